What follows belongs to an exercise in optimizing a design on an open flow for a short achievable clock period and few clock cycles; a production flow would make more cautious choices.
At most, simulation tests tie the RTL to the original design; equivalence was not proved.
The runs stand in the order in which they began. Some may have run side by side, so a run need not build on the results above it, and the first need not be the original design.
Not every run is shown, and edits may drop behaviour that the tests do not exercise.
Only the layout flow was run in run 3; the RTL was not checked for function there.
Power is estimated from default activity; no workload was simulated.

==> flow/design.v <==
/*verilator lint_off WIDTHEXPAND*/
/*verilator lint_off UNUSEDPARAM*/
/*verilator lint_off LATCH*/
/*verilator lint_off COMBDLY*/
/*verilator lint_off SYNCASYNCNET*/
/*verilator lint_off MULTIDRIVEN*/
/*verilator lint_off UNOPTFLAT*/
module alu (
    input wire [31:0] i_op_a,
    input wire [31:0] i_op_b,
    input wire [3:0] i_alu_op,
    output reg [31:0] o_alu_data
);
    localparam ADD = 4'b0000;
    localparam SUB = 4'b1000;
    localparam SLL = 4'b0001;
    localparam SLT = 4'b0010;
    localparam SLTU = 4'b0011;
    localparam XOR = 4'b0100;
    localparam SRL = 4'b0101;
    localparam SRA = 4'b1101;
    localparam OR = 4'b0110;
    localparam AND = 4'b0111;
    localparam LUI = 4'b1111;  
    wire[31:0] temp_i_op_b;
    assign temp_i_op_b = i_op_b^{32{i_alu_op[3]}};
    wire sign_bit_sra;
    assign sign_bit_sra = i_op_a[31]&i_alu_op[3];
    wire A_lt_B;
    wire [31:0] A_xor_B;  
    wire [31:0] not_A_and_B;  
    genvar i;
    generate
        for (i = 0; i < 32; i = i + 1) begin : bit_comparison
            assign A_xor_B[i] = i_op_a[i] ^ i_op_b[i];  
            assign not_A_and_B[i] = ~i_op_a[i] & i_op_b[i];  
        end
    endgenerate
    wire [31:0] lt_temp;
    assign lt_temp[0] = not_A_and_B[0];
    generate
        for (i = 1; i < 32; i = i + 1) begin : lt_check
            assign lt_temp[i] = not_A_and_B[i] | (lt_temp[i-1] & ~A_xor_B[i]);
        end
    endgenerate
    assign A_lt_B = lt_temp[31];
    always @(*) begin
        case (i_alu_op[2:0])
            ADD[2:0]: o_alu_data <= i_op_a + temp_i_op_b + i_alu_op[3];  
            XOR[2:0]: o_alu_data <= i_op_a ^ i_op_b;
            AND[2:0]: o_alu_data <= (i_op_a | {32{i_alu_op[3]}}) & i_op_b;
            OR[2:0]: o_alu_data <= i_op_a | i_op_b;
            SLL[2:0]: begin
                case (i_op_b[4:0])
                    1: o_alu_data <= {i_op_a[30:0], 1'd0};
                    2: o_alu_data <= {i_op_a[29:0], 2'd0};
                    3: o_alu_data <= {i_op_a[28:0], 3'd0};
                    4: o_alu_data <= {i_op_a[27:0], 4'd0};
                    5: o_alu_data <= {i_op_a[26:0], 5'd0};
                    6: o_alu_data <= {i_op_a[25:0], 6'd0};
                    7: o_alu_data <= {i_op_a[24:0], 7'd0};
                    8: o_alu_data <= {i_op_a[23:0], 8'd0};
                    9: o_alu_data <= {i_op_a[22:0], 9'd0};
                    10: o_alu_data <= {i_op_a[21:0], 10'd0};
                    11: o_alu_data <= {i_op_a[20:0], 11'd0};
                    12: o_alu_data <= {i_op_a[19:0], 12'd0};
                    13: o_alu_data <= {i_op_a[18:0], 13'd0};
                    14: o_alu_data <= {i_op_a[17:0], 14'd0};
                    15: o_alu_data <= {i_op_a[16:0], 15'd0};
                    16: o_alu_data <= {i_op_a[15:0], 16'd0};
                    17: o_alu_data <= {i_op_a[14:0], 17'd0};
                    18: o_alu_data <= {i_op_a[13:0], 18'd0};
                    19: o_alu_data <= {i_op_a[12:0], 19'd0};
                    20: o_alu_data <= {i_op_a[11:0], 20'd0};
                    21: o_alu_data <= {i_op_a[10:0], 21'd0};
                    22: o_alu_data <= {i_op_a[9:0], 22'd0};
                    23: o_alu_data <= {i_op_a[8:0], 23'd0};
                    24: o_alu_data <= {i_op_a[7:0], 24'd0};
                    25: o_alu_data <= {i_op_a[6:0], 25'd0};
                    26: o_alu_data <= {i_op_a[5:0], 26'd0};
                    27: o_alu_data <= {i_op_a[4:0], 27'd0};
                    28: o_alu_data <= {i_op_a[3:0], 28'd0};
                    29: o_alu_data <= {i_op_a[2:0], 29'd0};
                    30: o_alu_data <= {i_op_a[1:0], 30'd0};
                    31: o_alu_data <= {i_op_a[0:0], 31'd0};
                    default: o_alu_data <= i_op_a[31:0];
                endcase
            end
            SRL[2:0]: begin  
                case (i_op_b[4:0])
                    1: o_alu_data <= {{1{sign_bit_sra}}, i_op_a[31:1]};
                    2: o_alu_data <= {{2{sign_bit_sra}}, i_op_a[31:2]};
                    3: o_alu_data <= {{3{sign_bit_sra}}, i_op_a[31:3]};
                    4: o_alu_data <= {{4{sign_bit_sra}}, i_op_a[31:4]};
                    5: o_alu_data <= {{5{sign_bit_sra}}, i_op_a[31:5]};
                    6: o_alu_data <= {{6{sign_bit_sra}}, i_op_a[31:6]};
                    7: o_alu_data <= {{7{sign_bit_sra}}, i_op_a[31:7]};
                    8: o_alu_data <= {{8{sign_bit_sra}}, i_op_a[31:8]};
                    9: o_alu_data <= {{9{sign_bit_sra}}, i_op_a[31:9]};
                    10: o_alu_data <= {{10{sign_bit_sra}}, i_op_a[31:10]};
                    11: o_alu_data <= {{11{sign_bit_sra}}, i_op_a[31:11]};
                    12: o_alu_data <= {{12{sign_bit_sra}}, i_op_a[31:12]};
                    13: o_alu_data <= {{13{sign_bit_sra}}, i_op_a[31:13]};
                    14: o_alu_data <= {{14{sign_bit_sra}}, i_op_a[31:14]};
                    15: o_alu_data <= {{15{sign_bit_sra}}, i_op_a[31:15]};
                    16: o_alu_data <= {{16{sign_bit_sra}}, i_op_a[31:16]};
                    17: o_alu_data <= {{17{sign_bit_sra}}, i_op_a[31:17]};
                    18: o_alu_data <= {{18{sign_bit_sra}}, i_op_a[31:18]};
                    19: o_alu_data <= {{19{sign_bit_sra}}, i_op_a[31:19]};
                    20: o_alu_data <= {{20{sign_bit_sra}}, i_op_a[31:20]};
                    21: o_alu_data <= {{21{sign_bit_sra}}, i_op_a[31:21]};
                    22: o_alu_data <= {{22{sign_bit_sra}}, i_op_a[31:22]};
                    23: o_alu_data <= {{23{sign_bit_sra}}, i_op_a[31:23]};
                    24: o_alu_data <= {{24{sign_bit_sra}}, i_op_a[31:24]};
                    25: o_alu_data <= {{25{sign_bit_sra}}, i_op_a[31:25]};
                    26: o_alu_data <= {{26{sign_bit_sra}}, i_op_a[31:26]};
                    27: o_alu_data <= {{27{sign_bit_sra}}, i_op_a[31:27]};
                    28: o_alu_data <= {{28{sign_bit_sra}}, i_op_a[31:28]};
                    29: o_alu_data <= {{29{sign_bit_sra}}, i_op_a[31:29]};
                    30: o_alu_data <= {{30{sign_bit_sra}}, i_op_a[31:30]};
                    31: o_alu_data <= {{31{sign_bit_sra}}, i_op_a[31:31]};
                    default: o_alu_data <= i_op_a[31:0];
                endcase
            end
            SLTU[2:0]:  o_alu_data <= {31'd0, A_lt_B};
            SLT[2:0]: o_alu_data <= {31'd0, (A_lt_B ^ (~i_op_a[31] & i_op_b[31]) ^ (i_op_a[31] & ~i_op_b[31]))};
            default: ;
        endcase
    end
endmodule
/*verilator lint_off WIDTHEXPAND*/
/*verilator lint_off UNUSEDPARAM*/
/*verilator lint_off LATCH*/
/*verilator lint_off COMBDLY*/
/*verilator lint_off SYNCASYNCNET*/
/*verilator lint_off MULTIDRIVEN*/
/*verilator lint_off UNOPTFLAT*/
/*verilator lint_off DECLFILENAME*/
module brc (
    input wire [31:0] i_rs1_data,
    input wire [31:0] i_rs2_data,
    input wire i_br_un,  
    output wire o_br_less,
    output wire o_br_equal
);
wire [31:0] A_xor_B;  
wire [31:0] not_A_and_B;  
genvar i;
generate
    for (i = 0; i < 32; i = i + 1) begin : bit_comparison
        assign A_xor_B[i] = i_rs1_data[i] ^ i_rs2_data[i];  
        assign not_A_and_B[i] = ~i_rs1_data[i] & i_rs2_data[i];  
    end
endgenerate
assign o_br_equal = &(~A_xor_B);  
wire [31:0] lt_temp;
assign lt_temp[0] = not_A_and_B[0];
generate
    for (i = 1; i < 32; i = i + 1) begin : lt_check
        assign lt_temp[i] = not_A_and_B[i] | (lt_temp[i-1] & ~A_xor_B[i]);
    end
endgenerate
assign o_br_less = lt_temp[31] ^ (~i_br_un & (~i_rs1_data[31] & i_rs2_data[31])) ^ (~i_br_un & (i_rs1_data[31] & ~i_rs2_data[31]));
endmodule
module brc_control (
    input wire [31:0] i_rs1_data,
    input wire [31:0] i_rs2_data,
    input wire i_br_un,  
    input wire [2:0] i_br_type,
    output reg o_jump
);
    localparam BEQ = 3'b000;
    localparam BNE = 3'b001;
    localparam BLT = 3'b100;
    localparam BGE = 3'b101;
    localparam BLTU = 3'b110;
    localparam BGEU = 3'b111;
    wire br_less, br_equal;
    brc branchcompare(
        .i_rs1_data(i_rs1_data),
        .i_rs2_data(i_rs2_data),
        .i_br_un(i_br_un),  
        .o_br_less(br_less),
        .o_br_equal(br_equal)
    );
    always @(*) begin
        case (i_br_type)
            BEQ: o_jump <= br_equal;
            BNE: o_jump <= !br_equal;
            BLT: o_jump <= br_less; 
            BGE: o_jump <= !br_less; 
            BLTU: o_jump <= br_less; 
            BGEU: o_jump <= !br_less; 
            default: o_jump <= 0; 
        endcase
    end
endmodule
/*verilator lint_off WIDTHEXPAND*/
/*verilator lint_off UNUSEDPARAM*/
/*verilator lint_off LATCH*/
/*verilator lint_off COMBDLY*/
/*verilator lint_off SYNCASYNCNET*/
/*verilator lint_off MULTIDRIVEN*/
module control_unit (
    input wire i_clk,
    input wire i_reset,
    input wire[31:0] i_instr,
    output wire o_pc_sel,
    output wire [2:0] o_imm_sel,
    output wire o_rd_wren,
    output wire o_insn_vld,
    output wire o_br_un,
    output wire o_opa_sel,
    output wire o_opb_sel,
    output wire[3:0] o_alu_op,
    output wire o_mem_wren,
    output wire[1:0] o_wb_sel,
    output wire [1:0] o_lsu_op,  
    output wire o_ld_un  
);
    reg [18:0] crom [511:0];
    initial begin
        $readmemb("rom.mem", crom);
    end
    reg[8:0] romAddr;
    always @(*) begin
        if (i_reset) romAddr <= 9'd0;
        else romAddr <= {i_instr[30], i_instr[14:12], i_instr[6:2]};
    end
    assign o_pc_sel = crom[romAddr][18];
    assign o_imm_sel = crom[romAddr][17:15];
    assign o_rd_wren = crom[romAddr][14];
    assign o_insn_vld = crom[romAddr][13];
    assign o_br_un = crom[romAddr][12];
    assign o_opa_sel = crom[romAddr][11];
    assign o_opb_sel = crom[romAddr][10];
    assign o_alu_op = crom[romAddr][9:6];
    assign o_mem_wren = crom[romAddr][5];
    assign o_wb_sel = crom[romAddr][4:3];
    assign o_lsu_op = crom[romAddr][2:1];
    assign o_ld_un = crom[romAddr][0];
endmodule
/*verilator lint_off WIDTHEXPAND*/
/*verilator lint_off UNUSEDPARAM*/
/*verilator lint_off LATCH*/
/*verilator lint_off COMBDLY*/
/*verilator lint_off SYNCASYNCNET*/
/*verilator lint_off MULTIDRIVEN*/
module forwarding_unit(
    input  wire [4:0] ex_rs1_addr,
    input  wire [4:0] ex_rs2_addr,
    input  wire [4:0] mem_rd_addr,
    input  wire       mem_reg_write,
    input  wire [4:0] wb_rd_addr,
    input  wire       wb_reg_write,
    input  wire [4:0] temp_rd_addr,
    input  wire       temp_reg_write,
    output reg [1:0]  forward_a,
    output reg [1:0]  forward_b
);
    always @(*) begin
        if (mem_reg_write && (mem_rd_addr != 0) && (mem_rd_addr == ex_rs1_addr)) 
            forward_a = 2'b10;
        else if (wb_reg_write && (wb_rd_addr != 0) && (wb_rd_addr == ex_rs1_addr))
            forward_a = 2'b01;
        else if (temp_reg_write && (temp_rd_addr != 0) && (temp_rd_addr == ex_rs1_addr))
            forward_a = 2'b11;
        else 
            forward_a = 2'b00;
        if (mem_reg_write && (mem_rd_addr != 0) && (mem_rd_addr == ex_rs2_addr))
            forward_b = 2'b10;
        else if (wb_reg_write && (wb_rd_addr != 0) && (wb_rd_addr == ex_rs2_addr))
            forward_b = 2'b01;
        else if (temp_reg_write && (temp_rd_addr != 0) && (temp_rd_addr == ex_rs2_addr))
            forward_b = 2'b11;
        else 
            forward_b = 2'b00;
    end
endmodule
module hazard_detection (
    input  wire        i_clk,
    input  wire        i_reset,
    input  wire [4:0]  ex_rs1_addr,         
    input  wire [4:0]  ex_rs2_addr,         
    input  wire        ex_branch,      
    input  wire [4:0]  mem_rd_addr,
    input  wire        mem_is_load,
    input  wire        mem_rd_wren,
    output reg        pc_stall,       
    output reg        if_id_stall,    
    output reg        id_ex_stall,    
    output reg        if_id_flush,    
    output reg        id_ex_flush,    
    output reg        ex_mem_flush    
);
    wire load_use_hazard;
    assign load_use_hazard = (mem_rd_wren && mem_is_load && ((ex_rs1_addr == mem_rd_addr) || ((ex_rs2_addr == mem_rd_addr))) &&
                            (mem_rd_addr != 5'b0));  
    wire branch_hazard;
    assign branch_hazard = ex_branch & ~load_use_hazard;
    assign pc_stall    = load_use_hazard;
    assign if_id_stall = load_use_hazard;
    assign id_ex_stall = load_use_hazard;
    assign id_ex_flush = branch_hazard;
    assign if_id_flush = branch_hazard;
    assign ex_mem_flush = load_use_hazard;
endmodule
/*verilator lint_off WIDTHEXPAND*/
/*verilator lint_off UNUSEDPARAM*/
/*verilator lint_off LATCH*/
/*verilator lint_off COMBDLY*/
/*verilator lint_off SYNCASYNCNET*/
/*verilator lint_off MULTIDRIVEN*/
module immgen (
	      input wire[31:7] i_instr,
          input wire[2:0] i_imm_sel,  
          output reg[31:0] o_imm
);
    localparam S_type = 3'b000;
    localparam B_type = 3'b001;
    localparam I_type = 3'b011;
    localparam J_type = 3'b010;
    localparam U_type = 3'b110;
    always @(*) begin
        case (i_imm_sel)
            S_type: o_imm = {{20{i_instr[31]}}, i_instr[31:25], i_instr[11:7]};
            I_type: o_imm = {{20{i_instr[31]}}, i_instr[31:20]};
            B_type: o_imm = {{20{i_instr[31]}}, i_instr[7], i_instr[30:25], i_instr[11:8], 1'b0};
            U_type: o_imm = {i_instr[31:12], 12'd0};
            J_type: o_imm = {{12{i_instr[31]}}, i_instr[19:12], i_instr[20], i_instr[30:25], i_instr[24:21], 1'b0};
            default: o_imm = 32'd0;
        endcase
    end
endmodule
/*verilator lint_off WIDTHEXPAND*/
/*verilator lint_off UNUSEDPARAM*/
/*verilator lint_off LATCH*/
/*verilator lint_off COMBDLY*/
/*verilator lint_off SYNCASYNCNET*/
/*verilator lint_off MULTIDRIVEN*/
module lsu (
    input wire i_clk,           
    input wire i_reset,         
    input wire [31:0] i_lsu_addr,  
    input wire [31:0] i_st_data,   
    input wire i_lsu_wren,      
    output reg [31:0] o_ld_data,  
    output wire [31:0] o_io_ledr,  
    output wire [31:0] o_io_ledg,  
    output wire [6:0] o_io_hex0,   
    output wire [6:0] o_io_hex1,   
    output wire [6:0] o_io_hex2,   
    output wire [6:0] o_io_hex3,   
    output wire [6:0] o_io_hex4,   
    output wire [6:0] o_io_hex5,   
    output wire [6:0] o_io_hex6,   
    output wire [6:0] o_io_hex7,   
    output wire [31:0] o_io_lcd,   
    input wire [31:0] i_io_sw,     
    input wire [1:0] i_lsu_op,  
    input wire i_ld_un,  
    input wire flush,
    input wire stall,
    input wire[31:0] i_pc,
    output reg[31:0] o_instr,
    output wire [16-3:0] o_imem_addr,
    input wire [31:0] i_imem_rdata,
    output wire [16-3:0] o_dmem_addr,
    output wire o_dmem_we,
    output reg [3:0] o_dmem_wmask,
    output reg [31:0] o_dmem_wdata,
    input wire [31:0] i_dmem_rdata
);
    reg [31:0] sw_buffer;
    reg [31:0] io_buffer[15:0];
    assign o_io_ledr = io_buffer[0];
    assign o_io_ledg = io_buffer[1];
    assign o_io_hex0 = io_buffer[2][6:0];
    assign o_io_hex1 = io_buffer[2][14:8];
    assign o_io_hex2 = io_buffer[2][22:16];
    assign o_io_hex3 = io_buffer[2][30:24];
    assign o_io_hex4 = io_buffer[3][6:0];
    assign o_io_hex5 = io_buffer[3][14:8];
    assign o_io_hex6 = io_buffer[3][22:16];
    assign o_io_hex7 = io_buffer[3][30:24];
    assign o_io_lcd = io_buffer[4];
    assign sw_buffer = i_io_sw;
    reg [16-3:0] pc_addr;
    assign pc_addr = {i_pc[16-1:2]};
    assign o_imem_addr = pc_addr;
    always @(*) begin
        o_instr <= i_imem_rdata;
    end
    assign o_dmem_addr = i_lsu_addr[16-1:2];
    assign o_dmem_we = i_lsu_wren & (i_lsu_addr[31:16] == 16'h0000);
    always @(*) begin
        if (!i_lsu_op[1]) begin
            o_dmem_wmask = 4'b1111;
            o_dmem_wdata = i_st_data;
        end
        else if (~i_lsu_op[0]) begin
            o_dmem_wmask = i_lsu_addr[1] ? 4'b1100 : 4'b0011;
            o_dmem_wdata = {2{i_st_data[15:0]}};
        end
        else begin
            o_dmem_wmask = 4'b0001 << i_lsu_addr[1:0];
            o_dmem_wdata = {4{i_st_data[7:0]}};
        end
    end
    always @(posedge i_clk or posedge i_reset) begin
        if (i_reset) begin
            o_ld_data <= 32'b0;
            for (int k = 0; k < 16; k++) io_buffer[k] <= 32'b0;
        end 
        else begin
            if (i_lsu_wren) begin
                case (i_lsu_addr[31:16])
                    16'h1000: begin
                        if (!i_lsu_op[1]) io_buffer[i_lsu_addr[15:12]] <= i_st_data;
                        else if (i_lsu_op[1] & ~i_lsu_op[0]) begin
                            if (!i_lsu_addr[1]) io_buffer[i_lsu_addr[15:12]][15:0] <= i_st_data[15:0];
                            else io_buffer[i_lsu_addr[15:12]][31:16] <= i_st_data[15:0];
                        end
                        else if (i_lsu_op[1] & i_lsu_op[0]) begin
                            case (i_lsu_addr[1:0])
                                2'b00: io_buffer[i_lsu_addr[15:12]][7:0] <= i_st_data[7:0];
                                2'b01: io_buffer[i_lsu_addr[15:12]][15:8] <= i_st_data[7:0];
                                2'b10: io_buffer[i_lsu_addr[15:12]][23:16] <= i_st_data[7:0];
                                2'b11: io_buffer[i_lsu_addr[15:12]][31:24] <= i_st_data[7:0];
                            endcase
                        end
                    end
                    default: ;
                endcase
            end
            else begin
                case (i_lsu_addr[31:16])
                    16'h1000: begin
                        if (!i_lsu_op[1]) begin 
                            o_ld_data <= io_buffer[i_lsu_addr[15:12]];
                        end
                        else if (i_lsu_op[1] & ~i_lsu_op[0]) begin
                            if (!i_lsu_addr[1]) begin
                                o_ld_data[15:0] <= io_buffer[i_lsu_addr[15:12]][15:0];
                                o_ld_data[31:16] <= {16{io_buffer[i_lsu_addr[15:12]][15] & ~i_ld_un}};
                            end
                            else begin
                                o_ld_data[15:0] <= io_buffer[i_lsu_addr[15:12]][31:16];
                                o_ld_data[31:16] <= {16{io_buffer[i_lsu_addr[15:12]][31] & ~i_ld_un}};
                            end
                        end
                        else if (i_lsu_op[1] & i_lsu_op[0]) begin
                            case (i_lsu_addr[1:0])
                                2'b00: begin
                                    o_ld_data[7:0] <= io_buffer[i_lsu_addr[15:12]][7:0];
                                    o_ld_data[31:8] <= {24{io_buffer[i_lsu_addr[15:12]][7] & ~i_ld_un}};
                                end
                                2'b01: begin
                                    o_ld_data[7:0] <= io_buffer[i_lsu_addr[15:12]][15:8];
                                    o_ld_data[31:8] <= {24{io_buffer[i_lsu_addr[15:12]][15] & ~i_ld_un}};
                                end
                                2'b10: begin
                                    o_ld_data[7:0] <= io_buffer[i_lsu_addr[15:12]][23:16];
                                    o_ld_data[31:8] <= {24{io_buffer[i_lsu_addr[15:12]][23] & ~i_ld_un}};
                                end
                                2'b11: begin
                                    o_ld_data[7:0] <= io_buffer[i_lsu_addr[15:12]][31:24];
                                    o_ld_data[31:8] <= {24{io_buffer[i_lsu_addr[15:12]][31] & ~i_ld_un}};
                                end
                            endcase
                        end
                    end
                    16'h1001: begin
                        if (!i_lsu_op[1]) begin 
                            o_ld_data <= sw_buffer;
                        end
                        else if (i_lsu_op[1] & ~i_lsu_op[0]) begin
                            if (!i_lsu_addr[1]) begin
                                o_ld_data[15:0] <= sw_buffer[15:0];
                                o_ld_data[31:16] <= {16{sw_buffer[15] & ~i_ld_un}};
                            end
                            else begin
                                o_ld_data[15:0] <= sw_buffer[31:16];
                                o_ld_data[31:16] <= {16{sw_buffer[31] & ~i_ld_un}};
                            end
                        end
                        else if (i_lsu_op[1] & i_lsu_op[0]) begin
                            case (i_lsu_addr[1:0])
                                2'b00: begin
                                    o_ld_data[7:0] <= sw_buffer[7:0];
                                    o_ld_data[31:8] <= {24{sw_buffer[7] & ~i_ld_un}};
                                end
                                2'b01: begin
                                    o_ld_data[7:0] <= sw_buffer[15:8];
                                    o_ld_data[31:8] <= {24{sw_buffer[15] & ~i_ld_un}};
                                end
                                2'b10: begin
                                    o_ld_data[7:0] <= sw_buffer[23:16];
                                    o_ld_data[31:8] <= {24{sw_buffer[23] & ~i_ld_un}};
                                end
                                2'b11: begin
                                    o_ld_data[7:0] <= sw_buffer[31:24];
                                    o_ld_data[31:8] <= {24{sw_buffer[31] & ~i_ld_un}};
                                end
                            endcase
                        end
                    end
                    16'h0000: begin
                        if (!i_lsu_op[1]) begin
                            o_ld_data <= i_dmem_rdata;
                        end
                        else if (i_lsu_op[1] & ~i_lsu_op[0]) begin
                            if (!i_lsu_addr[1]) begin
                                o_ld_data[15:0] <= i_dmem_rdata[15:0];
                                o_ld_data[31:16] <= {16{i_dmem_rdata[15] & ~i_ld_un}};
                            end
                            else begin
                                o_ld_data[15:0] <= i_dmem_rdata[31:16];
                                o_ld_data[31:16] <= {16{i_dmem_rdata[31] & ~i_ld_un}};
                            end
                        end
                        else begin
                            case (i_lsu_addr[1:0])
                                2'b00: begin
                                    o_ld_data[7:0] <= i_dmem_rdata[7:0];
                                    o_ld_data[31:8] <= {24{i_dmem_rdata[7] & ~i_ld_un}};
                                end
                                2'b01: begin
                                    o_ld_data[7:0] <= i_dmem_rdata[15:8];
                                    o_ld_data[31:8] <= {24{i_dmem_rdata[15] & ~i_ld_un}};
                                end
                                2'b10: begin
                                    o_ld_data[7:0] <= i_dmem_rdata[23:16];
                                    o_ld_data[31:8] <= {24{i_dmem_rdata[23] & ~i_ld_un}};
                                end
                                2'b11: begin
                                    o_ld_data[7:0] <= i_dmem_rdata[31:24];
                                    o_ld_data[31:8] <= {24{i_dmem_rdata[31] & ~i_ld_un}};
                                end
                            endcase
                        end
                    end
                    default: ;
                endcase
            end
        end
    end
endmodule
/*verilator lint_off WIDTHEXPAND*/
/*verilator lint_off UNUSEDPARAM*/
/*verilator lint_off LATCH*/
/*verilator lint_off COMBDLY*/
/*verilator lint_off SYNCASYNCNET*/
/*verilator lint_off MULTIDRIVEN*/
module pipeline_register #(
    parameter DATA_WIDTH = 32,            
    parameter RESET_VALUE = 0             
) (
    input  wire                     clk,        
    input  wire                     reset,      
    input  wire                     flush,      
    input  wire                     stall,      
    input  wire [DATA_WIDTH-1:0]    data_in,    
    output reg  [DATA_WIDTH-1:0]    data_out    
);
always @(posedge clk or posedge reset) begin
    if (reset) begin
        data_out <= RESET_VALUE;
    end else begin
        if (flush) begin
            data_out <= RESET_VALUE;   
        end else if (!stall) begin
            data_out <= data_in;       
        end
    end
end
endmodule
/*verilator lint_off WIDTHEXPAND*/
/*verilator lint_off UNUSEDPARAM*/
/*verilator lint_off LATCH*/
/*verilator lint_off COMBDLY*/
/*verilator lint_off SYNCASYNCNET*/
/*verilator lint_off MULTIDRIVEN*/
module regfile (
	      input wire i_clk,
	      input wire i_reset,
	      input wire[4:0] i_rs1_addr,
          input wire[4:0] i_rs2_addr,
          output reg[31:0] o_rs1_data,
          output reg[31:0] o_rs2_data,
	      input wire[4:0] i_rd_addr,
          input wire[31:0] i_rd_data,
	      input wire i_rd_wren
);
    reg [31:0] regfile_mem[31:0];
    always @(posedge i_clk or posedge i_reset) begin
        if (i_reset) begin
        end
        else begin
            if (i_rd_wren) begin
                if (i_rd_wren && i_rd_addr != 5'd0) regfile_mem[i_rd_addr] <= i_rd_data;
            end   
        end
    end
    always @(*) begin
        o_rs1_data <= (i_rs1_addr == 5'd0) ? 32'd0 :
                      (i_rd_wren && i_rd_addr == i_rs1_addr) ? i_rd_data : regfile_mem[i_rs1_addr];
        o_rs2_data <= (i_rs2_addr == 5'd0) ? 32'd0 :
                      (i_rd_wren && i_rd_addr == i_rs2_addr) ? i_rd_data : regfile_mem[i_rs2_addr];
    end
endmodule
/*verilator lint_off WIDTHEXPAND*/
/*verilator lint_off UNUSEDPARAM*/
/*verilator lint_off LATCH*/
/*verilator lint_off COMBDLY*/
/*verilator lint_off SYNCASYNCNET*/
/*verilator lint_off MULTIDRIVEN*/
module branch_predictor_2bit #(
    parameter NUM_ENTRIES = 1024,   
    parameter PC_WIDTH = 32         
) (
    input wire clk,
    input wire reset,
    input wire [PC_WIDTH-1:0] pc,
    input wire [PC_WIDTH-1:0] ex_pc,
    output reg predict_taken,
    input wire update_en,
    input wire actual_taken
);
reg [1:0] counter [0:NUM_ENTRIES-1];
localparam INDEX_BITS = $clog2(NUM_ENTRIES);
wire [INDEX_BITS-1:0] index = pc[INDEX_BITS+1:2];   
wire [INDEX_BITS-1:0] ex_index = ex_pc[INDEX_BITS+1:2];
always @(*) begin
    predict_taken = counter[index][1];   
end
always @(posedge clk or posedge reset) begin
    if (reset) begin
        for (int k = 0; k < NUM_ENTRIES; k++) counter[k] <= 2'b01;
    end
    else if (update_en) begin
        case (counter[ex_index])
            2'b00: counter[ex_index] <= actual_taken ? 2'b01 : 2'b00;
            2'b01: counter[ex_index] <= actual_taken ? 2'b10 : 2'b00;
            2'b10: counter[ex_index] <= actual_taken ? 2'b11 : 2'b01;
            2'b11: counter[ex_index] <= actual_taken ? 2'b11 : 2'b10;
        endcase
    end
end
endmodule
module branch_control (
    input wire clk,
    input wire reset,
    input wire [31:0] i_instr,
    input wire [31:0] pc,
    input wire [31:0] ex_pc,
    output reg [31:0] branch_pc,
    output reg branch_taken,
    input wire update_en,
    input wire actual_taken
);
    wire prediction;
    branch_predictor_2bit #(
        .PC_WIDTH(32),
        .NUM_ENTRIES(64)
    ) predictor (
        .clk(clk),
        .reset(reset),
        .pc(pc),
        .ex_pc(ex_pc),
        .predict_taken(prediction),
        .update_en(update_en),
        .actual_taken(actual_taken)
    );
    always @(*) begin
        if (i_instr[6:2] == 5'b11011) begin
            branch_taken = 1;
            branch_pc = pc + {{12{i_instr[31]}}, i_instr[19:12], i_instr[20], i_instr[30:25], i_instr[24:21], 1'b0};
        end
        else if (i_instr[6:2] == 5'b11000) begin  
            branch_taken = prediction;
            branch_pc = pc + {{20{i_instr[31]}}, i_instr[7], i_instr[30:25], i_instr[11:8], 1'b0};
        end
        else begin 
            branch_taken = 0;
            branch_pc = 0;
        end
    end
endmodule
/*verilator lint_off WIDTHEXPAND*/
/*verilator lint_off UNUSEDPARAM*/
/*verilator lint_off LATCH*/
/*verilator lint_off COMBDLY*/
/*verilator lint_off SYNCASYNCNET*/
/*verilator lint_off MULTIDRIVEN*/
module pipelined (
    input wire i_clk,
    input wire i_reset,
    output reg [31:0] o_pc_debug,
    output reg o_insn_vld,
    output reg o_ctrl,
    output reg o_mispred,
    output reg [31:0] o_io_ledr,  
    output reg [31:0] o_io_ledg,  
    output reg [6:0] o_io_hex0,   
    output reg [6:0] o_io_hex1,   
    output reg [6:0] o_io_hex2,   
    output reg [6:0] o_io_hex3,   
    output reg [6:0] o_io_hex4,   
    output reg [6:0] o_io_hex5,   
    output reg [6:0] o_io_hex6,   
    output reg [6:0] o_io_hex7,   
    output reg [31:0] o_io_lcd,   
    input wire [31:0] i_io_sw,    
    output wire [13:0] o_imem_addr,
    input wire [31:0] i_imem_rdata,
    output wire [13:0] o_dmem_addr,
    output wire o_dmem_we,
    output wire [3:0] o_dmem_wmask,
    output wire [31:0] o_dmem_wdata,
    input wire [31:0] i_dmem_rdata
);
    wire pc_stall, if_id_stall, id_ex_stall;
    wire if_id_flush, id_ex_flush, ex_mem_flush;
    wire [31:0] pc_four;
    reg [31:0] pc_next;
    wire [31:0] if_pc;
    wire[31:0] if_instr;
    wire [31:0] id_pc;
    wire id_insn_vld;
    wire id_cu_insn_vld, id_valid;
    wire[31:0] id_rs1_data, id_rs2_data;
    wire[31:0] id_imm;
    wire[31:0] id_instr;  
    wire [2:0] id_imm_sel;  
    wire id_pc_sel;  
    wire id_br_un;  
    wire id_opa_sel;  
    wire id_opb_sel;  
    wire[3:0] id_alu_op;  
    wire id_branch_cmd;
    wire[2:0] id_branch_type;
    wire id_mem_wren;  
    wire[1:0] id_lsu_op;
    wire id_ld_un;
    wire id_rd_wren;  
    wire[1:0] id_wb_sel;
    wire[4:0] id_wb_addr;
    wire[31:0] operand_a, operand_b;
    wire[31:0] ex_alu_data;
    wire [31:0] ex_pc;
    wire ex_insn_vld;
    wire ex_ctrl;
    wire[31:0] ex_rs1_data, ex_rs2_data;
    wire[31:0] ex_imm;
    wire ex_pc_sel;  
    wire ex_br_un;  
    wire ex_opa_sel;  
    wire ex_opb_sel;  
    wire[3:0] ex_alu_op;  
    wire ex_branch_cmd;
    wire[2:0] ex_branch_type;
    wire[1:0] ex_forward_a, ex_forward_b;
    wire[4:0] ex_rs1_addr, ex_rs2_addr;
    wire ex_mem_wren;  
    wire[1:0] ex_lsu_op;
    wire ex_ld_un;
    wire ex_rd_wren;  
    wire[1:0] ex_wb_sel;
    wire[4:0] ex_wb_addr;
    wire ex_jmp, ex_br_jmp;
    wire ex_mem_read;
    wire [31:0] ex_pc4;
    wire[31:0] mem_alu_data;
    wire [31:0] mem_pc;
    wire mem_insn_vld;
    wire mem_ctrl, mem_mispred;
    wire[31:0] mem_rs2_data, mem_pc_four, mem_alu_pc_data;
    wire mem_mem_wren;  
    wire[1:0] mem_lsu_op;
    wire mem_ld_un;
    wire mem_rd_wren;  
    wire[1:0] mem_wb_sel;
    wire[4:0] mem_wb_addr;
    wire mem_mem_read;
    wire wb_rd_wren;  
    wire[1:0] wb_wb_sel;
    wire[4:0] wb_wb_addr;
    wire wb_mem_read;
    wire[31:0] wb_alu_pc_data, wb_ld_data, wb_wb_data;
    wire temp_rd_wren;  
    wire[4:0] temp_wb_addr;
    wire[31:0] temp_wb_data;
    wire mem_branch_taken;
    wire if_branch_taken, id_branch_taken, ex_branch_taken, ex_br_mispred;
    wire [31:0] if_branch_pc;
    branch_control brpc(
        .clk(i_clk),
        .reset(i_reset),
        .i_instr(if_instr),
        .pc(if_pc),
        .ex_pc(ex_pc),
        .branch_pc(if_branch_pc),
        .branch_taken(if_branch_taken),
        .update_en(ex_branch_cmd),
        .actual_taken(ex_br_jmp)
    );
    hazard_detection hzd(
        .i_clk(i_clk),
        .i_reset(i_reset),
        .ex_rs1_addr(ex_rs1_addr),         
        .ex_rs2_addr(ex_rs2_addr),         
        .ex_branch(ex_jmp|ex_br_mispred),      
        .mem_rd_addr(mem_wb_addr),
        .mem_is_load(mem_mem_read), 
        .mem_rd_wren(mem_rd_wren),
        .pc_stall(pc_stall),       
        .if_id_stall(if_id_stall),    
        .id_ex_stall(id_ex_stall),    
        .if_id_flush(if_id_flush),    
        .id_ex_flush(id_ex_flush),    
        .ex_mem_flush(ex_mem_flush)    
    );
    forwarding_unit fw(
        .ex_rs1_addr(ex_rs1_addr),
        .ex_rs2_addr(ex_rs2_addr),
        .mem_rd_addr(mem_wb_addr),
        .mem_reg_write(mem_rd_wren),
        .wb_rd_addr(wb_wb_addr),
        .wb_reg_write(wb_rd_wren),
        .temp_rd_addr(temp_wb_addr),
        .temp_reg_write(temp_rd_wren),
        .forward_a(ex_forward_a),
        .forward_b(ex_forward_b)
    );
    always @(*) begin
        if (ex_jmp) begin
            pc_next <= ex_alu_data;
        end
        else if (ex_br_mispred) begin
            if (ex_br_jmp) pc_next <= ex_alu_data;
            else pc_next <= ex_pc4;
        end
        else if (if_branch_taken) pc_next <= if_branch_pc;
        else pc_next <= pc_four;
    end
    assign pc_four = if_pc + 4;
    pipeline_register #(32, 0) z_if_pc_reg (
        .clk(i_clk), .reset(i_reset), .flush(1'b0),
        .stall(pc_stall), .data_in(pc_next), .data_out(if_pc)
    );
    pipeline_register #(32, 0) if_id_pc_reg (
        .clk(i_clk), .reset(i_reset), .flush(if_id_flush),
        .stall(if_id_stall), .data_in(if_pc), .data_out(id_pc)
    );
    pipeline_register #(32, 0) if_id_instr_reg (
        .clk(i_clk), .reset(i_reset), .flush(if_id_flush),
        .stall(if_id_stall), .data_in(if_instr), .data_out(id_instr)
    );
    pipeline_register #(1, 0) if_id_valid_reg (
        .clk(i_clk), .reset(i_reset), .flush(if_id_flush),
        .stall(if_id_stall), .data_in(1'b1), .data_out(id_valid)
    );
    pipeline_register #(1, 0) if_id_branch_taken_reg (
        .clk(i_clk), .reset(i_reset), .flush(if_id_flush),
        .stall(if_id_stall), .data_in(if_branch_taken), .data_out(id_branch_taken)
    );
    control_unit CU(
        .i_clk(i_clk),
        .i_reset(i_reset),
        .i_instr(id_instr),  
        .o_imm_sel(id_imm_sel),  
        .o_pc_sel(id_pc_sel),  
        .o_br_un(id_br_un),  
        .o_opa_sel(id_opa_sel),  
        .o_opb_sel(id_opb_sel),  
        .o_alu_op(id_alu_op),  
        .o_mem_wren(id_mem_wren),  
        .o_lsu_op(id_lsu_op),  
        .o_ld_un(id_ld_un),  
        .o_wb_sel(id_wb_sel),  
        .o_rd_wren(id_rd_wren),  
        .o_insn_vld(id_cu_insn_vld)  
    );
    regfile RF(
        .i_clk(i_clk),
        .i_reset(i_reset),
        .i_rs1_addr(id_instr[19:15]),
        .i_rs2_addr(id_instr[24:20]),
        .o_rs1_data(id_rs1_data),
        .o_rs2_data(id_rs2_data),
        .i_rd_addr(wb_wb_addr),
        .i_rd_data(wb_wb_data),
        .i_rd_wren(wb_rd_wren)
    );
    assign id_wb_addr = id_instr[11:7];
    assign id_insn_vld = id_cu_insn_vld & id_valid;
    immgen IG(
        .i_instr(id_instr[31:7]),
        .i_imm_sel(id_imm_sel), 
        .o_imm(id_imm)
    );
    assign id_branch_cmd = ~id_imm_sel[2] & ~id_imm_sel[1] & id_imm_sel[0];
    assign id_branch_type = id_instr[14:12];
    pipeline_register #(32, 0) id_ex_pc_reg (
        .clk(i_clk), .reset(i_reset), .flush(id_ex_flush),
        .stall(id_ex_stall), .data_in(id_pc), .data_out(ex_pc)
    );
    pipeline_register #(1, 0) id_ex_insn_vld_reg (
        .clk(i_clk), .reset(i_reset), .flush(id_ex_flush),
        .stall(id_ex_stall), .data_in(id_insn_vld), .data_out(ex_insn_vld)
    );
    pipeline_register #(1, 0) id_ex_branch_taken_reg (
        .clk(i_clk), .reset(i_reset), .flush(id_ex_flush),
        .stall(id_ex_stall), .data_in(id_branch_taken), .data_out(ex_branch_taken)
    );
    pipeline_register #(32, 3) id_ex_imm_reg (
        .clk(i_clk), .reset(i_reset), .flush(id_ex_flush),
        .stall(id_ex_stall), .data_in(id_imm), .data_out(ex_imm)
    );
    pipeline_register #(32, 0) id_ex_rs1_reg (
        .clk(i_clk), .reset(i_reset), .flush(id_ex_flush),
        .stall(id_ex_stall), .data_in(id_rs1_data), .data_out(ex_rs1_data)
    );
    pipeline_register #(32, 0) id_ex_rs2_reg (
        .clk(i_clk), .reset(i_reset), .flush(id_ex_flush),
        .stall(id_ex_stall), .data_in(id_rs2_data), .data_out(ex_rs2_data)
    );
    pipeline_register #(5, 0) id_ex_rs1_addr_reg (
        .clk(i_clk), .reset(i_reset), .flush(id_ex_flush),
        .stall(id_ex_stall), .data_in(id_instr[19:15]), .data_out(ex_rs1_addr)
    );
    pipeline_register #(5, 0) id_ex_rs2_addr_reg (
        .clk(i_clk), .reset(i_reset), .flush(id_ex_flush),
        .stall(id_ex_stall), .data_in(id_instr[24:20]), .data_out(ex_rs2_addr)
    );
    pipeline_register #(1, 0) id_ex_pc_sel_reg (
        .clk(i_clk), .reset(i_reset), .flush(id_ex_flush),
        .stall(id_ex_stall), .data_in(id_pc_sel), .data_out(ex_pc_sel)
    );
    pipeline_register #(1, 0) id_ex_br_un_reg (
        .clk(i_clk), .reset(i_reset), .flush(id_ex_flush),
        .stall(id_ex_stall), .data_in(id_br_un), .data_out(ex_br_un)
    );
    pipeline_register #(1, 0) id_ex_opa_sel_reg (
        .clk(i_clk), .reset(i_reset), .flush(id_ex_flush),
        .stall(id_ex_stall), .data_in(id_opa_sel), .data_out(ex_opa_sel)
    );
    pipeline_register #(1, 1) id_ex_opb_sel_reg (
        .clk(i_clk), .reset(i_reset), .flush(id_ex_flush),
        .stall(id_ex_stall), .data_in(id_opb_sel), .data_out(ex_opb_sel)
    );
    pipeline_register #(4, 0) id_ex_alu_op_reg (
        .clk(i_clk), .reset(i_reset), .flush(id_ex_flush),
        .stall(id_ex_stall), .data_in(id_alu_op), .data_out(ex_alu_op)
    );
    pipeline_register #(1, 0) id_ex_branch_cmd_reg (
        .clk(i_clk), .reset(i_reset), .flush(id_ex_flush),
        .stall(id_ex_stall), .data_in(id_branch_cmd), .data_out(ex_branch_cmd)
    );
    pipeline_register #(3, 0) id_ex_branch_type_reg (
        .clk(i_clk), .reset(i_reset), .flush(id_ex_flush),
        .stall(id_ex_stall), .data_in(id_branch_type), .data_out(ex_branch_type)
    );
    pipeline_register #(1, 0) id_ex_mem_wren_reg (
        .clk(i_clk), .reset(i_reset), .flush(id_ex_flush),
        .stall(id_ex_stall), .data_in(id_mem_wren), .data_out(ex_mem_wren)
    );
    pipeline_register #(2, 0) id_ex_lsu_op_reg (
        .clk(i_clk), .reset(i_reset), .flush(id_ex_flush),
        .stall(id_ex_stall), .data_in(id_lsu_op), .data_out(ex_lsu_op)
    );
    pipeline_register #(1, 0) id_ex_ld_un_reg (
        .clk(i_clk), .reset(i_reset), .flush(id_ex_flush),
        .stall(id_ex_stall), .data_in(id_ld_un), .data_out(ex_ld_un)
    );
    pipeline_register #(2, 1) id_ex_wb_sel_reg (
        .clk(i_clk), .reset(i_reset), .flush(id_ex_flush),
        .stall(id_ex_stall), .data_in(id_wb_sel), .data_out(ex_wb_sel)
    );
    pipeline_register #(1, 1) id_ex_rd_wren_reg (
        .clk(i_clk), .reset(i_reset), .flush(id_ex_flush),
        .stall(id_ex_stall), .data_in(id_rd_wren), .data_out(ex_rd_wren)
    );
    pipeline_register #(5, 0) id_ex_wb_addr_reg (
        .clk(i_clk), .reset(i_reset), .flush(id_ex_flush),
        .stall(id_ex_stall), .data_in(id_wb_addr), .data_out(ex_wb_addr)
    );
    wire [31:0] fw_a, fw_b;
    assign ex_pc4 = ex_pc+4;
    assign fw_a = (ex_forward_a[1]&ex_forward_a[0]) ? temp_wb_data : (ex_forward_a[1]&~ex_forward_a[0]) ? mem_alu_pc_data : (~ex_forward_a[1]&ex_forward_a[0]) ? wb_wb_data : ex_rs1_data;
    assign fw_b = (ex_forward_b[1]&ex_forward_b[0]) ? temp_wb_data : (ex_forward_b[1]&~ex_forward_b[0]) ? mem_alu_pc_data : (~ex_forward_b[1]&ex_forward_b[0]) ? wb_wb_data : ex_rs2_data;
    assign operand_a = (ex_opa_sel) ? ex_pc : fw_a;
    assign operand_b = (ex_opb_sel) ? ex_imm : fw_b;
    alu AL(
        .i_op_a(operand_a),
        .i_op_b(operand_b),
        .i_alu_op(ex_alu_op),
        .o_alu_data(ex_alu_data)
    );
    brc_control BRC(
        .i_rs1_data(fw_a),
        .i_rs2_data(fw_b),
        .i_br_un(ex_br_un),  
        .i_br_type(ex_branch_type),
        .o_jump(ex_br_jmp)
    );
    assign ex_jmp = (~ex_branch_taken & ex_pc_sel);
    assign ex_br_mispred = ex_branch_cmd & (ex_branch_taken ^ ex_br_jmp);
    assign ex_ctrl = ex_pc_sel | ex_branch_cmd;
    assign ex_mem_read = (~ex_wb_sel[1]) & (~ex_wb_sel[0]);
    pipeline_register #(32, 0) ex_mem_pc_reg (
        .clk(i_clk), .reset(i_reset), .flush(ex_mem_flush),
        .stall(1'b0), .data_in(ex_pc), .data_out(mem_pc)
    );
    pipeline_register #(1, 0) ex_mem_insn_vld_reg (
        .clk(i_clk), .reset(i_reset), .flush(ex_mem_flush),
        .stall(1'b0), .data_in(ex_insn_vld), .data_out(mem_insn_vld)
    );
    pipeline_register #(1, 0) ex_mem_ctrl_reg (
        .clk(i_clk), .reset(i_reset), .flush(ex_mem_flush),
        .stall(1'b0), .data_in(ex_ctrl), .data_out(mem_ctrl)
    );
    pipeline_register #(1, 0) ex_mem_mispred_reg (
        .clk(i_clk), .reset(i_reset), .flush(ex_mem_flush),
        .stall(1'b0), .data_in(ex_br_mispred|ex_jmp), .data_out(mem_mispred)
    );
    pipeline_register #(32, 0) ex_mem_pc_four_reg (
        .clk(i_clk), .reset(i_reset), .flush(ex_mem_flush),
        .stall(1'b0), .data_in(ex_pc4), .data_out(mem_pc_four)
    );
    pipeline_register #(32, 0) ex_mem_alu_data_reg (
        .clk(i_clk), .reset(i_reset), .flush(ex_mem_flush),
        .stall(1'b0), .data_in(ex_alu_data), .data_out(mem_alu_data)
    );
    pipeline_register #(32, 0) ex_mem_rs2_reg (
        .clk(i_clk), .reset(i_reset), .flush(ex_mem_flush),
        .stall(1'b0), .data_in(fw_b), .data_out(mem_rs2_data)
    );
    pipeline_register #(1, 0) ex_mem_mem_wren_reg (
        .clk(i_clk), .reset(i_reset), .flush(ex_mem_flush),
        .stall(1'b0), .data_in(ex_mem_wren), .data_out(mem_mem_wren)
    );
    pipeline_register #(2, 0) ex_mem_lsu_op_reg (
        .clk(i_clk), .reset(i_reset), .flush(ex_mem_flush),
        .stall(1'b0), .data_in(ex_lsu_op), .data_out(mem_lsu_op)
    );
    pipeline_register #(1, 0) ex_mem_ld_un_reg (
        .clk(i_clk), .reset(i_reset), .flush(ex_mem_flush),
        .stall(1'b0), .data_in(ex_ld_un), .data_out(mem_ld_un)
    );
    pipeline_register #(1, 0) ex_mem_branch_taken_reg (
        .clk(i_clk), .reset(i_reset), .flush(ex_mem_flush),
        .stall(1'b0), .data_in(ex_br_jmp), .data_out(mem_branch_taken)
    );
    pipeline_register #(1, 0) ex_mem_is_read_reg (
        .clk(i_clk), .reset(i_reset), .flush(ex_mem_flush),
        .stall(1'b0), .data_in(ex_mem_read), .data_out(mem_mem_read)
    );
    pipeline_register #(2, 1) ex_mem_wb_sel_reg (
        .clk(i_clk), .reset(i_reset), .flush(ex_mem_flush),
        .stall(1'b0), .data_in(ex_wb_sel), .data_out(mem_wb_sel)
    );
    pipeline_register #(1, 0) ex_mem_rd_wren_reg (
        .clk(i_clk), .reset(i_reset), .flush(ex_mem_flush),
        .stall(1'b0), .data_in(ex_rd_wren), .data_out(mem_rd_wren)
    );
    pipeline_register #(5, 0) ex_mem_wb_addr_reg (
        .clk(i_clk), .reset(i_reset), .flush(ex_mem_flush),
        .stall(1'b0), .data_in(ex_wb_addr), .data_out(mem_wb_addr)
    );
    lsu LS(
        .i_clk(i_clk),
        .i_reset(i_reset),
        .i_lsu_addr(mem_alu_data),  
        .i_st_data(mem_rs2_data),   
        .i_lsu_wren(mem_mem_wren),      
        .o_ld_data(wb_ld_data),  
        .o_io_ledr(o_io_ledr),  
        .o_io_ledg(o_io_ledg),  
        .o_io_hex0(o_io_hex0),   
        .o_io_hex1(o_io_hex1),   
        .o_io_hex2(o_io_hex2),   
        .o_io_hex3(o_io_hex3),   
        .o_io_hex4(o_io_hex4),   
        .o_io_hex5(o_io_hex5),   
        .o_io_hex6(o_io_hex6),   
        .o_io_hex7(o_io_hex7),   
        .o_io_lcd(o_io_lcd),   
        .i_io_sw(i_io_sw),    
        .i_lsu_op(mem_lsu_op),  
        .i_ld_un(mem_ld_un),  
        .stall(if_id_stall),
        .flush(if_id_flush),
        .i_pc(if_pc),  
        .o_instr(if_instr),  
        .o_imem_addr(o_imem_addr),
        .i_imem_rdata(i_imem_rdata),
        .o_dmem_addr(o_dmem_addr),
        .o_dmem_we(o_dmem_we),
        .o_dmem_wmask(o_dmem_wmask),
        .o_dmem_wdata(o_dmem_wdata),
        .i_dmem_rdata(i_dmem_rdata)
    );
    assign mem_alu_pc_data = (mem_wb_sel[1]) ?  mem_pc_four : mem_alu_data;  
    pipeline_register #(32, 0) mem_wb_pc_reg (
        .clk(i_clk), .reset(i_reset), .flush(1'b0),
        .stall(1'b0), .data_in(mem_pc), .data_out(o_pc_debug)
    );
    pipeline_register #(1, 0) mem_wb_insn_vld_reg (
        .clk(i_clk), .reset(i_reset), .flush(1'b0),
        .stall(1'b0), .data_in(mem_insn_vld), .data_out(o_insn_vld)
    );
    pipeline_register #(1, 0) mem_wb_ctrl_reg (
        .clk(i_clk), .reset(i_reset), .flush(1'b0),
        .stall(1'b0), .data_in(mem_ctrl), .data_out(o_ctrl)
    );
    pipeline_register #(1, 0) mem_wb_mispred_reg (
        .clk(i_clk), .reset(i_reset), .flush(1'b0),
        .stall(1'b0), .data_in(mem_mispred), .data_out(o_mispred)
    );
    pipeline_register #(1, 0) mem_wb_mem_read_reg (
        .clk(i_clk), .reset(i_reset), .flush(1'b0),
        .stall(1'b0), .data_in(mem_mem_read), .data_out(wb_mem_read)
    );
    pipeline_register #(32, 0) mem_wb_alu_pc_reg (
        .clk(i_clk), .reset(i_reset), .flush(1'b0),
        .stall(1'b0), .data_in(mem_alu_pc_data), .data_out(wb_alu_pc_data)
    );
    pipeline_register #(2, 1) mem_wb_wb_sel_reg (
        .clk(i_clk), .reset(i_reset), .flush(1'b0),
        .stall(1'b0), .data_in(mem_wb_sel), .data_out(wb_wb_sel)
    );
    pipeline_register #(1, 0) mem_wb_rd_wren_reg (
        .clk(i_clk), .reset(i_reset), .flush(1'b0),
        .stall(1'b0), .data_in(mem_rd_wren), .data_out(wb_rd_wren)
    );
    pipeline_register #(5, 0) mem_wb_wb_addr_reg (
        .clk(i_clk), .reset(i_reset), .flush(1'b0),
        .stall(1'b0), .data_in(mem_wb_addr), .data_out(wb_wb_addr)
    );
    assign wb_wb_data = (wb_wb_sel[1] | wb_wb_sel[0]) ? wb_alu_pc_data : wb_ld_data;  
    pipeline_register #(1, 0) wb_temp_rd_wren_reg (
        .clk(i_clk), .reset(i_reset), .flush(1'b0),
        .stall(1'b0), .data_in(wb_rd_wren), .data_out(temp_rd_wren)
    );
    pipeline_register #(5, 0) wb_temp_wb_addr_reg (
        .clk(i_clk), .reset(i_reset), .flush(1'b0),
        .stall(1'b0), .data_in(wb_wb_addr), .data_out(temp_wb_addr)
    );
    pipeline_register #(32, 0) wb_temp_wb_data_reg (
        .clk(i_clk), .reset(i_reset), .flush(1'b0),
        .stall(1'b0), .data_in(wb_wb_data), .data_out(temp_wb_data)
    );
endmodule
==> flow/rom.mem <==
0011110010000000110
0000000000000000000
0000000000000000000
0011010010000001000
0011110010000001000
0110110110000001000
0000000000000000000
0000000000000000000
0000010010000100110
0000000000000000000
0000000000000000000
0000000000000000000
0000110000000001000
0110110111111001000
0000000000000000000
0000000000000000000
0000000000000000000
0000000000000000000
0000000000000000000
0000000000000000000
0000000000000000000
0000000000000000000
0000000000000000000
0000000000000000000
0001010110000000000
1011110010000010000
0000000000000000000
1010110110000010000
0011010010000001000
0000000000000000000
0000000000000000000
0000000000000000000
0011110010000000100
0000000000000000000
0000000000000000000
0000000000000000000
0011110010001001000
0110110110000001000
0000000000000000000
0000000000000000000
0000010010000100100
0000000000000000000
0000000000000000000
0000000000000000000
0000110000001001000
0110110111111001000
0000000000000000000
0000000000000000000
0000000000000000000
0000000000000000000
0000000000000000000
0000000000000000000
0000000000000000000
0000000000000000000
0000000000000000000
0000000000000000000
0001010110000000000
0000000000000000000
0000000000000000000
1010110110000010000
0000000000000000000
0000000000000000000
0000000000000000000
0000000000000000000
0011110010000000000
0000000000000000000
0000000000000000000
0000000000000000000
0011110010010001000
0110110110000001000
0000000000000000000
0000000000000000000
0000010010000100000
0000000000000000000
0000000000000000000
0000000000000000000
0000110000010001000
0110110111111001000
0000000000000000000
0000000000000000000
0000000000000000000
0000000000000000000
0000000000000000000
0000000000000000000
0000000000000000000
0000000000000000000
0000000000000000000
0000000000000000000
0000000000000000000
0000000000000000000
0000000000000000000
1010110110000010000
0000000000000000000
0000000000000000000
0000000000000000000
0000000000000000000
0000000000000000000
0000000000000000000
0000000000000000000
0000000000000000000
0011110010011001000
0110110110000001000
0000000000000000000
0000000000000000000
0000000000000000000
0000000000000000000
0000000000000000000
0000000000000000000
0000110000011001000
0110110111111001000
0000000000000000000
0000000000000000000
0000000000000000000
0000000000000000000
0000000000000000000
0000000000000000000
0000000000000000000
0000000000000000000
0000000000000000000
0000000000000000000
0000000000000000000
0000000000000000000
0000000000000000000
1010110110000010000
0000000000000000000
0000000000000000000
0000000000000000000
0000000000000000000
0011110010000000111
0000000000000000000
0000000000000000000
0000000000000000000
0011110010100001000
0110110110000001000
0000000000000000000
0000000000000000000
0000000000000000000
0000000000000000000
0000000000000000000
0000000000000000000
0000110000100001000
0110110111111001000
0000000000000000000
0000000000000000000
0000000000000000000
0000000000000000000
0000000000000000000
0000000000000000000
0000000000000000000
0000000000000000000
0000000000000000000
0000000000000000000
0001010110000000000
0000000000000000000
0000000000000000000
1010110110000010000
0000000000000000000
0000000000000000000
0000000000000000000
0000000000000000000
0011110010000000101
0000000000000000000
0000000000000000000
0000000000000000000
0011110010101001000
0110110110000001000
0000000000000000000
0000000000000000000
0000000000000000000
0000000000000000000
0000000000000000000
0000000000000000000
0000110000101001000
0110110111111001000
0000000000000000000
0000000000000000000
0000000000000000000
0000000000000000000
0000000000000000000
0000000000000000000
0000000000000000000
0000000000000000000
0000000000000000000
0000000000000000000
0001010110000000000
0000000000000000000
0000000000000000000
1010110110000010000
0000000000000000000
0000000000000000000
0000000000000000000
0000000000000000000
0000000000000000000
0000000000000000000
0000000000000000000
0000000000000000000
0011110010110001000
0110110110000001000
0000000000000000000
0000000000000000000
0000000000000000000
0000000000000000000
0000000000000000000
0000000000000000000
0000110000110001000
0110110111111001000
0000000000000000000
0000000000000000000
0000000000000000000
0000000000000000000
0000000000000000000
0000000000000000000
0000000000000000000
0000000000000000000
0000000000000000000
0000000000000000000
0001011110000000000
0000000000000000000
0000000000000000000
1010110110000010000
0000000000000000000
0000000000000000000
0000000000000000000
0000000000000000000
0000000000000000000
0000000000000000000
0000000000000000000
0000000000000000000
0011110010111001000
0110110110000001000
0000000000000000000
0000000000000000000
0000000000000000000
0000000000000000000
0000000000000000000
0000000000000000000
0000110000111001000
0110110111111001000
0000000000000000000
0000000000000000000
0000000000000000000
0000000000000000000
0000000000000000000
0000000000000000000
0000000000000000000
0000000000000000000
0000000000000000000
0000000000000000000
0001011110000000000
0000000000000000000
0000000000000000000
1010110110000010000
0000000000000000000
0000000000000000000
0000000000000000000
0000000000000000000
0011110010000000110
0000000000000000000
0000000000000000000
0011010010000001000
0011110010000001000
0110110110000001000
0000000000000000000
0000000000000000000
0000010010000100110
0000000000000000000
0000000000000000000
0000000000000000000
0000110001000001000
0110110111111001000
0000000000000000000
0000000000000000000
0000000000000000000
0000000000000000000
0000000000000000000
0000000000000000000
0000000000000000000
0000000000000000000
0000000000000000000
0000000000000000000
0001010110000000000
1011110010000010000
0000000000000000000
1010110110000010000
0011010010000001000
0000000000000000000
0000000000000000000
0000000000000000000
0011110010000000100
0000000000000000000
0000000000000000000
0000000000000000000
0000000000000000000
0110110110000001000
0000000000000000000
0000000000000000000
0000010010000100100
0000000000000000000
0000000000000000000
0000000000000000000
0000000000000000000
0110110111111001000
0000000000000000000
0000000000000000000
0000000000000000000
0000000000000000000
0000000000000000000
0000000000000000000
0000000000000000000
0000000000000000000
0000000000000000000
0000000000000000000
0001010110000000000
0000000000000000000
0000000000000000000
1010110110000010000
0000000000000000000
0000000000000000000
0000000000000000000
0000000000000000000
0011110010000000000
0000000000000000000
0000000000000000000
0000000000000000000
0011110010010001000
0110110110000001000
0000000000000000000
0000000000000000000
0000010010000100000
0000000000000000000
0000000000000000000
0000000000000000000
0000000000000000000
0110110111111001000
0000000000000000000
0000000000000000000
0000000000000000000
0000000000000000000
0000000000000000000
0000000000000000000
0000000000000000000
0000000000000000000
0000000000000000000
0000000000000000000
0000000000000000000
0000000000000000000
0000000000000000000
1010110110000010000
0000000000000000000
0000000000000000000
0000000000000000000
0000000000000000000
0000000000000000000
0000000000000000000
0000000000000000000
0000000000000000000
0011110010011001000
0110110110000001000
0000000000000000000
0000000000000000000
0000000000000000000
0000000000000000000
0000000000000000000
0000000000000000000
0000000000000000000
0110110111111001000
0000000000000000000
0000000000000000000
0000000000000000000
0000000000000000000
0000000000000000000
0000000000000000000
0000000000000000000
0000000000000000000
0000000000000000000
0000000000000000000
0000000000000000000
0000000000000000000
0000000000000000000
1010110110000010000
0000000000000000000
0000000000000000000
0000000000000000000
0000000000000000000
0011110010000000111
0000000000000000000
0000000000000000000
0000000000000000000
0011110010100001000
0110110110000001000
0000000000000000000
0000000000000000000
0000000000000000000
0000000000000000000
0000000000000000000
0000000000000000000
0000000000000000000
0110110111111001000
0000000000000000000
0000000000000000000
0000000000000000000
0000000000000000000
0000000000000000000
0000000000000000000
0000000000000000000
0000000000000000000
0000000000000000000
0000000000000000000
0001010110000000000
0000000000000000000
0000000000000000000
1010110110000010000
0000000000000000000
0000000000000000000
0000000000000000000
0000000000000000000
0011110010000000101
0000000000000000000
0000000000000000000
0000000000000000000
0011110011101001000
0110110110000001000
0000000000000000000
0000000000000000000
0000000000000000000
0000000000000000000
0000000000000000000
0000000000000000000
0000110001101001000
0110110111111001000
0000000000000000000
0000000000000000000
0000000000000000000
0000000000000000000
0000000000000000000
0000000000000000000
0000000000000000000
0000000000000000000
0000000000000000000
0000000000000000000
0001010110000000000
0000000000000000000
0000000000000000000
1010110110000010000
0000000000000000000
0000000000000000000
0000000000000000000
0000000000000000000
0000000000000000000
0000000000000000000
0000000000000000000
0000000000000000000
0011110010110001000
0110110110000001000
0000000000000000000
0000000000000000000
0000000000000000000
0000000000000000000
0000000000000000000
0000000000000000000
0000000000000000000
0110110111111001000
0000000000000000000
0000000000000000000
0000000000000000000
0000000000000000000
0000000000000000000
0000000000000000000
0000000000000000000
0000000000000000000
0000000000000000000
0000000000000000000
0001011110000000000
0000000000000000000
0000000000000000000
1010110110000010000
0000000000000000000
0000000000000000000
0000000000000000000
0000000000000000000
0000000000000000000
0000000000000000000
0000000000000000000
0000000000000000000
0011110010111001000
0110110110000001000
0000000000000000000
0000000000000000000
0000000000000000000
0000000000000000000
0000000000000000000
0000000000000000000
0000000000000000000
0110110111111001000
0000000000000000000
0000000000000000000
0000000000000000000
0000000000000000000
0000000000000000000
0000000000000000000
0000000000000000000
0000000000000000000
0000000000000000000
0000000000000000000
0001011110000000000
0000000000000000000
0000000000000000000
1010110110000010000
0000000000000000000
0000000000000000000
0000000000000000000
0000000000000000000
==> flow/run.sh <==
#!/bin/bash
# synth_recipe.tcl (not shown) runs the flow's synth.tcl, then flattens the netlist and writes it again
# the make line also repeats each setting of config.mk as NAME=value (left out here)
make -C /OpenROAD-flow-scripts/flow DESIGN_CONFIG=/design/flow/config.mk WORK_HOME=/design/flow/orfs CLKGATE_MAP_FILE= SYNTH_SCRIPT=/design/flow/synth_recipe.tcl finish
==> flow/config.mk <==
export PLATFORM = sky130hd
export DESIGN_NAME = pipelined
export DESIGN_NICKNAME = pipelined
export VERILOG_FILES = /design/flow/design.v
export SDC_FILE = /design/flow/constraint.sdc
export NUM_CORES = 4
export LEC_CHECK = 0
export CAP_MARGIN = 20
export CORE_MARGIN = 2
export CORE_UTILIZATION = 40
export SLEW_MARGIN = 20
export SYNTH_MEMORY_MAX_BITS = 20000
==> flow/constraint.sdc <==
create_clock -name core_clock -period 10.5 [get_ports {i_clk}]
set_input_delay 2.1000 -clock core_clock [delete_from_list [all_inputs] [get_ports {i_clk}]]
set_output_delay 2.1000 -clock core_clock [all_outputs]
set_load 0.01 [all_outputs]
==> results of run 1 <==
critical path, stage by stage (launching register included):
cell	delay, ns
dfrtp_1	0.69
xnor2_1	0.20
nand4_1	0.39
nor2_4	0.66
nor2_2	0.18
buf_4	0.28
o21ai_0	0.46
o21ai_0	0.26
ha_1	0.37
nand3_1	0.12
o22ai_1	0.20
o221ai_1	0.17
a31o_2	0.28
a211oi_1	0.30
xor2_1	0.18
or4_1	0.46
and3_1	0.18
buf_4	0.22
a211o_1	0.65
nor2_4	0.89
o21ai_4	0.43
o21ai_0	0.28
cells in the final DEF, fill, tap and decap left out, drive strengths merged, types with 80 or more instances in the layout:
cell and instances:
a21oi 532, a222oi 88, nand3 280, clkbuf 309
clkdlybuf4s50 347, nor3 276, a22o 334, a22oi 745
buf 432, a221oi 289, dfrtp 1115, edfxtp 992
mux2 330, nand2 994, mux2i 110, nand4 254
nor2 707, o21ai 850, inv 200, and2 80
o22ai 256, ha 182, xnor2 121
power by group through the flow:
stage | logic, mW | registers (mW) | clock network [mW]
global placement | 25.9 | 12.5 | 0
CTS | 26.1 | 12.4 | 8.65
global route | 28.2 | 12.6 | 9.01
floorplan | 14.7 | 11.6 | 0
finish | 27.9 | 12.5 | 8.63
detailed placement | 26.0 | 12.6 | 0
cells by family (layout without fill, tap and decap cells):
kind of cell,after synthesis,after routing,synth area share
multiplexers,441,441,0.0427
AND/OR/NAND/NOR,2907,2907,0.118
other,0,21,0
XOR/XNOR,178,178,0.0138
AO/OA/AOI/OAI,3824,3824,0.235
buffers and inverters,1218,1412,0.0446
flip-flops,2178,2178,0.526
adder cells (fa/ha/maj),186,186,0.0207
registers in the layout, indices dropped and copies added, names as in the netlist, 30 cells and up:
name / cells
if_id_pc_reg.data_out: 32
ex_mem_pc_reg.data_out: 30
mem_wb_pc_reg.data_out: 32
id_ex_pc_reg.data_out: 32
ex_mem_pc_four_reg.data_out: 32
id_ex_rs1_reg.data_out: 32
RF.regfile_mem: 992
LS.io_buffer: 512
z_if_pc_reg.data_out: 32
id_ex_imm_reg.data_out: 32
wb_temp_wb_data_reg.data_out: 32
id_ex_rs2_reg.data_out: 32
ex_mem_rs2_reg.data_out: 32
ex_mem_alu_data_reg.data_out: 32
if_id_instr_reg.data_out: 30
brpc.predictor.counter: 128
mem_wb_alu_pc_reg.data_out: 32
LS.o_ld_data: 32
layout make-up:
cell class / instances / area [um2]
Antenna cell: 21 / 52.6
Clock buffer: 308 / 6390
Clock inverter: 121 / 1470
Fill cell: 26200 / 152000
Inverter: 203 / 769
Multi-Input combinational cell: 7536 / 49900
Sequential cell: 2178 / 59600
Tap cell: 3743 / 4680
Timing Repair Buffer: 780 / 6790
how the worst min path moves through the flow:
stage,endpoint
global placement,mem_wb_pc_reg.data_out[23]
CTS,mem_wb_pc_reg.data_out[12]
detailed placement,mem_wb_pc_reg.data_out[12]
finish,mem_wb_pc_reg.data_out[3]
global route,mem_wb_pc_reg.data_out[12]
floorplan,mem_wb_ctrl_reg.data_out
through the flow:
stage / std cells / setup WS, ns / utilization
4_1_cts: 14900 / 2.44 / 0.459
3_3_place_gp: 14400 / 2.59 / 0.431
3_5_place_dp: 14400 / 2.50 / 0.431
5_1_grt: 14900 / 2.12 / 0.459
2_1_floorplan: 10900 / 2.21 / -
6_report: 14900 / 2.42 / 0.460
metal layers:
metal | vias up | wire [um] | global-route usage
li1 | 42100 | - | -
met4 | 16 | 48600 | 0.253
met5 | - | 131 | 0.00167
met2 | 9992 | 239000 | 0.560
met1 | 52900 | 215000 | 0.509
met3 | 2688 | 90600 | 0.156
==> flow_summary_export.csv, run 1 <==
group,metric,value,unit
timing,fin_setup_tns,0,ns
clock_tree,cts_tree,"yes",
finish,final_area,130000,um2
hold_path,holdPathStages,0,
detailed_routing,vias,108000,
clock_tree,holdBufCountCts,0,
timing,fmax,0.124,GHz
power,clock_power_share,0.176,
clock_tree,clockBufferDepth,4,
logic_synthesis,synth_cell_type_count,105,
logic_synthesis,synth_flop_cell,"dfrtp_1",
setup_path,setup.worst_path.class,"register to register",
flow_run,maxCapViolCount,0,
detailed_routing,drt_first_pass_iters,13,
power,ir_drop,0.000391,V
timing,skew,0.150,ns
timing,min_period,8.08,ns
setup_path,r2r_slack,2.42,ns
clock_tree,h-tree-depth,4,
die,die-height,536,um
global_route,overflow,0,
global_route,grt_first_pass_wirelength,812000,um
timing,slew_headroom,0.0437,
power,powerDensity,378,nW/um2
detailed_routing,drt_wl_total,593000,um
setup_path,start_kind,"register",
setup_path,cp.required,11.27,ns
timing,slew_viol_final,0,
power,p_sw_frac,0.524,
die,die_area,288000,um2
clock_tree,clk_latency,0.99,ns
clock_tree,cts.repair.resized,0,
power,seq_power_share,0.255,
logic_synthesis,synth-async-reset-ratio,0.545,
setup_path,r2r-end,"id_ex_rs1_reg.data_out[30]",
placed_design,place_congestion,1.05,
logic_synthesis,synth.most_common_cell,"dfrtp_1",
finish,layout-drive-gt1-share,0.131,
die,start_util,0.402,
logic_synthesis,ys_ff_latch,2178,
power,intPower,23.3,mW
setup_path,reg2reg_depth,21,
die,core,282000,um2
detailed_routing,routedWlPerCell,39.8,um
logic_synthesis,netlist_top_cells_count,"1,115 x dfrtp_1, 992 x edfxtp_1, 992 x nand2_1",
setup_path,cp_data_arrival_time,8.85,ns
die,rows,195,
logic_synthesis,yosysTopAreaCellShare,0.263,
clock_tree,clk_transition_reported_paths,0.06,ns
clock_tree,cts_setup_buffers,0,
power,p_total,49.0,mW
clock_tree,cts_made_buffers,232,
global_route,track_usage,0.398,
placed_design,dpl_cell_area,122000,um2
global_route,first_global_vias,101000,
global_route,antenna_found_initial,40,
logic_synthesis,synth_nets,11200,
detailed_routing,vias_per_cell,7.23,
finish,syn_to_final_growth,14.4,%
logic_synthesis,yosys_warnings,30,
setup_path,startpoint,"mem_wb_wb_addr_reg.data_out[1]",
timing,timing.hold.ws,0.347,ns
global_route,grt_start_max_net_pins,151,
timing,setup_viol,0,
die,io_pins,350,
logic_synthesis,yosysSeqAreaShare,0.526,
timing,worstMarginPinSlew,1.43,ns
logic_synthesis,yosysTopAreaCell,"edfxtp_1",
detailed_routing,drt_iter0_drc,19800,
hold_path,hp-start,"ex_mem_pc_reg.data_out[3]",
status,outcome,"complete, no violations",
power,comb_power_share,0.569,
power,p_sw,25.7,mW
timing,hold_viol,0,
setup_path,critPathCapture,"id_ex_rs1_reg.data_out[30]",
logic_synthesis,synth.top_cells.by_area,"edfxtp_1 26%, dfrtp_1 25%, a22oi_1 4.9%, o21ai_0 3.7%, nand2_1 3.3%",
clock_tree,cts_root_buf,"clkbuf_16",
power,p_leak,48.4,nW
finish,finalNetCount,11200,
detailed_routing,ant_nets,0,
logic_synthesis,syn_area_per_cell,10.4,um2
die,die_w,536,um
clock_tree,cts_sinks,2178,
setup_path,endpoint_kind,"register",
timing,fin_crit_sh,0.769,
detailed_routing,drc,0,
setup_path,rr_startpoint,"mem_wb_wb_addr_reg.data_out[1]",
logic_synthesis,synth_area,113000,um2
setup_path,worstPathMaxFanout,33,
logic_synthesis,synthCells,10900,
timing,grt_setup_unrepaired,"no",
placed_design,dpl.hpwl,373000,um
placed_design,io_buffer_count,347,
hold_path,hp-class,"register to register",
logic_synthesis,synth_edf_count,992,
Testbench counts, summed over its fixed seeds: cycles 102,988.
==> run 2, diff against run 1 <==
==> flow/design.v (replaced) <==
module pipelined (
    input wire i_clk,
    input wire i_reset,
    output reg [31:0] o_pc_debug,
    output reg o_insn_vld,
    output reg o_ctrl,
    output reg o_mispred,
    output reg [31:0] o_io_ledr,
    output reg [31:0] o_io_ledg,
    output reg [6:0] o_io_hex0,
    output reg [6:0] o_io_hex1,
    output reg [6:0] o_io_hex2,
    output reg [6:0] o_io_hex3,
    output reg [6:0] o_io_hex4,
    output reg [6:0] o_io_hex5,
    output reg [6:0] o_io_hex6,
    output reg [6:0] o_io_hex7,
    output reg [31:0] o_io_lcd,
    input wire [31:0] i_io_sw,
    output wire [13:0] o_imem_addr,
    input wire [31:0] i_imem_rdata,
    output wire [13:0] o_dmem_addr,
    output wire o_dmem_we,
    output wire [3:0] o_dmem_wmask,
    output wire [31:0] o_dmem_wdata,
    input wire [31:0] i_dmem_rdata
);
    localparam BI = 5;               
    localparam BN = 1 << BI;         
    localparam RI = 2;               
    localparam RN = 1 << RI;
    reg [31:0] pc_f;
    reg [BN-1:0]    btb_v;
    reg [31:BI+2]   btb_tag [0:BN-1];
    reg [31:2]      btb_tgt [0:BN-1];
    reg [1:0]       btb_typ [0:BN-1];    
    reg [1:0]       btb_ctr [0:BN-1];
    reg [31:2]      ras [0:RN-1];
    reg [RI-1:0]    ras_p;
    reg        valid_d;
    reg [31:0] ins_d;
    reg [31:0] pc_d;
    reg [31:0] pnpc_d;       
    reg        ptk_d;        
    reg        hit_d;
    reg [1:0]  ctr_d;
    reg        valid_e;
    reg [31:0] pc_e, pc4_e, tgt_e, pnpc_e;
    reg [31:0] a_e, b_e, s_e, pv_e;
    reg        fa_m, fa_w, fa_r, fb_m, fb_w, fb_r, fs_m, fs_w, fs_r;
    reg        sub_e, uns_e, sra_e;
    reg        r_add, r_xor, r_or, r_and, r_sll, r_sr, r_slt, r_pass;
    reg        br_e, jal_e, jalr_e, ld_e, st_e, wen_e, ctrl_e, rpt_e;
    reg [2:0]  f3_e;
    reg [4:0]  rd_e;
    reg        hit_e, ret_e;
    reg [1:0]  ctr_e;
    reg        valid_m;
    reg [31:0] pc_m, res_m, addr_m, pnpc_m, tgt_m;
    reg        we_m;
    reg [3:0]  wmask_m;
    reg [31:0] wdata_m;
    reg        ld_m, st_m, wen_m, jalr_m, br_m, jal_m, ret_m, hit_m, tkn_m, ctrl_m, mis_m, vrpt_m;
    reg [2:0]  f3_m;
    reg [4:0]  rd_m;
    reg [1:0]  ctr_m;
    reg        wen_w;
    reg [4:0]  rd_w;
    reg [31:0] res_w;
    reg [31:0] rf [1:31];
    reg [31:0] io [0:15];
    wire        red_m, red_e, red_d, stall;
    wire [31:0] tgt_red_m, tgt_red_e, tgt_red_d;
    assign o_imem_addr = pc_f[15:2];
    wire [BI-1:0] fi = pc_f[BI+1:2];
    wire        f_hit = btb_v[fi] && (btb_tag[fi] == pc_f[31:BI+2]);
    wire [1:0]  f_typ = btb_typ[fi];
    wire [1:0]  f_ctr = btb_ctr[fi];
    wire        f_ptk = f_hit && (f_typ != 2'd0 || f_ctr[1]);
    wire [31:0] f_pc4 = pc_f + 32'd4;
    wire [31:2] f_ptgt = (f_typ == 2'd2) ? ras[ras_p] : btb_tgt[fi];
    wire [31:0] f_pnpc = f_ptk ? {f_ptgt, 2'b00} : f_pc4;
    wire [31:0] pc_n = red_m ? tgt_red_m :
                       red_e ? tgt_red_e :
                       stall ? pc_f :
                       red_d ? tgt_red_d : f_pnpc;
    always @(posedge i_clk or posedge i_reset) begin
        if (i_reset) pc_f <= 32'd0;
        else pc_f <= pc_n;
    end
    always @(posedge i_clk or posedge i_reset) begin
        if (i_reset) valid_d <= 1'b0;
        else valid_d <= ~(red_m | red_e) & (stall ? valid_d : ~red_d);
    end
    always @(posedge i_clk) begin
        if (!stall) begin
            ins_d  <= i_imem_rdata;
            pc_d   <= pc_f;
            pnpc_d <= f_pnpc;
            ptk_d  <= f_ptk;
            hit_d  <= f_hit;
            ctr_d  <= f_ctr;
        end
    end
    wire [4:0] d_op  = ins_d[6:2];
    wire [2:0] d_f3  = ins_d[14:12];
    wire       d_b30 = ins_d[30];
    wire [4:0] d_rs1 = ins_d[19:15];
    wire [4:0] d_rs2 = ins_d[24:20];
    wire [4:0] d_rd  = ins_d[11:7];
    wire d_lui   = d_op == 5'b01101;
    wire d_auipc = d_op == 5'b00101;
    wire d_jal   = d_op == 5'b11011;
    wire d_jalr  = (d_op == 5'b11001) && d_f3 == 3'd0;
    wire d_br    = (d_op == 5'b11000) && d_f3 != 3'd2 && d_f3 != 3'd3;
    wire d_ld    = (d_op == 5'b00000) && d_f3 != 3'd3 && d_f3[2:1] != 2'b11;
    wire d_st    = (d_op == 5'b01000) && d_f3[2:1] != 2'b11 && !d_f3[2];
    wire d_opi   = (d_op == 5'b00100) && !(d_b30 && d_f3 == 3'd1);
    wire d_opr   = (d_op == 5'b01100) && !(d_b30 && d_f3 != 3'd0 && d_f3 != 3'd5);
    wire d_nop   = (d_op == 5'b00011 || d_op == 5'b11100) && d_f3 == 3'd0;
    wire d_rpt   = d_lui | d_auipc | d_jal | d_jalr | d_br | d_ld | d_st | d_opi | d_opr | d_nop;
    wire d_wen   = (d_lui | d_auipc | d_jal | d_jalr | d_ld | d_opi | d_opr) && d_rd != 5'd0;
    wire d_use1  = d_jalr | d_br | d_ld | d_st | d_opi | d_opr;
    wire d_use2  = d_br | d_st | d_opr;
    wire [31:0] immI = {{20{ins_d[31]}}, ins_d[31:20]};
    wire [31:0] immS = {{20{ins_d[31]}}, ins_d[31:25], ins_d[11:7]};
    wire [31:0] immB = {{20{ins_d[31]}}, ins_d[7], ins_d[30:25], ins_d[11:8], 1'b0};
    wire [31:0] immU = {ins_d[31:12], 12'd0};
    wire [31:0] immJ = {{12{ins_d[31]}}, ins_d[19:12], ins_d[20], ins_d[30:21], 1'b0};
    wire [31:0] d_pc4 = pc_d + 32'd4;
    wire [31:0] d_toff = d_jal ? immJ : d_br ? immB : immU;
    wire [31:0] d_tgt = pc_d + d_toff;
    wire [31:0] d_pv  = d_lui ? immU : d_auipc ? d_tgt : d_pc4;
    wire [31:0] d_r1 = (d_rs1 == 5'd0) ? 32'd0 : (wen_w && rd_w == d_rs1) ? res_w : rf[d_rs1];
    wire [31:0] d_r2 = (d_rs2 == 5'd0) ? 32'd0 : (wen_w && rd_w == d_rs2) ? res_w : rf[d_rs2];
    wire        d_bimm = d_opi | d_ld | d_jalr | d_st;
    wire [31:0] d_b = d_st ? immS : d_bimm ? immI : d_r2;
    wire e_pw = valid_e & wen_e;
    wire m_pw = valid_m & wen_m;
    wire d1_m = e_pw && rd_e == d_rs1;
    wire d1_w = !d1_m && m_pw && rd_m == d_rs1;
    wire d2_m = e_pw && rd_e == d_rs2;
    wire d2_w = !d2_m && m_pw && rd_m == d_rs2;
    wire lu = valid_d && valid_e && ld_e && wen_e &&
              ((d_use1 && rd_e == d_rs1) || (d_use2 && rd_e == d_rs2));
    assign stall = lu;
    assign red_d = valid_d & d_jal & ~ptk_d;
    assign tgt_red_d = d_tgt;
    wire d_alu = d_opi | d_opr;
    wire d_add = (d_alu && d_f3 == 3'd0);
    always @(posedge i_clk or posedge i_reset) begin
        if (i_reset) valid_e <= 1'b0;
        else valid_e <= ~(red_m | red_e) & ~stall & valid_d;
    end
    always @(posedge i_clk) begin
        pc_e   <= pc_d;
        pc4_e  <= d_pc4;
        tgt_e  <= d_tgt;
        pnpc_e <= red_d ? d_tgt : pnpc_d;
        a_e    <= d_r1;
        b_e    <= d_b;
        s_e    <= d_r2;
        pv_e   <= d_pv;
        fa_m   <= d1_m;
        fa_w   <= d1_w;
        fa_r   <= !d1_m && !d1_w;
        fb_m   <= d2_m & !d_bimm;
        fb_w   <= d2_w & !d_bimm;
        fb_r   <= d_bimm | (!d2_m && !d2_w);
        fs_m   <= d2_m;
        fs_w   <= d2_w;
        fs_r   <= !d2_m && !d2_w;
        sub_e  <= d_opr && d_b30 && d_f3 == 3'd0;
        uns_e  <= d_br ? d_f3[1] : d_f3[0];
        sra_e  <= d_b30;
        r_add  <= d_add;
        r_xor  <= d_alu && d_f3 == 3'd4;
        r_or   <= d_alu && d_f3 == 3'd6;
        r_and  <= d_alu && d_f3 == 3'd7;
        r_sll  <= d_alu && d_f3 == 3'd1;
        r_sr   <= d_alu && d_f3 == 3'd5;
        r_slt  <= d_alu && d_f3[2:1] == 2'b01;
        r_pass <= d_lui | d_auipc | d_jal | d_jalr;
        br_e   <= d_br;
        jal_e  <= d_jal;
        jalr_e <= d_jalr;
        ld_e   <= d_ld;
        st_e   <= d_st;
        wen_e  <= d_wen;
        ctrl_e <= d_br | d_jal | d_jalr;
        rpt_e  <= d_rpt;
        f3_e   <= d_f3;
        rd_e   <= d_rd;
        hit_e  <= hit_d;
        ctr_e  <= ctr_d;
        ret_e  <= d_jalr && d_rs1 == 5'd1 && d_rd == 5'd0;
    end
    wire d_go = valid_d & ~stall;
    wire d_call = (d_jal | d_jalr) && d_rd == 5'd1;
    wire d_ret = d_jalr && d_rs1 == 5'd1 && d_rd == 5'd0;
    integer k;
    always @(posedge i_clk or posedge i_reset) begin
        if (i_reset) begin
            ras_p <= {RI{1'b0}};
            for (k = 0; k < RN; k = k + 1) ras[k] <= 30'd0;
        end else if (d_go && d_call) begin
            ras_p <= ras_p + 1'b1;
            ras[ras_p + 1'b1] <= d_pc4[31:2];
        end else if (d_go && d_ret) begin
            ras_p <= ras_p - 1'b1;
        end
    end
    wire [31:0] ea = ({32{fa_m}} & res_m) | ({32{fa_w}} & res_w) | ({32{fa_r}} & a_e);
    wire [31:0] eb = ({32{fb_m}} & res_m) | ({32{fb_w}} & res_w) | ({32{fb_r}} & b_e);
    wire [31:0] es = ({32{fs_m}} & res_m) | ({32{fs_w}} & res_w) | ({32{fs_r}} & s_e);
    wire [31:0] e_sum = ea + (eb ^ {32{sub_e}}) + {31'd0, sub_e};
    wire        e_eq  = ea == eb;
    wire        e_ltu31 = ea[30:0] < eb[30:0];
    wire        e_lt  = (ea[31] ^ eb[31]) ? (uns_e ? eb[31] : ea[31]) : e_ltu31;
    wire [31:0] e_sll = ea << eb[4:0];
    wire [31:0] e_fill = {32{sra_e & ea[31]}};
    wire [31:0] e_sr = (ea >> eb[4:0]) | (e_fill & ~(32'hFFFFFFFF >> eb[4:0]));
    wire [31:0] e_res = ({32{r_add}} & e_sum) |
                        ({32{r_xor}} & (ea ^ eb)) |
                        ({32{r_or}}  & (ea | eb)) |
                        ({32{r_and}} & (ea & eb)) |
                        ({32{r_sll}} & e_sll) |
                        ({32{r_sr}}  & e_sr) |
                        ({31'd0, r_slt & e_lt}) |
                        ({32{r_pass}} & pv_e);
    wire e_cond = f3_e[2] ? (e_lt ^ f3_e[0]) : (e_eq ^ f3_e[0]);
    wire e_tkn  = br_e ? e_cond : jal_e;
    wire e_neq_t = tgt_e[31:1] != pnpc_e[31:1];
    wire e_neq_n = pc4_e[31:1] != pnpc_e[31:1];
    assign red_e = valid_e & ~jalr_e & (e_tkn ? e_neq_t : e_neq_n);
    assign tgt_red_e = e_tkn ? tgt_e : pc4_e;
    reg [3:0]  e_wmask;
    reg [31:0] e_wdata;
    always @(*) begin
        case (f3_e[1:0])
            2'd0: begin e_wmask = 4'b0001 << e_sum[1:0]; e_wdata = {4{es[7:0]}}; end
            2'd1: begin e_wmask = e_sum[1] ? 4'b1100 : 4'b0011; e_wdata = {2{es[15:0]}}; end
            default: begin e_wmask = 4'b1111; e_wdata = es; end
        endcase
    end
    always @(posedge i_clk or posedge i_reset) begin
        if (i_reset) begin
            valid_m <= 1'b0;
            vrpt_m <= 1'b0;
            mis_m <= 1'b0;
            we_m <= 1'b0;
        end else begin
            valid_m <= valid_e & ~red_m;
            vrpt_m <= valid_e & ~red_m & rpt_e;
            mis_m <= red_e & ctrl_e & ~red_m;
            we_m <= valid_e & ~red_m & st_e & (e_sum[31:16] == 16'h0000);
        end
    end
    always @(posedge i_clk) begin
        pc_m    <= pc_e;
        res_m   <= e_res;
        addr_m  <= e_sum;
        pnpc_m  <= pnpc_e;
        tgt_m   <= tgt_e;
        wmask_m <= e_wmask;
        wdata_m <= e_wdata;
        ld_m    <= ld_e;
        st_m    <= st_e;
        wen_m   <= wen_e;
        jalr_m  <= jalr_e;
        br_m    <= br_e;
        jal_m   <= jal_e;
        ret_m   <= ret_e;
        hit_m   <= hit_e;
        ctr_m   <= ctr_e;
        tkn_m   <= e_tkn;
        ctrl_m  <= ctrl_e;
        f3_m    <= f3_e;
        rd_m    <= rd_e;
    end
    assign o_dmem_addr  = addr_m[15:2];
    assign o_dmem_we    = we_m;
    assign o_dmem_wmask = wmask_m;
    assign o_dmem_wdata = wdata_m;
    assign red_m = valid_m & jalr_m & (addr_m[31:1] != pnpc_m[31:1]);
    assign tgt_red_m = {addr_m[31:1], 1'b0};
    wire m_io = addr_m[31:16] == 16'h1000;
    wire m_sw = addr_m[31:16] == 16'h1001;
    wire io_we = valid_m & st_m & m_io;
    integer j;
    always @(posedge i_clk or posedge i_reset) begin
        if (i_reset) begin
            for (j = 0; j < 16; j = j + 1) io[j] <= 32'd0;
        end else if (io_we) begin
            if (wmask_m[0]) io[addr_m[15:12]][7:0]   <= wdata_m[7:0];
            if (wmask_m[1]) io[addr_m[15:12]][15:8]  <= wdata_m[15:8];
            if (wmask_m[2]) io[addr_m[15:12]][23:16] <= wdata_m[23:16];
            if (wmask_m[3]) io[addr_m[15:12]][31:24] <= wdata_m[31:24];
        end
    end
    always @(*) begin
        o_io_ledr = io[0];
        o_io_ledg = io[1];
        o_io_hex0 = io[2][6:0];
        o_io_hex1 = io[2][14:8];
        o_io_hex2 = io[2][22:16];
        o_io_hex3 = io[2][30:24];
        o_io_hex4 = io[3][6:0];
        o_io_hex5 = io[3][14:8];
        o_io_hex6 = io[3][22:16];
        o_io_hex7 = io[3][30:24];
        o_io_lcd  = io[4];
    end
    wire [31:0] m_raw = m_io ? io[addr_m[15:12]] : m_sw ? i_io_sw : i_dmem_rdata;
    wire [7:0]  m_byte = addr_m[1] ? (addr_m[0] ? m_raw[31:24] : m_raw[23:16])
                                   : (addr_m[0] ? m_raw[15:8]  : m_raw[7:0]);
    wire [15:0] m_half = addr_m[1] ? m_raw[31:16] : m_raw[15:0];
    wire [31:0] m_ld = (f3_m[1:0] == 2'd0) ? {{24{~f3_m[2] & m_byte[7]}}, m_byte} :
                       (f3_m[1:0] == 2'd1) ? {{16{~f3_m[2] & m_half[15]}}, m_half} : m_raw;
    always @(posedge i_clk or posedge i_reset) begin
        if (i_reset) wen_w <= 1'b0;
        else wen_w <= valid_m & wen_m;
    end
    always @(posedge i_clk) begin
        rd_w  <= rd_m;
        res_w <= ld_m ? m_ld : res_m;
    end
    always @(*) begin
        o_insn_vld = vrpt_m;
        o_pc_debug = pc_m;
        o_ctrl     = ctrl_m;
        o_mispred  = mis_m;
    end
    wire [BI-1:0] mi = pc_m[BI+1:2];
    wire m_upd = valid_m & (jal_m | jalr_m | (br_m & (hit_m | tkn_m)));
    reg [1:0] m_ctr;
    always @(*) begin
        if (!hit_m) m_ctr = 2'b10;
        else if (tkn_m) m_ctr = (ctr_m == 2'b11) ? 2'b11 : ctr_m + 2'b01;
        else m_ctr = (ctr_m == 2'b00) ? 2'b00 : ctr_m - 2'b01;
    end
    always @(posedge i_clk or posedge i_reset) begin
        if (i_reset) btb_v <= {BN{1'b0}};
        else if (m_upd) btb_v[mi] <= 1'b1;
    end
    always @(posedge i_clk) begin
        if (m_upd) begin
            btb_tag[mi] <= pc_m[31:BI+2];
            btb_tgt[mi] <= jalr_m ? addr_m[31:2] : tgt_m[31:2];
            btb_typ[mi] <= br_m ? 2'd0 : ret_m ? 2'd2 : 2'd1;
            btb_ctr[mi] <= m_ctr;
        end
    end
    always @(posedge i_clk) begin
        if (wen_w) rf[rd_w] <= res_w;
    end
endmodule
--- a/flow/config.mk
+++ b/flow/config.mk
@@ -5,8 +5,10 @@
 export SDC_FILE = /design/flow/constraint.sdc
 export NUM_CORES = 4
 export LEC_CHECK = 0
+export ABC_CLOCK_PERIOD_IN_PS = 3000
 export CAP_MARGIN = 20
 export CORE_MARGIN = 2
 export CORE_UTILIZATION = 40
+export SETUP_SLACK_MARGIN = 5
 export SLEW_MARGIN = 20
 export SYNTH_MEMORY_MAX_BITS = 20000
removed: flow/rom.mem
==> flow_summary_export.csv, run 2 <==
group,metric,value,unit
finish,fin_util,0.460,
clock_tree,cts_root_buf,"clkbuf_16",
timing,fin_crit_sh,0.555,
finish,regMostFlops,"rf",
placed_design,dpl.hpwl,386000,um
die,core,452000,um2
setup_path,cp_data_arrival_time,6.72,ns
status,outcome,"complete, no violations",
placed_design,place_congestion,0.969,
die,rows,247,
flow_run,maxCapViolCount,0,
timing,min_period,5.83,ns
clock_tree,clk_transition_reported_paths,0.06,ns
clock_tree,clockBufferDepth,4,
detailed_routing,vias_per_cell,6.16,
finish,nFillCells,38600,
logic_synthesis,synthCells,11300,
power,powerDensity,235,nW/um2
logic_synthesis,synth_cell_type_count,91,
detailed_routing,routedWlPerCell,33.8,um
detailed_routing,drt_iter0_drc,15000,
global_route,antenna_found_initial,28,
finish,layout_commonest_cell,"edfxtp_1",
clock_tree,cts_tree,"yes",
power,p_sw,15.8,mW
logic_synthesis,yosys_warnings,3,
power,intPower,33.1,mW
finish,final_cell_mix,"2,977 x edfxtp_1, 1,102 x mux4_2, 701 x dfrtp_1",
timing,slew_viol_final,0,
logic_synthesis,synth.top_cells.by_area,"edfxtp_1 49%, mux4_2 14%, dfrtp_1 9.7%, dfxtp_1 6.0%, mux2_2 3.7%",
timing,setup_ws,4.67,ns
die,die-height,677,um
clock_tree,holdBufCountCts,0,
power,comb_power_share,0.253,
global_route,grt_first_pass_wirelength,851000,um
clock_tree,cts_sinks,4229,
timing,setup_viol,0,
logic_synthesis,synth_edf_count,2977,
clock_tree,clk_latency,1.04,ns
clock_tree,cts_made_buffers,435,
logic_synthesis,synth.most_common_cell,"edfxtp_1",
global_route,first_global_vias,110000,
detailed_routing,vias,111000,
logic_synthesis,ys_ff_latch,4229,
finish,largest_reg_flops,992,
detailed_routing,drt_first_pass_iters,10,
detailed_routing,ant_nets,0,
power,clock_power_share,0.311,
logic_synthesis,synth_flop_cell,"edfxtp_1",
timing,timing.hold.ws,0.319,ns
die,start_util,0.401,
die,die_area,458000,um2
power,p_total,48.9,mW
timing,grt_setup_unrepaired,"yes",
detailed_routing,drc,0,
setup_path,worstPathMaxFanout,10,
logic_synthesis,synth_nets,11500,
setup_path,start_kind,"register",
setup_path,cp.required,11.39,ns
placed_design,io_buffer_count,347,
finish,top_regs,"rf: 992 flops, btb_tgt: 960 flops, btb_tag: 800 flops",
global_route,track_usage,0.259,
clock_tree,h-tree-depth,5,
setup_path,endpoint_kind,"register",
setup_path,setup.worst_path.class,"register to register",
power,p_leak,74.3,nW
logic_synthesis,synth-async-reset-ratio,0.167,
global_route,overflow,0,
hold_path,hp-class,"register to register",
logic_synthesis,synth_area,181000,um2
power,p_sw_frac,0.323,
logic_synthesis,yosysTopAreaCellShare,0.493,
finish,syn_to_final_growth,14.8,%
die,io_pins,350,
placed_design,place_ws,2.16,ns
finish,finalNetCount,12000,
timing,worstMarginPinSlew,1.41,ns
finish,layout-drive-gt1-share,0.248,
logic_synthesis,syn_area_per_cell,16.1,um2
timing,skew,0.0956,ns
detailed_routing,drt_wl_total,610000,um
die,die_w,677,um
logic_synthesis,netlist_top_cells_count,"2,977 x edfxtp_1, 1,102 x mux4_2, 705 x dfrtp_1",
power,ir_drop,0.000200,V
logic_synthesis,yosysSeqAreaShare,0.651,
timing,hold_viol,0,
timing,fmax,0.171,GHz
timing,slew_headroom,0.0483,
logic_synthesis,yosysTopAreaCell,"edfxtp_1",
power,seq_power_share,0.436,
global_route,grt_start_max_net_pins,161,
run 2: kinds of logic (layout without fill, tap and decap cells):
kind of cell / Yosys count / in the layout / share of synthesized area
AOI/OAI and AO/OA: 1823 / 1823 / 0.0669
adders and majority gates: 169 / 169 / 0.0118
and+or+nand+nor: 1756 / 1759 / 0.0432
buffers and inverters: 1017 / 1822 / 0.0233
DFF: 4229 / 4229 / 0.651
xor gates and xnor gates: 258 / 258 / 0.0125
muxes: 2007 / 2007 / 0.191
other: 0 / 10 / 0
run 2: timing repair:
item	4_1_cts	5_1_grt
gates resized for setup	91	56
endpoints found under the setup margin	78	111
gates cloned	7	6
pin swaps	48	34
setup buffers	62	20
run 2: power groups by stage:
stage          sequential [mW]  combinational [mW]  clock, mW
2_1_floorplan             20.9                7.31          0
3_3_place_gp              21.6                11.8          0
3_5_place_dp              21.6                11.9          0
4_1_cts                   21.2                12.2       15.4
5_1_grt                   21.3                13.0       16.1
6_report                  21.3                12.3       15.2
run 2: path summary, 6_finish.rpt:
kind                          start          to  slack [ns]  depth (start not counted)
min in group asynchronous   i_reset   btb_v[12]        1.73                          2
hold / removal             ctr_e[1]    ctr_m[1]        0.32                          0
hold reg to reg            ctr_e[1]    ctr_m[1]        0.32                          0
setup / recovery               fb_m    pc_f[22]        4.67                         18
max in group asynchronous   i_reset  io[12][29]        6.54                          4
setup reg to reg               fb_m    pc_f[22]        4.67                         18
run 2: layout make-up:
class                           count  area [um2]  share of cell area
Sequential cell                  4229      118000               0.568
Multi-Input combinational cell   6016       60200               0.289
Clock buffer                      615       12200              0.0586
Tap cell                         5976        7480              0.0360
Timing Repair Buffer              795        7410              0.0356
Clock inverter                    196        1770             0.00849
Inverter                          216         832             0.00400
Antenna cell                       10        25.0            0.000120
run 2: worst max-delay path, cell delays in order, from the launching register on:
cell	delay, ns
dfxtp_4	0.36
buf_12	0.15
a222oi_1	0.80
inv_1	0.18
ha_4	0.27
or4_4	0.45
or4_4	0.49
or4_4	0.58
a221oi_4	0.34
nand3_4	0.22
buf_12	0.21
mux2i_1	0.26
a22o_1	0.28
nor4_4	0.08
buf_4	0.15
a211oi_4	0.42
buf_6	0.24
a21oi_1	0.09
o221a_1	0.13
run 2: through the flow:
step	TNS (ns)	instances	cell area, um2
finish	0	18100	208000
global route	0	18000	208000
CTS	0	18000	207000
detailed placement	0	17100	192000
global placement	0	17100	192000
floorplan	-882.60	11300	181000
run 2: routing by layer:
| layer | wire length [um] | track usage | vias to the layer above |
|---|---|---|---|
| li1 | - | - | 45400 |
| met1 | 243000 | 0.353 | 58800 |
| met2 | 282000 | 0.407 | 5867 |
| met3 | 51100 | 0.0441 | 1158 |
| met4 | 33900 | 0.120 | 14 |
| met5 | 94 | 0 | - |
Testbench counts for the RTL of run 2, summed over its fixed seeds: cycles 98,159.
==> run 3, diff against run 2 <==
--- a/flow/design.v
+++ b/flow/design.v
@@ -31,11 +31,11 @@
     localparam RN = 1 << RI;
     reg [31:0] pc_f;
     reg [BN-1:0]    btb_v;
-    reg [31:BI+2]   btb_tag [0:BN-1];
-    reg [31:2]      btb_tgt [0:BN-1];
+    reg [15:BI+2]   btb_tag [0:BN-1];
+    reg [15:2]      btb_tgt [0:BN-1];
     reg [1:0]       btb_typ [0:BN-1];    
     reg [1:0]       btb_ctr [0:BN-1];
-    reg [31:2]      ras [0:RN-1];
+    reg [15:2]      ras [0:RN-1];
     reg [RI-1:0]    ras_p;
     reg        valid_d;
     reg [31:0] ins_d;
@@ -56,7 +56,8 @@
     reg        hit_e, ret_e;
     reg [1:0]  ctr_e;
     reg        valid_m;
-    reg [31:0] pc_m, res_m, addr_m, pnpc_m, tgt_m;
+    reg [31:0] pc_m, res_m, addr_m, pnpc_m, tgt_m, pc4_m;
+    reg        neqt_m, neqn_m;
     reg        we_m;
     reg [3:0]  wmask_m;
     reg [31:0] wdata_m;
@@ -73,13 +74,13 @@
     wire [31:0] tgt_red_m, tgt_red_e, tgt_red_d;
     assign o_imem_addr = pc_f[15:2];
     wire [BI-1:0] fi = pc_f[BI+1:2];
-    wire        f_hit = btb_v[fi] && (btb_tag[fi] == pc_f[31:BI+2]);
+    wire        f_hit = btb_v[fi] && (btb_tag[fi] == pc_f[15:BI+2]);
     wire [1:0]  f_typ = btb_typ[fi];
     wire [1:0]  f_ctr = btb_ctr[fi];
     wire        f_ptk = f_hit && (f_typ != 2'd0 || f_ctr[1]);
     wire [31:0] f_pc4 = pc_f + 32'd4;
-    wire [31:2] f_ptgt = (f_typ == 2'd2) ? ras[ras_p] : btb_tgt[fi];
-    wire [31:0] f_pnpc = f_ptk ? {f_ptgt, 2'b00} : f_pc4;
+    wire [15:2] f_ptgt = (f_typ == 2'd2) ? ras[ras_p] : btb_tgt[fi];
+    wire [31:0] f_pnpc = f_ptk ? {16'd0, f_ptgt, 2'b00} : f_pc4;
     wire [31:0] pc_n = red_m ? tgt_red_m :
                        red_e ? tgt_red_e :
                        stall ? pc_f :
@@ -202,10 +203,10 @@
     always @(posedge i_clk or posedge i_reset) begin
         if (i_reset) begin
             ras_p <= {RI{1'b0}};
-            for (k = 0; k < RN; k = k + 1) ras[k] <= 30'd0;
+            for (k = 0; k < RN; k = k + 1) ras[k] <= 14'd0;
         end else if (d_go && d_call) begin
             ras_p <= ras_p + 1'b1;
-            ras[ras_p + 1'b1] <= d_pc4[31:2];
+            ras[ras_p + 1'b1] <= d_pc4[15:2];
         end else if (d_go && d_ret) begin
             ras_p <= ras_p - 1'b1;
         end
@@ -232,8 +233,8 @@
     wire e_tkn  = br_e ? e_cond : jal_e;
     wire e_neq_t = tgt_e[31:1] != pnpc_e[31:1];
     wire e_neq_n = pc4_e[31:1] != pnpc_e[31:1];
-    assign red_e = valid_e & ~jalr_e & (e_tkn ? e_neq_t : e_neq_n);
-    assign tgt_red_e = e_tkn ? tgt_e : pc4_e;
+    assign red_e = 1'b0;
+    assign tgt_red_e = 32'd0;
     reg [3:0]  e_wmask;
     reg [31:0] e_wdata;
     always @(*) begin
@@ -252,7 +253,7 @@
         end else begin
             valid_m <= valid_e & ~red_m;
             vrpt_m <= valid_e & ~red_m & rpt_e;
-            mis_m <= red_e & ctrl_e & ~red_m;
+            mis_m <= valid_e & ~red_m & ctrl_e & ~jalr_e & (e_tkn ? e_neq_t : e_neq_n);
             we_m <= valid_e & ~red_m & st_e & (e_sum[31:16] == 16'h0000);
         end
     end
@@ -262,6 +263,9 @@
         addr_m  <= e_sum;
         pnpc_m  <= pnpc_e;
         tgt_m   <= tgt_e;
+        pc4_m   <= pc4_e;
+        neqt_m  <= e_neq_t;
+        neqn_m  <= e_neq_n;
         wmask_m <= e_wmask;
         wdata_m <= e_wdata;
         ld_m    <= ld_e;
@@ -282,8 +286,9 @@
     assign o_dmem_we    = we_m;
     assign o_dmem_wmask = wmask_m;
     assign o_dmem_wdata = wdata_m;
-    assign red_m = valid_m & jalr_m & (addr_m[31:1] != pnpc_m[31:1]);
-    assign tgt_red_m = {addr_m[31:1], 1'b0};
+    wire m_jmis = addr_m[31:1] != pnpc_m[31:1];
+    assign red_m = valid_m & (jalr_m ? m_jmis : tkn_m ? neqt_m : neqn_m);
+    assign tgt_red_m = jalr_m ? {addr_m[31:1], 1'b0} : tkn_m ? tgt_m : pc4_m;
     wire m_io = addr_m[31:16] == 16'h1000;
     wire m_sw = addr_m[31:16] == 16'h1001;
     wire io_we = valid_m & st_m & m_io;
@@ -345,8 +350,8 @@
     end
     always @(posedge i_clk) begin
         if (m_upd) begin
-            btb_tag[mi] <= pc_m[31:BI+2];
-            btb_tgt[mi] <= jalr_m ? addr_m[31:2] : tgt_m[31:2];
+            btb_tag[mi] <= pc_m[15:BI+2];
+            btb_tgt[mi] <= jalr_m ? addr_m[15:2] : tgt_m[15:2];
             btb_typ[mi] <= br_m ? 2'd0 : ret_m ? 2'd2 : 2'd1;
             btb_ctr[mi] <= m_ctr;
         end
==> flow/flow/run.sh (new file) <==
#!/bin/bash
# Layout flow: the standard ORFS flow, with the timing repair steps aiming at a
# setup slack margin of MARGIN ns instead of at least 0, so that they keep improving
# the design's own critical paths while the design's constraints are met with room.
set -euo pipefail
MARGIN=7.0
bash standard.sh SETUP_SLACK_MARGIN=$MARGIN finish > flow_standard.log 2>&1
==> flow/standard.sh (new file) <==
#!/bin/bash
# synth_recipe.tcl (not shown) runs the flow's synth.tcl, then flattens the netlist and writes it again
# the make line also repeats each setting of config.mk as NAME=value (left out here)
make -C /OpenROAD-flow-scripts/flow DESIGN_CONFIG=/design/flow/config.mk WORK_HOME=/design/flow/orfs CLKGATE_MAP_FILE= SYNTH_SCRIPT=/design/flow/synth_recipe.tcl "${@:-finish}"
--- a/flow/config.mk
+++ b/flow/config.mk
@@ -9,6 +9,5 @@
 export CAP_MARGIN = 20
 export CORE_MARGIN = 2
 export CORE_UTILIZATION = 40
-export SETUP_SLACK_MARGIN = 5
 export SLEW_MARGIN = 20
 export SYNTH_MEMORY_MAX_BITS = 20000
removed: flow/run.sh
==> flow_summary_export.csv, run 3 <==
group,metric,value,unit
status,outcome,"complete, no violations",
setup_path,slowest_stage,"or3_4",
setup_path,crit_buf_inv,6,
global_route,overflow,0,
logic_synthesis,yosysSeqAreaShare,0.612,
detailed_routing,ant_nets,0,
timing,fmax,0.233,GHz
finish,layout_commonest_cell,"edfxtp_1",
timing,worstMarginPinSlew,1.20,ns
finish,top_regs,"rf: 992 flops, io: 512 flops, btb_tgt: 448 flops",
logic_synthesis,synth_nets,9804,
hold_path,holdPathStages,0,
logic_synthesis,synth-async-reset-ratio,0.202,
die,die_w,598,um
global_route,use_met1,0.402,
logic_synthesis,synth_edf_count,1953,
setup_path,setup.worst_path.class,"register to register",
logic_synthesis,yosysTopAreaCellShare,0.416,
clock_tree,cts_root_buf,"clkbuf_16",
setup_path,path_delay_family,"simple AND/OR/NAND/NOR gates",
setup_path,cp.depth,20,
logic_synthesis,synthCells,9537,
setup_path,cp.required,11.33,ns
clock_tree,cts_made_buffers,344,
logic_synthesis,yosys_warnings,3,
placed_design,dpl.hpwl,317000,um
power,p_total,40.6,mW
timing,setup_ws,6.21,ns
power,powerDensity,230,nW/um2
detailed_routing,drc,0,
timing,grt_setup_unrepaired,"yes",
hold_path,hp-start,"tgt_e[26]",
logic_synthesis,syn_area_per_cell,14.8,um2
placed_design,place_ws,4.78,ns
placed_design,place_congestion,0.970,
logic_synthesis,netlist_top_cells_count,"1,953 x edfxtp_1, 810 x mux4_2, 641 x dfrtp_1",
finish,largest_reg_flops,992,
logic_synthesis,synth.top_cells.by_area,"edfxtp_1 42%, mux4_2 13%, dfrtp_1 11%, dfxtp_1 8.2%, mux2_2 4.6%",
flow_run,maxCapViolCount,0,
placed_design,io_buffer_count,347,
power,ir_drop,0.000168,V
global_route,busiest_layer,"met2",
setup_path,reg2reg_depth,20,
global_route,grt_first_pass_wirelength,743000,um
global_route,track_usage,0.293,
clock_tree,clk_latency,1.02,ns
die,die_area,357000,um2
timing,slew_headroom,0.202,
setup_path,worstPathMaxFanout,6,
logic_synthesis,yosysTopAreaCell,"edfxtp_1",
setup_path,critPathMostFrequentCell,"buf_6",
clock_tree,cts_sinks,3174,
timing,setup_viol,0,
setup_path,cp_data_arrival_time,5.12,ns
global_route,grtUsageMet3,0.0680,
finish,fin_util,0.501,
die,core,352000,um2
detailed_routing,drt_iter0_drc,13100,
clock_tree,cts_tree,"yes",
setup_path,r2r_slack,6.21,ns
timing,fin_setup_tns,0,ns
placed_design,dpl_cell_area,151000,um2
finish,finalNetCount,10900,
finish,final_cell_mix,"1,953 x edfxtp_1, 810 x mux4_2, 766 x buf_4",
timing,skew,0.126,ns
finish,final_area,176000,um2
logic_synthesis,synth_area,141000,um2
timing,min_period,4.29,ns
logic_synthesis,ys_ff_latch,3174,
detailed_routing,routedWlPerCell,34.9,um
detailed_routing,vias,98600,
finish,syn_to_final_growth,24.9,%
clock_tree,clk_transition_reported_paths,0.06,ns
detailed_routing,vias_per_cell,6.34,
hold_path,holdPathEnd,"tgt_m[26]",
finish,layout-drive-gt1-share,0.382,
timing,fin_crit_sh,0.408,
timing,slew_viol_final,0,
global_route,grt_use_met2,0.440,
global_route,antenna_found_initial,30,
power,p_leak,66.6,nW
finish,regMostFlops,"rf",
die,io_pins,350,
timing,hold_viol,0,
detailed_routing,drt_wl_total,543000,um
logic_synthesis,synth_flop_cell,"edfxtp_1",
detailed_routing,drt_first_pass_iters,10,
logic_synthesis,synth_cell_type_count,87,
hold_path,hp-class,"register to register",
die,rows,218,
setup_path,rr_startpoint,"ins_d[4]",
setup_path,endpoint_kind,"register",
die,die-height,598,um
global_route,first_global_vias,95600,
die,start_util,0.401,
setup_path,worst_path_largest_cell_delay,0.46,ns
setup_path,r2r-end,"pv_e[31]",
global_route,grt_start_max_net_pins,133,
clock_tree,clockBufferDepth,4,
setup_path,start_kind,"register",
logic_synthesis,synth.most_common_cell,"edfxtp_1",
setup_path,crit_chain,"buf_6 -> nor2b_4 -> nand4_1 -> inv_4 -> nor2_4 -> buf_6 -> buf_6 -> a21o_1 -> ha_4 -> nand4_1 -> or3_4 -> a211oi_4 -> buf_6 -> nor3_4 -> o31ai_2 -> a21oi_2 -> a21oi_2 -> buf_6 -> mux2_4 -> nor2_4",
clock_tree,h-tree-depth,5,
[run 3: what timing repair did]
action                     in CTS  in global routing
hold endpoints to repair        0                  0
pin swaps                     233                177
hold buffers                    0                  0
setup buffers                 582                181
cloned                         62                 10
gates resized for setup      2294                506
setup endpoints to repair    2076                759
[run 3: kinds of logic (layout without fill, tap and decap cells)]
| group | count (synthesis) | after routing | synth area share |
|---|---|---|---|
| mux | 1683 | 1683 | 0.196 |
| buf+inv | 906 | 2291 | 0.0272 |
| compound gates | 1657 | 1657 | 0.0798 |
| other cells | 0 | 14 | 0 |
| flops | 3174 | 3174 | 0.612 |
| fa+ha+maj | 169 | 169 | 0.0151 |
| simple gates | 1675 | 1681 | 0.0528 |
| xor+xnor | 273 | 273 | 0.0170 |
[run 3: how the worst max path moves through the flow]
stage	start	end	slack, ns
finish	ins_d[4]	pv_e[31]	6.21
global route	ins_d[4]	pc_f[23]	6.15
CTS	fa_m	mis_m	6.38
detailed placement	pc_f[3]	pc_f[0]	4.78
global placement	pc_f[3]	pc_f[0]	4.82
floorplan	i_reset	btb_v[0]	-0.36
[run 3: layer usage]
layer	wire, um	share of wire	vias up
met2	239000	0.44	6562
met5	55	0.00010	-
met3	62100	0.11	1275
met1	210000	0.39	51300
li1	-	-	39500
met4	32000	0.059	8
[run 3: report_power, final]
part | leakage (nW) | total (mW) | switching, mW | internal (mW)
Sequential | 31.6 | 15.8 | 1.07 | 14.7
Combinational | 29.5 | 12.5 | 7.31 | 5.24
Clock | 5.51 | 12.2 | 5.22 | 6.97
Total | 66.6 | 40.6 | 13.6 | 27.0
[run 3: metrics by stage]
stage               std cells  hold WS, ns
global route            15600        0.323
finish                  15600        0.313
detailed placement      14100        0.313
global placement        14100        0.312
CTS                     15400        0.315
floorplan                9537        0.310
[run 3: final cells by class]
cell class                      count  area [um2]
Timing Repair Buffer             1461       15600
Fill cell                       29100      176000
Clock buffer                      468        9670
Sequential cell                  3174       86700
Multi-Input combinational cell   5463       56000
Tap cell                         4620        5780
Timing Repair inverter              2        15.0
Clock inverter                    159        1610
Antenna cell                       14        35.0
Inverter                          201         831
==> run 4, diff against run 3 <==
==> flow/design.v (replaced) <==
module pipelined (
    input wire i_clk,
    input wire i_reset,
    output reg [31:0] o_pc_debug,
    output reg o_insn_vld,
    output reg o_ctrl,
    output reg o_mispred,
    output reg [31:0] o_io_ledr,
    output reg [31:0] o_io_ledg,
    output reg [6:0] o_io_hex0,
    output reg [6:0] o_io_hex1,
    output reg [6:0] o_io_hex2,
    output reg [6:0] o_io_hex3,
    output reg [6:0] o_io_hex4,
    output reg [6:0] o_io_hex5,
    output reg [6:0] o_io_hex6,
    output reg [6:0] o_io_hex7,
    output reg [31:0] o_io_lcd,
    input wire [31:0] i_io_sw,
    output wire [13:0] o_imem_addr,
    input wire [31:0] i_imem_rdata,
    output wire [13:0] o_dmem_addr,
    output wire o_dmem_we,
    output wire [3:0] o_dmem_wmask,
    output wire [31:0] o_dmem_wdata,
    input wire [31:0] i_dmem_rdata
);
    localparam BI = 5;               
    localparam BN = 1 << BI;         
    localparam TB = 5;               
    localparam RI = 2;               
    localparam RN = 1 << RI;
    reg [31:0] pc_f;
    reg [BN-1:0]    btb_v;
    reg [TB-1:0]    btb_tag [0:BN-1];
    reg [15:2]      btb_tgt [0:BN-1];
    reg [1:0]       btb_typ [0:BN-1];    
    reg [1:0]       btb_ctr [0:BN-1];
    reg [BN-1:0]    btb_tv;              
    reg [4:0]       btb_trip [0:BN-1];   
    reg [BI-1:0]    lp_idx, lpc_idx;
    reg [4:0]       lp_cnt, lpc_cnt;
    reg [15:2]      ras [0:RN-1];
    reg [RI-1:0]    ras_p;
    reg        valid_d;
    reg [31:0] ins_d;
    reg [31:0] pc_d;
    reg [31:0] pnpc_d;       
    reg        ptk_d;        
    reg        hit_d;
    reg [1:0]  ctr_d;
    reg        pd_lui, pd_auipc, pd_jal, pd_jalr, pd_br, pd_ld, pd_st, pd_opi, pd_opr, pd_rpt;
    reg        pd_wen, pd_use1, pd_use2, pd_bimm, pd_call, pd_ret;
    reg        valid_e;
    reg [31:0] pc_e, pc4_e, tgt_e, pnpc_e, alt_e;
    reg        pdir_e;
    reg [31:0] a_e, b_e, s_e, pv_e;
    reg        fa_m, fa_r, fb_m, fb_r, fs_m, fs_r;
    reg        sub_e, uns_e, sra_e;
    reg        r_add, r_xor, r_or, r_and, r_sll, r_sr, r_slt, r_pass;
    reg        br_e, jal_e, jalr_e, ld_e, st_e, wen_e, ctrl_e, rpt_e;
    reg [2:0]  f3_e;
    reg        c_eq, c_ne, c_lt, c_ge;
    reg [4:0]  rd_e;
    reg        hit_e, ret_e, bwd_e;
    reg [1:0]  ctr_e;
    reg        valid_m;
    reg [31:0] pc_m, res_m, addr_m, pnpc_m, tgt_m, pc4_m;
    reg        neqt_m, neqn_m;
    reg        we_m;
    reg [3:0]  wmask_m;
    reg [31:0] wdata_m;
    reg        bwd_m, pdir_m;
    reg        ld_m, st_m, wen_m, jalr_m, br_m, jal_m, ret_m, hit_m, tkn_m, ctrl_m, vrpt_m;
    reg [31:2] alt_m;
    reg [15:2] dm_addr;      
    reg        vrpt_w, ctrl_w, mis_w;
    reg [31:0] pc_w;
    reg [2:0]  f3_m;
    reg [4:0]  rd_m;
    reg [1:0]  ctr_m;
    reg        wen_w;
    reg [4:0]  rd_w;
    reg [31:0] res_w;
    reg [31:0] rf [1:31];
    reg [31:0] io [0:15];
    wire        red_m, red_e, red_d, stall;
    wire        red_fast;
    wire        d_pt;                    
    wire [31:0] tgt_fast, tgt_fast4;
    wire [31:0] m_wb;                    
    wire [31:0] tgt_red_m, tgt_red_e, tgt_red_d;
    assign o_imem_addr = pc_f[15:2];
    reg  [BI+TB+1:2] pcb;
    wire [BI-1:0] fi = pcb[BI+1:2];
    reg  [BN-1:0] b_tk;              
    reg  [BN-1:0] b_tm;              
    reg  [15:2]   b_tx [0:BN-1];     
    wire [15:2]   ras_top = ras[ras_p];
    integer bi;
    always @(*) begin
        for (bi = 0; bi < BN; bi = bi + 1) begin
            b_tk[bi] = btb_v[bi] && (btb_typ[bi] != 2'd0 ||
                       (btb_tv[bi] ? (((lp_idx == bi) ? lp_cnt : 5'd0) != btb_trip[bi])
                                   : btb_ctr[bi][1]));
            b_tm[bi] = btb_tag[bi] == pcb[BI+TB+1:BI+2];
            b_tx[bi] = (btb_typ[bi] == 2'd2) ? ras_top : btb_tgt[bi];
        end
    end
    wire        f_hit = btb_v[fi] && b_tm[fi];
    wire [1:0]  f_ctr = btb_ctr[fi];
    wire        f_ptk = b_tk[fi] && b_tm[fi];
    wire [31:0] f_pc4 = pc_f + 32'd4;
    wire [15:2] f_ptgt = b_tx[fi];
    wire [31:0] f_pnpc = f_ptk ? {16'd0, f_ptgt, 2'b00} : f_pc4;
    wire        pc_keep = red_m | stall | red_d;
    wire [31:0] pc_alt = red_m ? (red_fast ? tgt_fast4 : tgt_red_m) : stall ? pc_f : tgt_red_d;
    wire [31:0] pc_n = (!pc_keep && f_ptk) ? {16'd0, f_ptgt, 2'b00} :
                       pc_keep ? pc_alt : f_pc4;
    always @(posedge i_clk or posedge i_reset) begin
        if (i_reset) pc_f <= 32'd0;
        else pc_f <= pc_n;
    end
    always @(posedge i_clk) pcb <= pc_n[BI+TB+1:2];
    always @(posedge i_clk or posedge i_reset) begin
        if (i_reset) valid_d <= 1'b0;
        else valid_d <= red_fast | (~(red_m | red_e) & (stall ? valid_d : ~red_d));
    end
    wire [31:0] fw = red_fast ? i_dmem_rdata : i_imem_rdata;
    wire [4:0]  f_op  = fw[6:2];
    wire [2:0]  f_f3  = fw[14:12];
    wire f_lui   = f_op == 5'b01101;
    wire f_auipc = f_op == 5'b00101;
    wire f_jal   = f_op == 5'b11011;
    wire f_jalr  = (f_op == 5'b11001) && f_f3 == 3'd0;
    wire f_br    = (f_op == 5'b11000) && f_f3 != 3'd2 && f_f3 != 3'd3;
    wire f_ld    = (f_op == 5'b00000) && f_f3 != 3'd3 && f_f3[2:1] != 2'b11;
    wire f_st    = (f_op == 5'b01000) && f_f3[2:1] != 2'b11 && !f_f3[2];
    wire f_opi   = (f_op == 5'b00100) && !(fw[30] && f_f3 == 3'd1);
    wire f_opr   = (f_op == 5'b01100) && !(fw[30] && f_f3 != 3'd0 && f_f3 != 3'd5);
    wire f_nop   = (f_op == 5'b00011 || f_op == 5'b11100) && f_f3 == 3'd0;
    always @(posedge i_clk) begin
        if (!stall || red_m) begin
            pd_lui   <= f_lui;
            pd_auipc <= f_auipc;
            pd_jal   <= f_jal;
            pd_jalr  <= f_jalr;
            pd_br    <= f_br;
            pd_ld    <= f_ld;
            pd_st    <= f_st;
            pd_opi   <= f_opi;
            pd_opr   <= f_opr;
            pd_rpt   <= f_lui | f_auipc | f_jal | f_jalr | f_br | f_ld | f_st | f_opi | f_opr | f_nop;
            pd_wen   <= (f_lui | f_auipc | f_jal | f_jalr | f_ld | f_opi | f_opr) && fw[11:7] != 5'd0;
            pd_use1  <= f_jalr | f_br | f_ld | f_st | f_opi | f_opr;
            pd_use2  <= f_br | f_st | f_opr;
            pd_bimm  <= f_opi | f_ld | f_jalr | f_st;
            pd_call  <= (f_jal | f_jalr) && fw[11:7] == 5'd1;
            pd_ret   <= f_jalr && fw[19:15] == 5'd1 && fw[11:7] == 5'd0;
            ins_d  <= fw;
            pc_d   <= red_fast ? tgt_fast : pc_f;
            pnpc_d <= red_fast ? tgt_fast4 : f_pnpc;
            ptk_d  <= f_ptk & ~red_fast;
            hit_d  <= f_hit & ~red_fast;
            ctr_d  <= f_ctr;
        end
    end
    wire [4:0] d_op  = ins_d[6:2];
    wire [2:0] d_f3  = ins_d[14:12];
    wire       d_b30 = ins_d[30];
    wire [4:0] d_rs1 = ins_d[19:15];
    wire [4:0] d_rs2 = ins_d[24:20];
    wire [4:0] d_rd  = ins_d[11:7];
    wire d_lui   = pd_lui;
    wire d_auipc = pd_auipc;
    wire d_jal   = pd_jal;
    wire d_jalr  = pd_jalr;
    wire d_br    = pd_br;
    wire d_ld    = pd_ld;
    wire d_st    = pd_st;
    wire d_opi   = pd_opi;
    wire d_opr   = pd_opr;
    wire d_rpt   = pd_rpt;
    wire d_wen   = pd_wen;
    wire d_use1  = pd_use1;
    wire d_use2  = pd_use2;
    wire [31:0] immI = {{20{ins_d[31]}}, ins_d[31:20]};
    wire [31:0] immS = {{20{ins_d[31]}}, ins_d[31:25], ins_d[11:7]};
    wire [31:0] immB = {{20{ins_d[31]}}, ins_d[7], ins_d[30:25], ins_d[11:8], 1'b0};
    wire [31:0] immU = {ins_d[31:12], 12'd0};
    wire [31:0] immJ = {{12{ins_d[31]}}, ins_d[19:12], ins_d[20], ins_d[30:21], 1'b0};
    wire [31:0] pd_immt = pd_jal ? immJ : pd_br ? immB : immU;
    wire [31:0] pd_immb = pd_st ? immS : immI;
    wire [31:0] d_pc4 = pc_d + 32'd4;
    wire [31:0] d_tgt = pc_d + pd_immt;
    wire [31:0] d_pv  = d_lui ? pd_immt : d_auipc ? d_tgt : d_pc4;
    wire [31:0] d_r1 = (d_rs1 == 5'd0) ? 32'd0 : (wen_w && rd_w == d_rs1) ? res_w : rf[d_rs1];
    wire [31:0] d_r2 = (d_rs2 == 5'd0) ? 32'd0 : (wen_w && rd_w == d_rs2) ? res_w : rf[d_rs2];
    wire        d_bimm = pd_bimm;
    wire [31:0] d_b = d_bimm ? pd_immb : d_r2;
    wire e_pw = valid_e & wen_e;
    wire m_pw = valid_m & wen_m;
    wire d1_m = e_pw && rd_e == d_rs1;
    wire d1_w = !d1_m && m_pw && rd_m == d_rs1;
    wire d2_m = e_pw && rd_e == d_rs2;
    wire d2_w = !d2_m && m_pw && rd_m == d_rs2;
    wire lu = valid_d && valid_e && ld_e && wen_e &&
              ((d_use1 && rd_e == d_rs1) || (d_use2 && rd_e == d_rs2));
    assign stall = lu;
    assign red_d = valid_d & ~ptk_d & (d_jal | (d_br & ins_d[31] & ~hit_d) | pd_ret);
    assign tgt_red_d = pd_ret ? {16'd0, ras_top, 2'b00} : d_tgt;
    wire d_alu = d_opi | d_opr;
    wire d_add = (d_alu && d_f3 == 3'd0);
    always @(posedge i_clk or posedge i_reset) begin
        if (i_reset) valid_e <= 1'b0;
        else valid_e <= ~(red_m | red_e) & ~stall & valid_d;
    end
    always @(posedge i_clk) begin
        pc_e   <= pc_d;
        pc4_e  <= d_pc4;
        tgt_e  <= d_tgt;
        pdir_e <= d_pt;
        alt_e  <= d_pt ? d_pc4 : d_tgt;
        pnpc_e <= red_d ? tgt_red_d : pnpc_d;
        a_e    <= d1_w ? m_wb : d_r1;
        b_e    <= (d2_w && !d_bimm) ? m_wb : d_b;
        s_e    <= d2_w ? m_wb : d_r2;
        pv_e   <= d_pv;
        fa_m   <= d1_m;
        fa_r   <= !d1_m;
        fb_m   <= d2_m & !d_bimm;
        fb_r   <= d_bimm | !d2_m;
        fs_m   <= d2_m;
        fs_r   <= !d2_m;
        sub_e  <= (d_opr && d_b30 && d_f3 == 3'd0) || d_br || (d_alu && d_f3[2:1] == 2'b01);
        uns_e  <= d_br ? d_f3[1] : d_f3[0];
        sra_e  <= d_b30;
        r_add  <= d_add;
        r_xor  <= d_alu && d_f3 == 3'd4;
        r_or   <= d_alu && d_f3 == 3'd6;
        r_and  <= d_alu && d_f3 == 3'd7;
        r_sll  <= d_alu && d_f3 == 3'd1;
        r_sr   <= d_alu && d_f3 == 3'd5;
        r_slt  <= d_alu && d_f3[2:1] == 2'b01;
        r_pass <= d_lui | d_auipc | d_jal | d_jalr;
        br_e   <= d_br;
        jal_e  <= d_jal;
        jalr_e <= d_jalr;
        ld_e   <= d_ld;
        st_e   <= d_st;
        wen_e  <= d_wen;
        ctrl_e <= d_br | d_jal | d_jalr;
        rpt_e  <= d_rpt;
        f3_e   <= d_f3;
        c_eq   <= d_br && d_f3[2] == 1'b0 && d_f3[0] == 1'b0;
        c_ne   <= d_br && d_f3[2] == 1'b0 && d_f3[0] == 1'b1;
        c_lt   <= d_br && d_f3[2] == 1'b1 && d_f3[0] == 1'b0;
        c_ge   <= d_br && d_f3[2] == 1'b1 && d_f3[0] == 1'b1;
        rd_e   <= d_rd;
        hit_e  <= hit_d;
        ctr_e  <= ctr_d;
        ret_e  <= pd_ret;
        bwd_e  <= ins_d[31];
    end
    wire d_go = valid_d & ~stall;
    wire d_call = pd_call;
    wire d_ret = pd_ret;
    integer k;
    always @(posedge i_clk or posedge i_reset) begin
        if (i_reset) begin
            ras_p <= {RI{1'b0}};
            for (k = 0; k < RN; k = k + 1) ras[k] <= 14'd0;
        end else if (d_go && d_call) begin
            ras_p <= ras_p + 1'b1;
            ras[ras_p + 1'b1] <= d_pc4[15:2];
        end else if (d_go && d_ret) begin
            ras_p <= ras_p - 1'b1;
        end
    end
    wire d_bb_go = valid_d & ~stall & d_br & ins_d[31];
    assign d_pt = ptk_d | red_d;
    wire [BI-1:0] d_idx = pc_d[BI+1:2];
    wire [BI-1:0] m_idx = pc_m[BI+1:2];
    wire m_bb = valid_m & br_m & bwd_m;
    reg  [BI-1:0] lpc_idx_n;
    reg  [4:0]    lpc_cnt_n;
    always @(*) begin
        lpc_idx_n = lpc_idx;
        lpc_cnt_n = lpc_cnt;
        if (m_bb) begin
            lpc_idx_n = m_idx;
            if (!tkn_m) lpc_cnt_n = 5'd0;
            else if (lpc_idx != m_idx) lpc_cnt_n = 5'd1;
            else if (lpc_cnt != 5'd31) lpc_cnt_n = lpc_cnt + 5'd1;
        end
    end
    always @(posedge i_clk or posedge i_reset) begin
        if (i_reset) begin
            lpc_idx <= {BI{1'b0}};
            lpc_cnt <= 5'd0;
            lp_idx <= {BI{1'b0}};
            lp_cnt <= 5'd0;
        end else begin
            lpc_idx <= lpc_idx_n;
            lpc_cnt <= lpc_cnt_n;
            if (red_m) begin
                lp_idx <= lpc_idx_n;
                lp_cnt <= lpc_cnt_n;
            end else if (d_bb_go) begin
                lp_idx <= d_idx;
                if (!d_pt) lp_cnt <= 5'd0;
                else if (lp_idx != d_idx) lp_cnt <= 5'd1;
                else if (lp_cnt != 5'd31) lp_cnt <= lp_cnt + 5'd1;
            end
        end
    end
    wire [31:0] ea = ({32{fa_m}} & res_m) | ({32{fa_r}} & a_e);
    wire [31:0] eb = ({32{fb_m}} & res_m) | ({32{fb_r}} & b_e);
    wire [31:0] es = ({32{fs_m}} & res_m) | ({32{fs_r}} & s_e);
    wire [32:0] e_sum33 = {1'b0, ea} + {1'b0, eb ^ {32{sub_e}}} + {32'd0, sub_e};
    wire [31:0] e_sum = e_sum33[31:0];
    wire        e_eq  = ea == eb;
    wire        e_ltu = ~e_sum33[32];
    wire        e_lt  = (ea[31] ^ eb[31]) ? (uns_e ? eb[31] : ea[31]) : e_ltu;
    wire [16:0] e_lo_c = {1'b0, ea[15:0]} + {1'b0, eb[15:0] ^ {16{sub_e}}} + {16'd0, sub_e};
    wire        e_c16 = e_lo_c[16];
    wire [31:16] e_bx = eb[31:16] ^ {16{sub_e}};
    wire [31:16] e_hx = ea[31:16] ^ e_bx;
    wire [31:17] e_ho = ea[30:16] | e_bx[30:16];
    wire        e_hi0 = (e_hx[31:17] == e_ho[31:17]) && (e_hx[16] == e_c16);
    wire [31:0] e_sll = ea << eb[4:0];
    wire [31:0] e_fill = {32{sra_e & ea[31]}};
    wire [31:0] e_sr = (ea >> eb[4:0]) | (e_fill & ~(32'hFFFFFFFF >> eb[4:0]));
    wire [31:0] e_res = ({32{r_add}} & e_sum) |
                        ({32{r_xor}} & (ea ^ eb)) |
                        ({32{r_or}}  & (ea | eb)) |
                        ({32{r_and}} & (ea & eb)) |
                        ({32{r_sll}} & e_sll) |
                        ({32{r_sr}}  & e_sr) |
                        ({31'd0, r_slt & e_lt}) |
                        ({32{r_pass}} & pv_e);
    wire e_tkn  = (c_eq & e_eq) | (c_ne & ~e_eq) | (c_lt & e_lt) | (c_ge & ~e_lt) | jal_e;
    wire e_neq_t = tgt_e[31:1] != pnpc_e[31:1];
    wire e_neq_n = pc4_e[31:1] != pnpc_e[31:1];
    assign red_e = 1'b0;
    assign tgt_red_e = 32'd0;
    reg [3:0]  e_wmask;
    reg [31:0] e_wdata;
    always @(*) begin
        case (f3_e[1:0])
            2'd0: begin e_wmask = 4'b0001 << e_sum[1:0]; e_wdata = {4{es[7:0]}}; end
            2'd1: begin e_wmask = e_sum[1] ? 4'b1100 : 4'b0011; e_wdata = {2{es[15:0]}}; end
            default: begin e_wmask = 4'b1111; e_wdata = es; end
        endcase
    end
    always @(posedge i_clk or posedge i_reset) begin
        if (i_reset) begin
            valid_m <= 1'b0;
            vrpt_m <= 1'b0;
            we_m <= 1'b0;
        end else begin
            valid_m <= valid_e & ~red_m;
            vrpt_m <= valid_e & ~red_m & rpt_e;
            we_m <= valid_e & ~red_m & st_e & e_hi0;
        end
    end
    always @(posedge i_clk) begin
        pc_m    <= pc_e;
        res_m   <= e_res;
        addr_m  <= e_sum;
        alt_m   <= alt_e[31:2];
        dm_addr <= br_e ? alt_e[15:2] : e_sum[15:2];
        pdir_m  <= pdir_e;
        pnpc_m  <= pnpc_e;
        tgt_m   <= tgt_e;
        pc4_m   <= pc4_e;
        neqt_m  <= e_neq_t;
        neqn_m  <= e_neq_n;
        wmask_m <= e_wmask;
        wdata_m <= e_wdata;
        ld_m    <= ld_e;
        st_m    <= st_e;
        wen_m   <= wen_e;
        jalr_m  <= jalr_e;
        br_m    <= br_e;
        jal_m   <= jal_e;
        ret_m   <= ret_e;
        bwd_m   <= bwd_e;
        hit_m   <= hit_e;
        ctr_m   <= ctr_e;
        tkn_m   <= e_tkn;
        ctrl_m  <= ctrl_e;
        f3_m    <= f3_e;
        rd_m    <= rd_e;
    end
    assign o_dmem_addr  = dm_addr;
    assign o_dmem_we    = we_m;
    assign o_dmem_wmask = wmask_m;
    assign o_dmem_wdata = wdata_m;
    wire m_jmis = addr_m[31:1] != pnpc_m[31:1];
    assign red_m = valid_m & (jalr_m ? m_jmis : tkn_m ? neqt_m : neqn_m);
    assign tgt_red_m = jalr_m ? {addr_m[31:1], 1'b0} : tkn_m ? tgt_m : pc4_m;
    assign red_fast = red_m & (jalr_m | (br_m & (tkn_m != pdir_m)));
    assign tgt_fast = br_m ? {alt_m, 2'b00} : {addr_m[31:1], 1'b0};
    assign tgt_fast4 = tgt_fast + 32'd4;
    wire m_io = addr_m[31:16] == 16'h1000;
    wire m_sw = addr_m[31:16] == 16'h1001;
    wire io_we = valid_m & st_m & m_io;
    integer j;
    always @(posedge i_clk or posedge i_reset) begin
        if (i_reset) begin
            for (j = 0; j < 16; j = j + 1) io[j] <= 32'd0;
        end else if (io_we) begin
            if (wmask_m[0]) io[addr_m[15:12]][7:0]   <= wdata_m[7:0];
            if (wmask_m[1]) io[addr_m[15:12]][15:8]  <= wdata_m[15:8];
            if (wmask_m[2]) io[addr_m[15:12]][23:16] <= wdata_m[23:16];
            if (wmask_m[3]) io[addr_m[15:12]][31:24] <= wdata_m[31:24];
        end
    end
    always @(*) begin
        o_io_ledr = io[0];
        o_io_ledg = io[1];
        o_io_hex0 = io[2][6:0];
        o_io_hex1 = io[2][14:8];
        o_io_hex2 = io[2][22:16];
        o_io_hex3 = io[2][30:24];
        o_io_hex4 = io[3][6:0];
        o_io_hex5 = io[3][14:8];
        o_io_hex6 = io[3][22:16];
        o_io_hex7 = io[3][30:24];
        o_io_lcd  = io[4];
    end
    wire        m_lb = ld_m && f3_m[1:0] == 2'd0;
    wire        m_lh = ld_m && f3_m[1:0] == 2'd1;
    wire        m_lw = ld_m && f3_m[1] == 1'b1;
    wire        m_sx = ~f3_m[2];
    wire [31:0] m_ior = io[addr_m[15:12]];
    wire        s_mm = !m_io && !m_sw;
    wire [31:0] m_raw = ({32{s_mm}} & i_dmem_rdata) | ({32{m_sw}} & i_io_sw) | ({32{m_io}} & m_ior);
    wire sb0 = m_lw | (m_lh & !addr_m[1]) | (m_lb && addr_m[1:0] == 2'd0);
    wire sb1 = m_lb && addr_m[1:0] == 2'd1;
    wire sb2 = (m_lh & addr_m[1]) | (m_lb && addr_m[1:0] == 2'd2);
    wire sb3 = m_lb && addr_m[1:0] == 2'd3;
    wire sh0 = m_lw | (m_lh & !addr_m[1]);
    wire sh1 = m_lh & addr_m[1];
    wire sx7  = m_sx && m_lb && addr_m[1:0] == 2'd0;
    wire sx15 = m_sx && ((m_lb && addr_m[1:0] == 2'd1) || (m_lh && !addr_m[1]));
    wire sx23 = m_sx && m_lb && addr_m[1:0] == 2'd2;
    wire sx31 = m_sx && ((m_lb && addr_m[1:0] == 2'd3) || (m_lh && addr_m[1]));
    wire m_ext = (sx7 & m_raw[7]) | (sx15 & m_raw[15]) | (sx23 & m_raw[23]) | (sx31 & m_raw[31]);
    wire s_r = !ld_m;
    wire s_x16 = m_lb | m_lh;
    assign m_wb[7:0] = ({8{sb0}} & m_raw[7:0]) | ({8{sb1}} & m_raw[15:8]) |
                       ({8{sb2}} & m_raw[23:16]) | ({8{sb3}} & m_raw[31:24]) |
                       ({8{s_r}} & res_m[7:0]);
    assign m_wb[15:8] = ({8{sh0}} & m_raw[15:8]) | ({8{sh1}} & m_raw[31:24]) |
                        ({8{m_lb}} & {8{m_ext}}) | ({8{s_r}} & res_m[15:8]);
    assign m_wb[31:16] = ({16{m_lw}} & m_raw[31:16]) | ({16{s_x16}} & {16{m_ext}}) |
                         ({16{s_r}} & res_m[31:16]);
    always @(posedge i_clk or posedge i_reset) begin
        if (i_reset) begin
            wen_w  <= 1'b0;
            vrpt_w <= 1'b0;
            mis_w  <= 1'b0;
        end else begin
            wen_w  <= valid_m & wen_m;
            vrpt_w <= vrpt_m;
            mis_w  <= vrpt_m & ctrl_m & red_m;
        end
    end
    always @(posedge i_clk) begin
        pc_w   <= pc_m;
        ctrl_w <= ctrl_m;
    end
    always @(posedge i_clk) begin
        rd_w  <= rd_m;
        res_w <= m_wb;
    end
    always @(*) begin
        o_insn_vld = vrpt_w;
        o_pc_debug = pc_w;
        o_ctrl     = ctrl_w;
        o_mispred  = mis_w;
    end
    wire [BI-1:0] mi = pc_m[BI+1:2];
    wire m_upd = valid_m & (jal_m | jalr_m | (br_m & (hit_m | tkn_m)));
    reg [1:0] m_ctr;
    always @(*) begin
        if (!hit_m) m_ctr = 2'b10;
        else if (tkn_m) m_ctr = (ctr_m == 2'b11) ? 2'b11 : ctr_m + 2'b01;
        else m_ctr = (ctr_m == 2'b00) ? 2'b00 : ctr_m - 2'b01;
    end
    wire m_trip_we = m_bb & ~tkn_m & hit_m;
    always @(posedge i_clk or posedge i_reset) begin
        if (i_reset) begin
            btb_v <= {BN{1'b0}};
            btb_tv <= {BN{1'b0}};
        end else begin
            if (m_upd) btb_v[mi] <= 1'b1;
            if (m_trip_we) btb_tv[mi] <= (lpc_idx != m_idx) || (lpc_cnt != 5'd31);
            else if (m_upd && !hit_m) btb_tv[mi] <= 1'b0;
        end
    end
    always @(posedge i_clk) begin
        if (m_trip_we) btb_trip[mi] <= (lpc_idx == m_idx) ? lpc_cnt : 5'd0;
    end
    always @(posedge i_clk) begin
        if (m_upd) begin
            btb_tag[mi] <= pc_m[BI+TB+1:BI+2];
            btb_tgt[mi] <= jalr_m ? addr_m[15:2] : tgt_m[15:2];
            btb_typ[mi] <= br_m ? 2'd0 : ret_m ? 2'd2 : 2'd1;
            btb_ctr[mi] <= m_ctr;
        end
    end
    always @(posedge i_clk) begin
        if (wen_w) rf[rd_w] <= res_w;
    end
endmodule
==> flow/flow/run.sh (replaced) <==
#!/bin/bash
# Layout flow: the standard ORFS flow (standard.sh) with two changes:
#  - the timing repair steps aim at a setup slack margin of MARGIN ns instead of 0,
#    so they keep working on the design's own critical paths while the design's
#    constraints are met with room to spare;
#  - the port buffers that the flow puts on every input and output are buf_4 cells.
# The make output goes to flow_standard.log; ORFS writes each step's log under orfs/logs.
set -euo pipefail
MARGIN=7.0
bash standard.sh SETUP_SLACK_MARGIN=$MARGIN "BUFFER_PORTS_ARGS=-buffer_cell sky130_fd_sc_hd__buf_4" finish > flow_standard.log 2>&1
==> flow/config.mk (replaced) <==
export PLATFORM = sky130hd
export DESIGN_NAME = pipelined
export DESIGN_NICKNAME = pipelined
export VERILOG_FILES = /design/flow/design.v
export SDC_FILE = /design/flow/constraint.sdc
export NUM_CORES = 4
export LEC_CHECK = 0
export CAP_MARGIN = 35
export CORE_MARGIN = 2
export CORE_UTILIZATION = 40
export SLEW_MARGIN = 30
export SYNTH_MEMORY_MAX_BITS = 20000
==> flow_summary_export.csv, run 4 <==
group,metric,value,unit
global_route,grt_first_pass_wirelength,900000,um
setup_path,cp_data_arrival_time,4.90,ns
finish,largest_reg_flops,992,
detailed_routing,drt_first_pass_iters,9,
clock_tree,clockBufferDepth,4,
setup_path,cp.required,11.36,ns
clock_tree,holdBufCountCts,0,
timing,skew,0.0638,ns
logic_synthesis,synth.most_common_cell,"edfxtp_1",
setup_path,endpoint_kind,"register",
clock_tree,clk_latency,1.00,ns
finish,syn_to_final_growth,24.1,%
timing,fmax,0.248,GHz
logic_synthesis,yosysTopAreaCell,"edfxtp_1",
power,ir_drop,0.000160,V
finish,finalNetCount,13200,
logic_synthesis,synth_area,158000,um2
logic_synthesis,synth_cell_type_count,115,
logic_synthesis,yosysTopAreaCellShare,0.379,
clock_tree,cts_sinks,3397,
timing,timing.hold.ws,0.317,ns
die,die_area,400000,um2
detailed_routing,ant_nets,0,
finish,final_cell_mix,"1,996 x edfxtp_1, 891 x buf_4, 720 x nand2_1",
detailed_routing,vias_per_cell,6.46,
logic_synthesis,netlist_top_cells_count,"1,996 x edfxtp_1, 807 x nand2_1, 732 x mux2i_1",
finish,layout-drive-gt1-share,0.335,
die,rows,230,
detailed_routing,drc,0,
logic_synthesis,ys_ff_latch,3397,
finish,regMostFlops,"rf",
detailed_routing,drt_iter0_drc,17200,
status,outcome,"complete, no violations",
placed_design,place_ws,4.52,ns
logic_synthesis,synth_edf_count,1996,
logic_synthesis,synthCells,12000,
global_route,busiest_layer,"met2",
finish,nFillCells,33300,
timing,setup_viol,0,
clock_tree,clk_transition_reported_paths,0.07,ns
setup_path,setup.worst_path.class,"register to register",
clock_tree,h-tree-depth,5,
setup_path,worstPathMaxFanout,5,
power,p_total,45.2,mW
finish,layout_commonest_cell,"edfxtp_1",
detailed_routing,vias,120000,
timing,setup_ws,6.46,ns
timing,fin_crit_sh,0.385,
timing,slew_viol_final,0,
logic_synthesis,synth_nets,12200,
global_route,first_global_vias,114000,
placed_design,io_buffer_count,347,
finish,multi_input_area,68400,um2
placed_design,dpl.hpwl,416000,um
logic_synthesis,yosysSeqAreaShare,0.579,
die,die-height,633,um
die,start_util,0.402,
global_route,use_met1,0.433,
timing,slew_headroom,0.246,
timing,grt_setup_unrepaired,"yes",
global_route,track_usage,0.317,
global_route,grt_use_met2,0.464,
logic_synthesis,synth-async-reset-ratio,0.204,
logic_synthesis,yosys_warnings,4,
timing,worstMarginPinSlew,1.13,ns
logic_synthesis,syn_area_per_cell,13.2,um2
flow_run,maxCapViolCount,0,
placed_design,place_congestion,0.997,
global_route,antenna_found_initial,35,
detailed_routing,routedWlPerCell,35.7,um
timing,min_period,4.04,ns
global_route,grt_start_max_net_pins,121,
global_route,grtUsageMet3,0.0825,
global_route,overflow,0,
detailed_routing,drt_wl_total,660000,um
logic_synthesis,synth.top_cells.by_area,"edfxtp_1 38%, dfrtp_1 11%, dfxtp_1 9.0%, mux4_2 8.1%, mux2i_1 4.6%",
finish,top_regs,"rf: 992 flops, io: 512 flops, btb_tgt: 448 flops",
hold_path,hp-class,"register to register",
die,core,393000,um2
setup_path,start_kind,"register",
timing,hold_viol,0,
clock_tree,cts_made_buffers,374,
die,die_w,633,um
finish,seq_area,91900,um2
clock_tree,cts_tree,"yes",
die,io_pins,350,
power,p_leak,74.4,nW
power,powerDensity,231,nW/um2
clock_tree,cts_root_buf,"clkbuf_16",
logic_synthesis,synth_flop_cell,"edfxtp_1",
-- run 4: cell types whose count changed after synthesis, moves of 68 or more --
cell and delta:
clkbuf_1 +130, a22o_1 +68, mux2i_1 +432, xor2_1 +146, mux4_2 -242, nand3_1 +83, nor4_1 +86, nand2_1 +198
xnor2_1 +154, dfxtp_1 +127, o21ai_0 +115, o22ai_1 +230
-- run 4: kinds of logic after synthesis --
kind of cell | Yosys count | share of synthesized area
AO/OA/AOI/OAI | 2333 | 0.0998
XOR/XNOR | 573 | 0.0318
adder cells (fa/ha/maj) | 159 | 0.0127
buffers and inverters | 1151 | 0.0306
flip-flops | 3397 | 0.579
multiplexers | 1911 | 0.171
AND/OR/NAND/NOR | 2454 | 0.0754
-- run 4: path summary, 6_finish.rpt --
path                          start  slack [ns]  cells after the start         to
max in group asynchronous   i_reset        7.34                      4   ras_p[0]
min in group asynchronous   i_reset        1.24                      2     vrpt_m
hold / removal              pc_e[6]        0.32                      0    pc_m[6]
hold reg to reg             pc_e[6]        0.32                      0    pc_m[6]
setup reg to reg           res_m[5]        6.46                     17  res_m[18]
setup / recovery           res_m[5]        6.46                     17  res_m[18]
-- run 4: what timing repair did --
item	CTS	global route
pin swaps	208	291
gates resized for setup	1424	523
setup endpoints to repair	2052	669
buffers inserted	493	207
cloned	45	15
-- run 4: power by group --
part | switching, mW | internal [mW]
registers | 1.46 | 15.9
clock network | 5.75 | 7.55
logic | 9.03 | 5.53
total | 16.2 | 29.0
-- run 4: cell type report --
cell class | count | area share
tap | 5220 | 0.0333
timing repair buffer | 1510 | 0.0816
clock inverter | 180 | 0.00943
sequential | 3397 | 0.469
multi-input combinational | 7434 | 0.349
antenna | 25 | 0.000319
inverter | 224 | 0.00481
clock buffer | 512 | 0.0528
-- run 4: critical path, cell delays in order (launching register included) --
cell and delay, ns:
dfxtp_1 0.62, a22oi_2 0.15, buf_4 0.20, xnor2_1 0.13
ha_2 0.42, o21ai_0 0.12, or4_4 0.44, o21ai_4 0.31
buf_6 0.15, buf_6 0.08, buf_6 0.08, nand2b_4 0.11
a221o_1 0.18, a21oi_2 0.08, o21bai_1 0.24, a21oi_2 0.12
xnor2_2 0.18, a221o_1 0.32
-- run 4: per-layer routing --
metal  vias to the layer above  wire length [um]
met5                         -               482
met4                        17             41400
met3                      1718             78800
met2                      8167            282000
met1                     61600            258000
li1                      48000                 -
-- run 4: through the flow --
step,std cells,area (um2),util,TNS (ns)
6_report,18500,196000,0.499,0
2_1_floorplan,12000,159000,-,-762.05
4_1_cts,18200,192000,0.488,0
3_3_place_gp,17000,167000,0.426,0
3_5_place_dp,17000,168000,0.428,0
5_1_grt,18500,196000,0.499,0
Testbench counts for the RTL of run 4, summed over its fixed seeds: cycles 94,358.
==> run 5, diff against run 4 <==
--- a/flow/design.v
+++ b/flow/design.v
@@ -52,15 +52,13 @@
     reg        pd_lui, pd_auipc, pd_jal, pd_jalr, pd_br, pd_ld, pd_st, pd_opi, pd_opr, pd_rpt;
     reg        pd_wen, pd_use1, pd_use2, pd_bimm, pd_call, pd_ret;
     reg        valid_e;
-    reg [31:0] pc_e, pc4_e, tgt_e, pnpc_e, alt_e;
-    reg        pdir_e;
+    reg [31:0] pc_e, pc4_e, tgt_e, pnpc_e;
     reg [31:0] a_e, b_e, s_e, pv_e;
     reg        fa_m, fa_r, fb_m, fb_r, fs_m, fs_r;
     reg        sub_e, uns_e, sra_e;
     reg        r_add, r_xor, r_or, r_and, r_sll, r_sr, r_slt, r_pass;
     reg        br_e, jal_e, jalr_e, ld_e, st_e, wen_e, ctrl_e, rpt_e;
     reg [2:0]  f3_e;
-    reg        c_eq, c_ne, c_lt, c_ge;
     reg [4:0]  rd_e;
     reg        hit_e, ret_e, bwd_e;
     reg [1:0]  ctr_e;
@@ -70,12 +68,8 @@
     reg        we_m;
     reg [3:0]  wmask_m;
     reg [31:0] wdata_m;
-    reg        bwd_m, pdir_m;
-    reg        ld_m, st_m, wen_m, jalr_m, br_m, jal_m, ret_m, hit_m, tkn_m, ctrl_m, vrpt_m;
-    reg [31:2] alt_m;
-    reg [15:2] dm_addr;      
-    reg        vrpt_w, ctrl_w, mis_w;
-    reg [31:0] pc_w;
+    reg        bwd_m;
+    reg        ld_m, st_m, wen_m, jalr_m, br_m, jal_m, ret_m, hit_m, tkn_m, ctrl_m, mis_m, vrpt_m;
     reg [2:0]  f3_m;
     reg [4:0]  rd_m;
     reg [1:0]  ctr_m;
@@ -85,9 +79,6 @@
     reg [31:0] rf [1:31];
     reg [31:0] io [0:15];
     wire        red_m, red_e, red_d, stall;
-    wire        red_fast;
-    wire        d_pt;                    
-    wire [31:0] tgt_fast, tgt_fast4;
     wire [31:0] m_wb;                    
     wire [31:0] tgt_red_m, tgt_red_e, tgt_red_d;
     assign o_imem_addr = pc_f[15:2];
@@ -114,7 +105,7 @@
     wire [15:2] f_ptgt = b_tx[fi];
     wire [31:0] f_pnpc = f_ptk ? {16'd0, f_ptgt, 2'b00} : f_pc4;
     wire        pc_keep = red_m | stall | red_d;
-    wire [31:0] pc_alt = red_m ? (red_fast ? tgt_fast4 : tgt_red_m) : stall ? pc_f : tgt_red_d;
+    wire [31:0] pc_alt = red_m ? tgt_red_m : stall ? pc_f : tgt_red_d;
     wire [31:0] pc_n = (!pc_keep && f_ptk) ? {16'd0, f_ptgt, 2'b00} :
                        pc_keep ? pc_alt : f_pc4;
     always @(posedge i_clk or posedge i_reset) begin
@@ -124,9 +115,9 @@
     always @(posedge i_clk) pcb <= pc_n[BI+TB+1:2];
     always @(posedge i_clk or posedge i_reset) begin
         if (i_reset) valid_d <= 1'b0;
-        else valid_d <= red_fast | (~(red_m | red_e) & (stall ? valid_d : ~red_d));
+        else valid_d <= ~(red_m | red_e) & (stall ? valid_d : ~red_d);
     end
-    wire [31:0] fw = red_fast ? i_dmem_rdata : i_imem_rdata;
+    wire [31:0] fw = i_imem_rdata;
     wire [4:0]  f_op  = fw[6:2];
     wire [2:0]  f_f3  = fw[14:12];
     wire f_lui   = f_op == 5'b01101;
@@ -140,7 +131,7 @@
     wire f_opr   = (f_op == 5'b01100) && !(fw[30] && f_f3 != 3'd0 && f_f3 != 3'd5);
     wire f_nop   = (f_op == 5'b00011 || f_op == 5'b11100) && f_f3 == 3'd0;
     always @(posedge i_clk) begin
-        if (!stall || red_m) begin
+        if (!stall) begin
             pd_lui   <= f_lui;
             pd_auipc <= f_auipc;
             pd_jal   <= f_jal;
@@ -157,11 +148,11 @@
             pd_bimm  <= f_opi | f_ld | f_jalr | f_st;
             pd_call  <= (f_jal | f_jalr) && fw[11:7] == 5'd1;
             pd_ret   <= f_jalr && fw[19:15] == 5'd1 && fw[11:7] == 5'd0;
-            ins_d  <= fw;
-            pc_d   <= red_fast ? tgt_fast : pc_f;
-            pnpc_d <= red_fast ? tgt_fast4 : f_pnpc;
-            ptk_d  <= f_ptk & ~red_fast;
-            hit_d  <= f_hit & ~red_fast;
+            ins_d  <= i_imem_rdata;
+            pc_d   <= pc_f;
+            pnpc_d <= f_pnpc;
+            ptk_d  <= f_ptk;
+            hit_d  <= f_hit;
             ctr_d  <= f_ctr;
         end
     end
@@ -219,8 +210,6 @@
         pc_e   <= pc_d;
         pc4_e  <= d_pc4;
         tgt_e  <= d_tgt;
-        pdir_e <= d_pt;
-        alt_e  <= d_pt ? d_pc4 : d_tgt;
         pnpc_e <= red_d ? tgt_red_d : pnpc_d;
         a_e    <= d1_w ? m_wb : d_r1;
         b_e    <= (d2_w && !d_bimm) ? m_wb : d_b;
@@ -252,10 +241,6 @@
         ctrl_e <= d_br | d_jal | d_jalr;
         rpt_e  <= d_rpt;
         f3_e   <= d_f3;
-        c_eq   <= d_br && d_f3[2] == 1'b0 && d_f3[0] == 1'b0;
-        c_ne   <= d_br && d_f3[2] == 1'b0 && d_f3[0] == 1'b1;
-        c_lt   <= d_br && d_f3[2] == 1'b1 && d_f3[0] == 1'b0;
-        c_ge   <= d_br && d_f3[2] == 1'b1 && d_f3[0] == 1'b1;
         rd_e   <= d_rd;
         hit_e  <= hit_d;
         ctr_e  <= ctr_d;
@@ -278,7 +263,7 @@
         end
     end
     wire d_bb_go = valid_d & ~stall & d_br & ins_d[31];
-    assign d_pt = ptk_d | red_d;
+    wire d_pt = ptk_d | red_d;
     wire [BI-1:0] d_idx = pc_d[BI+1:2];
     wire [BI-1:0] m_idx = pc_m[BI+1:2];
     wire m_bb = valid_m & br_m & bwd_m;
@@ -339,7 +324,8 @@
                         ({32{r_sr}}  & e_sr) |
                         ({31'd0, r_slt & e_lt}) |
                         ({32{r_pass}} & pv_e);
-    wire e_tkn  = (c_eq & e_eq) | (c_ne & ~e_eq) | (c_lt & e_lt) | (c_ge & ~e_lt) | jal_e;
+    wire e_cond = f3_e[2] ? (e_lt ^ f3_e[0]) : (e_eq ^ f3_e[0]);
+    wire e_tkn  = br_e ? e_cond : jal_e;
     wire e_neq_t = tgt_e[31:1] != pnpc_e[31:1];
     wire e_neq_n = pc4_e[31:1] != pnpc_e[31:1];
     assign red_e = 1'b0;
@@ -357,10 +343,12 @@
         if (i_reset) begin
             valid_m <= 1'b0;
             vrpt_m <= 1'b0;
+            mis_m <= 1'b0;
             we_m <= 1'b0;
         end else begin
             valid_m <= valid_e & ~red_m;
             vrpt_m <= valid_e & ~red_m & rpt_e;
+            mis_m <= valid_e & ~red_m & ctrl_e & ~jalr_e & (e_tkn ? e_neq_t : e_neq_n);
             we_m <= valid_e & ~red_m & st_e & e_hi0;
         end
     end
@@ -368,9 +356,6 @@
         pc_m    <= pc_e;
         res_m   <= e_res;
         addr_m  <= e_sum;
-        alt_m   <= alt_e[31:2];
-        dm_addr <= br_e ? alt_e[15:2] : e_sum[15:2];
-        pdir_m  <= pdir_e;
         pnpc_m  <= pnpc_e;
         tgt_m   <= tgt_e;
         pc4_m   <= pc4_e;
@@ -393,16 +378,13 @@
         f3_m    <= f3_e;
         rd_m    <= rd_e;
     end
-    assign o_dmem_addr  = dm_addr;
+    assign o_dmem_addr  = addr_m[15:2];
     assign o_dmem_we    = we_m;
     assign o_dmem_wmask = wmask_m;
     assign o_dmem_wdata = wdata_m;
     wire m_jmis = addr_m[31:1] != pnpc_m[31:1];
     assign red_m = valid_m & (jalr_m ? m_jmis : tkn_m ? neqt_m : neqn_m);
     assign tgt_red_m = jalr_m ? {addr_m[31:1], 1'b0} : tkn_m ? tgt_m : pc4_m;
-    assign red_fast = red_m & (jalr_m | (br_m & (tkn_m != pdir_m)));
-    assign tgt_fast = br_m ? {alt_m, 2'b00} : {addr_m[31:1], 1'b0};
-    assign tgt_fast4 = tgt_fast + 32'd4;
     wire m_io = addr_m[31:16] == 16'h1000;
     wire m_sw = addr_m[31:16] == 16'h1001;
     wire io_we = valid_m & st_m & m_io;
@@ -430,57 +412,26 @@
         o_io_hex7 = io[3][30:24];
         o_io_lcd  = io[4];
     end
-    wire        m_lb = ld_m && f3_m[1:0] == 2'd0;
-    wire        m_lh = ld_m && f3_m[1:0] == 2'd1;
-    wire        m_lw = ld_m && f3_m[1] == 1'b1;
-    wire        m_sx = ~f3_m[2];
-    wire [31:0] m_ior = io[addr_m[15:12]];
-    wire        s_mm = !m_io && !m_sw;
-    wire [31:0] m_raw = ({32{s_mm}} & i_dmem_rdata) | ({32{m_sw}} & i_io_sw) | ({32{m_io}} & m_ior);
-    wire sb0 = m_lw | (m_lh & !addr_m[1]) | (m_lb && addr_m[1:0] == 2'd0);
-    wire sb1 = m_lb && addr_m[1:0] == 2'd1;
-    wire sb2 = (m_lh & addr_m[1]) | (m_lb && addr_m[1:0] == 2'd2);
-    wire sb3 = m_lb && addr_m[1:0] == 2'd3;
-    wire sh0 = m_lw | (m_lh & !addr_m[1]);
-    wire sh1 = m_lh & addr_m[1];
-    wire sx7  = m_sx && m_lb && addr_m[1:0] == 2'd0;
-    wire sx15 = m_sx && ((m_lb && addr_m[1:0] == 2'd1) || (m_lh && !addr_m[1]));
-    wire sx23 = m_sx && m_lb && addr_m[1:0] == 2'd2;
-    wire sx31 = m_sx && ((m_lb && addr_m[1:0] == 2'd3) || (m_lh && addr_m[1]));
-    wire m_ext = (sx7 & m_raw[7]) | (sx15 & m_raw[15]) | (sx23 & m_raw[23]) | (sx31 & m_raw[31]);
-    wire s_r = !ld_m;
-    wire s_x16 = m_lb | m_lh;
-    assign m_wb[7:0] = ({8{sb0}} & m_raw[7:0]) | ({8{sb1}} & m_raw[15:8]) |
-                       ({8{sb2}} & m_raw[23:16]) | ({8{sb3}} & m_raw[31:24]) |
-                       ({8{s_r}} & res_m[7:0]);
-    assign m_wb[15:8] = ({8{sh0}} & m_raw[15:8]) | ({8{sh1}} & m_raw[31:24]) |
-                        ({8{m_lb}} & {8{m_ext}}) | ({8{s_r}} & res_m[15:8]);
-    assign m_wb[31:16] = ({16{m_lw}} & m_raw[31:16]) | ({16{s_x16}} & {16{m_ext}}) |
-                         ({16{s_r}} & res_m[31:16]);
+    wire [31:0] m_raw = m_io ? io[addr_m[15:12]] : m_sw ? i_io_sw : i_dmem_rdata;
+    wire [7:0]  m_byte = addr_m[1] ? (addr_m[0] ? m_raw[31:24] : m_raw[23:16])
+                                   : (addr_m[0] ? m_raw[15:8]  : m_raw[7:0]);
+    wire [15:0] m_half = addr_m[1] ? m_raw[31:16] : m_raw[15:0];
+    assign m_wb = ld_m ? m_ld : res_m;
+    wire [31:0] m_ld = (f3_m[1:0] == 2'd0) ? {{24{~f3_m[2] & m_byte[7]}}, m_byte} :
+                       (f3_m[1:0] == 2'd1) ? {{16{~f3_m[2] & m_half[15]}}, m_half} : m_raw;
     always @(posedge i_clk or posedge i_reset) begin
-        if (i_reset) begin
-            wen_w  <= 1'b0;
-            vrpt_w <= 1'b0;
-            mis_w  <= 1'b0;
-        end else begin
-            wen_w  <= valid_m & wen_m;
-            vrpt_w <= vrpt_m;
-            mis_w  <= vrpt_m & ctrl_m & red_m;
-        end
-    end
-    always @(posedge i_clk) begin
-        pc_w   <= pc_m;
-        ctrl_w <= ctrl_m;
+        if (i_reset) wen_w <= 1'b0;
+        else wen_w <= valid_m & wen_m;
     end
     always @(posedge i_clk) begin
         rd_w  <= rd_m;
         res_w <= m_wb;
     end
     always @(*) begin
-        o_insn_vld = vrpt_w;
-        o_pc_debug = pc_w;
-        o_ctrl     = ctrl_w;
-        o_mispred  = mis_w;
+        o_insn_vld = vrpt_m;
+        o_pc_debug = pc_m;
+        o_ctrl     = ctrl_m;
+        o_mispred  = mis_m;
     end
     wire [BI-1:0] mi = pc_m[BI+1:2];
     wire m_upd = valid_m & (jal_m | jalr_m | (br_m & (hit_m | tkn_m)));
==> flow_summary_export.csv, run 5 <==
group,metric,value,unit
logic_synthesis,synth_flop_cell,"edfxtp_1",
logic_synthesis,synth_compound_area_frac,0.104,
timing,skew,0.0765,ns
setup_path,cp_data_arrival_time,4.87,ns
setup_path,setup.worst_path.class,"register to register",
global_route,antenna_found_initial,46,
logic_synthesis,yosys.area_share.simple,0.0777,
hold_path,holdPathEnd,"pc_m[3]",
power,ir_drop,0.000164,V
timing,slew_viol_final,0,
timing,hold_viol,0,
placed_design,io_buffer_count,347,
finish,fin_cells,18200,
die,start_util,0.401,
power,powerDensity,239,nW/um2
hold_path,hp-class,"register to register",
setup_path,cp.required,11.32,ns
clock_tree,h-tree-depth,5,
logic_synthesis,synth_nets,12000,
finish,syn_to_final_growth,25.2,%
logic_synthesis,syn_area_per_cell,13.2,um2
global_route,grt_first_pass_wirelength,875000,um
logic_synthesis,synth_edf_count,1996,
finish,largest_reg_flops,992,
detailed_routing,ant_nets,0,
timing,fmax,0.247,GHz
placed_design,place_congestion,0.970,
detailed_routing,vias_per_cell,6.42,
logic_synthesis,synth-async-reset-ratio,0.211,
placed_design,dpl.hpwl,396000,um
logic_synthesis,synth_area,154000,um2
setup_path,crit_chain,"buf_6 -> nor2b_4 -> buf_4 -> a22o_4 -> ha_4 -> a21o_1 -> a21o_1 -> a21oi_4 -> and3_4 -> a21o_4 -> a2111oi_4 -> buf_4 -> or2_4 -> a21o_1 -> xor2_4 -> o311a_1",
setup_path,reg2reg_depth,16,
setup_path,slowest_stage,"edfxtp_1",
global_route,first_global_vias,113000,
logic_synthesis,synth_mux_area_frac,0.166,
die,io_pins,350,
setup_path,endpoint_kind,"register",
clock_tree,cts_tree,"yes",
logic_synthesis,yosysTopAreaCell,"edfxtp_1",
global_route,track_usage,0.313,
finish,finalNetCount,13100,
clock_tree,clockBufferDepth,4,
logic_synthesis,yosysSeqAreaShare,0.577,
logic_synthesis,synth.most_common_cell,"edfxtp_1",
detailed_routing,vias,117000,
logic_synthesis,yosysTopAreaCellShare,0.388,
finish,regMostFlops,"rf",
die,core,385000,um2
setup_path,worstPathMaxFanout,6,
clock_tree,cts_root_buf,"clkbuf_16",
setup_path,r2r_slack,6.45,ns
finish,layout-drive-gt1-share,0.348,
clock_tree,cts_sinks,3283,
hold_path,holdPathStages,0,
logic_synthesis,synth_top_family_by_area,"multiplexers",
timing,slew_headroom,0.230,
global_route,grt_start_max_net_pins,186,
timing,worstMarginPinSlew,1.15,ns
finish,final_cell_mix,"1,996 x edfxtp_1, 924 x buf_4, 812 x nand2_1",
die,die_w,625,um
detailed_routing,drt_first_pass_iters,9,
setup_path,r2r-end,"pc_f[30]",
detailed_routing,drt_iter0_drc,17100,
finish,nFillCells,32300,
flow_run,maxCapViolCount,0,
hold_path,hp-start,"pc_e[3]",
power,p_total,46.2,mW
setup_path,worst_path_largest_cell_delay,0.50,ns
timing,grt_setup_unrepaired,"yes",
detailed_routing,routedWlPerCell,35.0,um
logic_synthesis,netlist_top_cells_count,"1,996 x edfxtp_1, 900 x nand2_1, 693 x dfrtp_1",
die,die_area,391000,um2
timing,fin_setup_tns,0,ns
logic_synthesis,synth_xor_area_frac,0.0304,
die,die-height,625,um
status,outcome,"complete, no violations",
logic_synthesis,yosys_warnings,4,
finish,layout_commonest_cell,"edfxtp_1",
global_route,overflow,0,
logic_synthesis,synthCells,11700,
logic_synthesis,ys_ff_latch,3283,
detailed_routing,drc,0,
timing,min_period,4.05,ns
logic_synthesis,synth_fa_ha_area_frac,0.0129,
clock_tree,clk_transition_reported_paths,0.06,ns
setup_path,rr_startpoint,"pd_jal",
timing,setup_viol,0,
clock_tree,holdBufCountCts,0,
logic_synthesis,synth.top_cells.by_area,"edfxtp_1 39%, dfrtp_1 11%, mux4_2 8.4%, dfxtp_1 7.7%, mux2_2 4.4%",
setup_path,start_kind,"register",
setup_path,critPathMostFrequentCell,"a21o_1",
power,p_leak,73.4,nW
detailed_routing,drt_wl_total,638000,um
timing,fin_crit_sh,0.386,
finish,top_regs,"rf: 992 flops, io: 512 flops, btb_tgt: 448 flops",
clock_tree,cts_made_buffers,366,
clock_tree,clk_latency,1.00,ns
placed_design,dp.cells,16600,
logic_synthesis,synth_cell_type_count,114,
die,rows,228,
[run 5: cell types whose count changed in the layout (fill, tap and decap cells not counted), moves of 34 or more]
cell      previous run  this run
nand3_1            190       146
xor2_1             226       153
nand2_1            720       812
o21ai_1             32        66
xnor2_1            294       344
nand2b_1            28        63
mux2i_1            697       549
o21ai_0            337       434
nor4_1              91        52
dfxtp_1            550       455
o22ai_1            255       179
a21oi_1            341       289
[run 5: critical path: cells and delay by family (launching register included)]
family | cells | cell delay (ns)
flops | 1 | 0.50
xor+xnor | 1 | 0.19
buf+inv | 3 | 0.55
simple gates | 3 | 0.78
fa+ha+maj | 1 | 0.23
compound gates | 8 | 1.60
[run 5: cells by family (layout without fill, tap and decap cells)]
| family | count (synthesis) | after routing |
|---|---|---|
| DFF | 3283 | 3283 |
| and+or+nand+nor | 2495 | 2496 |
| AOI/OAI and AO/OA | 2379 | 2380 |
| muxes | 1769 | 1769 |
| buffers and inverters | 1123 | 2499 |
| xor gates and xnor gates | 536 | 536 |
| adders and majority gates | 158 | 158 |
| other | 0 | 30 |
[run 5: where the power goes]
part	switching, mW	internal [mW]	total (mW)
combinational	9.94	6.43	16.4
clock	5.63	7.66	13.3
sequential	1.27	15.3	16.6
total	16.8	29.4	46.2
[run 5: stage by stage]
step | instance area, um2 | hold WS [ns] | util | setup slack [ns]
6_report | 193000 | 0.324 | 0.502 | 6.45
5_1_grt | 193000 | 0.325 | 0.502 | 6.38
4_1_cts | 189000 | 0.325 | 0.491 | 6.52
3_5_place_dp | 164000 | 0.313 | 0.425 | 5.14
3_3_place_gp | 163000 | 0.312 | 0.424 | 5.10
2_1_floorplan | 155000 | 0.310 | - | -1.08
[run 5: routing by layer]
metal	vias to the layer above	global-route usage	wire, um	part of all wire
met5	-	0	170	0.00027
met4	28	0.137	34700	0.054
met3	1527	0.0795	77900	0.12
met2	7702	0.464	275000	0.43
met1	60200	0.436	250000	0.39
li1	47400	-	-	-
[run 5: timing repair]
item | 4_1_cts | 5_1_grt
endpoints found under the setup margin | 1299 | 937
resized for setup | 1627 | 473
gates cloned | 54 | 21
setup buffers | 593 | 179
pin swaps | 322 | 360
[run 5: layout make-up]
class	instances	area, um2	share of cell area
clock buffers	492	10200	0.0529
well taps	5060	6330	0.0327
repair inverters	6	75.1	0.000388
repair buffers	1588	17200	0.0890
flip-flops and latches	3283	89600	0.463
multi-input cells	7339	66800	0.345
inverters	224	938	0.00485
clock inverters	189	2120	0.0110
diodes	30	75.1	0.000388
[run 5: worst max path at each step]
stage / from / end / slack, ns / depth (start not counted)
CTS: pd_br / pc_f[30] / 6.52 / 15
global route: pd_jal / pc_f[30] / 6.38 / 16
finish: pd_jal / pc_f[30] / 6.45 / 16
floorplan: i_reset / btb_tv[0] / -1.08 / 1
global placement: addr_m[13] / a_e[19] / 5.10 / 12
detailed placement: ras_p[1] / pc_f[2] / 5.14 / 13
Testbench counts for the RTL of run 5, summed over its fixed seeds: cycles 95,520.
==> run 6, diff against run 5 <==
--- a/flow/design.v
+++ b/flow/design.v
@@ -51,14 +51,16 @@
     reg [1:0]  ctr_d;
     reg        pd_lui, pd_auipc, pd_jal, pd_jalr, pd_br, pd_ld, pd_st, pd_opi, pd_opr, pd_rpt;
     reg        pd_wen, pd_use1, pd_use2, pd_bimm, pd_call, pd_ret;
+    reg [31:0] pd_immt, pd_immb;     
     reg        valid_e;
-    reg [31:0] pc_e, pc4_e, tgt_e, pnpc_e;
+    reg [31:0] pc_e, pc4_e, tgt_e, pnpc_e, alt_e;
+    reg        pdir_e;
     reg [31:0] a_e, b_e, s_e, pv_e;
-    reg        fa_m, fa_r, fb_m, fb_r, fs_m, fs_r;
     reg        sub_e, uns_e, sra_e;
     reg        r_add, r_xor, r_or, r_and, r_sll, r_sr, r_slt, r_pass;
     reg        br_e, jal_e, jalr_e, ld_e, st_e, wen_e, ctrl_e, rpt_e;
     reg [2:0]  f3_e;
+    reg        c_eq, c_ne, c_lt, c_ge;
     reg [4:0]  rd_e;
     reg        hit_e, ret_e, bwd_e;
     reg [1:0]  ctr_e;
@@ -68,8 +70,12 @@
     reg        we_m;
     reg [3:0]  wmask_m;
     reg [31:0] wdata_m;
-    reg        bwd_m;
-    reg        ld_m, st_m, wen_m, jalr_m, br_m, jal_m, ret_m, hit_m, tkn_m, ctrl_m, mis_m, vrpt_m;
+    reg        bwd_m, pdir_m;
+    reg        ld_m, st_m, wen_m, jalr_m, br_m, jal_m, ret_m, hit_m, tkn_m, ctrl_m, vrpt_m;
+    reg [31:2] alt_m;
+    reg [15:2] dm_addr;      
+    reg        vrpt_w, ctrl_w, mis_w;
+    reg [31:0] pc_w;
     reg [2:0]  f3_m;
     reg [4:0]  rd_m;
     reg [1:0]  ctr_m;
@@ -78,16 +84,20 @@
     reg [31:0] res_w;
     reg [31:0] rf [1:31];
     reg [31:0] io [0:15];
-    wire        red_m, red_e, red_d, stall;
+    wire        red_m, red_d, stall;
+    wire        red_fast;
+    wire        d_pt;                    
+    wire [31:0] tgt_fast, tgt_fast4;
     wire [31:0] m_wb;                    
-    wire [31:0] tgt_red_m, tgt_red_e, tgt_red_d;
+    wire [31:0] e_res;                   
+    wire [31:0] tgt_red_m, tgt_red_d;
     assign o_imem_addr = pc_f[15:2];
     reg  [BI+TB+1:2] pcb;
     wire [BI-1:0] fi = pcb[BI+1:2];
     reg  [BN-1:0] b_tk;              
     reg  [BN-1:0] b_tm;              
     reg  [15:2]   b_tx [0:BN-1];     
-    wire [15:2]   ras_top = ras[ras_p];
+    reg  [15:2]   ras_top;           
     integer bi;
     always @(*) begin
         for (bi = 0; bi < BN; bi = bi + 1) begin
@@ -105,7 +115,7 @@
     wire [15:2] f_ptgt = b_tx[fi];
     wire [31:0] f_pnpc = f_ptk ? {16'd0, f_ptgt, 2'b00} : f_pc4;
     wire        pc_keep = red_m | stall | red_d;
-    wire [31:0] pc_alt = red_m ? tgt_red_m : stall ? pc_f : tgt_red_d;
+    wire [31:0] pc_alt = red_m ? (red_fast ? tgt_fast4 : tgt_red_m) : stall ? pc_f : tgt_red_d;
     wire [31:0] pc_n = (!pc_keep && f_ptk) ? {16'd0, f_ptgt, 2'b00} :
                        pc_keep ? pc_alt : f_pc4;
     always @(posedge i_clk or posedge i_reset) begin
@@ -115,44 +125,56 @@
     always @(posedge i_clk) pcb <= pc_n[BI+TB+1:2];
     always @(posedge i_clk or posedge i_reset) begin
         if (i_reset) valid_d <= 1'b0;
-        else valid_d <= ~(red_m | red_e) & (stall ? valid_d : ~red_d);
+        else valid_d <= red_fast | (~red_m & (stall ? valid_d : ~red_d));
     end
-    wire [31:0] fw = i_imem_rdata;
-    wire [4:0]  f_op  = fw[6:2];
-    wire [2:0]  f_f3  = fw[14:12];
-    wire f_lui   = f_op == 5'b01101;
-    wire f_auipc = f_op == 5'b00101;
-    wire f_jal   = f_op == 5'b11011;
-    wire f_jalr  = (f_op == 5'b11001) && f_f3 == 3'd0;
-    wire f_br    = (f_op == 5'b11000) && f_f3 != 3'd2 && f_f3 != 3'd3;
-    wire f_ld    = (f_op == 5'b00000) && f_f3 != 3'd3 && f_f3[2:1] != 2'b11;
-    wire f_st    = (f_op == 5'b01000) && f_f3[2:1] != 2'b11 && !f_f3[2];
-    wire f_opi   = (f_op == 5'b00100) && !(fw[30] && f_f3 == 3'd1);
-    wire f_opr   = (f_op == 5'b01100) && !(fw[30] && f_f3 != 3'd0 && f_f3 != 3'd5);
-    wire f_nop   = (f_op == 5'b00011 || f_op == 5'b11100) && f_f3 == 3'd0;
+    localparam PDW = 16 + 32 + 32 + 32;
+    function automatic [PDW-1:0] predec(input [31:0] w);
+        reg [4:0] op;
+        reg [2:0] f3;
+        reg lui, auipc, jal, jalr, br, ld, st, opi, opr, nop;
+        reg [31:0] iI, iS, iB, iU, iJ;
+        begin
+            op = w[6:2];
+            f3 = w[14:12];
+            lui   = op == 5'b01101;
+            auipc = op == 5'b00101;
+            jal   = op == 5'b11011;
+            jalr  = (op == 5'b11001) && f3 == 3'd0;
+            br    = (op == 5'b11000) && f3 != 3'd2 && f3 != 3'd3;
+            ld    = (op == 5'b00000) && f3 != 3'd3 && f3[2:1] != 2'b11;
+            st    = (op == 5'b01000) && f3[2:1] != 2'b11 && !f3[2];
+            opi   = (op == 5'b00100) && !(w[30] && f3 == 3'd1);
+            opr   = (op == 5'b01100) && !(w[30] && f3 != 3'd0 && f3 != 3'd5);
+            nop   = (op == 5'b00011 || op == 5'b11100) && f3 == 3'd0;
+            iI = {{20{w[31]}}, w[31:20]};
+            iS = {{20{w[31]}}, w[31:25], w[11:7]};
+            iB = {{20{w[31]}}, w[7], w[30:25], w[11:8], 1'b0};
+            iU = {w[31:12], 12'd0};
+            iJ = {{12{w[31]}}, w[19:12], w[20], w[30:21], 1'b0};
+            predec = {lui | auipc | jal | jalr | br | ld | st | opi | opr | nop,
+                      lui, auipc, jal, jalr, br, ld, st, opi, opr,
+                      (lui | auipc | jal | jalr | ld | opi | opr) && w[11:7] != 5'd0,
+                      jalr | br | ld | st | opi | opr,
+                      br | st | opr,
+                      opi | ld | jalr | st,
+                      (jal | jalr) && w[11:7] == 5'd1,
+                      jalr && w[19:15] == 5'd1 && w[11:7] == 5'd0,
+                      jal ? iJ : br ? iB : iU,
+                      st ? iS : iI,
+                      w};
+        end
+    endfunction
+    wire [PDW-1:0] pdv_i = predec(i_imem_rdata);
+    wire [PDW-1:0] pdv_m = predec(i_dmem_rdata);
+    wire [PDW-1:0] pdv = red_fast ? pdv_m : pdv_i;
     always @(posedge i_clk) begin
-        if (!stall) begin
-            pd_lui   <= f_lui;
-            pd_auipc <= f_auipc;
-            pd_jal   <= f_jal;
-            pd_jalr  <= f_jalr;
-            pd_br    <= f_br;
-            pd_ld    <= f_ld;
-            pd_st    <= f_st;
-            pd_opi   <= f_opi;
-            pd_opr   <= f_opr;
-            pd_rpt   <= f_lui | f_auipc | f_jal | f_jalr | f_br | f_ld | f_st | f_opi | f_opr | f_nop;
-            pd_wen   <= (f_lui | f_auipc | f_jal | f_jalr | f_ld | f_opi | f_opr) && fw[11:7] != 5'd0;
-            pd_use1  <= f_jalr | f_br | f_ld | f_st | f_opi | f_opr;
-            pd_use2  <= f_br | f_st | f_opr;
-            pd_bimm  <= f_opi | f_ld | f_jalr | f_st;
-            pd_call  <= (f_jal | f_jalr) && fw[11:7] == 5'd1;
-            pd_ret   <= f_jalr && fw[19:15] == 5'd1 && fw[11:7] == 5'd0;
-            ins_d  <= i_imem_rdata;
-            pc_d   <= pc_f;
-            pnpc_d <= f_pnpc;
-            ptk_d  <= f_ptk;
-            hit_d  <= f_hit;
+        if (!stall || red_m) begin
+            {pd_rpt, pd_lui, pd_auipc, pd_jal, pd_jalr, pd_br, pd_ld, pd_st, pd_opi, pd_opr,
+             pd_wen, pd_use1, pd_use2, pd_bimm, pd_call, pd_ret, pd_immt, pd_immb, ins_d} <= pdv;
+            pc_d   <= red_fast ? tgt_fast : pc_f;
+            pnpc_d <= red_fast ? tgt_fast4 : f_pnpc;
+            ptk_d  <= f_ptk & ~red_fast;
+            hit_d  <= f_hit & ~red_fast;
             ctr_d  <= f_ctr;
         end
     end
@@ -175,13 +197,6 @@
     wire d_wen   = pd_wen;
     wire d_use1  = pd_use1;
     wire d_use2  = pd_use2;
-    wire [31:0] immI = {{20{ins_d[31]}}, ins_d[31:20]};
-    wire [31:0] immS = {{20{ins_d[31]}}, ins_d[31:25], ins_d[11:7]};
-    wire [31:0] immB = {{20{ins_d[31]}}, ins_d[7], ins_d[30:25], ins_d[11:8], 1'b0};
-    wire [31:0] immU = {ins_d[31:12], 12'd0};
-    wire [31:0] immJ = {{12{ins_d[31]}}, ins_d[19:12], ins_d[20], ins_d[30:21], 1'b0};
-    wire [31:0] pd_immt = pd_jal ? immJ : pd_br ? immB : immU;
-    wire [31:0] pd_immb = pd_st ? immS : immI;
     wire [31:0] d_pc4 = pc_d + 32'd4;
     wire [31:0] d_tgt = pc_d + pd_immt;
     wire [31:0] d_pv  = d_lui ? pd_immt : d_auipc ? d_tgt : d_pc4;
@@ -204,23 +219,19 @@
     wire d_add = (d_alu && d_f3 == 3'd0);
     always @(posedge i_clk or posedge i_reset) begin
         if (i_reset) valid_e <= 1'b0;
-        else valid_e <= ~(red_m | red_e) & ~stall & valid_d;
+        else valid_e <= ~red_m & ~stall & valid_d;
     end
     always @(posedge i_clk) begin
         pc_e   <= pc_d;
         pc4_e  <= d_pc4;
         tgt_e  <= d_tgt;
+        pdir_e <= d_pt;
+        alt_e  <= d_pt ? d_pc4 : d_tgt;
         pnpc_e <= red_d ? tgt_red_d : pnpc_d;
-        a_e    <= d1_w ? m_wb : d_r1;
-        b_e    <= (d2_w && !d_bimm) ? m_wb : d_b;
-        s_e    <= d2_w ? m_wb : d_r2;
+        a_e    <= d1_m ? e_res : d1_w ? m_wb : d_r1;
+        b_e    <= (d2_m && !d_bimm) ? e_res : (d2_w && !d_bimm) ? m_wb : d_b;
+        s_e    <= d2_m ? e_res : d2_w ? m_wb : d_r2;
         pv_e   <= d_pv;
-        fa_m   <= d1_m;
-        fa_r   <= !d1_m;
-        fb_m   <= d2_m & !d_bimm;
-        fb_r   <= d_bimm | !d2_m;
-        fs_m   <= d2_m;
-        fs_r   <= !d2_m;
         sub_e  <= (d_opr && d_b30 && d_f3 == 3'd0) || d_br || (d_alu && d_f3[2:1] == 2'b01);
         uns_e  <= d_br ? d_f3[1] : d_f3[0];
         sra_e  <= d_b30;
@@ -241,6 +252,10 @@
         ctrl_e <= d_br | d_jal | d_jalr;
         rpt_e  <= d_rpt;
         f3_e   <= d_f3;
+        c_eq   <= d_br && d_f3[2] == 1'b0 && d_f3[0] == 1'b0;
+        c_ne   <= d_br && d_f3[2] == 1'b0 && d_f3[0] == 1'b1;
+        c_lt   <= d_br && d_f3[2] == 1'b1 && d_f3[0] == 1'b0;
+        c_ge   <= d_br && d_f3[2] == 1'b1 && d_f3[0] == 1'b1;
         rd_e   <= d_rd;
         hit_e  <= hit_d;
         ctr_e  <= ctr_d;
@@ -254,16 +269,19 @@
     always @(posedge i_clk or posedge i_reset) begin
         if (i_reset) begin
             ras_p <= {RI{1'b0}};
+            ras_top <= 14'd0;
             for (k = 0; k < RN; k = k + 1) ras[k] <= 14'd0;
         end else if (d_go && d_call) begin
             ras_p <= ras_p + 1'b1;
             ras[ras_p + 1'b1] <= d_pc4[15:2];
+            ras_top <= d_pc4[15:2];
         end else if (d_go && d_ret) begin
             ras_p <= ras_p - 1'b1;
+            ras_top <= ras[ras_p - 1'b1];
         end
     end
     wire d_bb_go = valid_d & ~stall & d_br & ins_d[31];
-    wire d_pt = ptk_d | red_d;
+    assign d_pt = ptk_d | red_d;
     wire [BI-1:0] d_idx = pc_d[BI+1:2];
     wire [BI-1:0] m_idx = pc_m[BI+1:2];
     wire m_bb = valid_m & br_m & bwd_m;
@@ -299,9 +317,9 @@
             end
         end
     end
-    wire [31:0] ea = ({32{fa_m}} & res_m) | ({32{fa_r}} & a_e);
-    wire [31:0] eb = ({32{fb_m}} & res_m) | ({32{fb_r}} & b_e);
-    wire [31:0] es = ({32{fs_m}} & res_m) | ({32{fs_r}} & s_e);
+    wire [31:0] ea = a_e;
+    wire [31:0] eb = b_e;
+    wire [31:0] es = s_e;
     wire [32:0] e_sum33 = {1'b0, ea} + {1'b0, eb ^ {32{sub_e}}} + {32'd0, sub_e};
     wire [31:0] e_sum = e_sum33[31:0];
     wire        e_eq  = ea == eb;
@@ -316,7 +334,7 @@
     wire [31:0] e_sll = ea << eb[4:0];
     wire [31:0] e_fill = {32{sra_e & ea[31]}};
     wire [31:0] e_sr = (ea >> eb[4:0]) | (e_fill & ~(32'hFFFFFFFF >> eb[4:0]));
-    wire [31:0] e_res = ({32{r_add}} & e_sum) |
+    assign e_res = ({32{r_add}} & e_sum) |
                         ({32{r_xor}} & (ea ^ eb)) |
                         ({32{r_or}}  & (ea | eb)) |
                         ({32{r_and}} & (ea & eb)) |
@@ -324,12 +342,9 @@
                         ({32{r_sr}}  & e_sr) |
                         ({31'd0, r_slt & e_lt}) |
                         ({32{r_pass}} & pv_e);
-    wire e_cond = f3_e[2] ? (e_lt ^ f3_e[0]) : (e_eq ^ f3_e[0]);
-    wire e_tkn  = br_e ? e_cond : jal_e;
+    wire e_tkn  = (c_eq & e_eq) | (c_ne & ~e_eq) | (c_lt & e_lt) | (c_ge & ~e_lt) | jal_e;
     wire e_neq_t = tgt_e[31:1] != pnpc_e[31:1];
     wire e_neq_n = pc4_e[31:1] != pnpc_e[31:1];
-    assign red_e = 1'b0;
-    assign tgt_red_e = 32'd0;
     reg [3:0]  e_wmask;
     reg [31:0] e_wdata;
     always @(*) begin
@@ -343,12 +358,10 @@
         if (i_reset) begin
             valid_m <= 1'b0;
             vrpt_m <= 1'b0;
-            mis_m <= 1'b0;
             we_m <= 1'b0;
         end else begin
             valid_m <= valid_e & ~red_m;
             vrpt_m <= valid_e & ~red_m & rpt_e;
-            mis_m <= valid_e & ~red_m & ctrl_e & ~jalr_e & (e_tkn ? e_neq_t : e_neq_n);
             we_m <= valid_e & ~red_m & st_e & e_hi0;
         end
     end
@@ -356,6 +369,9 @@
         pc_m    <= pc_e;
         res_m   <= e_res;
         addr_m  <= e_sum;
+        alt_m   <= alt_e[31:2];
+        dm_addr <= br_e ? alt_e[15:2] : e_sum[15:2];
+        pdir_m  <= pdir_e;
         pnpc_m  <= pnpc_e;
         tgt_m   <= tgt_e;
         pc4_m   <= pc4_e;
@@ -378,13 +394,16 @@
         f3_m    <= f3_e;
         rd_m    <= rd_e;
     end
-    assign o_dmem_addr  = addr_m[15:2];
+    assign o_dmem_addr  = dm_addr;
     assign o_dmem_we    = we_m;
     assign o_dmem_wmask = wmask_m;
     assign o_dmem_wdata = wdata_m;
     wire m_jmis = addr_m[31:1] != pnpc_m[31:1];
     assign red_m = valid_m & (jalr_m ? m_jmis : tkn_m ? neqt_m : neqn_m);
     assign tgt_red_m = jalr_m ? {addr_m[31:1], 1'b0} : tkn_m ? tgt_m : pc4_m;
+    assign red_fast = red_m & (jalr_m | (br_m & (tkn_m != pdir_m)));
+    assign tgt_fast = br_m ? {alt_m, 2'b00} : {addr_m[31:1], 1'b0};
+    assign tgt_fast4 = tgt_fast + 32'd4;
     wire m_io = addr_m[31:16] == 16'h1000;
     wire m_sw = addr_m[31:16] == 16'h1001;
     wire io_we = valid_m & st_m & m_io;
@@ -412,26 +431,57 @@
         o_io_hex7 = io[3][30:24];
         o_io_lcd  = io[4];
     end
-    wire [31:0] m_raw = m_io ? io[addr_m[15:12]] : m_sw ? i_io_sw : i_dmem_rdata;
-    wire [7:0]  m_byte = addr_m[1] ? (addr_m[0] ? m_raw[31:24] : m_raw[23:16])
-                                   : (addr_m[0] ? m_raw[15:8]  : m_raw[7:0]);
-    wire [15:0] m_half = addr_m[1] ? m_raw[31:16] : m_raw[15:0];
-    assign m_wb = ld_m ? m_ld : res_m;
-    wire [31:0] m_ld = (f3_m[1:0] == 2'd0) ? {{24{~f3_m[2] & m_byte[7]}}, m_byte} :
-                       (f3_m[1:0] == 2'd1) ? {{16{~f3_m[2] & m_half[15]}}, m_half} : m_raw;
+    wire        m_lb = ld_m && f3_m[1:0] == 2'd0;
+    wire        m_lh = ld_m && f3_m[1:0] == 2'd1;
+    wire        m_lw = ld_m && f3_m[1] == 1'b1;
+    wire        m_sx = ~f3_m[2];
+    wire [31:0] m_ior = io[addr_m[15:12]];
+    wire        s_mm = !m_io && !m_sw;
+    wire [31:0] m_raw = ({32{s_mm}} & i_dmem_rdata) | ({32{m_sw}} & i_io_sw) | ({32{m_io}} & m_ior);
+    wire sb0 = m_lw | (m_lh & !addr_m[1]) | (m_lb && addr_m[1:0] == 2'd0);
+    wire sb1 = m_lb && addr_m[1:0] == 2'd1;
+    wire sb2 = (m_lh & addr_m[1]) | (m_lb && addr_m[1:0] == 2'd2);
+    wire sb3 = m_lb && addr_m[1:0] == 2'd3;
+    wire sh0 = m_lw | (m_lh & !addr_m[1]);
+    wire sh1 = m_lh & addr_m[1];
+    wire sx7  = m_sx && m_lb && addr_m[1:0] == 2'd0;
+    wire sx15 = m_sx && ((m_lb && addr_m[1:0] == 2'd1) || (m_lh && !addr_m[1]));
+    wire sx23 = m_sx && m_lb && addr_m[1:0] == 2'd2;
+    wire sx31 = m_sx && ((m_lb && addr_m[1:0] == 2'd3) || (m_lh && addr_m[1]));
+    wire m_ext = (sx7 & m_raw[7]) | (sx15 & m_raw[15]) | (sx23 & m_raw[23]) | (sx31 & m_raw[31]);
+    wire s_r = !ld_m;
+    wire s_x16 = m_lb | m_lh;
+    assign m_wb[7:0] = ({8{sb0}} & m_raw[7:0]) | ({8{sb1}} & m_raw[15:8]) |
+                       ({8{sb2}} & m_raw[23:16]) | ({8{sb3}} & m_raw[31:24]) |
+                       ({8{s_r}} & res_m[7:0]);
+    assign m_wb[15:8] = ({8{sh0}} & m_raw[15:8]) | ({8{sh1}} & m_raw[31:24]) |
+                        ({8{m_lb}} & {8{m_ext}}) | ({8{s_r}} & res_m[15:8]);
+    assign m_wb[31:16] = ({16{m_lw}} & m_raw[31:16]) | ({16{s_x16}} & {16{m_ext}}) |
+                         ({16{s_r}} & res_m[31:16]);
     always @(posedge i_clk or posedge i_reset) begin
-        if (i_reset) wen_w <= 1'b0;
-        else wen_w <= valid_m & wen_m;
+        if (i_reset) begin
+            wen_w  <= 1'b0;
+            vrpt_w <= 1'b0;
+            mis_w  <= 1'b0;
+        end else begin
+            wen_w  <= valid_m & wen_m;
+            vrpt_w <= vrpt_m;
+            mis_w  <= vrpt_m & ctrl_m & red_m;
+        end
+    end
+    always @(posedge i_clk) begin
+        pc_w   <= pc_m;
+        ctrl_w <= ctrl_m;
     end
     always @(posedge i_clk) begin
         rd_w  <= rd_m;
         res_w <= m_wb;
     end
     always @(*) begin
-        o_insn_vld = vrpt_m;
-        o_pc_debug = pc_m;
-        o_ctrl     = ctrl_m;
-        o_mispred  = mis_m;
+        o_insn_vld = vrpt_w;
+        o_pc_debug = pc_w;
+        o_ctrl     = ctrl_w;
+        o_mispred  = mis_w;
     end
     wire [BI-1:0] mi = pc_m[BI+1:2];
     wire m_upd = valid_m & (jal_m | jalr_m | (br_m & (hit_m | tkn_m)));
==> flow_summary_export.csv, run 6 <==
group,metric,value,unit
status,outcome,"complete, no violations",
power,p_total,46.5,mW
placed_design,io_buffer_count,347,
setup_path,worst_path_largest_cell_delay,0.83,ns
setup_path,path_delay_family,"compound AO/OA/AOI/OAI gates",
placed_design,place_congestion,1.00,
hold_path,holdPathStages,0,
clock_tree,holdBufCountCts,0,
clock_tree,cts_root_buf,"clkbuf_16",
placed_design,place_ws,4.86,ns
setup_path,cp.required,11.37,ns
detailed_routing,vias_per_cell,6.38,
logic_synthesis,synth_fa_ha_area_frac,0.0124,
die,die_w,639,um
setup_path,start_kind,"register",
timing,timing.hold.ws,0.319,ns
placed_design,dpl.hpwl,409000,um
detailed_routing,drt_wl_total,647000,um
setup_path,slowest_stage,"a222oi_1",
setup_path,endpoint_kind,"register",
finish,nFillCells,34400,
logic_synthesis,synth_cell_type_count,112,
timing,fin_crit_sh,0.397,
detailed_routing,drt_iter0_drc,16900,
detailed_routing,drt_first_pass_iters,9,
logic_synthesis,synth_flop_cell,"edfxtp_1",
placed_design,dp.cells,17300,
global_route,grt_first_pass_wirelength,891000,um
die,die-height,639,um
hold_path,hp-start,"pc_m[31]",
clock_tree,clk_transition_reported_paths,0.06,ns
logic_synthesis,yosysTopAreaCell,"edfxtp_1",
clock_tree,h-tree-depth,5,
logic_synthesis,yosys_warnings,4,
logic_synthesis,yosysTopAreaCellShare,0.378,
finish,layout-drive-gt1-share,0.322,
setup_path,startpoint,"addr_m[13]",
timing,fin_setup_tns,0,ns
detailed_routing,ant_nets,0,
logic_synthesis,synth_nets,12400,
logic_synthesis,yosys.area_share.simple,0.0747,
timing,skew,0.107,ns
finish,fin_cells,18800,
logic_synthesis,yosysSeqAreaShare,0.575,
die,start_util,0.401,
hold_path,holdPathEnd,"pc_w[31]",
clock_tree,cts_made_buffers,374,
setup_path,rr_startpoint,"addr_m[13]",
finish,final_area,198000,um2
clock_tree,cts_sinks,3440,
setup_path,reg2reg_depth,16,
logic_synthesis,synth_compound_area_frac,0.0959,
timing,setup_viol,0,
detailed_routing,vias,120000,
clock_tree,clockBufferDepth,4,
global_route,grt_start_max_net_pins,163,
setup_path,r2r-end,"b_e[1]",
hold_path,hp-class,"register to register",
logic_synthesis,synth_area,161000,um2
logic_synthesis,synth.most_common_cell,"edfxtp_1",
finish,finalNetCount,13400,
finish,top_regs,"rf: 992 flops, io: 512 flops, btb_tgt: 448 flops",
global_route,antenna_found_initial,85,
die,core,402000,um2
setup_path,crit_chain,"buf_12 -> buf_16 -> buf_8 -> buf_6 -> buf_6 -> nor4bb_4 -> buf_6 -> a222oi_1 -> o2111ai_1 -> o311ai_2 -> buf_4 -> nand2_8 -> a222oi_1 -> o211a_1 -> o21ai_4 -> mux2_2",
placed_design,dpl_cell_area,172000,um2
timing,slew_headroom,0.296,
logic_synthesis,synth_top_family_by_area,"multiplexers",
logic_synthesis,synth_xor_area_frac,0.0313,
timing,grt_setup_unrepaired,"yes",
finish,syn_to_final_growth,22.8,%
die,io_pins,350,
die,die_area,408000,um2
timing,worstMarginPinSlew,1.04,ns
clock_tree,clk_latency,1.00,ns
finish,multi_input_area,68600,um2
setup_path,worstPathMaxFanout,7,
die,rows,233,
detailed_routing,drc,0,
power,powerDensity,235,nW/um2
power,ir_drop,0.000173,V
setup_path,setup.worst_path.class,"register to register",
power,p_leak,75.7,nW
logic_synthesis,synthCells,12100,
global_route,overflow,0,
timing,fmax,0.240,GHz
timing,hold_viol,0,
finish,regMostFlops,"rf",
timing,min_period,4.17,ns
setup_path,critPathMostFrequentCell,"buf_6",
flow_run,maxCapViolCount,0,
finish,final_cell_mix,"2,031 x edfxtp_1, 916 x buf_4, 726 x mux2i_1",
clock_tree,cts_tree,"yes",
setup_path,r2r_slack,6.33,ns
timing,slew_viol_final,0,
logic_synthesis,netlist_top_cells_count,"2,031 x edfxtp_1, 765 x nor2_1, 742 x mux2i_1",
logic_synthesis,syn_area_per_cell,13.3,um2
finish,fin_util,0.492,
finish,largest_reg_flops,992,
logic_synthesis,ys_ff_latch,3440,
setup_path,cp_data_arrival_time,5.04,ns
timing,setup_ws,6.33,ns
detailed_routing,routedWlPerCell,34.4,um
logic_synthesis,synth_edf_count,2031,
setup_path,crit_buf_inv,7,
finish,seq_area,93100,um2
global_route,track_usage,0.307,
logic_synthesis,synth_mux_area_frac,0.180,
finish,layout_commonest_cell,"edfxtp_1",
logic_synthesis,synth-async-reset-ratio,0.206,
global_route,first_global_vias,113000,
logic_synthesis,synth.top_cells.by_area,"edfxtp_1 38%, dfrtp_1 11%, mux4_2 8.8%, dfxtp_1 8.7%, mux2i_1 4.6%",
==> run 6: cell families after synthesis <==
kind of cell | Yosys count
mux | 2028
xor+xnor | 576
fa+ha+maj | 159
compound gates | 2271
simple gates | 2502
flops | 3440
buf+inv | 1160
==> run 6: metal layers <==
metal,vias to the layer above,global-route usage,share of wire
met4,22,0.180,0.069
met1,61400,0.416,0.38
met5,-,0.00118,0.00033
met2,7985,0.449,0.43
li1,48800,-,-
met3,1748,0.0731,0.11
==> run 6: layout make-up <==
cell class | instances | share of cell area
inverter | 240 | 0.00473
clock inverter | 156 | 0.00746
antenna | 84 | 0.00106
timing repair buffer | 1524 | 0.0815
sequential | 3440 | 0.470
tap | 5287 | 0.0334
clock buffer | 531 | 0.0550
multi-input combinational | 7538 | 0.347
==> run 6: worst max path at each step <==
stage	endpoint	depth (start not counted)
floorplan	async pin	1
global placement	b_e[20]	13
detailed placement	b_e[20]	13
CTS	b_e[23]	12
global route	b_e[23]	12
finish	b_e[1]	16
==> run 6: timing repair <==
item | CTS | global route
setup endpoints to repair | 1577 | 701
gates resized for setup | 1350 | 283
pin swaps | 233 | 164
gates cloned | 46 | 5
buffers inserted | 520 | 147
==> run 6: report_power, final <==
group,total (mW),leakage [nW],switching [mW],internal (mW)
Combinational,15.3,35.3,9.46,5.87
Clock,13.4,6.05,5.71,7.68
Sequential,17.8,34.3,1.63,16.2
==> run 6: worst reg2reg max path: stages, from the launching register on <==
cell and delay [ns]:
dfxtp_4 0.49, buf_12 0.18, buf_16 0.14, buf_8 0.14, buf_6 0.12, buf_6 0.10
nor4bb_4 0.05, buf_6 0.13, a222oi_1 0.83, o2111ai_1 0.26, o311ai_2 0.35, buf_4 0.25
nand2_8 0.08, a222oi_1 0.32, o211a_1 0.32, o21ai_4 0.10, mux2_2 0.28
Testbench counts for the RTL of run 6, summed over its fixed seeds: cycles 94,358.
==> run 7, diff against run 6 <==
--- a/flow/config.mk
+++ b/flow/config.mk
@@ -7,6 +7,7 @@
 export LEC_CHECK = 0
 export CAP_MARGIN = 35
 export CORE_MARGIN = 2
-export CORE_UTILIZATION = 40
+export CORE_UTILIZATION = 50
+export PLACE_DENSITY = 0.68
 export SLEW_MARGIN = 30
 export SYNTH_MEMORY_MAX_BITS = 20000
==> flow_summary_export.csv, run 7 <==
group,metric,value,unit
timing,min_period,4.01,ns
power,powerDensity,236,nW/um2
setup_path,slowest_stage,"nand4_1",
detailed_routing,routedWlPerCell,36.0,um
global_route,antenna_found_initial,63,
logic_synthesis,synth_flop_cell,"edfxtp_1",
power,ir_drop,0.000240,V
clock_tree,holdBufCountCts,0,
global_route,first_global_vias,116000,
setup_path,rr_startpoint,"pcb[4]",
timing,worstMarginPinSlew,1.08,ns
finish,final_area,196000,um2
timing,fmax,0.249,GHz
setup_path,cp_data_arrival_time,4.74,ns
timing,hold_viol,0,
clock_tree,clk_transition_reported_paths,0.06,ns
finish,fin_util,0.610,
clock_tree,cts_made_buffers,362,
finish,syn_to_final_growth,21.4,%
logic_synthesis,synth_area,161000,um2
detailed_routing,drt_wl_total,638000,um
clock_tree,cts_root_buf,"clkbuf_16",
logic_synthesis,synth_cell_type_count,112,
timing,fin_setup_tns,0,ns
detailed_routing,ant_nets,0,
global_route,grt_first_pass_wirelength,877000,um
finish,final_cell_mix,"2,031 x edfxtp_1, 913 x buf_4, 728 x mux2i_1",
power,p_total,46.2,mW
setup_path,startpoint,"pcb[4]",
logic_synthesis,yosysTopAreaCellShare,0.378,
logic_synthesis,ys_ff_latch,3440,
logic_synthesis,synth_nets,12400,
placed_design,dpl.hpwl,399000,um
finish,fin_cells,17700,
finish,regMostFlops,"rf",
logic_synthesis,yosys_warnings,4,
timing,grt_setup_unrepaired,"yes",
detailed_routing,drt_first_pass_iters,12,
clock_tree,cts_tree,"yes",
timing,skew,0.113,ns
logic_synthesis,yosysTopAreaCell,"edfxtp_1",
status,outcome,"complete, no violations",
die,die_area,327000,um2
die,io_pins,350,
setup_path,crit_chain,"buf_4 -> inv_1 -> nor3_2 -> nand2_1 -> buf_4 -> o22ai_1 -> nor4_1 -> nand4_1 -> o21ai_2 -> inv_1 -> mux2i_1 -> o21ai_1",
setup_path,worst_path_largest_cell_delay,0.58,ns
timing,fin_crit_sh,0.382,
placed_design,place_congestion,1.01,
setup_path,endpoint_kind,"register",
setup_path,path_delay_family,"simple AND/OR/NAND/NOR gates",
finish,finalNetCount,13300,
die,die_w,572,um
setup_path,crit_buf_inv,4,
global_route,track_usage,0.377,
logic_synthesis,synth.top_cells.by_area,"edfxtp_1 38%, dfrtp_1 11%, mux4_2 8.8%, dfxtp_1 8.7%, mux2i_1 4.6%",
clock_tree,clockBufferDepth,4,
logic_synthesis,synth_edf_count,2031,
placed_design,dpl_cell_area,170000,um2
power,p_leak,75.0,nW
detailed_routing,vias,122000,
detailed_routing,drc,0,
setup_path,worstPathMaxFanout,14,
logic_synthesis,synth-async-reset-ratio,0.206,
clock_tree,h-tree-depth,5,
clock_tree,cts_sinks,3440,
detailed_routing,vias_per_cell,6.88,
logic_synthesis,yosysSeqAreaShare,0.575,
die,die-height,572,um
setup_path,start_kind,"register",
finish,layout-drive-gt1-share,0.322,
finish,layout_commonest_cell,"edfxtp_1",
setup_path,cp.required,11.23,ns
timing,slew_headroom,0.272,
finish,top_regs,"rf: 992 flops, io: 512 flops, btb_tgt: 448 flops",
hold_path,hp-start,"pc_m[23]",
global_route,overflow,0,
placed_design,io_buffer_count,347,
timing,setup_viol,0,
die,rows,208,
setup_path,setup.worst_path.class,"register to register",
placed_design,dp.cells,16300,
logic_synthesis,syn_area_per_cell,13.3,um2
global_route,grt_start_max_net_pins,170,
flow_run,maxCapViolCount,0,
die,start_util,0.502,
hold_path,hp-class,"register to register",
finish,largest_reg_flops,992,
timing,timing.hold.ws,0.323,ns
logic_synthesis,synthCells,12100,
timing,setup_ws,6.49,ns
placed_design,place_ws,5.08,ns
timing,slew_viol_final,0,
logic_synthesis,synth.most_common_cell,"edfxtp_1",
die,core,321000,um2
clock_tree,clk_latency,0.99,ns
logic_synthesis,netlist_top_cells_count,"2,031 x edfxtp_1, 765 x nor2_1, 742 x mux2i_1",
detailed_routing,drt_iter0_drc,19300,
==> run 7: cell counts after synthesis <==
No cell type changed its count.
==> run 7: worst paths after layout <==
| check | to | slack (ns) | cells after the start |
|---|---|---|---|
| setup reg to reg | pnpc_d[3] | 6.49 | 12 |
| setup / recovery | pnpc_d[3] | 6.49 | 12 |
| max in group asynchronous | io[3][12] | 7.51 | 5 |
| hold / removal | pc_w[23] | 0.32 | 0 |
| hold reg to reg | pc_w[23] | 0.32 | 0 |
| min in group asynchronous | io[0][16] | 1.12 | 2 |
==> run 7: layout make-up <==
cell class / instances / area [um2]
Fill cell: 24100 / 125000
Sequential cell: 3440 / 93100
Multi-Input combinational cell: 7537 / 68600
Timing Repair Buffer: 1488 / 15400
Clock buffer: 499 / 10200
Tap cell: 4305 / 5390
Clock inverter: 175 / 1910
Inverter: 240 / 958
Antenna cell: 41 / 103
Timing Repair inverter: 1 / 11.3
==> run 7: power by group <==
group          internal [mW]  leakage, nW  switching [mW]  total [mW]
logic                   5.69         34.9            9.56        15.2
registers               16.2         34.3            1.55        17.7
clock network           7.50         5.90            5.69        13.2
==> run 7: timing repair <==
item | 4_1_cts | 5_1_grt
setup endpoints to repair | 1302 | 565
hold endpoints to repair | 0 | 0
gates cloned | 39 | 9
resized for setup | 1263 | 375
buffers inserted | 458 | 209
pin swaps | 198 | 210
==> run 7: layer usage <==
layer  vias up  GRT usage  routed length, um
met5         -    0.00588                467
met4        32      0.203              43000
met3      2136      0.118              90500
met2      9542      0.545             271000
met1     61600      0.508             233000
li1      48600          -                  -
==> run 7: logic make-up (layout without fill, tap and decap cells) <==
family | count (synthesis) | count (layout) | synth area share
flip-flops | 3440 | 3440 | 0.575
AND/OR/NAND/NOR | 2502 | 2502 | 0.0747
AO/OA/AOI/OAI | 2271 | 2272 | 0.0959
XOR/XNOR | 576 | 576 | 0.0313
multiplexers | 2028 | 2028 | 0.180
other | 0 | 41 | 0
buffers and inverters | 1160 | 2403 | 0.0302
adder cells (fa/ha/maj) | 159 | 159 | 0.0124
==> run 8, diff against run 7 <==
--- a/flow/design.v
+++ b/flow/design.v
@@ -73,7 +73,8 @@
     reg        bwd_m, pdir_m;
     reg        ld_m, st_m, wen_m, jalr_m, br_m, jal_m, ret_m, hit_m, tkn_m, ctrl_m, vrpt_m;
     reg [31:2] alt_m;
-    reg [15:2] dm_addr;      
+    reg [15:2] dm_addr;
+    reg [15:0] io_sel_m;     
     reg        vrpt_w, ctrl_w, mis_w;
     reg [31:0] pc_w;
     reg [2:0]  f3_m;
@@ -228,9 +229,10 @@
         pdir_e <= d_pt;
         alt_e  <= d_pt ? d_pc4 : d_tgt;
         pnpc_e <= red_d ? tgt_red_d : pnpc_d;
-        a_e    <= d1_m ? e_res : d1_w ? m_wb : d_r1;
-        b_e    <= (d2_m && !d_bimm) ? e_res : (d2_w && !d_bimm) ? m_wb : d_b;
-        s_e    <= d2_m ? e_res : d2_w ? m_wb : d_r2;
+        a_e    <= ({32{d1_m}} & e_res) | ({32{d1_w}} & m_wb) | ({32{!d1_m && !d1_w}} & d_r1);
+        b_e    <= ({32{d2_m && !d_bimm}} & e_res) | ({32{d2_w && !d_bimm}} & m_wb) |
+                  ({32{d_bimm || (!d2_m && !d2_w)}} & d_b);
+        s_e    <= ({32{d2_m}} & e_res) | ({32{d2_w}} & m_wb) | ({32{!d2_m && !d2_w}} & d_r2);
         pv_e   <= d_pv;
         sub_e  <= (d_opr && d_b30 && d_f3 == 3'd0) || d_br || (d_alu && d_f3[2:1] == 2'b01);
         uns_e  <= d_br ? d_f3[1] : d_f3[0];
@@ -371,6 +373,7 @@
         addr_m  <= e_sum;
         alt_m   <= alt_e[31:2];
         dm_addr <= br_e ? alt_e[15:2] : e_sum[15:2];
+        io_sel_m <= 16'd1 << e_sum[15:12];
         pdir_m  <= pdir_e;
         pnpc_m  <= pnpc_e;
         tgt_m   <= tgt_e;
@@ -435,7 +438,12 @@
     wire        m_lh = ld_m && f3_m[1:0] == 2'd1;
     wire        m_lw = ld_m && f3_m[1] == 1'b1;
     wire        m_sx = ~f3_m[2];
-    wire [31:0] m_ior = io[addr_m[15:12]];
+    reg  [31:0] m_ior;
+    integer ii;
+    always @(*) begin
+        m_ior = 32'd0;
+        for (ii = 0; ii < 16; ii = ii + 1) m_ior = m_ior | ({32{io_sel_m[ii]}} & io[ii]);
+    end
     wire        s_mm = !m_io && !m_sw;
     wire [31:0] m_raw = ({32{s_mm}} & i_dmem_rdata) | ({32{m_sw}} & i_io_sw) | ({32{m_io}} & m_ior);
     wire sb0 = m_lw | (m_lh & !addr_m[1]) | (m_lb && addr_m[1:0] == 2'd0);
--- a/flow/config.mk
+++ b/flow/config.mk
@@ -7,7 +7,6 @@
 export LEC_CHECK = 0
 export CAP_MARGIN = 35
 export CORE_MARGIN = 2
-export CORE_UTILIZATION = 50
-export PLACE_DENSITY = 0.68
+export CORE_UTILIZATION = 40
 export SLEW_MARGIN = 30
 export SYNTH_MEMORY_MAX_BITS = 20000
==> flow_summary_export.csv, run 8 <==
group,metric,value,unit
clock_tree,cts_root_buf,"clkbuf_16",
die,die_w,637,um
flow_run,maxCapViolCount,0,
logic_synthesis,synth_nets,12300,
power,ir_drop,0.000199,V
detailed_routing,drt_first_pass_iters,7,
global_route,grt_start_max_net_pins,146,
setup_path,endpoint_kind,"register",
power,p_leak,73.9,nW
global_route,antenna_found_initial,58,
global_route,grt_first_pass_wirelength,882000,um
logic_synthesis,synth-async-reset-ratio,0.205,
hold_path,holdPathEnd,"alt_m[23]",
detailed_routing,drt_iter0_drc,17000,
placed_design,dpl.hpwl,403000,um
logic_synthesis,synth_cell_type_count,111,
finish,largest_reg_flops,992,
die,rows,232,
clock_tree,cts_sinks,3456,
timing,slew_viol_final,0,
timing,fmax,0.265,GHz
logic_synthesis,synth_edf_count,2031,
clock_tree,clk_latency,1.02,ns
setup_path,reg2reg_depth,13,
setup_path,setup.worst_path.class,"register to register",
logic_synthesis,synth.most_common_cell,"edfxtp_1",
setup_path,worstPathMaxFanout,5,
timing,slew_headroom,0.0621,
die,core,399000,um2
clock_tree,cts_made_buffers,374,
power,powerDensity,229,nW/um2
logic_synthesis,synth_flop_cell,"edfxtp_1",
logic_synthesis,ys_ff_latch,3456,
timing,min_period,3.77,ns
status,outcome,"complete, no violations",
finish,regMostFlops,"rf",
clock_tree,cts_tree,"yes",
power,p_total,44.6,mW
logic_synthesis,synth.top_cells.by_area,"edfxtp_1 38%, dfrtp_1 11%, dfxtp_1 9.0%, mux4_2 8.7%, mux2_2 4.6%",
setup_path,start_kind,"register",
timing,grt_setup_unrepaired,"yes",
detailed_routing,vias,119000,
timing,skew,0.116,ns
finish,seq_area,93500,um2
finish,syn_to_final_growth,21.6,%
hold_path,hp-class,"register to register",
die,die_area,406000,um2
timing,worstMarginPinSlew,1.41,ns
detailed_routing,vias_per_cell,6.41,
logic_synthesis,synthCells,12000,
logic_synthesis,yosys_warnings,4,
logic_synthesis,netlist_top_cells_count,"2,031 x edfxtp_1, 743 x nand2_1, 717 x dfxtp_1",
logic_synthesis,yosysTopAreaCellShare,0.380,
finish,nFillCells,34000,
setup_path,cp_data_arrival_time,4.65,ns
placed_design,place_congestion,0.992,
logic_synthesis,synth_area,160000,um2
clock_tree,h-tree-depth,5,
logic_synthesis,syn_area_per_cell,13.3,um2
detailed_routing,drt_wl_total,643000,um
finish,layout_commonest_cell,"edfxtp_1",
finish,top_regs,"rf: 992 flops, io: 512 flops, btb_tgt: 448 flops",
clock_tree,clockBufferDepth,4,
timing,hold_viol,0,
detailed_routing,drc,0,
clock_tree,clk_transition_reported_paths,0.07,ns
detailed_routing,routedWlPerCell,34.7,um
placed_design,io_buffer_count,347,
timing,fin_crit_sh,0.359,
finish,final_cell_mix,"2,031 x edfxtp_1, 846 x buf_4, 708 x nand2_1",
die,die-height,637,um
detailed_routing,ant_nets,0,
finish,fin_util,0.489,
setup_path,cp.required,11.38,ns
die,io_pins,350,
setup_path,rr_startpoint,"sub_e",
hold_path,hp-start,"alt_e[23]",
setup_path,r2r-end,"b_e[8]",
finish,multi_input_area,67300,um2
logic_synthesis,yosysSeqAreaShare,0.580,
setup_path,r2r_slack,6.73,ns
timing,fin_setup_tns,0,ns
finish,layout-drive-gt1-share,0.317,
global_route,first_global_vias,114000,
global_route,overflow,0,
timing,setup_viol,0,
die,start_util,0.402,
finish,finalNetCount,13100,
logic_synthesis,yosysTopAreaCell,"edfxtp_1",
hold_path,holdPathStages,0,
global_route,track_usage,0.304,
run 8: changes by cell type in the layout (fill, tap and decap cells not counted), sizes merged, moves of 30 or more:
cell	previous run	this run
a221oi	60	95
nor3	123	166
o21ai	477	445
mux2i	742	694
buf	1452	1327
xnor2	340	310
nand2	713	744
nor2	765	684
a211oi	158	211
clkinv	113	152
a22oi	174	206
run 8: through the flow:
stage	setup slack [ns]	area (um2)	cells	hold slack, ns
2_1_floorplan	-1.29	161000	12000	0.310
3_5_place_dp	5.30	170000	17100	0.312
3_3_place_gp	5.34	169000	17100	0.310
4_1_cts	6.75	191000	18300	0.299
5_1_grt	6.69	195000	18500	0.312
6_report	6.73	195000	18500	0.302
run 8: repair_timing:
item                       4_1_cts  5_1_grt
pin swaps                      146      181
cloned                          41       13
hold buffers                     0        0
setup endpoints to repair     2303      641
resized for setup             1149      392
buffers inserted               419      163
run 8: per-layer routing:
metal	wire (um)	part of all wire	track usage
met1	253000	0.39	0.417
met2	275000	0.43	0.445
met3	79600	0.12	0.0876
met4	35700	0.055	0.139
met5	293	0.00046	0
run 8: cell families after synthesis:
family	synth area share
buffers and inverters	0.0297
XOR/XNOR	0.0311
AND/OR/NAND/NOR	0.0723
multiplexers	0.176
flip-flops	0.580
AO/OA/AOI/OAI	0.0983
adder cells (fa/ha/maj)	0.0124
run 8: area by class of cell:
type                            count  area share
Inverter                          249     0.00509
Timing Repair Buffer             1366      0.0731
Antenna cell                       52    0.000667
Clock buffer                      504      0.0540
Sequential cell                  3456       0.479
Multi-Input combinational cell   7442       0.345
Timing Repair inverter              1   0.0000449
Clock inverter                    185     0.00896
Tap cell                         5265      0.0338
run 8: power by group:
group | leakage, nW | internal, mW | switching [mW]
clock network | 6.07 | 7.55 | 5.77
registers | 34.3 | 16.2 | 1.53
logic | 33.5 | 4.94 | 8.60
total | 73.9 | 28.7 | 15.9
run 8: worst max path at each step:
stage                     slack (ns)         endpoint       startpoint
after floorplan                -1.29        async pin          i_reset
after global placement          5.34           b_e[9]  i_dmem_rdata[7]
after detailed placement        5.30           b_e[8]         register
after CTS                       6.75  o_imem_addr[10]         pc_f[12]
after global routing            6.69          b_e[31]            sub_e
final                           6.73           b_e[8]            sub_e
run 8: critical path, cell delays in order (launching register included):
cell      delay (ns)
dfxtp_4         0.36
buf_12          0.16
xor2_2          0.15
ha_1            0.34
nor2b_2         0.18
o21ai_2         0.17
a21boi_2        0.09
o21a_2          0.25
or2_4           0.27
a31oi_4         0.22
xnor2_4         0.11
a221o_2         0.52
a221o_2         0.52
mux2_2          0.29
Testbench counts for the RTL of run 8, summed over its fixed seeds: cycles 94,358.
==> run 9, diff against run 8 <==
--- a/flow/config.mk
+++ b/flow/config.mk
@@ -7,6 +7,7 @@
 export LEC_CHECK = 0
 export CAP_MARGIN = 35
 export CORE_MARGIN = 2
-export CORE_UTILIZATION = 40
+export CORE_UTILIZATION = 50
+export PLACE_DENSITY = 0.68
 export SLEW_MARGIN = 30
 export SYNTH_MEMORY_MAX_BITS = 20000
==> flow_summary_export.csv, run 9 <==
group,metric,value,unit
timing,fin_setup_tns,0,ns
finish,final_cell_mix,"2,031 x edfxtp_1, 817 x buf_4, 698 x nand2_1",
global_route,grt_start_max_net_pins,124,
global_route,track_usage,0.365,
logic_synthesis,synth_area,160000,um2
logic_synthesis,synth_mux_area_frac,0.176,
logic_synthesis,ys_ff_latch,3456,
global_route,antenna_found_initial,33,
timing,setup_ws,6.65,ns
detailed_routing,vias_per_cell,6.81,
placed_design,dpl.hpwl,384000,um
finish,syn_to_final_growth,19.8,%
die,rows,207,
power,p_leak,73.4,nW
global_route,first_global_vias,114000,
setup_path,start_kind,"register",
power,intPower,28.5,mW
logic_synthesis,yosysTopAreaCellShare,0.380,
detailed_routing,drt_wl_total,611000,um
timing,fmax,0.260,GHz
finish,multi_input_area,67000,um2
clock_tree,cts_sinks,3456,
logic_synthesis,synth_edf_count,2031,
timing,worstMarginPinSlew,1.04,ns
logic_synthesis,synth.top_cells.by_area,"edfxtp_1 38%, dfrtp_1 11%, dfxtp_1 9.0%, mux4_2 8.7%, mux2_2 4.6%",
die,start_util,0.503,
setup_path,reg2reg_depth,17,
hold_path,holdPathStages,0,
logic_synthesis,syn_area_per_cell,13.3,um2
setup_path,cp.required,11.33,ns
die,core,319000,um2
detailed_routing,vias,118000,
power,clock_power_share,0.303,
logic_synthesis,yosysSeqAreaShare,0.580,
status,outcome,"complete, no violations",
placed_design,place_congestion,1.01,
logic_synthesis,synth_cell_type_count,111,
power,p_sw_frac,0.348,
detailed_routing,drt_iter0_drc,17200,
hold_path,hp-class,"register to register",
power,powerDensity,228,nW/um2
timing,slew_headroom,0.301,
flow_run,maxCapViolCount,0,
clock_tree,cts_tree,"yes",
detailed_routing,drt_first_pass_iters,9,
clock_tree,h-tree-depth,5,
setup_path,cp_data_arrival_time,4.67,ns
logic_synthesis,netlist_top_cells_count,"2,031 x edfxtp_1, 743 x nand2_1, 717 x dfxtp_1",
logic_synthesis,synth_top_family_by_area,"multiplexers",
clock_tree,clk_transition_reported_paths,0.06,ns
detailed_routing,ant_nets,0,
global_route,overflow,0,
logic_synthesis,yosys.area_share.simple,0.0723,
clock_tree,cts_root_buf,"clkbuf_16",
finish,regMostFlops,"rf",
placed_design,place_ws,5.30,ns
finish,layout_commonest_cell,"edfxtp_1",
setup_path,endpoint_kind,"register",
setup_path,setup.worst_path.class,"register to register",
finish,layout-drive-gt1-share,0.308,
power,seq_power_share,0.408,
timing,slew_viol_final,0,
power,ir_drop,0.000159,V
timing,min_period,3.85,ns
power,comb_power_share,0.289,
detailed_routing,drc,0,
global_route,grt_first_pass_wirelength,849000,um
timing,skew,0.117,ns
finish,nFillCells,23800,
logic_synthesis,synth_compound_area_frac,0.0983,
finish,seq_area,93500,um2
logic_synthesis,synth_nets,12300,
timing,fin_crit_sh,0.366,
die,die_area,325000,um2
timing,hold_viol,0,
power,p_total,43.7,mW
logic_synthesis,synth-async-reset-ratio,0.205,
detailed_routing,routedWlPerCell,35.3,um
die,io_pins,350,
setup_path,worstPathMaxFanout,6,
power,p_sw,15.2,mW
finish,top_regs,"rf: 992 flops, io: 512 flops, btb_tgt: 448 flops",
logic_synthesis,yosys_warnings,4,
placed_design,io_buffer_count,347,
logic_synthesis,yosysTopAreaCell,"edfxtp_1",
logic_synthesis,synth.most_common_cell,"edfxtp_1",
die,die_w,570,um
finish,largest_reg_flops,992,
clock_tree,clk_latency,1.00,ns
logic_synthesis,synth_xor_area_frac,0.0311,
timing,grt_setup_unrepaired,"yes",
die,die-height,570,um
logic_synthesis,synthCells,12000,
clock_tree,clockBufferDepth,4,
timing,setup_viol,0,
logic_synthesis,synth_fa_ha_area_frac,0.0124,
finish,finalNetCount,13100,
clock_tree,cts_made_buffers,365,
logic_synthesis,synth_flop_cell,"edfxtp_1",
-- run 9: logic make-up after synthesis --
group                    after synthesis
adder cells (fa/ha/maj)              158
AO/OA/AOI/OAI                       2300
buffers and inverters               1146
XOR/XNOR                             570
flip-flops                          3456
AND/OR/NAND/NOR                     2447
multiplexers                        1962
-- run 9: worst max-delay path, stage by stage, from the launching register on --
cell      delay (ns)
dfxtp_4         0.39
buf_12          0.16
buf_16          0.16
buf_6           0.12
buf_6           0.10
xor2_1          0.15
ha_1            0.36
inv_4           0.05
nor3_4          0.27
nand4_1         0.27
o211ai_4        0.24
buf_12          0.16
mux2i_2         0.07
a21oi_2         0.24
nand4_1         0.15
buf_6           0.16
a221o_2         0.45
o21a_1          0.20
-- run 9: area by class of cell --
class	count	share of cell area
diodes	12	0.000156
clock buffers	514	0.0542
clock inverters	163	0.00963
inverters	249	0.00510
multi-input cells	7442	0.349
flip-flops and latches	3456	0.487
well taps	4180	0.0272
repair buffers	1298	0.0685
-- run 9: worst paths after layout --
path | startpoint | to | slack (ns)
min in group asynchronous | i_reset | btb_v[11] | 1.21
hold / removal | alt_e[10] | alt_m[10] | 0.28
hold reg to reg | alt_e[10] | alt_m[10] | 0.28
setup / recovery | sub_e | b_e[17] | 6.65
max in group asynchronous | i_reset | io[3][19] | 7.26
setup reg to reg | sub_e | b_e[17] | 6.65
-- run 9: timing repair --
item	CTS	global route
setup endpoints to repair	1804	956
setup buffers	415	134
resized for setup	1118	292
cloned	29	13
pin swaps	153	124
hold buffers	0	0
-- run 9: per-layer routing --
metal | GRT usage | share of wire | wire, um
met5 | 0 | 0.00018 | 109
met4 | 0.193 | 0.066 | 40100
met3 | 0.0910 | 0.12 | 75200
met2 | 0.553 | 0.44 | 271000
met1 | 0.486 | 0.37 | 225000
-- run 9: through the flow --
step | hold slack (ns) | utilization | cells | area (um2)
floorplan | 0.310 | - | 12000 | 161000
global placement | 0.310 | 0.527 | 16000 | 168000
detailed placement | 0.312 | 0.528 | 16000 | 168000
CTS | 0.288 | 0.595 | 17100 | 189000
global route | 0.299 | 0.603 | 17300 | 192000
finish | 0.279 | 0.603 | 17300 | 192000
-- run 9: power groups by stage --
| stage | clock network, mW | logic [mW] | registers [mW] |
|---|---|---|---|
| finish | 13.3 | 12.6 | 17.8 |
| global route | 13.9 | 13.0 | 17.9 |
| CTS | 13.3 | 11.6 | 17.7 |
| detailed placement | 0 | 9.76 | 18.1 |
| global placement | 0 | 9.56 | 18.0 |
| floorplan | 0 | 5.79 | 17.2 |
==> run 10, diff against run 9 <==
--- a/flow/design.v
+++ b/flow/design.v
@@ -90,6 +90,7 @@
     wire        d_pt;                    
     wire [31:0] tgt_fast, tgt_fast4;
     wire [31:0] m_wb;                    
+    wire [31:0] m_fw;                    
     wire [31:0] e_res;                   
     wire [31:0] tgt_red_m, tgt_red_d;
     assign o_imem_addr = pc_f[15:2];
@@ -213,7 +214,9 @@
     wire d2_w = !d2_m && m_pw && rd_m == d_rs2;
     wire lu = valid_d && valid_e && ld_e && wen_e &&
               ((d_use1 && rd_e == d_rs1) || (d_use2 && rd_e == d_rs2));
-    assign stall = lu;
+    wire lu2 = valid_d && valid_m && ld_m && wen_m && !f3_m[2] && !f3_m[1] &&
+               ((d_use1 && rd_m == d_rs1) || (d_use2 && rd_m == d_rs2));
+    assign stall = lu | lu2;
     assign red_d = valid_d & ~ptk_d & (d_jal | (d_br & ins_d[31] & ~hit_d) | pd_ret);
     assign tgt_red_d = pd_ret ? {16'd0, ras_top, 2'b00} : d_tgt;
     wire d_alu = d_opi | d_opr;
@@ -229,10 +232,10 @@
         pdir_e <= d_pt;
         alt_e  <= d_pt ? d_pc4 : d_tgt;
         pnpc_e <= red_d ? tgt_red_d : pnpc_d;
-        a_e    <= ({32{d1_m}} & e_res) | ({32{d1_w}} & m_wb) | ({32{!d1_m && !d1_w}} & d_r1);
-        b_e    <= ({32{d2_m && !d_bimm}} & e_res) | ({32{d2_w && !d_bimm}} & m_wb) |
+        a_e    <= ({32{d1_m}} & e_res) | ({32{d1_w}} & m_fw) | ({32{!d1_m && !d1_w}} & d_r1);
+        b_e    <= ({32{d2_m && !d_bimm}} & e_res) | ({32{d2_w && !d_bimm}} & m_fw) |
                   ({32{d_bimm || (!d2_m && !d2_w)}} & d_b);
-        s_e    <= ({32{d2_m}} & e_res) | ({32{d2_w}} & m_wb) | ({32{!d2_m && !d2_w}} & d_r2);
+        s_e    <= ({32{d2_m}} & e_res) | ({32{d2_w}} & m_fw) | ({32{!d2_m && !d2_w}} & d_r2);
         pv_e   <= d_pv;
         sub_e  <= (d_opr && d_b30 && d_f3 == 3'd0) || d_br || (d_alu && d_f3[2:1] == 2'b01);
         uns_e  <= d_br ? d_f3[1] : d_f3[0];
@@ -466,6 +469,9 @@
                         ({8{m_lb}} & {8{m_ext}}) | ({8{s_r}} & res_m[15:8]);
     assign m_wb[31:16] = ({16{m_lw}} & m_raw[31:16]) | ({16{s_x16}} & {16{m_ext}}) |
                          ({16{s_r}} & res_m[31:16]);
+    assign m_fw[7:0] = m_wb[7:0];
+    assign m_fw[15:8] = ({8{sh0}} & m_raw[15:8]) | ({8{sh1}} & m_raw[31:24]) | ({8{s_r}} & res_m[15:8]);
+    assign m_fw[31:16] = ({16{m_lw}} & m_raw[31:16]) | ({16{s_r}} & res_m[31:16]);
     always @(posedge i_clk or posedge i_reset) begin
         if (i_reset) begin
             wen_w  <= 1'b0;
--- a/flow/config.mk
+++ b/flow/config.mk
@@ -7,7 +7,6 @@
 export LEC_CHECK = 0
 export CAP_MARGIN = 35
 export CORE_MARGIN = 2
-export CORE_UTILIZATION = 50
-export PLACE_DENSITY = 0.68
+export CORE_UTILIZATION = 40
 export SLEW_MARGIN = 30
 export SYNTH_MEMORY_MAX_BITS = 20000
==> flow_summary_export.csv, run 10 <==
group,metric,value,unit
setup_path,crit_buf_inv,3,
status,outcome,"complete, no violations",
power,seq_power_share,0.402,
detailed_routing,routedWlPerCell,34.7,um
global_route,first_global_vias,113000,
logic_synthesis,yosys_warnings,4,
die,rows,232,
global_route,grt_first_pass_wirelength,881000,um
logic_synthesis,yosysSeqAreaShare,0.579,
timing,timing.hold.ws,0.270,ns
setup_path,r2r_slack,6.55,ns
hold_path,holdPathStages,0,
power,p_sw,15.5,mW
setup_path,cp_data_arrival_time,4.71,ns
logic_synthesis,synth_edf_count,2031,
logic_synthesis,synth_flop_cell,"edfxtp_1",
clock_tree,h-tree-depth,5,
power,p_total,44.1,mW
hold_path,hp-start,"pc_e[22]",
logic_synthesis,synth_cell_type_count,108,
logic_synthesis,ys_ff_latch,3456,
finish,fin_cells,18400,
hold_path,hp-class,"register to register",
setup_path,cp.required,11.26,ns
setup_path,cp.depth,11,
die,die_area,407000,um2
finish,syn_to_final_growth,20.2,%
setup_path,setup.worst_path.class,"register to register",
die,core,400000,um2
finish,finalNetCount,13100,
power,ir_drop,0.000194,V
timing,setup_viol,0,
placed_design,place_congestion,1.01,
detailed_routing,vias,117000,
clock_tree,clk_transition_reported_paths,0.06,ns
setup_path,rr_startpoint,"pcb[4]",
timing,min_period,3.95,ns
die,io_pins,350,
placed_design,dpl.hpwl,409000,um
hold_path,holdPathEnd,"pc_m[22]",
logic_synthesis,yosysTopAreaCell,"edfxtp_1",
timing,worstMarginPinSlew,1.04,ns
setup_path,r2r-end,"pnpc_d[8]",
clock_tree,clockBufferDepth,4,
timing,fin_crit_sh,0.376,
finish,regMostFlops,"rf",
timing,slew_headroom,0.303,
timing,slew_viol_final,0,
timing,fmax,0.253,GHz
finish,layout_commonest_cell,"edfxtp_1",
timing,grt_setup_unrepaired,"yes",
die,start_util,0.402,
detailed_routing,ant_nets,0,
placed_design,io_buffer_count,347,
clock_tree,cts_root_buf,"clkbuf_16",
setup_path,path_delay_family,"simple AND/OR/NAND/NOR gates",
power,p_leak,73.3,nW
die,die_w,638,um
placed_design,dp.cells,17100,
clock_tree,cts_made_buffers,372,
logic_synthesis,syn_area_per_cell,13.3,um2
logic_synthesis,synthCells,12100,
finish,final_cell_mix,"2,031 x edfxtp_1, 757 x buf_4, 729 x nand2_1",
detailed_routing,drt_iter0_drc,15400,
logic_synthesis,synth_nets,12300,
detailed_routing,vias_per_cell,6.36,
global_route,overflow,0,
clock_tree,clk_latency,1.02,ns
logic_synthesis,yosysTopAreaCellShare,0.379,
power,comb_power_share,0.297,
setup_path,worst_path_largest_cell_delay,0.63,ns
setup_path,reg2reg_depth,11,
logic_synthesis,synth_area,161000,um2
global_route,grt_start_max_net_pins,142,
detailed_routing,drc,0,
timing,skew,0.104,ns
power,intPower,28.7,mW
logic_synthesis,synth-async-reset-ratio,0.205,
finish,top_regs,"rf: 992 flops, io: 512 flops, btb_tgt: 448 flops",
logic_synthesis,synth.most_common_cell,"edfxtp_1",
logic_synthesis,synth.top_cells.by_area,"edfxtp_1 38%, dfrtp_1 11%, mux4_2 9.0%, dfxtp_1 8.9%, mux2_2 4.6%",
setup_path,critPathMostFrequentCell,"buf_4",
power,p_sw_frac,0.351,
finish,layout-drive-gt1-share,0.306,
setup_path,slowest_stage,"nor4_1",
clock_tree,cts_sinks,3456,
logic_synthesis,netlist_top_cells_count,"2,031 x edfxtp_1, 783 x nand2_1, 717 x dfxtp_1",
timing,fin_setup_tns,0,ns
power,clock_power_share,0.301,
die,die-height,638,um
global_route,track_usage,0.304,
setup_path,crit_chain,"buf_6 -> nor3_1 -> buf_4 -> nand2_1 -> buf_4 -> o22ai_1 -> nor4_1 -> nand4_1 -> o21ai_0 -> mux2_4 -> a21oi_2",
global_route,antenna_found_initial,71,
setup_path,endpoint_kind,"register",
power,powerDensity,228,nW/um2
finish,largest_reg_flops,992,
setup_path,start_kind,"register",
finish,fin_util,0.483,
detailed_routing,drt_first_pass_iters,9,
setup_path,worstPathMaxFanout,15,
timing,hold_viol,0,
clock_tree,cts_tree,"yes",
detailed_routing,drt_wl_total,641000,um
flow_run,maxCapViolCount,0,
==> run 10: cell types whose count changed after synthesis, sizes merged, moves of 24 or more <==
| cell | change |
|---|---|
| a211oi | -87 |
| o21ai | +44 |
| nand2 | +40 |
| a221o | -38 |
| xnor2 | -24 |
==> run 10: what timing repair did <==
action,in CTS,in global routing
resized for setup,1122,290
setup buffers,379,149
endpoints found under the hold margin,0,0
gates cloned,35,4
hold buffers,0,0
endpoints found under the setup margin,1652,708
pin swaps,113,117
==> run 10: worst max-delay path by stage <==
stage              start         to  slack [ns]
3_5_place_dp      b_e[0]     b_e[0]        5.13
5_1_grt            sub_e    b_e[28]        6.57
3_3_place_gp      b_e[0]     b_e[0]        5.16
2_1_floorplan    i_reset  async pin       -1.29
6_report          pcb[4]  pnpc_d[8]        6.55
4_1_cts        lp_idx[0]  pnpc_d[3]        6.67
==> run 10: power by group through the flow <==
stage          clock, mW  sequential, mW  combinational (mW)
2_1_floorplan          0            17.2                5.91
3_3_place_gp           0            18.0                9.97
3_5_place_dp           0            18.0                10.1
4_1_cts             13.4            17.7                12.2
5_1_grt             14.0            17.8                13.5
6_report            13.3            17.7                13.1
==> run 10: cell type report <==
class | count | area (um2)
multi-input combinational | 7477 | 66800
sequential | 3456 | 93500
clock inverter | 181 | 1760
tap | 5265 | 6590
antenna | 38 | 95.1
inverter | 247 | 968
timing repair buffer | 1275 | 13100
clock buffer | 507 | 10500
fill | 34200 | 206000
==> run 10: routing by layer <==
metal	share of wire	wire length, um	global-route usage	vias to the layer above
met4	0.072	46100	0.187	18
met3	0.10	64300	0.0617	1676
met5	0.00015	97	0	-
met1	0.38	240000	0.394	60400
met2	0.45	290000	0.469	7245
li1	-	-	-	47900
==> run 10: per-stage QoR <==
step	setup WS (ns)	instance area (um2)
floorplan	-1.29	161000
global placement	5.16	169000
detailed placement	5.13	170000
CTS	6.67	190000
global route	6.57	193000
finish	6.55	193000
==> run 10: cells by family after synthesis <==
group                      Yosys count  synth area share
adders and majority gates          158            0.0124
xor gates and xnor gates           556            0.0303
buffers and inverters             1150            0.0297
DFF                               3456             0.579
and+or+nand+nor                   2509            0.0747
muxes                             2016             0.181
AOI/OAI and AO/OA                 2237            0.0935
Testbench counts for the RTL of run 10, summed over its fixed seeds: cycles 95,054.

static timing again, ports no longer ideal:
Ports are ideal in the flow. The routed layouts listed here were re-timed in OpenROAD. Step 1: set_driving_cell puts a clkbuf_16 on i_clk and a buf_2 on each other input, an assumption about the parent block. Step 2 adds t to the input delays and takes it off the output delays; t is the mean of the earliest and latest rising clock arrival at the registers after step 1. Input paths then give back, and output paths get back, about the clock's delay inside the block. a / b / c = ideal / step 1 / step 2; a / b = the first two.
run | t (ns) | setup WS [ns] | worst hold slack (ns) | worst setup path after step 2 | worst register clock-pin slew, ns
run 1 | 1.013 | 2.423 / 2.423 / 2.423 | 0.347 / 0.347 / 0.347 | register to register | 0.07 / 0.07
run 2 | 1.103 | 4.669 / 4.669 / 4.669 | 0.319 / 0.319 / 0.319 | register to register | 0.07 / 0.07
run 3 | 1.063 | 6.214 / 6.214 / 6.066 | 0.313 / 0.313 / 0.313 | input to register | 0.07 / 0.07
run 4 | 1.081 | 6.461 / 6.461 / 6.217 | 0.317 / 0.317 / 0.317 | input to register | 0.07 / 0.07
run 5 | 1.075 | 6.452 / 6.452 / 5.837 | 0.324 / 0.324 / 0.324 | input to register | 0.07 / 0.07
run 6 | 1.046 | 6.330 / 6.330 / 5.775 | 0.319 / 0.319 / 0.319 | input to register | 0.07 / 0.07
run 7 | 1.036 | 6.490 / 6.490 / 5.845 | 0.323 / 0.323 / 0.323 | input to register | 0.07 / 0.07
run 8 | 1.071 | 6.728 / 6.677 / 5.780 | 0.302 / 0.302 / 0.302 | input to register | 0.08 / 0.08
run 9 | 1.048 | 6.654 / 6.654 / 5.786 | 0.279 / 0.279 / 0.279 | input to register | 0.07 / 0.07
run 10 | 1.084 | 6.550 / 6.550 / 5.876 | 0.270 / 0.270 / 0.270 | input to register | 0.07 / 0.07
After both steps every run listed still meets setup and hold. For run 8, which loses most, drivers alone change the setup slack by -0.051 ns; drivers and shift together by -0.948 ns.
